Source: an optimization exercise on an open RTL-to-GDS flow (aim: a short achievable clock period and few clock cycles). Production flows keep margins and buffers that such runs may drop. Where RTL was checked, it was by simulation tests only, not by an equivalence proof against the original. Order is by start time. A run may have started before the one above it ended, and the first run may already hold edits. The series may have gaps, and a smaller design here may also do less where the tests do not look. Function not checked in runs 1, 2, 4, 5, 7 to 9 and 11: the RTL went through the layout flow alone. Power is estimated from default activity; no workload was simulated.

===== design/flow/run.sh =====
#!/bin/bash
# synth_recipe.tcl (not shown) runs the flow's synth.tcl, then flattens the netlist and writes it again
# the make line also repeats each setting of config.mk as NAME=value (left out here)
make -C /OpenROAD-flow-scripts/flow DESIGN_CONFIG=/design/flow/config.mk WORK_HOME=/design/flow/orfs CLKGATE_MAP_FILE= SYNTH_SCRIPT=/design/flow/synth_recipe.tcl finish

===== design/flow/constraint.sdc =====
create_clock -name core_clock -period 24.0 [get_ports {clk}]
set_input_delay 4.8000 -clock core_clock [delete_from_list [all_inputs] [get_ports {clk}]]
set_output_delay 4.8000 -clock core_clock [all_outputs]
set_load 0.01 [all_outputs]

===== design/flow/config.mk =====
export PLATFORM = sky130hd
export DESIGN_NAME = wisc_core
export DESIGN_NICKNAME = wisc_core
export VERILOG_FILES = /design/flow/design.v
export SDC_FILE = /design/flow/constraint.sdc
export NUM_CORES = 4
export LEC_CHECK = 0
export ABC_CLOCK_PERIOD_IN_PS = 4000
export CAP_MARGIN = 20
export CORE_MARGIN = 2
export CORE_UTILIZATION = 40
export SLEW_MARGIN = 20

===== design/flow/design.v =====
module wisc_core (
	err, halt, imem_addr, dmem_addr, dmem_wdata, dmem_en, dmem_wr,
	clk, rst, imem_rdata, dmem_rdata
	);
	input clk;
	input rst;
	output err;
	output halt;
	output [15:0] imem_addr;
	input  [15:0] imem_rdata;
	output [15:0] dmem_addr;
	output [15:0] dmem_wdata;
	output dmem_en;
	output dmem_wr;
	input  [15:0] dmem_rdata;
	reg [15:0] pc_f;             
	reg [15:0] ir_x;             
	reg [15:0] pc2_x;            
	reg        v_x;              
	reg        pt_x;             
	reg [15:0] m_addr, m_wdata;  
	reg        m_en, m_wr, m_ld;
	reg [2:0]  m_rd;             
	reg        halted;
	reg        err_r;
	reg [15:0] r0, r1, r2, r3, r4, r5, r6, r7;
	wire [4:0] op = ir_x[15:11];
	wire [2:0] rs = ir_x[10:8];
	wire [2:0] rt = ir_x[7:5];
	wire [2:0] rd = ir_x[4:2];
	wire i_halt  = (op == 5'b00000);
	wire i_ill   = (op[4:1] == 4'b0001);
	wire i_j     = (op == 5'b00100);
	wire i_jr    = (op == 5'b00101);
	wire i_jal   = (op == 5'b00110);
	wire i_jalr  = (op == 5'b00111);
	wire i_subi  = (op == 5'b01000);
	wire i_immal = (op[4:2] == 3'b010);    
	wire i_br    = (op[4:2] == 3'b011);
	wire i_st    = (op == 5'b10000);
	wire i_ld    = (op == 5'b10001);
	wire i_slbi  = (op == 5'b10010);
	wire i_stu   = (op == 5'b10011);
	wire i_shi   = (op[4:2] == 3'b101);
	wire i_lbi   = (op == 5'b11000);
	wire i_btr   = (op == 5'b11001);
	wire i_shr   = (op == 5'b11010);
	wire i_arith = (op == 5'b11011);
	wire i_set   = (op[4:2] == 3'b111);
	wire rs_used = ~(op[4:2] == 3'b000 || i_j || i_jal || i_lbi);
	wire rt_used = i_st | i_stu | i_shr | i_arith | i_set;
	function [15:0] rsel(input [2:0] s, input [15:0] a0, input [15:0] a1,
		input [15:0] a2, input [15:0] a3, input [15:0] a4, input [15:0] a5,
		input [15:0] a6, input [15:0] a7);
		case (s)
			3'd0: rsel = a0; 3'd1: rsel = a1; 3'd2: rsel = a2; 3'd3: rsel = a3;
			3'd4: rsel = a4; 3'd5: rsel = a5; 3'd6: rsel = a6; default: rsel = a7;
		endcase
	endfunction
	wire [15:0] A = rsel(rs, r0, r1, r2, r3, r4, r5, r6, r7);
	wire [15:0] B = rsel(rt, r0, r1, r2, r3, r4, r5, r6, r7);
	wire stall = v_x & m_ld & ((rs_used & (rs == m_rd)) | (rt_used & (rt == m_rd)));
	wire ex = v_x & ~stall & ~halted;    
	wire [15:0] imm5s  = {{11{ir_x[4]}}, ir_x[4:0]};
	wire [15:0] imm5z  = {11'd0, ir_x[4:0]};
	wire [15:0] imm8s  = {{8{ir_x[7]}}, ir_x[7:0]};
	wire [15:0] imm11s = {{5{ir_x[10]}}, ir_x[10:0]};
	wire sub_op = i_subi | (i_arith & (ir_x[1:0] == 2'b01));
	wire [15:0] add_a = sub_op ? ~A : A;
	wire [15:0] add_b = i_arith ? B : imm5s;
	wire [15:0] sum = add_a + add_b + {15'd0, sub_op};
	wire [16:0] diff = {1'b0, A} + {1'b0, ~B} + 17'd1;
	wire lt  = (A[15] ^ B[15]) ? A[15] : diff[15];
	wire eq  = (A == B);
	wire [16:0] csum = {1'b0, A} + {1'b0, B};
	reg set_v;
	always @(*) begin
		case (op[1:0])
			2'b00: set_v = eq;
			2'b01: set_v = lt;
			2'b10: set_v = lt | eq;
			default: set_v = csum[16];
		endcase
	end
	wire [3:0] cnt = i_shr ? B[3:0] : ir_x[3:0];
	wire [1:0] sop = i_shr ? ir_x[1:0] : op[1:0];
	wire [31:0] rotl_w = {A, A} << cnt;
	wire [31:0] rotr_w = {A, A} >> cnt;
	reg [15:0] shv;
	always @(*) begin
		case (sop)
			2'b00: shv = rotl_w[31:16];           
			2'b01: shv = A << cnt;                
			2'b10: shv = rotr_w[15:0];            
			default: shv = A >> cnt;              
		endcase
	end
	wire [15:0] rev;
	genvar gi;
	generate for (gi = 0; gi < 16; gi = gi + 1) begin : g_rev
		assign rev[gi] = A[15-gi];
	end endgenerate
	wire [15:0] lop_b = i_arith ? B : imm5z;
	wire [15:0] xorv  = A ^ lop_b;
	wire [15:0] andnv = A & ~lop_b;
	wire is_xor = i_arith ? (ir_x[1:0] == 2'b10) : (op[1:0] == 2'b11);
	wire is_andn = i_arith ? (ir_x[1:0] == 2'b11) : (op[1:0] == 2'b10);
	reg [15:0] res;
	always @(*) begin
		if (i_jal | i_jalr)            res = pc2_x;
		else if (i_set)                res = {15'd0, set_v};
		else if (i_shi | i_shr)        res = shv;
		else if (i_btr)                res = rev;
		else if (i_lbi)                res = imm8s;
		else if (i_slbi)               res = {A[7:0], ir_x[7:0]};
		else if (is_xor & (i_immal | i_arith))  res = xorv;
		else if (is_andn & (i_immal | i_arith)) res = andnv;
		else                           res = sum;
	end
	wire wr_en = i_immal | i_shi | i_ld | i_stu | i_lbi | i_slbi | i_btr |
		i_shr | i_arith | i_set | i_jal | i_jalr;
	wire wr_x = ex & wr_en & ~i_ld;    
	reg [2:0] wsel;
	always @(*) begin
		if (i_jal | i_jalr)                    wsel = 3'd7;
		else if (i_stu | i_lbi | i_slbi)       wsel = rs;
		else if (i_immal | i_shi | i_ld)       wsel = rt;
		else                                   wsel = rd;
	end
	reg cond;
	always @(*) begin
		case (op[1:0])
			2'b00: cond = (A != 16'd0);
			2'b01: cond = (A == 16'd0);
			2'b10: cond = A[15];
			default: cond = ~A[15];
		endcase
	end
	wire [15:0] tgt_pc  = pc2_x + ((i_j | i_jal) ? imm11s : imm8s);
	wire [15:0] tgt_reg = A + imm8s;
	wire taken = i_j | i_jal | i_jr | i_jalr | (i_br & cond);
	wire redirect = ex & ((i_jr | i_jalr) | ((i_br | i_j | i_jal) & (taken != pt_x)));
	wire [15:0] npc = (i_jr | i_jalr) ? tgt_reg : taken ? tgt_pc : pc2_x;
	wire [15:0] fi = imem_rdata;
	wire [15:0] pc2_f = pc_f + 16'd2;
	wire f_j  = (fi[15:13] == 3'b001) & ~fi[11];      
	wire f_br = (fi[15:13] == 3'b011);
	wire res_nz = (res != 16'd0);
	wire [7:0] w_r = {8{wr_x}} & (8'd1 << wsel);
	wire [15:0] rv [0:7];
	assign rv[0] = r0; assign rv[1] = r1; assign rv[2] = r2; assign rv[3] = r3;
	assign rv[4] = r4; assign rv[5] = r5; assign rv[6] = r6; assign rv[7] = r7;
	wire [7:0] nz_n, ng_n, pend;
	generate for (gi = 0; gi < 8; gi = gi + 1) begin : g_flags
		assign nz_n[gi] = w_r[gi] ? res_nz : (rv[gi] != 16'd0);
		assign ng_n[gi] = w_r[gi] ? res[15] : rv[gi][15];
		assign pend[gi] = ~w_r[gi] & ((m_ld & (m_rd == gi)) | (ex & i_ld & (rt == gi)));
	end endgenerate
	wire f_nz = nz_n[fi[10:8]];
	wire f_ng = ng_n[fi[10:8]];
	reg f_cond;
	always @(*) begin
		case (fi[12:11])
			2'b00: f_cond = f_nz;
			2'b01: f_cond = ~f_nz;
			2'b10: f_cond = f_ng;
			default: f_cond = ~f_ng;
		endcase
	end
	wire f_taken = f_j | (f_br & f_cond & ~pend[fi[10:8]]);
	wire [15:0] t8  = pc2_f + {{8{fi[7]}}, fi[7:0]};
	wire [15:0] t11 = pc2_f + {{5{fi[10]}}, fi[10:0]};
	wire [15:0] f_tgt = f_j ? t11 : t8;
	wire m_ld_wr = m_ld;    
	always @(posedge clk) begin
		if (rst) begin
			pc_f   <= 16'd0;
			v_x    <= 1'b0;
			m_en   <= 1'b0;
			m_wr   <= 1'b0;
			m_ld   <= 1'b0;
			halted <= 1'b0;
			err_r  <= 1'b0;
		end else begin
			if (redirect) begin
				pc_f <= npc;
				v_x  <= 1'b0;
			end else if (!stall) begin
				pc_f  <= f_taken ? f_tgt : pc2_f;
				ir_x  <= imem_rdata;
				pc2_x <= pc2_f;
				pt_x  <= f_taken;
				v_x   <= 1'b1;
			end
			m_en <= ex & (i_st | i_ld | i_stu);
			m_wr <= ex & (i_st | i_stu);
			m_ld <= ex & i_ld;
			if (ex & i_halt) halted <= 1'b1;
			err_r <= ex & i_ill;
		end
		m_addr  <= sum;
		m_wdata <= B;
		m_rd    <= rt;
	end
	always @(posedge clk) begin
		if (m_ld_wr & (m_rd == 3'd0)) r0 <= dmem_rdata;
		if (m_ld_wr & (m_rd == 3'd1)) r1 <= dmem_rdata;
		if (m_ld_wr & (m_rd == 3'd2)) r2 <= dmem_rdata;
		if (m_ld_wr & (m_rd == 3'd3)) r3 <= dmem_rdata;
		if (m_ld_wr & (m_rd == 3'd4)) r4 <= dmem_rdata;
		if (m_ld_wr & (m_rd == 3'd5)) r5 <= dmem_rdata;
		if (m_ld_wr & (m_rd == 3'd6)) r6 <= dmem_rdata;
		if (m_ld_wr & (m_rd == 3'd7)) r7 <= dmem_rdata;
		if (wr_x & (wsel == 3'd0)) r0 <= res;
		if (wr_x & (wsel == 3'd1)) r1 <= res;
		if (wr_x & (wsel == 3'd2)) r2 <= res;
		if (wr_x & (wsel == 3'd3)) r3 <= res;
		if (wr_x & (wsel == 3'd4)) r4 <= res;
		if (wr_x & (wsel == 3'd5)) r5 <= res;
		if (wr_x & (wsel == 3'd6)) r6 <= res;
		if (wr_x & (wsel == 3'd7)) r7 <= res;
	end
	assign imem_addr  = pc_f;
	assign dmem_addr  = m_addr;
	assign dmem_wdata = m_wdata;
	assign dmem_en    = m_en;
	assign dmem_wr    = m_wr;
	assign halt       = halted;
	assign err        = err_r;
endmodule

==> impl_metrics.csv, run 1 <==
group,metric,value,unit
status,run_status,"no timing/DRC/antenna violations",
yosys,synth-compound-area-share,0.243,
timing,fin_setup_tns,0,ps
yosys,yosysWarnings,1,
yosys,synth_seq_area_share,0.290,
clock_tree,postCtsSetupBuffers,0,
global_routing,grt_first_pass_wirelength,131000,um
layout,layout.cells.non_filler,3067,
die,die_area,53400,um^2
routing,drt.antenna.violating_nets,0,
timing,min_cycle_time_layout,8690,ps
clock_tree,ctsResizeCount,0,
pwr,peak_supply_drop,0.0000529,V
routing,route.detailed.vias_per_inst,6.79,
yosys,yosys_register_bits,218,
pwr,power_leakage,0.00846,uW
yosys,ys.flop_type,"edfxtp_1",
yosys,number_of_synthesized_flops_with_an_enable_pin,161,
worst_setup_path,timing.critical_path.from_type,"input port",
clock_tree,cts_buffers,26,
worst_setup_path,worst_r2r_path_depth,22,
global_routing,maximum_number_of_pins_on_one_net_before_global_route_repair,61,
min_path,holdPathStages,0,
clock_tree,cts.sinks,218,
clock_tree,htree_levels,1,
routing,routed_wl,89600,um
worst_setup_path,critPathKind,"in2reg",
clock_tree,clock_tree.root_cell,"clkbuf_16",
clock_tree,clk_transition_reported_paths,60,ps
die,start_util,0.403,
min_path,worstHoldEndpoint,"pc2_x[0]$_DFFE_PP_",
routing,dr_total_vias,20800,
timing,relSlewSlack,0.194,
die,core_region_area,51100,um^2
timing,slew_viol_final,0,
timing,clock_skew,22.2,ps
worst_setup_path,critical_path.endpoint_type,"flip-flop",
die,row_count,83,
yosys,post_synth_and_or_nand_nor_area_fraction,0.189,
yosys,ys_async_sr_fraction,0,
yosys,muxShareOfSynthArea,0.112,
worst_setup_path,cp.arrival,9160,ps
routing,drc_errors,0,
yosys,synth_cell_types,127,
routing,detail_route.iter0.violations,3131,
routing,drt-wirelength-per-cell,29.2,um
min_path,min-delay-path-class,"reg2reg",
die,pin_count,86,
layout,post_route_cells_drive_above_1_share,0.121,
layout,ff_latch_area,5980,um^2
yosys,most_frequent_cell_after_synthesis,"nand2_1",
yosys,netlist.area_leader.share,0.235,
min_path,hold_path.startpoint,"pc_f[0]$_SDFFE_PP0P_",
worst_setup_path,regToRegStartpoint,"ir_x[6]$_DFFE_PP_",
place,io_buffer_count,85,
yosys,netlist_top_cells_count,"nand2_1, nor2_1, edfxtp_1",
yosys,synth_area_leader_cell,"edfxtp_1",
die,die_w,231,um
place,place_congestion,1.02,
yosys,post_synth_main_area_contributors,"edfxtp_1, ha_1, dfxtp_1, nand2_1, mux2_2",
timing,timing_worst_slew_pin_value,1210,ps
clock_tree,clkLatencyLatePin,600,ps
pwr,p_per_area,72.3,nW/um^2
worst_setup_path,r2r-end,"pc_f[1]$_SDFFE_PP0P_",
global_routing,grt_overflow_total,0,
clock_tree,cts_hold_repair_buffers,0,
timing,timing.final.setup_violations,0,
layout,area_growth_syn_to_layout,10.3,%
layout,combined_area_of_the_multi_input_logic_cells,13500,um^2
global_routing,antenna_violations_before_repair,0,
yosys,combinational_family_with_the_most_area_after_synthesis,"compound AO/OA/AOI/OAI gates",
global_routing,first_global_vias,19400,
yosys,synth_cells,2360,
place,dpl.cell_count,3018,
timing,layout_worst_path_cycle_share,0.362,
yosys,yosys.area_share.xor_xnor,0.0395,
global_routing,grt.total_usage,0.326,
run,drv.max_cap_violation_count,0,
worst_setup_path,crit_required,24470,ps
place,place_ws,14820,ps
yosys,cell_area_synth,20600,um^2
timing,grt_setup_unrepaired,"no",
layout,fillerInstances,5050,
yosys,syn_area_per_cell,8.74,um^2
clock_tree,cts.path.max_buffers,3,
die,die_height,231,um
layout,antenna_cells,0,
place,place_hpwl,63800,um
worst_setup_path,path_max_fanout,28,
worst_setup_path,worst-r2r-setup-slack,16070,ps
timing,report.final.hold_viol_count,0,
yosys,yosys.area_share.adder,0.0698,
timing,fmaxAchievable,115,MHz
routing,drtPass1Iterations,8,
layout,finish.net_count,2513,
timing,setup_slack,15310,ps
clock_tree,tritoncts,"built",
-- cells by family after synthesis --
kind of cell | Yosys count
compound gates | 692
simple gates | 805
flops | 218
fa+ha+maj | 112
xor+xnor | 93
mux | 200
buf+inv | 240
-- power by group --
part	leakage [uW]	switching, uW	total (uW)	internal, uW
Combinational	0.00609	487	759	272
Clock	0.000411	177	396	219
Sequential	0.00196	35.7	490	454
Total	0.00846	700	1640	945
-- critical path, cell delays in order --
cell	delay, ps
clkdlybuf4s50_1	1090
inv_1	400
o21ai_0	410
ha_1	360
and3_1	190
a211oi_1	250
or3_1	200
o21bai_1	80
a21oi_1	240
o21bai_1	90
a21oi_1	180
xnor2_1	130
o31a_1	160
mux2_1	320
o31a_1	270
-- routing by layer --
layer  wire [um]  part of all wire  track usage  vias up
li1            -                 -            -     8999
met1       36300              0.41        0.440    10000
met2       37900              0.42        0.488     1531
met3        9890              0.11       0.0684      307
met4        5460             0.061        0.170        0
met5           0                 0            0        -
-- layout by cell type (no fill, tap or decap), drive strengths merged, types with 13 or more instances in the layout --
| cell type | count |
|---|---|
| a211oi | 23 |
| a21o | 19 |
| a21oi | 142 |
| a221oi | 24 |
| a22oi | 21 |
| a31oi | 36 |
| and3 | 14 |
| buf | 53 |
| clkbuf | 34 |
| clkdlybuf4s50 | 85 |
| dfxtp | 57 |
| edfxtp | 161 |
| ha | 107 |
| inv | 82 |
| mux2 | 95 |
| mux2i | 92 |
| mux4 | 13 |
| nand2 | 267 |
| nand2b | 18 |
| nand3 | 66 |
| nand4 | 24 |
| nor2 | 202 |
| nor2b | 21 |
| nor3 | 67 |
| nor4 | 38 |
| o2111ai | 16 |
| o211ai | 25 |
| o21a | 14 |
| o21ai | 141 |
| o21bai | 16 |
| o221ai | 17 |
| o22a | 13 |
| o22ai | 31 |
| o31ai | 14 |
| or2 | 14 |
| or3 | 18 |
| xnor2 | 64 |
| xor2 | 29 |
-- worst max-delay path by stage --
| stage | startpoint | to | cells after the start |
|---|---|---|---|
| 3_3_place_gp | imem_rdata[8] | pc_f[15]$_SDFFE_PP0P_ | 15 |
| 4_1_cts | imem_rdata[8] | pc_f[15]$_SDFFE_PP0P_ | 15 |
| 3_5_place_dp | imem_rdata[8] | pc_f[15]$_SDFFE_PP0P_ | 15 |
| 6_report | imem_rdata[8] | pc_f[15]$_SDFFE_PP0P_ | 15 |
| 2_1_floorplan | imem_rdata[15] | pc_f[15]$_SDFFE_PP0P_ | 16 |
| 5_1_grt | imem_rdata[8] | pc_f[15]$_SDFFE_PP0P_ | 15 |
-- per-stage QoR --
| step | cell area [um^2] | total power (uW) | hold slack (ps) | util |
|---|---|---|---|---|
| floorplan | 20600 | 956 | 425 | - |
| global placement | 21900 | 1220 | 567 | 0.428 |
| detailed placement | 21900 | 1230 | 563 | 0.428 |
| CTS | 22700 | 1620 | 576 | 0.445 |
| global route | 22700 | 1700 | 592 | 0.445 |
| finish | 22700 | 1640 | 576 | 0.445 |
-- area by class of cell --
cell class,instances,share of cell area
multi-input cells,1902,0.594
inverters,81,0.0136
clock buffers,34,0.0323
clock inverters,14,0.00473
well taps,680,0.0374
flip-flops and latches,218,0.263
repair buffers,138,0.0551
==> run 2, diff against run 1 <==
==> design/flow/flow/run.sh (new file) <==
#!/bin/bash
# Layout flow: the standard flow (standard.sh, unchanged synthesis), with
# strong port buffers and timing repair that aims for much more setup slack
# than the 24 ns clock needs. Each tool's output goes to a log file here.
set -e
export SETUP_SLACK_MARGIN=18.3
export BUFFER_PORTS_ARGS="-buffer_cell sky130_fd_sc_hd__buf_4"
bash standard.sh > standard.log 2>&1
==> design/flow/standard.sh (new file) <==
#!/bin/bash
# synth_recipe.tcl (not shown) runs the flow's synth.tcl, then flattens the netlist and writes it again
# the make line also repeats each setting of config.mk as NAME=value (left out here)
make -C /OpenROAD-flow-scripts/flow DESIGN_CONFIG=/design/flow/config.mk WORK_HOME=/design/flow/orfs CLKGATE_MAP_FILE= SYNTH_SCRIPT=/design/flow/synth_recipe.tcl "${@:-finish}"
removed: design/flow/run.sh
==> impl_metrics.csv, run 2 <==
group,metric,value,unit
yosys,synth_area_leader_cell,"edfxtp_1",
yosys,ys.flop_type,"edfxtp_1",
routing,routed_wl,89800,um
clock_tree,cts_buffers,27,
place,place_hpwl,62900,um
timing,layout_worst_path_cycle_share,0.315,
yosys,post_synth_main_area_contributors,"edfxtp_1, ha_1, dfxtp_1, nand2_1, mux2_2",
layout,fillerInstances,4925,
worst_setup_path,crit_required,24390,ps
worst_setup_path,cp.arrival,7960,ps
yosys,synth_cell_types,127,
timing,grt_setup_unrepaired,"yes",
layout,post_route_utilization,0.466,
clock_tree,tritoncts,"built",
routing,drc_errors,0,
timing,fmaxAchievable,132,MHz
die,core_region_area,51100,um^2
routing,drt-wirelength-per-cell,28.9,um
timing,timing_worst_slew_pin_value,1160,ps
yosys,yosysWarnings,1,
timing,clock_skew,49.2,ps
die,pin_count,86,
worst_setup_path,critical_path.endpoint_type,"flip-flop",
yosys,synth_seq_area_share,0.290,
layout,final_cell_mix,"nand2_1, nor2_1, edfxtp_1",
timing,min_cycle_time_layout,7570,ps
worst_setup_path,path_max_fanout,3,
routing,route.detailed.vias_per_inst,6.77,
place,place_congestion,0.997,
clock_tree,cts.sinks,218,
layout,post_route_cells_drive_above_1_share,0.215,
worst_setup_path,critPathKind,"in2reg",
layout,leading_cell_type_in_the_layout_fill_and_taps_excluded,"nand2_1",
clock_tree,clk_transition_reported_paths,60,ps
die,die_height,231,um
yosys,ys_async_sr_fraction,0,
routing,drt.antenna.violating_nets,0,
pwr,power_leakage,0.00902,uW
global_routing,grt_overflow_total,0,
routing,detail_route.iter0.violations,2976,
global_routing,grt.total_usage,0.325,
place,io_buffer_count,85,
worst_setup_path,timing.critical_path.from_type,"input port",
timing,report.final.hold_viol_count,0,
global_routing,first_global_vias,19600,
layout,finish.net_count,2557,
timing,relSlewSlack,0.224,
clock_tree,htree_levels,1,
die,start_util,0.403,
die,die_area,53400,um^2
timing,slew_viol_final,0,
timing,timing.final.setup_violations,0,
pwr,peak_supply_drop,0.0000533,V
global_routing,antenna_violations_before_repair,2,
layout,area_growth_syn_to_layout,15.4,%
clock_tree,clock_tree.root_cell,"clkbuf_16",
routing,dr_total_vias,21100,
routing,drtPass1Iterations,8,
global_routing,grt_first_pass_wirelength,131000,um
clock_tree,cts.path.max_buffers,3,
yosys,netlist_top_cells_count,"nand2_1, nor2_1, edfxtp_1",
yosys,number_of_synthesized_flops_with_an_enable_pin,161,
yosys,synth_cells,2360,
yosys,netlist.area_leader.share,0.235,
pwr,p_per_area,72.3,nW/um^2
global_routing,maximum_number_of_pins_on_one_net_before_global_route_repair,61,
timing,fin_setup_tns,0,ps
run,drv.max_cap_violation_count,0,
yosys,syn_area_per_cell,8.74,um^2
yosys,cell_area_synth,20600,um^2
status,run_status,"no timing/DRC/antenna violations",
die,die_w,231,um
clock_tree,clkLatencyLatePin,610,ps
yosys,yosys_register_bits,218,
yosys,most_frequent_cell_after_synthesis,"nand2_1",
die,row_count,83,
layout,antenna_cells,0,
min_path,min-delay-path-class,"reg2reg",
[run 2: cell counts after synthesis]
Identical to the previous run, type by type.
[run 2: final cells by class]
type                    count  area, um^2  area share
multi-input cells        1902       13900       0.583
flip-flops and latches    218        6080       0.255
repair buffers            180        1740      0.0730
well taps                 680         851      0.0358
clock buffers              39         827      0.0348
inverters                  81         330      0.0139
clock inverters            11        87.6     0.00368
repair inverters            1        7.51    0.000315
[run 2: path summary, 6_finish.rpt]
path                            slack [ps]               endpoint                  from  cells past startpoint
worst max-delay path                 16440  pc_f[12]$_SDFFE_PP0P_         imem_rdata[0]                     16
worst min-delay path                   610     pc2_x[0]$_DFFE_PP_  pc_f[0]$_SDFFE_PP0P_                      1
worst max register to register       17390  pc_f[13]$_SDFFE_PP0P_     ir_x[6]$_DFFE_PP_                     21
worst min register to register         610     pc2_x[0]$_DFFE_PP_  pc_f[0]$_SDFFE_PP0P_                      1
[run 2: critical path, stage by stage]
cell       delay, ps
buf_6            100
ha_4             150
fa_2             360
a21o_1           190
a21o_1           170
a21o_1           150
a21o_1           170
a21o_1           170
a21oi_2          150
o21bai_1         120
a2111o_1         400
nand2_1          110
xor2_2           200
nor4_1            80
a2111oi_0        400
a41oi_1          230
[run 2: power by group]
part           switching, uW  internal (uW)  total (uW)
registers               36.7            459         496
clock network            185            243         427
logic                    499            298         797
total                    720            999        1720
[run 2: cell families (layout without fill, tap and decap cells)]
group / after synthesis / in the layout / share of synthesized area
AOI/OAI and AO/OA: 692 / 692 / 0.243
xor gates and xnor gates: 93 / 93 / 0.0395
adders and majority gates: 112 / 112 / 0.0698
buffers and inverters: 240 / 312 / 0.0575
DFF: 218 / 218 / 0.290
muxes: 200 / 200 / 0.112
and+or+nand+nor: 805 / 805 / 0.189
[run 2: metrics by stage]
stage / area, um^2 / total power [uW] / setup WS, ps / std cells / hold slack, ps
floorplan: 20800 / 960 / 16240 / 2360 / 425
global placement: 21800 / 1200 / 15930 / 3016 / 569
detailed placement: 21800 / 1210 / 15830 / 3018 / 574
CTS: 23600 / 1680 / 16530 / 3104 / 606
global route: 23800 / 1780 / 16230 / 3112 / 612
finish: 23800 / 1720 / 16440 / 3112 / 608
[run 2: routing by layer]
layer / wire length, um / GRT usage
met1: 36300 / 0.444
met2: 38300 / 0.492
met3: 9990 / 0.0632
met5: 19 / 0
met4: 5100 / 0.156
[run 2: timing repair]
action	4_1_cts	5_1_grt
setup buffers	33	8
setup endpoints to repair	173	127
cloned	3	0
endpoints found under the hold margin	0	0
hold buffers	0	0
resized for setup	161	46
pin swaps	31	14
==> run 3, diff against run 2 <==
--- a/design/flow/design.v
+++ b/design/flow/design.v
@@ -18,5 +18,4 @@
 	reg [15:0] pc2_x;            
 	reg        v_x;              
-	reg        pt_x;             
 	reg [15:0] m_addr, m_wdata;  
 	reg        m_en, m_wr, m_ld;
@@ -140,36 +139,6 @@
 	wire [15:0] tgt_reg = A + imm8s;
 	wire taken = i_j | i_jal | i_jr | i_jalr | (i_br & cond);
-	wire redirect = ex & ((i_jr | i_jalr) | ((i_br | i_j | i_jal) & (taken != pt_x)));
-	wire [15:0] npc = (i_jr | i_jalr) ? tgt_reg : taken ? tgt_pc : pc2_x;
-	wire [15:0] fi = imem_rdata;
-	wire [15:0] pc2_f = pc_f + 16'd2;
-	wire f_j  = (fi[15:13] == 3'b001) & ~fi[11];      
-	wire f_br = (fi[15:13] == 3'b011);
-	wire res_nz = (res != 16'd0);
-	wire [7:0] w_r = {8{wr_x}} & (8'd1 << wsel);
-	wire [15:0] rv [0:7];
-	assign rv[0] = r0; assign rv[1] = r1; assign rv[2] = r2; assign rv[3] = r3;
-	assign rv[4] = r4; assign rv[5] = r5; assign rv[6] = r6; assign rv[7] = r7;
-	wire [7:0] nz_n, ng_n, pend;
-	generate for (gi = 0; gi < 8; gi = gi + 1) begin : g_flags
-		assign nz_n[gi] = w_r[gi] ? res_nz : (rv[gi] != 16'd0);
-		assign ng_n[gi] = w_r[gi] ? res[15] : rv[gi][15];
-		assign pend[gi] = ~w_r[gi] & ((m_ld & (m_rd == gi)) | (ex & i_ld & (rt == gi)));
-	end endgenerate
-	wire f_nz = nz_n[fi[10:8]];
-	wire f_ng = ng_n[fi[10:8]];
-	reg f_cond;
-	always @(*) begin
-		case (fi[12:11])
-			2'b00: f_cond = f_nz;
-			2'b01: f_cond = ~f_nz;
-			2'b10: f_cond = f_ng;
-			default: f_cond = ~f_ng;
-		endcase
-	end
-	wire f_taken = f_j | (f_br & f_cond & ~pend[fi[10:8]]);
-	wire [15:0] t8  = pc2_f + {{8{fi[7]}}, fi[7:0]};
-	wire [15:0] t11 = pc2_f + {{5{fi[10]}}, fi[10:0]};
-	wire [15:0] f_tgt = f_j ? t11 : t8;
+	wire redirect = ex & taken;
+	wire [15:0] npc = (i_jr | i_jalr) ? tgt_reg : tgt_pc;
 	wire m_ld_wr = m_ld;    
 	always @(posedge clk) begin
@@ -187,8 +156,7 @@
 				v_x  <= 1'b0;
 			end else if (!stall) begin
-				pc_f  <= f_taken ? f_tgt : pc2_f;
+				pc_f  <= pc_f + 16'd2;
 				ir_x  <= imem_rdata;
-				pc2_x <= pc2_f;
-				pt_x  <= f_taken;
+				pc2_x <= pc_f + 16'd2;
 				v_x   <= 1'b1;
 			end
==> design/flow/run.sh (new file) <==
#!/bin/bash
# synth_recipe.tcl (not shown) runs the flow's synth.tcl, then flattens the netlist and writes it again
# the make line also repeats each setting of config.mk as NAME=value (left out here)
make -C /OpenROAD-flow-scripts/flow DESIGN_CONFIG=/design/flow/config.mk WORK_HOME=/design/flow/orfs CLKGATE_MAP_FILE= SYNTH_SCRIPT=/design/flow/synth_recipe.tcl finish
--- a/design/flow/config.mk
+++ b/design/flow/config.mk
@@ -6,5 +6,4 @@
 export NUM_CORES = 4
 export LEC_CHECK = 0
-export ABC_CLOCK_PERIOD_IN_PS = 4000
 export CAP_MARGIN = 20
 export CORE_MARGIN = 2
removed: design/flow/flow/run.sh
removed: design/flow/standard.sh
==> impl_metrics.csv, run 3 <==
group,metric,value,unit
clock_tree,cts_buffers,26,
place,place_congestion,1.01,
routing,top_signal_layer_used,"met5",
worst_setup_path,regToRegStartpoint,"ir_x[8]$_DFFE_PP_",
layout,area_growth_syn_to_layout,12.4,%
worst_setup_path,critical_path.top_delay_family,"buffers and inverters",
yosys,yosys_register_bits,217,
layout,final_cell_mix,"nand2_1, nor2_1, edfxtp_1",
yosys,synth_area_leader_cell,"edfxtp_1",
global_routing,grt_first_pass_wirelength,116000,um
pwr,p_per_area,64.8,nW/um^2
worst_setup_path,crit_chain,"clkdlybuf4s50_1 > inv_1 > nand2_1 > nor2_4",
die,core_region_area,45600,um^2
yosys,yosysWarnings,1,
yosys,number_of_synthesized_flops_with_an_enable_pin,160,
yosys,synth_seq_area_share,0.320,
timing,min_cycle_time_layout,6610,ps
place,dpl.cell_count,2678,
routing,route.detailed.vias_per_inst,6.67,
yosys,netlist.area_leader.share,0.259,
worst_setup_path,timing.critical_path.buf_inv,2,
clock_tree,htree_levels,1,
min_path,hold_path.startpoint,"pc_f[0]$_SDFFE_PP0P_",
timing,grt_setup_unrepaired,"no",
worst_setup_path,cp_slowest_cell,"clkdlybuf4s50_1",
routing,routed_wl,79200,um
timing,layout_worst_path_cycle_share,0.275,
layout,fillerInstances,4397,
worst_setup_path,cpPeakStageDelay,780,ps
timing,fmaxAchievable,151,MHz
layout,finish.net_count,2236,
routing,detail_route.iter0.violations,2184,
yosys,ys_async_sr_fraction,0,
layout,layout.cells.non_filler,2727,
timing,relSlewSlack,0.314,
yosys,syn_area_per_cell,8.96,um^2
layout,combined_area_of_the_multi_input_logic_cells,11700,um^2
die,die_height,219,um
run,drv.max_cap_violation_count,0,
pwr,power_leakage,0.00778,uW
clock_tree,ctsResizeCount,0,
timing,clock_skew,18.1,ps
timing,timing_worst_slew_pin_value,1030,ps
worst_setup_path,cp.arrival,6780,ps
layout,leading_cell_type_in_the_layout_fill_and_taps_excluded,"nand2_1",
routing,drt-wirelength-per-cell,29.0,um
layout,ff_latch_area,5950,um^2
worst_setup_path,crit_required,24170,ps
clock_tree,clkLatencyLatePin,560,ps
worst_setup_path,path_max_fanout,33,
clock_tree,cts.sinks,217,
clock_tree,tritoncts,"built",
timing,report.final.hold_viol_count,0,
routing,wl_met1,31600,um
clock_tree,postCtsSetupBuffers,0,
routing,dr_wl_met3,8970,um
clock_tree,cts_hold_repair_buffers,0,
routing,wl_met2,34900,um
die,pin_count,86,
worst_setup_path,timing.critical_path.from_type,"input port",
place,io_buffer_count,85,
worst_setup_path,crit_path_start,"rst",
clock_tree,cts.path.max_buffers,3,
timing,timing.final.setup_violations,0,
global_routing,grt_overflow_total,0,
die,die_w,219,um
worst_setup_path,critical_path.endpoint_type,"flip-flop",
min_path,min-delay-path-class,"reg2reg",
yosys,most_frequent_cell_after_synthesis,"nand2_1",
global_routing,grt.total_usage,0.325,
yosys,synth_cell_types,113,
clock_tree,clock_tree.root_cell,"clkbuf_16",
die,start_util,0.407,
worst_setup_path,critPathKind,"in2reg",
routing,drt.antenna.violating_nets,0,
status,run_status,"no timing/DRC/antenna violations",
routing,drtPass1Iterations,9,
yosys,cell_area_synth,18600,um^2
timing,slew_viol_final,0,
die,row_count,78,
global_routing,first_global_vias,17500,
yosys,netlist_top_cells_count,"nand2_1, nor2_1, edfxtp_1",
routing,dr_total_vias,18200,
global_routing,antenna_violations_before_repair,4,
timing,fin_setup_tns,0,ps
die,die_area,48100,um^2
pwr,peak_supply_drop,0.0000705,V
layout,post_route_cells_drive_above_1_share,0.136,
routing,drc_errors,0,
yosys,synth_cells,2072,
global_routing,maximum_number_of_pins_on_one_net_before_global_route_repair,47,
clock_tree,clk_transition_reported_paths,60,ps
place,place_hpwl,56100,um
yosys,post_synth_main_area_contributors,"edfxtp_1, mux2_2, ha_1, dfxtp_1, nand2_1",
yosys,ys.flop_type,"edfxtp_1",
[run 3: cell count changes in the layout (fill, tap and decap cells not counted), sizes merged, moves of 15 or more]
cell           before  now
mux2i              92   68
buf               179   68
ha                107   92
nand2             267  191
xnor2              64   37
nor4               38   14
nor3               67   41
a211oi             23   41
clkdlybuf4s50       0   85
nor2              202  180
inv                82   57
nand4              24    7
a21oi             142  127
[run 3: routing by layer]
layer,vias to the layer above,GRT usage
met1,8810,0.426
met5,-,0
met3,249,0.0808
met4,2,0.136
met2,1156,0.511
li1,7985,-
[run 3: power breakdown]
| part | switching [uW] | total (uW) | internal, uW |
|---|---|---|---|
| sequential | 16.8 | 449 | 433 |
| clock | 168 | 402 | 234 |
| combinational | 318 | 501 | 183 |
| total | 503 | 1350 | 850 |
[run 3: cell type report]
class / count / share of cell area
antenna: 1 / 0.000120
clock buffer: 32 / 0.0343
clock inverter: 16 / 0.00696
inverter: 57 / 0.0104
multi-input combinational: 1651 / 0.562
sequential: 217 / 0.285
tap: 600 / 0.0360
timing repair buffer: 153 / 0.0652
[run 3: kinds of logic after synthesis]
family,after synthesis,share of synthesized area
DFF,217,0.320
and+or+nand+nor,644,0.167
AOI/OAI and AO/OA,658,0.246
buffers and inverters,204,0.0526
xor gates and xnor gates,66,0.0311
adders and majority gates,96,0.0663
muxes,187,0.117
[run 3: stage by stage]
step            util  setup slack [ps]  hold WS, ps  instance area, um^2  total power, uW
2_1_floorplan      -             16980          397                18600              759
3_3_place_gp   0.439             16870          500                20000              936
3_5_place_dp   0.439             16830          505                20000              941
4_1_cts        0.458             17410          529                20900             1340
5_1_grt        0.458             17190          544                20900             1400
6_report       0.458             17390          532                20900             1350
[run 3: path summary, 6_finish.rpt]
kind / endpoint / slack (ps) / cells after the start
max: pc2_x[2]$_DFFE_PP_ / 17390 / 4
min: pc2_x[0]$_DFFE_PP_ / 530 / 0
max reg2reg: r0[0]$_DFFE_PP_ / 17460 / 22
min reg2reg: pc2_x[0]$_DFFE_PP_ / 530 / 0
[run 3: worst reg2reg max path: cells and delay by family, from the launching register on]
kind,cells,cell delay [ps]
and+or+nand+nor,6,1410
adders and majority gates,2,790
DFF,1,570
buffers and inverters,2,1070
AOI/OAI and AO/OA,11,2290
muxes,1,290
Testbench counts for the RTL of run 3, summed over its fixed seeds: cycles 101,860.
==> run 4, diff against run 3 <==
--- a/design/flow/design.v
+++ b/design/flow/design.v
@@ -18,4 +18,5 @@
 	reg [15:0] pc2_x;            
 	reg        v_x;              
+	reg        pt_x;             
 	reg [15:0] m_addr, m_wdata;  
 	reg        m_en, m_wr, m_ld;
@@ -68,9 +69,15 @@
 	wire [15:0] add_a = sub_op ? ~A : A;
 	wire [15:0] add_b = i_arith ? B : imm5s;
-	wire [15:0] sum = add_a + add_b + {15'd0, sub_op};
-	wire [16:0] diff = {1'b0, A} + {1'b0, ~B} + 17'd1;
+	wire [15:0] sum;
+	wire sum_co;
+	ks_add #(16) u_sum (.a(add_a), .b(add_b), .cin(sub_op), .s(sum), .cout(sum_co));
+	wire [15:0] diff;
+	wire diff_co;
+	ks_add #(16) u_diff (.a(A), .b(~B), .cin(1'b1), .s(diff), .cout(diff_co));
 	wire lt  = (A[15] ^ B[15]) ? A[15] : diff[15];
 	wire eq  = (A == B);
-	wire [16:0] csum = {1'b0, A} + {1'b0, B};
+	wire [15:0] csum_s;
+	wire csum_co;
+	ks_add #(16) u_csum (.a(A), .b(B), .cin(1'b0), .s(csum_s), .cout(csum_co));
 	reg set_v;
 	always @(*) begin
@@ -79,5 +86,5 @@
 			2'b01: set_v = lt;
 			2'b10: set_v = lt | eq;
-			default: set_v = csum[16];
+			default: set_v = csum_co;
 		endcase
 	end
@@ -136,9 +143,55 @@
 		endcase
 	end
-	wire [15:0] tgt_pc  = pc2_x + ((i_j | i_jal) ? imm11s : imm8s);
-	wire [15:0] tgt_reg = A + imm8s;
+	wire [15:0] tgt_pc, tgt_reg;
+	wire tgt_pc_co, tgt_reg_co;
+	ks_add #(16) u_tpc (.a(pc2_x), .b((i_j | i_jal) ? imm11s : imm8s), .cin(1'b0), .s(tgt_pc), .cout(tgt_pc_co));
+	ks_add #(16) u_treg (.a(A), .b(imm8s), .cin(1'b0), .s(tgt_reg), .cout(tgt_reg_co));
 	wire taken = i_j | i_jal | i_jr | i_jalr | (i_br & cond);
-	wire redirect = ex & taken;
-	wire [15:0] npc = (i_jr | i_jalr) ? tgt_reg : tgt_pc;
+	wire redirect = ex & ((i_jr | i_jalr) | ((i_br | i_j | i_jal) & (taken != pt_x)));
+	wire [15:0] npc = (i_jr | i_jalr) ? tgt_reg : taken ? tgt_pc : pc2_x;
+	wire [15:0] fi = imem_rdata;
+	wire [15:0] pc2_f = pc_f + 16'd2;
+	wire f_j  = (fi[15:13] == 3'b001) & ~fi[11];      
+	wire f_br = (fi[15:13] == 3'b011);
+	wire res_nz = (res != 16'd0);
+	wire [7:0] w_r = {8{wr_x}} & (8'd1 << wsel);
+	wire [15:0] rv [0:7];
+	assign rv[0] = r0; assign rv[1] = r1; assign rv[2] = r2; assign rv[3] = r3;
+	assign rv[4] = r4; assign rv[5] = r5; assign rv[6] = r6; assign rv[7] = r7;
+	wire [7:0] nz_n, ng_n, pend;
+	generate for (gi = 0; gi < 8; gi = gi + 1) begin : g_flags
+		assign nz_n[gi] = w_r[gi] ? res_nz : (rv[gi] != 16'd0);
+		assign ng_n[gi] = w_r[gi] ? res[15] : rv[gi][15];
+		assign pend[gi] = ~w_r[gi] & ((m_ld & (m_rd == gi)) | (ex & i_ld & (rt == gi)));
+	end endgenerate
+	wire f_nz = nz_n[fi[10:8]];
+	wire f_ng = ng_n[fi[10:8]];
+	reg f_cond;
+	always @(*) begin
+		case (fi[12:11])
+			2'b00: f_cond = f_nz;
+			2'b01: f_cond = ~f_nz;
+			2'b10: f_cond = f_ng;
+			default: f_cond = ~f_ng;
+		endcase
+	end
+	wire f_taken = f_j | (f_br & f_cond & ~pend[fi[10:8]]);
+	wire [7:0] lo8;
+	wire c8;
+	ks_add #(8) u_t8 (.a(pc2_f[7:0]), .b(fi[7:0]), .cin(1'b0), .s(lo8), .cout(c8));
+	wire [7:0] h8 = pc2_f[15:8];
+	wire [7:0] h8p = h8 + 8'd1;
+	wire [7:0] h8m = h8 - 8'd1;
+	wire [15:0] t8 = {fi[7] ? (c8 ? h8 : h8m) : (c8 ? h8p : h8), lo8};
+	wire [10:0] lo11;
+	wire c11;
+	ks_add #(11) u_t11 (.a(pc2_f[10:0]), .b(fi[10:0]), .cin(1'b0), .s(lo11), .cout(c11));
+	wire [4:0] h5 = pc2_f[15:11];
+	wire [4:0] h5p = h5 + 5'd1;
+	wire [4:0] h5m = h5 - 5'd1;
+	wire [15:0] t11 = {fi[10] ? (c11 ? h5 : h5m) : (c11 ? h5p : h5), lo11};
+	wire [15:0] f_tgt = f_j ? t11 : t8;
+	wire take_f = f_taken & ~redirect & ~stall;
+	wire [15:0] pc_early = redirect ? npc : stall ? pc_f : pc2_f;
 	wire m_ld_wr = m_ld;    
 	always @(posedge clk) begin
@@ -152,11 +205,11 @@
 			err_r  <= 1'b0;
 		end else begin
+			pc_f <= take_f ? f_tgt : pc_early;
 			if (redirect) begin
-				pc_f <= npc;
 				v_x  <= 1'b0;
 			end else if (!stall) begin
-				pc_f  <= pc_f + 16'd2;
 				ir_x  <= imem_rdata;
-				pc2_x <= pc_f + 16'd2;
+				pc2_x <= pc2_f;
+				pt_x  <= f_taken;
 				v_x   <= 1'b1;
 			end
@@ -197,2 +250,35 @@
 	assign err        = err_r;
 endmodule
+module ks_add #(parameter N = 16) (a, b, cin, s, cout);
+	input  [N-1:0] a, b;
+	input          cin;
+	output [N-1:0] s;
+	output         cout;
+	localparam L = $clog2(N + 1);
+	localparam W = N + 1;
+	wire [(L+1)*W-1:0] g, p;
+	assign g[0] = cin;
+	assign p[0] = 1'b0;
+	genvar i, k;
+	generate
+		for (i = 0; i < N; i = i + 1) begin : g_in
+			assign g[i+1] = a[i] & b[i];
+			assign p[i+1] = a[i] ^ b[i];
+		end
+		for (k = 0; k < L; k = k + 1) begin : g_lvl
+			for (i = 0; i < W; i = i + 1) begin : g_bit
+				if (i >= (1 << k)) begin : g_op
+					assign g[(k+1)*W+i] = g[k*W+i] | (p[k*W+i] & g[k*W+i-(1<<k)]);
+					assign p[(k+1)*W+i] = p[k*W+i] & p[k*W+i-(1<<k)];
+				end else begin : g_pass
+					assign g[(k+1)*W+i] = g[k*W+i];
+					assign p[(k+1)*W+i] = p[k*W+i];
+				end
+			end
+		end
+		for (i = 0; i < N; i = i + 1) begin : g_sum
+			assign s[i] = p[i+1] ^ g[L*W+i];
+		end
+	endgenerate
+	assign cout = g[L*W+N];
+endmodule
==> design/flow/flow/run.sh (new file) <==
#!/bin/bash
# Layout flow: the standard flow (standard.sh, unchanged synthesis), with
# strong port buffers and timing repair that aims for much more setup slack
# than the 24 ns clock needs. Each tool's output goes to a log file here.
set -e
export SETUP_SLACK_MARGIN=18.3
export BUFFER_PORTS_ARGS="-buffer_cell sky130_fd_sc_hd__buf_4"
bash standard.sh > standard.log 2>&1
==> design/flow/standard.sh (new file) <==
#!/bin/bash
# synth_recipe.tcl (not shown) runs the flow's synth.tcl, then flattens the netlist and writes it again
# the make line also repeats each setting of config.mk as NAME=value (left out here)
make -C /OpenROAD-flow-scripts/flow DESIGN_CONFIG=/design/flow/config.mk WORK_HOME=/design/flow/orfs CLKGATE_MAP_FILE= SYNTH_SCRIPT=/design/flow/synth_recipe.tcl "${@:-finish}"
--- a/design/flow/config.mk
+++ b/design/flow/config.mk
@@ -6,4 +6,5 @@
 export NUM_CORES = 4
 export LEC_CHECK = 0
+export ABC_CLOCK_PERIOD_IN_PS = 4000
 export CAP_MARGIN = 20
 export CORE_MARGIN = 2
removed: design/flow/run.sh
==> impl_metrics.csv, run 4 <==
group,metric,value,unit
status,run_status,"no timing/DRC/antenna violations",
clock_tree,clock_tree.root_cell,"clkbuf_16",
routing,dr_total_vias,21600,
layout,finish.net_count,2635,
layout,area_growth_syn_to_layout,15.6,%
layout,fillerInstances,4975,
die,die_w,233,um
timing,clock_skew,21.9,ps
yosys,syn_area_per_cell,8.68,um^2
routing,drtPass1Iterations,6,
clock_tree,clkLatencyLatePin,580,ps
routing,drt-wirelength-per-cell,29.3,um
yosys,post_synth_main_area_contributors,"edfxtp_1, ha_1, dfxtp_1, a21oi_1, mux2_2",
timing,fmaxAchievable,135,MHz
global_routing,grt_first_pass_wirelength,135000,um
timing,min_cycle_time_layout,7430,ps
timing,fin_setup_tns,0,ps
clock_tree,clk_transition_reported_paths,60,ps
global_routing,grt_overflow_total,0,
min_path,hold_path.startpoint,"pc_f[14]$_SDFFE_PP0P_",
yosys,netlist.area_leader.share,0.231,
worst_setup_path,path_max_fanout,3,
layout,post_route_cells_drive_above_1_share,0.228,
routing,detail_route.iter0.violations,3368,
pwr,p_per_area,64.4,nW/um^2
layout,ff_latch_area,6070,um^2
layout,post_route_utilization,0.469,
layout,leading_cell_type_in_the_layout_fill_and_taps_excluded,"nor2_1",
global_routing,maximum_number_of_pins_on_one_net_before_global_route_repair,63,
yosys,cell_area_synth,20900,um^2
worst_setup_path,timing.critical_path.from_type,"input port",
place,io_buffer_count,85,
timing,relSlewSlack,0.270,
yosys,ys_async_sr_fraction,0,
run,drv.max_cap_violation_count,0,
yosys,synth_area_leader_cell,"edfxtp_1",
global_routing,antenna_violations_before_repair,1,
yosys,yosysWarnings,1,
clock_tree,tritoncts,"built",
die,pin_count,86,
routing,drt.antenna.violating_nets,0,
timing,grt_setup_unrepaired,"yes",
timing,report.final.hold_viol_count,0,
place,dpl.cell_count,3063,
die,core_region_area,51500,um^2
clock_tree,cts.sinks,218,
routing,route.detailed.vias_per_inst,6.76,
timing,slew_viol_final,0,
worst_setup_path,r2r-end,"pc_f[12]$_SDFFE_PP0P_",
routing,routed_wl,93400,um
place,place_congestion,1.02,
worst_setup_path,critical_path.endpoint_type,"flip-flop",
timing,timing_worst_slew_pin_value,1090,ps
yosys,yosys_register_bits,218,
worst_setup_path,crit_required,24450,ps
die,row_count,83,
clock_tree,cts_buffers,27,
die,die_area,54100,um^2
global_routing,first_global_vias,19900,
min_path,min-delay-path-class,"reg2reg",
min_path,holdPathStages,2,
layout,layout.cells.non_filler,3191,
pwr,power_leakage,0.00904,uW
worst_setup_path,worst-r2r-setup-slack,16990,ps
pwr,peak_supply_drop,0.0000653,V
yosys,synth_seq_area_share,0.286,
die,die_height,233,um
timing,layout_worst_path_cycle_share,0.310,
yosys,ys.flop_type,"edfxtp_1",
timing,timing.final.setup_violations,0,
routing,drc_errors,0,
clock_tree,cts.path.max_buffers,3,
worst_setup_path,worst_r2r_path_depth,25,
worst_setup_path,regToRegStartpoint,"ir_x[5]$_DFFE_PP_",
layout,final_cell_mix,"nor2_1, a21oi_1, nand2_1",
worst_setup_path,cp.arrival,7880,ps
global_routing,grt.total_usage,0.334,
min_path,worstHoldEndpoint,"pc_f[14]$_SDFFE_PP0P_",
yosys,netlist_top_cells_count,"a21oi_1, nor2_1, nand2_1",
layout,combined_area_of_the_multi_input_logic_cells,14000,um^2
yosys,number_of_synthesized_flops_with_an_enable_pin,161,
yosys,synth_cells,2409,
yosys,synth_cell_types,129,
clock_tree,htree_levels,1,
worst_setup_path,critPathKind,"in2reg",
place,place_hpwl,66600,um
die,start_util,0.406,
## run 4: cell types whose count changed after synthesis, sizes merged, moves of 21 or more
cell,change
a21oi,+95
clkbuf,+27
inv,+32
xnor2,+29
nor2,+43
nand2,+24
mux2,-21
nor4,+41
nor3,+39
o21ai,+30
nand4,+22
## run 4: critical path: stages
cell	delay, ps
buf_8	100
ha_4	150
fa_2	340
a21oi_2	120
nor2_1	60
nor2_2	120
o21bai_1	90
a21oi_2	230
o21bai_2	120
a21oi_4	180
nand4_1	120
or2_4	260
o22a_4	260
nor4b_2	210
and4b_1	230
a311oi_2	60
mux2i_1	140
a211oi_1	180
o32ai_1	100
## run 4: metrics by stage
step | hold slack, ps | cell area, um^2 | setup slack (ps) | power [uW]
finish | 530 | 24200 | 16570 | 1560
CTS | 525 | 23800 | 16590 | 1520
global route | 569 | 24200 | 16450 | 1610
global placement | 487 | 22000 | 15660 | 1060
floorplan | 422 | 21100 | 16180 | 850
detailed placement | 497 | 22000 | 15520 | 1070
## run 4: power by group
group,internal (uW),switching [uW]
combinational,251,421
clock,231,178
sequential,445,29.7
## run 4: kinds of logic after synthesis
| family | Yosys count | share of synthesized area |
|---|---|---|
| xor gates and xnor gates | 91 | 0.0381 |
| and+or+nand+nor | 793 | 0.189 |
| muxes | 154 | 0.0849 |
| AOI/OAI and AO/OA | 787 | 0.267 |
| buffers and inverters | 252 | 0.0655 |
| DFF | 218 | 0.286 |
| adders and majority gates | 114 | 0.0694 |
## run 4: worst max path at each step
| stage | start | to | cells past startpoint |
|---|---|---|---|
| 4_1_cts | imem_rdata[0] | pc_f[15]$_SDFFE_PP0P_ | 19 |
| 6_report | imem_rdata[0] | pc_f[15]$_SDFFE_PP0P_ | 19 |
| 3_5_place_dp | imem_rdata[0] | pc_f[15]$_SDFFE_PP0P_ | 19 |
| 2_1_floorplan | imem_rdata[0] | pc_f[15]$_SDFFE_PP0P_ | 18 |
| 3_3_place_gp | imem_rdata[0] | pc_f[15]$_SDFFE_PP0P_ | 19 |
| 5_1_grt | imem_rdata[0] | pc_f[15]$_SDFFE_PP0P_ | 19 |
## run 4: timing repair
item / CTS / global route
buffers inserted: 49 / 24
gates cloned: 2 / 2
hold buffers: 0 / 0
pin swaps: 26 / 14
endpoints found under the setup margin: 173 / 174
gates resized for setup: 162 / 43
## run 4: area by class of cell
cell class / count / share of cell area
clock buffer: 35 / 0.0309
multi-input combinational: 1940 / 0.578
sequential: 218 / 0.251
clock inverter: 15 / 0.00497
tap: 680 / 0.0352
inverter: 88 / 0.0152
timing repair buffer: 214 / 0.0847
antenna: 1 / 0.000104
## run 4: layer usage
metal / track usage / up-vias / routed length [um]
li1: - / 9325 / -
met1: 0.447 / 10400 / 37300
met2: 0.503 / 1482 / 40100
met3: 0.0678 / 326 / 9860
met4: 0.180 / 0 / 6170
met5: 0 / - / 0
==> run 5, diff against run 4 <==
--- a/design/flow/config.mk
+++ b/design/flow/config.mk
@@ -6,5 +6,5 @@
 export NUM_CORES = 4
 export LEC_CHECK = 0
-export ABC_CLOCK_PERIOD_IN_PS = 4000
+export ABC_CLOCK_PERIOD_IN_PS = 1000
 export CAP_MARGIN = 20
 export CORE_MARGIN = 2
==> impl_metrics.csv, run 5 <==
group,metric,value,unit
global_routing,grt_first_pass_wirelength,135000,um
global_routing,most_congested_layer_reported_by_global_routing,"met2",
yosys,synth_cell_types,129,
global_routing,groute.layer.met1.usage,0.447,
timing,min_cycle_time_layout,7430,ps
place,place_hpwl,66600,um
timing,slew_viol_final,0,
routing,drt.antenna.violating_nets,0,
worst_setup_path,path_max_fanout,3,
yosys,netlist_top_cells_count,"a21oi_1, nor2_1, nand2_1",
die,pin_count,86,
clock_tree,clkLatencyLatePin,580,ps
pwr,power.share.clock,0.263,
timing,clock_skew,21.9,ps
timing,timing.final.setup_violations,0,
pwr,seq_power_share,0.305,
worst_setup_path,timing.critical_path.to,"pc_f[15]$_SDFFE_PP0P_",
pwr,peak_supply_drop,0.0000653,V
yosys,synth_area_leader_cell,"edfxtp_1",
layout,area_growth_syn_to_layout,15.6,%
global_routing,grt_overflow_total,0,
clock_tree,tritoncts,"built",
yosys,yosys_register_bits,218,
pwr,power.switching,629,uW
routing,route.detailed.vias_per_inst,6.76,
min_path,min-delay-path-class,"reg2reg",
run,drv.max_cap_violation_count,0,
worst_setup_path,r2r-end,"pc_f[12]$_SDFFE_PP0P_",
clock_tree,cts_buffers,27,
yosys,yosysWarnings,1,
worst_setup_path,worst_r2r_path_depth,25,
global_routing,groute.layer.met2.usage,0.503,
timing,grt_setup_unrepaired,"yes",
global_routing,grt_use_met3,0.0678,
die,die_w,233,um
layout,post_route_cells_drive_above_1_share,0.228,
layout,layout.cells.non_filler,3191,
clock_tree,clk_transition_reported_paths,60,ps
layout,leading_cell_type_in_the_layout_fill_and_taps_excluded,"nor2_1",
layout,final_cell_mix,"nor2_1, a21oi_1, nand2_1",
yosys,syn_area_per_cell,8.68,um^2
global_routing,first_global_vias,19900,
timing,fin_setup_tns,0,ps
routing,drtPass1Iterations,6,
worst_setup_path,regToRegStartpoint,"ir_x[5]$_DFFE_PP_",
timing,relSlewSlack,0.270,
status,run_status,"no timing/DRC/antenna violations",
die,core_region_area,51500,um^2
layout,finish.net_count,2635,
place,io_buffer_count,85,
die,die_height,233,um
routing,detail_route.iter0.violations,3368,
die,row_count,83,
place,place_congestion,1.02,
global_routing,antenna_violations_before_repair,1,
worst_setup_path,critical_path.endpoint_type,"flip-flop",
worst_setup_path,crit_path_start,"imem_rdata[0]",
yosys,netlist.area_leader.share,0.231,
pwr,switching_share,0.404,
pwr,p_per_area,64.4,nW/um^2
timing,layout_worst_path_cycle_share,0.310,
yosys,cell_area_synth,20900,um^2
yosys,post_synth_main_area_contributors,"edfxtp_1, ha_1, dfxtp_1, a21oi_1, mux2_2",
worst_setup_path,worst-r2r-setup-slack,16990,ps
worst_setup_path,critPathKind,"in2reg",
timing,timing_worst_slew_pin_value,1090,ps
worst_setup_path,crit_required,24450,ps
place,dpl.cell_count,3063,
routing,dr_total_vias,21600,
die,start_util,0.406,
timing,fmaxAchievable,135,MHz
global_routing,grt.total_usage,0.334,
die,die_area,54100,um^2
yosys,ys.flop_type,"edfxtp_1",
pwr,power.internal,927,uW
yosys,synth_seq_area_share,0.286,
yosys,number_of_synthesized_flops_with_an_enable_pin,161,
clock_tree,clock_tree.root_cell,"clkbuf_16",
clock_tree,cts.sinks,218,
yosys,synth_cells,2409,
routing,drc_errors,0,
routing,routed_wl,93400,um
timing,report.final.hold_viol_count,0,
global_routing,maximum_number_of_pins_on_one_net_before_global_route_repair,63,
routing,drt-wirelength-per-cell,29.3,um
clock_tree,htree_levels,1,
pwr,comb_power_share,0.432,
worst_setup_path,timing.critical_path.from_type,"input port",
yosys,ys_async_sr_fraction,0,
pwr,power_leakage,0.00904,uW
clock_tree,cts.path.max_buffers,3,
worst_setup_path,cp.arrival,7880,ps
## run 5: cell families (layout without fill, tap and decap cells)
group	Yosys count	count (layout)	synth area share
DFF	218	218	0.286
AOI/OAI and AO/OA	787	788	0.267
muxes	154	154	0.0849
adders and majority gates	114	114	0.0694
buffers and inverters	252	352	0.0655
and+or+nand+nor	793	793	0.189
other	0	1	0
xor gates and xnor gates	91	91	0.0381
## run 5: final cells by class
class / count / area (um^2)
multi-input combinational: 1940 / 14000
clock buffer: 35 / 746
sequential: 218 / 6070
timing repair buffer: 214 / 2050
antenna: 1 / 2.50
tap: 680 / 851
clock inverter: 15 / 120
inverter: 88 / 367
fill: 4975 / 27300
## run 5: routing by layer
layer,part of all wire,wire length [um],vias to the layer above
li1,-,-,9325
met1,0.40,37300,10400
met2,0.43,40100,1482
met3,0.11,9860,326
met4,0.066,6170,0
met5,0,0,-
## run 5: worst max-delay path, cell delays in order
cell	delay [ps]
buf_8	100
ha_4	150
fa_2	340
a21oi_2	120
nor2_1	60
nor2_2	120
o21bai_1	90
a21oi_2	230
o21bai_2	120
a21oi_4	180
nand4_1	120
or2_4	260
o22a_4	260
nor4b_2	210
and4b_1	230
a311oi_2	60
mux2i_1	140
a211oi_1	180
o32ai_1	100
## run 5: what timing repair did
item	4_1_cts	5_1_grt
buffers inserted	49	24
hold buffers	0	0
gates resized for setup	162	43
setup endpoints to repair	173	174
pin swaps	26	14
endpoints found under the hold margin	0	0
gates cloned	2	2
## run 5: power groups by stage
stage	clock network, uW	logic [uW]	registers [uW]
3_3_place_gp	0	588	476
6_report	409	673	474
4_1_cts	412	635	474
2_1_floorplan	0	378	472
3_5_place_dp	0	591	477
5_1_grt	426	708	476
## run 5: how the worst min path moves through the flow
stage | startpoint | endpoint | slack (ps) | cells after the start
floorplan | ir_x[5]$_DFFE_PP_ | m_rd[0]$_DFF_P_ | 420 | 0
global placement | halted$_SDFFE_PP0P_ | halted$_SDFFE_PP0P_ | 490 | 2
detailed placement | halted$_SDFFE_PP0P_ | halted$_SDFFE_PP0P_ | 500 | 2
CTS | pc_f[14]$_SDFFE_PP0P_ | pc_f[14]$_SDFFE_PP0P_ | 530 | 2
global route | pc_f[14]$_SDFFE_PP0P_ | pc_f[14]$_SDFFE_PP0P_ | 570 | 2
finish | pc_f[14]$_SDFFE_PP0P_ | pc_f[14]$_SDFFE_PP0P_ | 530 | 2
## run 5: metrics by stage
stage | util | instance area (um^2) | setup slack (ps) | hold WS [ps] | total power, uW
final | 0.469 | 24200 | 16570 | 530 | 1560
after floorplan | - | 21100 | 16180 | 422 | 850
after CTS | 0.462 | 23800 | 16590 | 525 | 1520
after global placement | 0.426 | 22000 | 15660 | 487 | 1060
after detailed placement | 0.427 | 22000 | 15520 | 497 | 1070
after global routing | 0.469 | 24200 | 16450 | 569 | 1610
==> run 6, diff against run 5 <==
==> design/flow/design.v: back to that of run 3 <==
--- a/design/flow/config.mk
+++ b/design/flow/config.mk
@@ -6,5 +6,5 @@
 export NUM_CORES = 4
 export LEC_CHECK = 0
-export ABC_CLOCK_PERIOD_IN_PS = 1000
+export ABC_CLOCK_PERIOD_IN_PS = 4000
 export CAP_MARGIN = 20
 export CORE_MARGIN = 2
==> impl_metrics.csv, run 6 <==
group,metric,value,unit
yosys,most_frequent_cell_after_synthesis,"nand2_1",
yosys,yosys_register_bits,217,
min_path,min-delay-path-class,"reg2reg",
worst_setup_path,worst-r2r-setup-slack,18420,ps
global_routing,first_global_vias,17100,
yosys,ys_async_sr_fraction,0,
worst_setup_path,worst_r2r_path_depth,10,
yosys,yosysWarnings,1,
global_routing,antenna_violations_before_repair,0,
timing,timing_worst_slew_pin_value,1240,ps
routing,drt-wirelength-per-cell,28.2,um
worst_setup_path,cpPeakStageDelay,370,ps
timing,fin_setup_tns,0,ps
place,io_buffer_count,85,
global_routing,grt_first_pass_wirelength,113000,um
global_routing,groute.layer.met2.usage,0.471,
place,place_congestion,1.03,
yosys,syn_area_per_cell,8.96,um^2
yosys,netlist.area_leader.share,0.259,
timing,clock_skew,38.2,ps
min_path,worstHoldEndpoint,"pc_f[15]$_SDFFE_PP0P_",
die,die_height,219,um
die,die_w,219,um
yosys,netlist_top_cells_count,"nand2_1, nor2_1, edfxtp_1",
worst_setup_path,crit_required,19200,ps
global_routing,maximum_number_of_pins_on_one_net_before_global_route_repair,51,
worst_setup_path,critical_path.top_delay_family,"flip-flops",
yosys,synth_area_leader_cell,"edfxtp_1",
yosys,synth_cell_types,113,
layout,finish.net_count,2248,
worst_setup_path,crit_chain,"buf_6",
timing,final.hold.worst_slack,520,ps
routing,drt.antenna.violating_nets,0,
die,core_region_area,45600,um^2
worst_setup_path,critical_path.endpoint_type,"output pin",
yosys,synth_seq_area_share,0.320,
yosys,number_of_synthesized_flops_with_an_enable_pin,160,
routing,drtPass1Iterations,8,
clock_tree,clock_tree.root_cell,"clkbuf_16",
timing,grt_setup_unrepaired,"yes",
timing,fmaxAchievable,171,MHz
min_path,hold_path.startpoint,"pc_f[15]$_SDFFE_PP0P_",
pwr,peak_supply_drop,0.0000573,V
timing,slew_viol_final,0,
die,row_count,78,
yosys,post_synth_main_area_contributors,"edfxtp_1, mux2_2, ha_1, dfxtp_1, nand2_1",
worst_setup_path,critPathKind,"reg2out",
timing,setup_slack,18140,ps
global_routing,grt_use_met3,0.0633,
status,run_status,"no timing/DRC/antenna violations",
die,start_util,0.407,
timing,timing.final.setup_violations,0,
worst_setup_path,r2r-end,"r3[7]$_DFFE_PP_",
layout,area_growth_syn_to_layout,14.5,%
clock_tree,cts_buffers,27,
worst_setup_path,cp.arrival,1060,ps
routing,route.detailed.vias_per_inst,6.73,
timing,report.final.hold_viol_count,0,
clock_tree,cts.path.max_buffers,3,
pwr,power_leakage,0.00806,uW
global_routing,most_congested_layer_reported_by_global_routing,"met2",
timing,layout_worst_path_cycle_share,0.244,
layout,leading_cell_type_in_the_layout_fill_and_taps_excluded,"nand2_1",
global_routing,groute.layer.met1.usage,0.437,
clock_tree,tritoncts,"built",
run,drv.max_cap_violation_count,0,
timing,min_cycle_time_layout,5860,ps
die,pin_count,86,
clock_tree,cts_hold_repair_buffers,0,
die,die_area,48100,um^2
global_routing,grt.total_usage,0.314,
routing,detail_route.iter0.violations,3037,
yosys,synth_cells,2072,
layout,final_cell_mix,"nand2_1, nor2_1, edfxtp_1",
worst_setup_path,timing.critical_path.buf_inv,1,
clock_tree,clk_transition_reported_paths,70,ps
timing,relSlewSlack,0.166,
clock_tree,clkLatencyLatePin,570,ps
clock_tree,htree_levels,1,
pwr,p_per_area,64.8,nW/um^2
worst_setup_path,path_max_fanout,1,
routing,routed_wl,77300,um
routing,dr_total_vias,18400,
worst_setup_path,timing.critical_path.from_type,"flip-flop",
min_path,holdPathStages,2,
layout,post_route_cells_drive_above_1_share,0.214,
place,place_hpwl,54200,um
place,place_ws,17700,ps
worst_setup_path,cp_slowest_cell,"dfxtp_2",
yosys,cell_area_synth,18600,um^2
worst_setup_path,regToRegStartpoint,"ir_x[12]$_DFFE_PP_",
global_routing,grt_overflow_total,0,
clock_tree,cts.sinks,217,
routing,drc_errors,0,
yosys,ys.flop_type,"edfxtp_1",
run 6: changes by cell type after synthesis, moves of 16 or more:
cell and change:
nand2_1 -19, inv_1 -28, buf_2 +21, mux2_2 +28
nor4_1 -42, nor2_1 -42, nor3_1 -33, nand3_1 +16
xnor2_1 -29, a21oi_1 -92, nand4_1 -22, ha_1 -16
o21ai_0 -22
run 6: worst max-delay path by stage:
stage                           start            endpoint  slack, ps  cells after the start
finish                m_en$_SDFF_PP0_             dmem_en      18140                      1
global route         err_r$_SDFF_PP0_                 err      18140                      1
CTS                   m_en$_SDFF_PP0_             dmem_en      18130                      1
detailed placement  ir_x[7]$_DFFE_PP_    r1[10]$_DFFE_PP_      17700                     18
global placement                  rst  pc2_x[4]$_DFFE_PP_      17760                      4
floorplan                         rst   ir_x[0]$_DFFE_PP_      18010                      4
run 6: final cells by class:
class	count	area [um^2]
multi-input cells	1652	11800
inverters	57	228
repair buffers	163	1510
diodes	1	2.50
clock inverters	10	101
fillers	4331	24300
flip-flops and latches	217	6040
clock buffers	38	777
well taps	600	751
run 6: repair_timing:
action | CTS | global route
setup endpoints to repair | 131 | 134
resized for setup | 125 | 36
cloned | 0 | 1
setup buffers | 15 | 4
pin swaps | 0 | 2
run 6: per-layer routing:
metal	up-vias	part of all wire
li1	7986	-
met1	8772	0.40
met2	1455	0.43
met3	225	0.12
met4	0	0.047
met5	-	0
run 6: kinds of logic (layout without fill, tap and decap cells):
logic type / count (synthesis) / after routing / synth area share
AOI/OAI and AO/OA: 658 / 658 / 0.246
xor gates and xnor gates: 66 / 66 / 0.0311
adders and majority gates: 96 / 96 / 0.0663
buffers and inverters: 204 / 268 / 0.0526
DFF: 217 / 217 / 0.320
muxes: 187 / 187 / 0.117
other: 0 / 1 / 0
and+or+nand+nor: 644 / 645 / 0.167
run 6: per-stage QoR:
step	instances	util	area (um^2)	power, uW
after global placement	2668	0.433	19700	925
after CTS	2731	0.462	21100	1350
after floorplan	2072	-	18600	760
after detailed placement	2668	0.433	19700	928
after global routing	2737	0.466	21200	1420
final	2738	0.466	21200	1380
run 6: where the power goes:
| group | internal, uW | total (uW) | switching, uW |
|---|---|---|---|
| clock | 237 | 409 | 171 |
| sequential | 435 | 456 | 21.1 |
| combinational | 191 | 511 | 320 |
Testbench counts for the RTL of run 6, summed over its fixed seeds: cycles 101,860.
==> run 7, diff against run 6 <==
--- a/design/flow/design.v
+++ b/design/flow/design.v
@@ -18,4 +18,9 @@
 	reg [15:0] pc2_x;            
 	reg        v_x;              
+	reg        pt_x;             
+	reg [15:0] pc_x;             
+	reg [7:0]  jb_v;
+	reg [127:0] jb_pc;           
+	reg [127:0] jb_tgt;
 	reg [15:0] m_addr, m_wdata;  
 	reg        m_en, m_wr, m_ld;
@@ -68,9 +73,15 @@
 	wire [15:0] add_a = sub_op ? ~A : A;
 	wire [15:0] add_b = i_arith ? B : imm5s;
-	wire [15:0] sum = add_a + add_b + {15'd0, sub_op};
-	wire [16:0] diff = {1'b0, A} + {1'b0, ~B} + 17'd1;
+	wire [15:0] sum;
+	wire sum_co;
+	ks_add #(16) u_sum (.a(add_a), .b(add_b), .cin(sub_op), .s(sum), .cout(sum_co));
+	wire [15:0] diff;
+	wire diff_co;
+	ks_add #(16) u_diff (.a(A), .b(~B), .cin(1'b1), .s(diff), .cout(diff_co));
 	wire lt  = (A[15] ^ B[15]) ? A[15] : diff[15];
 	wire eq  = (A == B);
-	wire [16:0] csum = {1'b0, A} + {1'b0, B};
+	wire [15:0] csum_s;
+	wire csum_co;
+	ks_add #(16) u_csum (.a(A), .b(B), .cin(1'b0), .s(csum_s), .cout(csum_co));
 	reg set_v;
 	always @(*) begin
@@ -79,5 +90,5 @@
 			2'b01: set_v = lt;
 			2'b10: set_v = lt | eq;
-			default: set_v = csum[16];
+			default: set_v = csum_co;
 		endcase
 	end
@@ -136,13 +147,44 @@
 		endcase
 	end
-	wire [15:0] tgt_pc  = pc2_x + ((i_j | i_jal) ? imm11s : imm8s);
-	wire [15:0] tgt_reg = A + imm8s;
+	wire [15:0] tgt_pc, tgt_reg;
+	wire tgt_pc_co, tgt_reg_co;
+	ks_add #(16) u_tpc (.a(pc2_x), .b((i_j | i_jal) ? imm11s : imm8s), .cin(1'b0), .s(tgt_pc), .cout(tgt_pc_co));
+	ks_add #(16) u_treg (.a(A), .b(imm8s), .cin(1'b0), .s(tgt_reg), .cout(tgt_reg_co));
 	wire taken = i_j | i_jal | i_jr | i_jalr | (i_br & cond);
-	wire redirect = ex & taken;
-	wire [15:0] npc = (i_jr | i_jalr) ? tgt_reg : tgt_pc;
+	wire redirect = ex & ((i_jr | i_jalr) ? (~pt_x | (tgt_reg != pc_f)) :
+		((i_br | i_j | i_jal) & (taken != pt_x)));
+	wire [15:0] npc = (i_jr | i_jalr) ? tgt_reg : taken ? tgt_pc : pc2_x;
+	wire [15:0] fi = imem_rdata;
+	wire [15:0] pc2_f = pc_f + 16'd2;
+	wire res_nz = (res != 16'd0);
+	wire [7:0] w_r = {8{wr_x}} & (8'd1 << wsel);
+	wire [15:0] rv [0:7];
+	assign rv[0] = r0; assign rv[1] = r1; assign rv[2] = r2; assign rv[3] = r3;
+	assign rv[4] = r4; assign rv[5] = r5; assign rv[6] = r6; assign rv[7] = r7;
+	wire [7:0] nz_n, ng_n, pend;
+	generate for (gi = 0; gi < 8; gi = gi + 1) begin : g_flags
+		assign nz_n[gi] = w_r[gi] ? res_nz : (rv[gi] != 16'd0);
+		assign ng_n[gi] = w_r[gi] ? res[15] : rv[gi][15];
+		assign pend[gi] = ~w_r[gi] & ((m_ld & (m_rd == gi)) | (ex & i_ld & (rt == gi)));
+	end endgenerate
+	wire [31:0] fcz;
+	generate for (gi = 0; gi < 8; gi = gi + 1) begin : g_fcz
+		assign fcz[4*gi+0] = ~pend[gi] & nz_n[gi];     
+		assign fcz[4*gi+1] = ~pend[gi] & ~nz_n[gi];    
+		assign fcz[4*gi+2] = ~pend[gi] & ng_n[gi];     
+		assign fcz[4*gi+3] = ~pend[gi] & ~ng_n[gi];    
+	end endgenerate
+	wire [2:0] jb_i = pc_f[3:1];
+	wire jb_hit = jb_v[jb_i] & (jb_pc[16*jb_i +: 16] == pc_f);
+	wire [15:0] pc_early = redirect ? npc : stall ? pc_f : pc2_f;
+	wire [15:0] pc_next;
+	wire f_taken;
+	fetch_next u_fn (.fi(fi), .pc2(pc2_f), .h8p(pc2_f[15:8] + 8'd1), .h8m(pc2_f[15:8] - 8'd1),
+		.h5p(pc2_f[15:11] + 5'd1), .h5m(pc2_f[15:11] - 5'd1), .fcz(fcz),
+		.jb_hit(jb_hit), .jb_tgt(jb_tgt[16*jb_i +: 16]), .pc_early(pc_early),
+		.hold(redirect | stall), .rst(rst), .pc_next(pc_next), .taken(f_taken));
 	wire m_ld_wr = m_ld;    
 	always @(posedge clk) begin
 		if (rst) begin
-			pc_f   <= 16'd0;
 			v_x    <= 1'b0;
 			m_en   <= 1'b0;
@@ -153,10 +195,10 @@
 		end else begin
 			if (redirect) begin
-				pc_f <= npc;
 				v_x  <= 1'b0;
 			end else if (!stall) begin
-				pc_f  <= pc_f + 16'd2;
 				ir_x  <= imem_rdata;
-				pc2_x <= pc_f + 16'd2;
+				pc2_x <= pc2_f;
+				pc_x  <= pc_f;
+				pt_x  <= f_taken;
 				v_x   <= 1'b1;
 			end
@@ -167,7 +209,17 @@
 			err_r <= ex & i_ill;
 		end
+		pc_f    <= pc_next;    
 		m_addr  <= sum;
 		m_wdata <= B;
 		m_rd    <= rt;
+	end
+	always @(posedge clk) begin
+		if (rst)
+			jb_v <= 8'd0;
+		else if (ex & (i_jr | i_jalr)) begin
+			jb_v[pc_x[3:1]]   <= 1'b1;
+			jb_pc[16*pc_x[3:1] +: 16]  <= pc_x;
+			jb_tgt[16*pc_x[3:1] +: 16] <= tgt_reg;
+		end
 	end
 	always @(posedge clk) begin
@@ -197,2 +249,68 @@
 	assign err        = err_r;
 endmodule
+module ks_add #(parameter N = 16) (a, b, cin, s, cout);
+	input  [N-1:0] a, b;
+	input          cin;
+	output [N-1:0] s;
+	output         cout;
+	localparam L = $clog2(N + 1);
+	localparam W = N + 1;
+	wire [(L+1)*W-1:0] g, p;
+	assign g[0] = cin;
+	assign p[0] = 1'b0;
+	genvar i, k;
+	generate
+		for (i = 0; i < N; i = i + 1) begin : g_in
+			assign g[i+1] = a[i] & b[i];
+			assign p[i+1] = a[i] ^ b[i];
+		end
+		for (k = 0; k < L; k = k + 1) begin : g_lvl
+			for (i = 0; i < W; i = i + 1) begin : g_bit
+				if (i >= (1 << k)) begin : g_op
+					assign g[(k+1)*W+i] = g[k*W+i] | (p[k*W+i] & g[k*W+i-(1<<k)]);
+					assign p[(k+1)*W+i] = p[k*W+i] & p[k*W+i-(1<<k)];
+				end else begin : g_pass
+					assign g[(k+1)*W+i] = g[k*W+i];
+					assign p[(k+1)*W+i] = p[k*W+i];
+				end
+			end
+		end
+		for (i = 0; i < N; i = i + 1) begin : g_sum
+			assign s[i] = p[i+1] ^ g[L*W+i];
+		end
+	endgenerate
+	assign cout = g[L*W+N];
+endmodule
+module fetch_next (fi, pc2, h8p, h8m, h5p, h5m, fcz, jb_hit, jb_tgt, pc_early,
+	hold, rst, pc_next, taken);
+	input  [15:0] fi;
+	input  [15:0] pc2;         
+	input  [7:0]  h8p, h8m;    
+	input  [4:0]  h5p, h5m;    
+	input  [31:0] fcz;
+	input         jb_hit;
+	input  [15:0] jb_tgt;
+	input  [15:0] pc_early;    
+	input         hold;        
+	input         rst;
+	output [15:0] pc_next;
+	output        taken;
+	wire f_j  = (fi[15:13] == 3'b001) & ~fi[11];      
+	wire f_jr = (fi[15:13] == 3'b001) & fi[11];       
+	wire f_br = (fi[15:13] == 3'b011);
+	wire f_cond = fcz[{fi[10:8], fi[12:11]}];
+	assign taken = f_j | (f_br & f_cond) | (f_jr & jb_hit);
+	wire [7:0] lo8;
+	wire c8;
+	ks_add #(8) u_t8 (.a(pc2[7:0]), .b(fi[7:0]), .cin(1'b0), .s(lo8), .cout(c8));
+	wire [7:0] h8 = pc2[15:8];
+	wire [15:0] t8 = {fi[7] ? (c8 ? h8 : h8m) : (c8 ? h8p : h8), lo8};
+	wire [10:0] lo11;
+	wire c11;
+	ks_add #(11) u_t11 (.a(pc2[10:0]), .b(fi[10:0]), .cin(1'b0), .s(lo11), .cout(c11));
+	wire [4:0] h5 = pc2[15:11];
+	wire [15:0] t11 = {fi[10] ? (c11 ? h5 : h5m) : (c11 ? h5p : h5), lo11};
+	wire [15:0] tgt = f_jr ? jb_tgt : f_j ? t11 : t8;
+	wire take = taken & ~hold;
+	assign pc_next = rst ? 16'd0 : take ? tgt : pc_early;
+endmodule
==> design/flow/flow/run.sh (replaced) <==
#!/bin/bash
# Layout flow: the standard flow (standard.sh, unchanged synthesis), with
# strong port buffers and timing repair that aims for much more setup slack
# than the 24 ns clock needs. Adders are left to ABC (no full-adder cells). Each tool's output goes to a log file here.
set -e
export SETUP_SLACK_MARGIN=18.3
export ADDER_MAP_FILE=
export BUFFER_PORTS_ARGS="-buffer_cell sky130_fd_sc_hd__buf_4"
bash standard.sh > standard.log 2>&1
--- a/design/flow/config.mk
+++ b/design/flow/config.mk
@@ -6,7 +6,9 @@
 export NUM_CORES = 4
 export LEC_CHECK = 0
-export ABC_CLOCK_PERIOD_IN_PS = 4000
+export ABC_CLOCK_PERIOD_IN_PS = 1000
 export CAP_MARGIN = 20
 export CORE_MARGIN = 2
 export CORE_UTILIZATION = 40
 export SLEW_MARGIN = 20
+export SYNTH_HIERARCHICAL = 1
+export SYNTH_MINIMUM_KEEP_SIZE = 0
==> impl_metrics.csv, run 7 <==
group,metric,value,unit
timing,fmaxAchievable,134,MHz
worst_setup_path,worst-r2r-setup-slack,16510,ps
clock_tree,clkLatencyLatePin,690,ps
worst_setup_path,timing.critical_path.from_type,"flip-flop",
yosys,cell_area_synth,35700,um^2
place,place_hpwl,94200,um
global_routing,grt.total_usage,0.304,
global_routing,first_global_vias,29200,
clock_tree,cts_hold_repair_buffers,0,
worst_setup_path,r2r-end,"pc_f[1]$_DFF_P_",
min_path,worstHoldEndpoint,"jb_v[5]$_SDFFE_PP0P_",
timing,min_cycle_time_layout,7490,ps
worst_setup_path,crit_required,24540,ps
clock_tree,cts.path.max_buffers,3,
die,pin_count,86,
routing,routed_wl,143000,um
routing,drtPass1Iterations,6,
timing,grt_setup_unrepaired,"yes",
global_routing,antenna_violations_before_repair,2,
routing,route.detailed.vias_per_inst,6.50,
min_path,hold_path.startpoint,"jb_v[5]$_SDFFE_PP0P_",
global_routing,maximum_number_of_pins_on_one_net_before_global_route_repair,53,
status,run_status,"no timing/DRC/antenna violations",
global_routing,grt_overflow_total,0,
clock_tree,tritoncts,"built",
layout,fillerInstances,7976,
pwr,power_leakage,0.0151,uW
clock_tree,clk_transition_reported_paths,60,ps
layout,area_growth_syn_to_layout,20.7,%
worst_setup_path,regToRegStartpoint,"ir_x[11]$_DFFE_PP_",
worst_setup_path,cp.arrival,8020,ps
min_path,min-delay-path-class,"reg2reg",
global_routing,grt_first_pass_wirelength,205000,um
routing,drc_errors,0,
worst_setup_path,cp_slowest_cell,"nand2_2",
die,die_height,303,um
pwr,p_per_area,71.8,nW/um^2
worst_setup_path,timing.critical_path.buf_inv,4,
routing,dr_total_vias,31000,
place,io_buffer_count,85,
yosys,synth_cells,3407,
die,start_util,0.404,
clock_tree,cts_buffers,58,
timing,clock_skew,90.8,ps
layout,leading_cell_type_in_the_layout_fill_and_taps_excluded,"edfxtp_1",
min_path,holdPathStages,1,
routing,detail_route.iter0.violations,4002,
worst_setup_path,critical_path.top_delay_family,"simple AND/OR/NAND/NOR gates",
worst_setup_path,cpPeakStageDelay,620,ps
worst_setup_path,critPathKind,"reg2reg",
worst_setup_path,path_max_fanout,37,
clock_tree,htree_levels,2,
timing,fin_setup_tns,0,ps
yosys,yosysWarnings,7,
yosys,syn_area_per_cell,10.5,um^2
timing,report.final.hold_viol_count,0,
worst_setup_path,crit_chain,"buf_4 > nor2b_1 > nand2_1 > nand2_1 > nand2_2 > a211oi_1 > a21oi_1 > a32o_1 > o41ai_2 > o221ai_2 > or4_4 > or2_4 > buf_4 > o41ai_2 > mux2_4 > or3_1 > a41oi_1 > o41a_1 > buf_12 > buf_12 > mux2i_1",
timing,setup_slack,16510,ps
layout,finish.net_count,3590,
place,place_congestion,1.02,
layout,final_cell_mix,"edfxtp_1, mux2_2, nand2_1",
timing,timing_worst_slew_pin_value,1250,ps
run,drv.max_cap_violation_count,0,
die,die_w,303,um
layout,post_route_cells_drive_above_1_share,0.329,
clock_tree,cts.sinks,497,
place,place_ws,15120,ps
worst_setup_path,critical_path.endpoint_type,"flip-flop",
worst_setup_path,worst_r2r_path_depth,21,
die,core_region_area,88400,um^2
timing,relSlewSlack,0.162,
die,row_count,109,
timing,timing.final.setup_violations,0,
die,die_area,91700,um^2
clock_tree,clock_tree.root_cell,"clkbuf_16",
routing,drt.antenna.violating_nets,0,
timing,layout_worst_path_cycle_share,0.312,
routing,drt-wirelength-per-cell,30.0,um
pwr,peak_supply_drop,0.0000673,V
timing,slew_viol_final,0,
-- run 7: how the worst max path moves through the flow --
stage / startpoint / depth (start not counted) / endpoint
after floorplan: rst / 3 / jb_pc[0]$_DFFE_PP_
after global placement: ir_x[9]$_DFFE_PP_ / 28 / pc_f[10]$_DFF_P_
after detailed placement: ir_x[9]$_DFFE_PP_ / 28 / pc_f[10]$_DFF_P_
after CTS: ir_x[8]$_DFFE_PP_ / 29 / pc_f[2]$_DFF_P_
after global routing: ir_x[8]$_DFFE_PP_ / 33 / pc_f[5]$_DFF_P_
final: ir_x[11]$_DFFE_PP_ / 21 / pc_f[1]$_DFF_P_
-- run 7: area by class of cell --
cell class / count / area, um^2 / area share
Antenna cell: 2 / 5.00 / 0.000116
Clock buffer: 76 / 1540 / 0.0357
Inverter: 73 / 338 / 0.00783
Timing Repair Buffer: 348 / 3650 / 0.0846
Sequential cell: 497 / 14400 / 0.333
Clock inverter: 34 / 493 / 0.0114
Multi-Input combinational cell: 2578 / 21300 / 0.493
Tap cell: 1165 / 1460 / 0.0338
-- run 7: per-stage QoR --
stage	hold slack, ps	instances	instance area (um^2)	util	total power [uW]
6_report	466	4773	43100	0.488	3100
5_1_grt	495	4771	43100	0.488	3200
4_1_cts	468	4734	42200	0.478	3040
3_5_place_dp	454	4502	37700	0.427	1990
3_3_place_gp	445	4502	37700	0.427	1990
2_1_floorplan	431	3416	36100	-	1670
-- run 7: power by group --
| part | switching, uW | internal, uW |
|---|---|---|
| registers | 47.6 | 992 |
| clock network | 392 | 554 |
| logic | 651 | 458 |
-- run 7: repair_timing --
item,in CTS,in global routing
setup endpoints to repair,498,229
gates cloned,15,7
setup buffers,107,30
resized for setup,292,93
pin swaps,60,52
-- run 7: metal layers --
layer  GRT usage  vias to the layer above  wire length, um
met5           0                        -                0
met4       0.152                        0             8860
met2       0.473                     1898            63900
met3      0.0659                      469            13900
li1            -                    13300                -
met1       0.399                    15300            56500
==> run 8, diff against run 7 <==
==> design/flow/flow/run.sh (replaced) <==
#!/bin/bash
# Layout flow: the standard flow (standard.sh, unchanged synthesis), with
# strong port buffers and timing repair that aims for much more setup slack
# than the 24 ns clock needs. Each tool's output goes to a log file here.
set -e
export SETUP_SLACK_MARGIN=18.3
export BUFFER_PORTS_ARGS="-buffer_cell sky130_fd_sc_hd__buf_4"
bash standard.sh > standard.log 2>&1
==> impl_metrics.csv, run 8 <==
group,metric,value,unit
status,run_status,"no timing/DRC/antenna violations",
worst_setup_path,timing.critical_path.from_type,"flip-flop",
routing,drt-wirelength-per-cell,30.2,um
worst_setup_path,regToRegStartpoint,"ir_x[9]$_DFFE_PP_",
layout,area_growth_syn_to_layout,19.9,%
routing,drtPass1Iterations,6,
layout,design_area,42900,um^2
die,die_height,303,um
pwr,comb_power_share,0.379,
worst_setup_path,path_max_fanout,15,
pwr,p_per_area,73.2,nW/um^2
layout,layout.cells.non_filler,4857,
worst_setup_path,cpPeakStageDelay,510,ps
global_routing,first_global_vias,30400,
clock_tree,cts.sinks,497,
routing,drt.antenna.violating_nets,0,
clock_tree,clkLatencyLatePin,710,ps
timing,report.final.hold_viol_count,0,
clock_tree,cts.path.max_buffers,3,
die,pin_count,86,
place,place_hpwl,95200,um
clock_tree,clock_tree.root_cell,"clkbuf_16",
pwr,peak_supply_drop,0.0000646,V
clock_tree,htree_levels,2,
die,die_area,91900,um^2
timing,grt_setup_unrepaired,"yes",
global_routing,antenna_violations_before_repair,4,
routing,routed_wl,147000,um
routing,dr_total_vias,32000,
worst_setup_path,critical_path.endpoint_type,"flip-flop",
pwr,power_leakage,0.0164,uW
min_path,min-delay-path-class,"reg2reg",
routing,route.detailed.vias_per_inst,6.60,
timing,relSlewSlack,0.271,
timing,layout_worst_path_cycle_share,0.297,
routing,detail_route.iter0.violations,3767,
timing,fmaxAchievable,140,MHz
worst_setup_path,cp_slowest_cell,"or4b_4",
worst_setup_path,worst-r2r-setup-slack,16870,ps
timing,min_cycle_time_layout,7130,ps
timing,timing_worst_slew_pin_value,1090,ps
yosys,yosysWarnings,7,
layout,final_cell_mix,"edfxtp_1, nand2_1, a22o_1",
worst_setup_path,critPathKind,"reg2reg",
pwr,power.share.clock,0.292,
place,io_buffer_count,85,
timing,fin_setup_tns,0,ps
run,drv.max_cap_violation_count,0,
worst_setup_path,timing.critical_path.to,"pc_f[10]$_DFF_P_",
die,start_util,0.404,
timing,timing.final.setup_violations,0,
layout,leading_cell_type_in_the_layout_fill_and_taps_excluded,"edfxtp_1",
global_routing,grt_overflow_total,0,
place,place_congestion,1.04,
layout,finish.net_count,3808,
timing,clock_skew,76.9,ps
layout,post_route_cells_drive_above_1_share,0.264,
die,die_w,303,um
pwr,power.switching,1150,uW
worst_setup_path,crit_path_start,"ir_x[9]$_DFFE_PP_",
clock_tree,cts_hold_repair_buffers,0,
clock_tree,cts_buffers,58,
worst_setup_path,worst_r2r_path_depth,30,
die,row_count,109,
yosys,cell_area_synth,35800,um^2
timing,slew_viol_final,0,
routing,drc_errors,0,
clock_tree,tritoncts,"built",
pwr,switching_share,0.367,
yosys,syn_area_per_cell,10.3,um^2
worst_setup_path,r2r-end,"pc_f[10]$_DFF_P_",
pwr,power.internal,1990,uW
layout,antenna_cells,0,
yosys,synth_cells,3490,
clock_tree,clk_transition_reported_paths,60,ps
place,dpl.cell_count,4570,
global_routing,maximum_number_of_pins_on_one_net_before_global_route_repair,59,
global_routing,grt.total_usage,0.309,
place,dpl_cell_area,37900,um^2
worst_setup_path,cp.arrival,7680,ps
pwr,seq_power_share,0.329,
worst_setup_path,crit_required,24550,ps
die,core_region_area,88500,um^2
global_routing,grt_first_pass_wirelength,210000,um
[run 8: timing repair]
item,4_1_cts,5_1_grt
gates resized for setup,228,135
cloned,14,6
pin swaps,32,45
setup endpoints to repair,449,350
buffers inserted,80,77
[run 8: critical path: cells and delay by family, from the launching register on]
family                   cells  cell delay (ps)
AO/OA/AOI/OAI               14             2630
AND/OR/NAND/NOR              5             1330
multiplexers                 3             1080
buffers and inverters        5              890
XOR/XNOR                     2              400
flip-flops                   1              380
adder cells (fa/ha/maj)      1              260
[run 8: power groups by stage]
stage	registers [uW]	logic, uW	clock network [uW]
3_5_place_dp	1070	1000	0
4_1_cts	1040	1100	932
3_3_place_gp	1070	997	0
2_1_floorplan	1030	685	0
5_1_grt	1040	1250	964
6_report	1030	1190	918
[run 8: metrics by stage]
stage	util	worst slack [ps]	power [uW]	hold WS, ps
after floorplan	-	14810	1720	427
after global placement	0.428	14470	2070	450
after detailed placement	0.428	14300	2070	446
after CTS	0.470	16940	3070	473
after global routing	0.485	16730	3250	499
final	0.485	16870	3140	474
[run 8: cell type report]
cell class,count,area [um^2]
fillers,8056,45600
multi-input cells,2645,21300
flip-flops and latches,497,14400
repair buffers,362,3510
clock buffers,74,1530
well taps,1165,1460
clock inverters,35,422
inverters,78,323
repair inverters,1,7.51
[run 8: how the worst min path moves through the flow]
| stage | depth (start not counted) | from | slack [ps] | endpoint |
|---|---|---|---|---|
| 5_1_grt | 1 | jb_v[4]$_SDFFE_PP0P_ | 500 | jb_v[4]$_SDFFE_PP0P_ |
| 6_report | 1 | jb_v[0]$_SDFFE_PP0P_ | 470 | jb_v[0]$_SDFFE_PP0P_ |
| 3_5_place_dp | 1 | jb_v[4]$_SDFFE_PP0P_ | 450 | jb_v[4]$_SDFFE_PP0P_ |
| 3_3_place_gp | 1 | jb_v[4]$_SDFFE_PP0P_ | 450 | jb_v[4]$_SDFFE_PP0P_ |
| 2_1_floorplan | 1 | jb_v[4]$_SDFFE_PP0P_ | 430 | jb_v[4]$_SDFFE_PP0P_ |
| 4_1_cts | 1 | jb_v[4]$_SDFFE_PP0P_ | 470 | jb_v[4]$_SDFFE_PP0P_ |
[run 8: metal layers]
| metal | GRT usage | vias to the layer above | part of all wire |
|---|---|---|---|
| li1 | - | 13800 | - |
| met1 | 0.416 | 15800 | 0.40 |
| met2 | 0.485 | 2022 | 0.44 |
| met3 | 0.0543 | 442 | 0.097 |
| met4 | 0.146 | 4 | 0.055 |
| met5 | 0 | - | 0.00022 |
==> run 9, diff against run 8 <==
--- a/design/flow/design.v
+++ b/design/flow/design.v
@@ -157,21 +157,16 @@
 	wire [15:0] fi = imem_rdata;
 	wire [15:0] pc2_f = pc_f + 16'd2;
-	wire res_nz = (res != 16'd0);
 	wire [7:0] w_r = {8{wr_x}} & (8'd1 << wsel);
 	wire [15:0] rv [0:7];
 	assign rv[0] = r0; assign rv[1] = r1; assign rv[2] = r2; assign rv[3] = r3;
 	assign rv[4] = r4; assign rv[5] = r5; assign rv[6] = r6; assign rv[7] = r7;
-	wire [7:0] nz_n, ng_n, pend;
-	generate for (gi = 0; gi < 8; gi = gi + 1) begin : g_flags
-		assign nz_n[gi] = w_r[gi] ? res_nz : (rv[gi] != 16'd0);
-		assign ng_n[gi] = w_r[gi] ? res[15] : rv[gi][15];
-		assign pend[gi] = ~w_r[gi] & ((m_ld & (m_rd == gi)) | (ex & i_ld & (rt == gi)));
-	end endgenerate
 	wire [31:0] fcz;
 	generate for (gi = 0; gi < 8; gi = gi + 1) begin : g_fcz
-		assign fcz[4*gi+0] = ~pend[gi] & nz_n[gi];     
-		assign fcz[4*gi+1] = ~pend[gi] & ~nz_n[gi];    
-		assign fcz[4*gi+2] = ~pend[gi] & ng_n[gi];     
-		assign fcz[4*gi+3] = ~pend[gi] & ~ng_n[gi];    
+		wire nz = (rv[gi] != 16'd0);
+		wire pend = (m_ld & (m_rd == gi)) | (ex & i_ld & (rt == gi));
+		assign fcz[4*gi+0] = w_r[gi] | (~pend & nz);             
+		assign fcz[4*gi+1] = ~w_r[gi] & ~pend & ~nz;             
+		assign fcz[4*gi+2] = ~w_r[gi] & ~pend & rv[gi][15];      
+		assign fcz[4*gi+3] = w_r[gi] | (~pend & ~rv[gi][15]);    
 	end endgenerate
 	wire [2:0] jb_i = pc_f[3:1];
==> impl_metrics.csv, run 9 <==
group,metric,value,unit
run,drv.max_cap_violation_count,0,
routing,drt-wirelength-per-cell,29.4,um
worst_setup_path,crit_chain,"buf_4 > ha_1 > and3_1 > nand3b_1 > o21ai_4 > mux2_4 > o211ai_1 > a311o_1 > mux2i_1",
place,io_buffer_count,85,
worst_setup_path,cpPeakStageDelay,500,ps
status,run_status,"no timing/DRC/antenna violations",
timing,slew_viol_final,0,
global_routing,grt_first_pass_wirelength,202000,um
die,start_util,0.403,
timing,relSlewSlack,0.235,
die,die_height,305,um
routing,route.detailed.vias_per_inst,6.64,
yosys,syn_area_per_cell,10.6,um^2
worst_setup_path,timing.critical_path.from_type,"input port",
timing,setup_slack,17430,ps
clock_tree,cts_buffers,58,
routing,dr_total_vias,31500,
pwr,power_leakage,0.0158,uW
global_routing,grt.total_usage,0.288,
clock_tree,clk_transition_reported_paths,60,ps
min_path,worstHoldEndpoint,"jb_v[4]$_SDFFE_PP0P_",
global_routing,maximum_number_of_pins_on_one_net_before_global_route_repair,62,
timing,fmaxAchievable,152,MHz
clock_tree,htree_levels,2,
routing,drt.antenna.violating_nets,0,
yosys,synth_cells,3422,
die,core_region_area,89900,um^2
pwr,p_per_area,73.9,nW/um^2
layout,final_cell_mix,"edfxtp_1, nand2_1, a22o_1",
die,pin_count,86,
worst_setup_path,crit_required,24540,ps
clock_tree,cts.sinks,497,
die,row_count,110,
min_path,hold_path.startpoint,"jb_v[4]$_SDFFE_PP0P_",
worst_setup_path,worst-r2r-setup-slack,18220,ps
layout,post_route_cells_drive_above_1_share,0.262,
routing,routed_wl,140000,um
die,die_area,93000,um^2
layout,antenna_cells,0,
clock_tree,clock_tree.root_cell,"clkbuf_16",
worst_setup_path,critical_path.endpoint_type,"flip-flop",
timing,fin_setup_tns,0,ps
worst_setup_path,r2r-end,"pc_f[9]$_DFF_P_",
layout,leading_cell_type_in_the_layout_fill_and_taps_excluded,"edfxtp_1",
global_routing,antenna_violations_before_repair,1,
routing,detail_route.iter0.violations,3810,
timing,min_cycle_time_layout,6570,ps
timing,timing_worst_slew_pin_value,1140,ps
global_routing,grt_overflow_total,0,
timing,final.hold.worst_slack,476,ps
worst_setup_path,worst_r2r_path_depth,24,
yosys,cell_area_synth,36200,um^2
worst_setup_path,cp.arrival,7110,ps
global_routing,first_global_vias,29400,
place,place_hpwl,92000,um
die,die_w,305,um
clock_tree,cts.path.max_buffers,3,
timing,grt_setup_unrepaired,"yes",
routing,drtPass1Iterations,7,
worst_setup_path,regToRegStartpoint,"ir_x[9]$_DFFE_PP_",
timing,timing.final.setup_violations,0,
timing,clock_skew,62.1,ps
worst_setup_path,path_max_fanout,10,
worst_setup_path,cp_slowest_cell,"ha_1",
routing,drc_errors,0,
clock_tree,clkLatencyLatePin,690,ps
worst_setup_path,critPathKind,"in2reg",
layout,finish.net_count,3686,
yosys,yosysWarnings,7,
clock_tree,tritoncts,"built",
place,place_ws,15860,ps
timing,report.final.hold_viol_count,0,
timing,layout_worst_path_cycle_share,0.274,
layout,area_growth_syn_to_layout,18.2,%
min_path,min-delay-path-class,"reg2reg",
place,place_congestion,1.01,
min_path,holdPathStages,1,
pwr,peak_supply_drop,0.0000645,V
## run 9: power breakdown
part	total, uW	switching, uW	internal [uW]
clock network	994	407	587
logic	1140	679	465
registers	1030	35.8	990
## run 9: worst max-delay path, delay by kind of cell
| family | cells | cell delay (ps) |
|---|---|---|
| fa+ha+maj | 1 | 500 |
| buf+inv | 1 | 160 |
| simple gates | 2 | 520 |
| mux | 2 | 410 |
| compound gates | 3 | 720 |
## run 9: layout make-up
class	instances	area [um^2]
Inverter	77	320
Fill cell	8243	47100
Multi-Input combinational cell	2574	21200
Clock buffer	70	1560
Tap cell	1176	1470
Clock inverter	38	573
Sequential cell	497	14400
Timing Repair Buffer	312	3290
Timing Repair inverter	1	5.00
## run 9: layer usage
layer  wire [um]  track usage  share of wire
met1       57600        0.402           0.41
met2       61000        0.440           0.44
met3       14100       0.0484           0.10
met4        6850        0.122          0.049
met5          34            0        0.00024
## run 9: worst max path at each step
stage                  start                   end  slack [ps]  depth (start not counted)
2_1_floorplan            rst  jb_v[2]$_SDFFE_PP0P_       14810                          4
3_3_place_gp             rst   jb_pc[45]$_DFFE_PP_       15880                          6
3_5_place_dp             rst   jb_pc[45]$_DFFE_PP_       15860                          6
4_1_cts        imem_rdata[0]      pc_f[11]$_DFF_P_       17490                         11
5_1_grt        imem_rdata[0]      pc_f[14]$_DFF_P_       17340                         12
6_report       imem_rdata[8]      pc_f[11]$_DFF_P_       17430                          9
## run 9: stage by stage
step           area (um^2)   util  power, uW  instances
6_report             42800  0.476       3160       4745
5_1_grt              42800  0.476       3270       4745
4_1_cts              41900  0.466       3110       4698
3_5_place_dp         38000  0.423       2030       4509
3_3_place_gp         38000  0.423       2020       4509
2_1_floorplan        36400      -       1690       3431
## run 9: what timing repair did
item	CTS	global route
pin swaps	43	44
buffers inserted	68	38
hold buffers	0	0
gates cloned	13	7
resized for setup	235	90
endpoints found under the setup margin	438	329
==> run 10, diff against run 9 <==
==> design/flow/design.v: back to that of run 3 <==
==> design/flow/config.mk (replaced) <==
export PLATFORM = sky130hd
export DESIGN_NAME = wisc_core
export DESIGN_NICKNAME = wisc_core
export VERILOG_FILES = /design/flow/design.v
export SDC_FILE = /design/flow/constraint.sdc
export NUM_CORES = 4
export LEC_CHECK = 0
export ABC_CLOCK_PERIOD_IN_PS = 4000
export CAP_MARGIN = 20
export CORE_MARGIN = 2
export CORE_UTILIZATION = 40
export CTS_CLUSTER_DIAMETER = 150
export CTS_CLUSTER_SIZE = 30
export SLEW_MARGIN = 20
==> impl_metrics.csv, run 10 <==
group,metric,value,unit
timing,relSlewSlack,0.188,
timing,final.hold.worst_slack,530,ps
pwr,power_leakage,0.00779,uW
clock_tree,cts.path.max_buffers,3,
routing,drtPass1Iterations,7,
clock_tree,cts_hold_repair_buffers,0,
die,start_util,0.407,
routing,routed_wl,76900,um
routing,drt.antenna.violating_nets,0,
layout,finish.net_count,2231,
worst_setup_path,regToRegStartpoint,"ir_x[12]$_DFFE_PP_",
place,io_buffer_count,85,
global_routing,antenna_violations_before_repair,0,
worst_setup_path,cp_slowest_cell,"dfxtp_4",
timing,clock_skew,21.7,ps
timing,timing_worst_slew_pin_value,1210,ps
yosys,synth_cell_types,113,
yosys,most_frequent_cell_after_synthesis,"nand2_1",
yosys,yosys.area_share.adder,0.0663,
die,die_height,219,um
yosys,yosys_register_bits,217,
routing,detail_route.iter0.violations,2860,
timing,layout_worst_path_cycle_share,0.243,
yosys,synth_cells,2072,
place,dpl.cell_count,2668,
clock_tree,clk_transition_reported_paths,120,ps
yosys,post_synth_main_area_contributors,"edfxtp_1, mux2_2, ha_1, dfxtp_1, nand2_1",
status,run_status,"no timing/DRC/antenna violations",
worst_setup_path,critPathKind,"reg2out",
place,place_congestion,1.03,
clock_tree,clkLatencyLatePin,500,ps
yosys,muxShareOfSynthArea,0.117,
yosys,netlist.area_leader.share,0.259,
timing,min_cycle_time_layout,5830,ps
die,core_region_area,45600,um^2
clock_tree,clock_tree.root_cell,"clkbuf_16",
yosys,syn_area_per_cell,8.96,um^2
layout,area_growth_syn_to_layout,11.4,%
worst_setup_path,worst_r2r_path_depth,10,
yosys,synth-compound-area-share,0.246,
worst_setup_path,cp.arrival,1030,ps
min_path,min-delay-path-class,"reg2reg",
yosys,yosys.area_share.xor_xnor,0.0311,
worst_setup_path,path_max_fanout,1,
worst_setup_path,crit_required,19200,ps
worst_setup_path,critical_path_depth,1,
routing,route.detailed.vias_per_inst,6.78,
clock_tree,tritoncts,"built",
yosys,ys.flop_type,"edfxtp_1",
yosys,synth_area_leader_cell,"edfxtp_1",
worst_setup_path,crit_chain,"buf_6",
timing,report.final.hold_viol_count,0,
die,die_w,219,um
yosys,netlist_top_cells_count,"nand2_1, nor2_1, edfxtp_1",
global_routing,grt_overflow_total,0,
yosys,yosysWarnings,1,
layout,final_cell_mix,"nand2_1, nor2_1, edfxtp_1",
routing,drt-wirelength-per-cell,28.4,um
worst_setup_path,timing.critical_path.buf_inv,1,
timing,fin_setup_tns,0,ps
yosys,post_synth_and_or_nand_nor_area_fraction,0.167,
yosys,synth_seq_area_share,0.320,
global_routing,maximum_number_of_pins_on_one_net_before_global_route_repair,51,
pwr,peak_supply_drop,0.0000417,V
worst_setup_path,r2r-end,"r6[7]$_DFFE_PP_",
worst_setup_path,timing.critical_path.from_type,"flip-flop",
yosys,combinational_family_with_the_most_area_after_synthesis,"compound AO/OA/AOI/OAI gates",
min_path,hold_path.startpoint,"pc_f[15]$_SDFFE_PP0P_",
yosys,ys_async_sr_fraction,0,
worst_setup_path,timing.critical_path.to,"err",
layout,fillerInstances,4386,
pwr,p_per_area,57.4,nW/um^2
clock_tree,cts_buffers,11,
timing,grt_setup_unrepaired,"yes",
run,drv.max_cap_violation_count,0,
worst_setup_path,crit_path_start,"err_r$_SDFF_PP0_",
die,die_area,48100,um^2
worst_setup_path,critical_path.endpoint_type,"output pin",
routing,dr_total_vias,18300,
layout,antenna_cells,0,
global_routing,first_global_vias,17100,
worst_setup_path,worst-r2r-setup-slack,18430,ps
routing,drc_errors,0,
timing,timing.final.setup_violations,0,
worst_setup_path,critical_path.top_delay_family,"flip-flops",
pwr,totalPowerFinal,1190,uW
clock_tree,cts.sinks,217,
timing,slew_viol_final,0,
place,place_hpwl,54200,um
layout,post_route_cells_drive_above_1_share,0.202,
global_routing,grt.total_usage,0.312,
timing,fmaxAchievable,172,MHz
global_routing,grt_first_pass_wirelength,112000,um
die,row_count,78,
layout,leading_cell_type_in_the_layout_fill_and_taps_excluded,"nand2_1",
die,pin_count,86,
layout,layout.cells.non_filler,2705,
yosys,number_of_synthesized_flops_with_an_enable_pin,160,
yosys,cell_area_synth,18600,um^2
clock_tree,htree_levels,1,
worst_setup_path,cpPeakStageDelay,420,ps
-- run 10: report_power, final --
| part | total [uW] | switching, uW | internal (uW) |
|---|---|---|---|
| clock network | 222 | 133 | 89.4 |
| logic | 509 | 319 | 191 |
| registers | 455 | 20.9 | 435 |
| total | 1190 | 472 | 715 |
-- run 10: worst min-delay path by stage --
stage,depth (start not counted),end
floorplan,0,m_rd[0]$_DFF_P_
global placement,0,pc2_x[0]$_DFFE_PP_
detailed placement,0,pc2_x[0]$_DFFE_PP_
CTS,2,pc_f[15]$_SDFFE_PP0P_
global route,2,pc_f[15]$_SDFFE_PP0P_
finish,2,pc_f[15]$_SDFFE_PP0P_
-- run 10: repair_timing --
action,CTS,global route
setup endpoints to repair,165,120
resized for setup,125,36
pin swaps,1,1
gates cloned,1,0
setup buffers,15,3
-- run 10: layer usage --
| metal | up-vias | part of all wire | track usage |
|---|---|---|---|
| li1 | 7940 | - | - |
| met5 | - | 0 | 0 |
| met4 | 0 | 0.045 | 0.131 |
| met1 | 8857 | 0.40 | 0.437 |
| met2 | 1344 | 0.43 | 0.467 |
| met3 | 189 | 0.12 | 0.0589 |
-- run 10: metrics by stage --
stage | util | setup slack, ps | instance area, um^2
floorplan | - | 18010 | 18600
global placement | 0.433 | 17760 | 19700
detailed placement | 0.433 | 17700 | 19700
CTS | 0.450 | 18180 | 20500
global route | 0.454 | 18150 | 20700
finish | 0.454 | 18170 | 20700
-- run 10: area by class of cell --
class | count | area [um^2] | area share
sequential | 217 | 6040 | 0.292
multi-input combinational | 1652 | 11800 | 0.572
timing repair buffer | 162 | 1510 | 0.0728
clock inverter | 2 | 27.5 | 0.00133
inverter | 57 | 228 | 0.0110
clock buffer | 15 | 290 | 0.0140
tap | 600 | 751 | 0.0363
-- run 10: cells by family after synthesis --
group	count (synthesis)
AOI/OAI and AO/OA	658
muxes	187
adders and majority gates	96
DFF	217
buffers and inverters	204
and+or+nand+nor	644
xor gates and xnor gates	66
Testbench counts for the RTL of run 10, summed over its fixed seeds: cycles 101,860.
==> run 11, diff against run 10 <==
--- a/design/flow/design.v
+++ b/design/flow/design.v
@@ -18,4 +18,9 @@
 	reg [15:0] pc2_x;            
 	reg        v_x;              
+	reg        pt_x;             
+	reg [15:0] pc_x;             
+	reg [15:0]  bt_v;
+	reg [255:0] bt_pc;
+	reg [255:0] bt_tgt;
 	reg [15:0] m_addr, m_wdata;  
 	reg        m_en, m_wr, m_ld;
@@ -139,6 +144,10 @@
 	wire [15:0] tgt_reg = A + imm8s;
 	wire taken = i_j | i_jal | i_jr | i_jalr | (i_br & cond);
-	wire redirect = ex & taken;
-	wire [15:0] npc = (i_jr | i_jalr) ? tgt_reg : tgt_pc;
+	wire ctl = i_j | i_jal | i_jr | i_jalr | i_br;
+	wire redirect = ex & ((taken != pt_x) | ((i_jr | i_jalr) & (tgt_reg != pc_f)));
+	wire [15:0] npc = ~taken ? pc2_x : (i_jr | i_jalr) ? tgt_reg : tgt_pc;
+	wire [3:0] bt_i = pc_f[4:1];
+	wire bt_hit = bt_v[bt_i] & (bt_pc[16*bt_i +: 16] == pc_f);
+	wire [15:0] pc2_f = pc_f + 16'd2;
 	wire m_ld_wr = m_ld;    
 	always @(posedge clk) begin
@@ -156,7 +165,9 @@
 				v_x  <= 1'b0;
 			end else if (!stall) begin
-				pc_f  <= pc_f + 16'd2;
+				pc_f  <= bt_hit ? bt_tgt[16*bt_i +: 16] : pc2_f;
 				ir_x  <= imem_rdata;
-				pc2_x <= pc_f + 16'd2;
+				pc2_x <= pc2_f;
+				pc_x  <= pc_f;
+				pt_x  <= bt_hit;
 				v_x   <= 1'b1;
 			end
@@ -170,4 +181,13 @@
 		m_wdata <= B;
 		m_rd    <= rt;
+	end
+	always @(posedge clk) begin
+		if (rst)
+			bt_v <= 16'd0;
+		else if (ex & ctl) begin
+			bt_v[pc_x[4:1]] <= taken;
+			bt_pc[16*pc_x[4:1] +: 16]  <= pc_x;
+			bt_tgt[16*pc_x[4:1] +: 16] <= npc;
+		end
 	end
 	always @(posedge clk) begin
--- a/design/flow/config.mk
+++ b/design/flow/config.mk
@@ -10,5 +10,3 @@
 export CORE_MARGIN = 2
 export CORE_UTILIZATION = 40
-export CTS_CLUSTER_DIAMETER = 150
-export CTS_CLUSTER_SIZE = 30
 export SLEW_MARGIN = 20
==> impl_metrics.csv, run 11 <==
group,metric,value,unit
die,row_count,122,
yosys,ys_async_sr_fraction,0,
min_path,holdPathStages,2,
clock_tree,cts.sinks,761,
timing,min_cycle_time_layout,6080,ps
clock_tree,clock_tree.root_cell,"clkbuf_16",
yosys,post_synth_main_area_contributors,"edfxtp_1, mux4_2, mux2_2, nand2_1, o21ai_0",
worst_setup_path,worst-r2r-setup-slack,18420,ps
run,drv.max_cap_violation_count,0,
clock_tree,cts_hold_repair_buffers,0,
routing,drc_errors,0,
routing,route.detailed.vias_per_inst,6.10,
min_path,worstHoldEndpoint,"bt_v[12]$_SDFFE_PP0P_",
yosys,netlist_top_cells_count,"edfxtp_1, nand2_1, o21ai_0",
worst_setup_path,critPathKind,"reg2out",
die,pin_count,86,
yosys,synth_seq_area_share,0.499,
place,place_congestion,1.00,
yosys,yosys_register_bits,761,
worst_setup_path,crit_required,19200,ps
clock_tree,cts.path.max_buffers,3,
pwr,p_per_area,76.4,nW/um^2
yosys,cell_area_synth,44400,um^2
place,io_buffer_count,85,
worst_setup_path,timing.critical_path.from_type,"flip-flop",
layout,fillerInstances,10200,
timing,timing_worst_slew_pin_value,1180,ps
yosys,ys.flop_type,"edfxtp_1",
timing,timing.final.setup_violations,0,
routing,drt-wirelength-per-cell,26.5,um
pwr,power_leakage,0.0183,uW
global_routing,grt_first_pass_wirelength,216000,um
yosys,synth_cells,3952,
clock_tree,cts_buffers,86,
routing,drt.antenna.violating_nets,0,
routing,detail_route.iter0.violations,3901,
routing,dr_total_vias,33800,
yosys,number_of_synthesized_flops_with_an_enable_pin,688,
yosys,syn_area_per_cell,11.2,um^2
clock_tree,tritoncts,"built",
place,place_hpwl,91100,um
timing,slew_viol_final,0,
worst_setup_path,r2r-end,"ir_x[1]$_DFFE_PP_",
global_routing,grt_overflow_total,0,
clock_tree,clk_transition_reported_paths,60,ps
layout,leading_cell_type_in_the_layout_fill_and_taps_excluded,"edfxtp_1",
pwr,peak_supply_drop,0.0000557,V
worst_setup_path,critical_path.endpoint_type,"output pin",
clock_tree,htree_levels,3,
yosys,synth_cell_types,105,
worst_setup_path,path_max_fanout,2,
layout,post_route_cells_drive_above_1_share,0.232,
layout,finish.net_count,4127,
timing,layout_worst_path_cycle_share,0.253,
worst_setup_path,worst_r2r_path_depth,19,
layout,combined_area_of_the_multi_input_logic_cells,21000,um^2
timing,relSlewSlack,0.209,
timing,fmaxAchievable,165,MHz
yosys,yosysWarnings,1,
clock_tree,clkLatencyLatePin,680,ps
die,die_area,114000,um^2
timing,report.final.hold_viol_count,0,
die,die_height,337,um
die,start_util,0.402,
min_path,hold_path.startpoint,"bt_v[12]$_SDFFE_PP0P_",
timing,grt_setup_unrepaired,"yes",
status,run_status,"no timing/DRC/antenna violations",
die,core_region_area,110000,um^2
yosys,netlist.area_leader.share,0.466,
worst_setup_path,cp.arrival,1280,ps
layout,ff_latch_area,22200,um^2
yosys,synth_area_leader_cell,"edfxtp_1",
routing,routed_wl,147000,um
min_path,min-delay-path-class,"reg2reg",
global_routing,grt.total_usage,0.254,
timing,clock_skew,51.7,ps
global_routing,maximum_number_of_pins_on_one_net_before_global_route_repair,93,
routing,drtPass1Iterations,6,
worst_setup_path,regToRegStartpoint,"ir_x[9]$_DFFE_PP_",
layout,layout.cells.non_filler,5551,
yosys,most_frequent_cell_after_synthesis,"edfxtp_1",
layout,area_growth_syn_to_layout,14.7,%
timing,fin_setup_tns,0,ps
pwr,totalPowerFinal,3890,uW
die,die_w,337,um
global_routing,first_global_vias,32400,
global_routing,antenna_violations_before_repair,5,
place,dpl.cell_count,5321,
layout,final_cell_mix,"edfxtp_1, nand2_1, o21ai_0",
## run 11: area by class of cell
class / count / area share
Sequential cell: 761 / 0.436
Clock inverter: 42 / 0.00823
Inverter: 69 / 0.00590
Timing Repair Buffer: 254 / 0.0525
Antenna cell: 4 / 0.000197
Tap cell: 1488 / 0.0366
Multi-Input combinational cell: 2820 / 0.413
Clock buffer: 113 / 0.0467
## run 11: worst max path at each step
stage	start	to	slack, ps	cells past startpoint
after floorplan	rst	bt_pc[0]$_DFFE_PP_	10950	3
after global placement	rst	bt_pc[193]$_DFFE_PP_	15890	5
after detailed placement	rst	bt_pc[17]$_DFFE_PP_	15870	5
after CTS	pc_f[7]$_SDFFE_PP0P_	imem_addr[7]	17890	2
after global routing	pc_f[7]$_SDFFE_PP0P_	imem_addr[7]	17900	2
final	pc_f[7]$_SDFFE_PP0P_	imem_addr[7]	17920	2
## run 11: power breakdown
part | switching (uW) | internal (uW) | total (uW)
Combinational | 622 | 392 | 1010
Sequential | 41.6 | 1520 | 1560
Clock | 572 | 747 | 1320
Total | 1240 | 2660 | 3890
## run 11: routing by layer
metal	vias up	wire [um]	share of wire	GRT usage
li1	15000	-	-	-
met1	16800	62200	0.42	0.357
met2	1650	66600	0.45	0.396
met3	328	12400	0.084	0.0403
met4	0	5670	0.039	0.0948
met5	-	0	0	0
## run 11: repair_timing
| action | 4_1_cts | 5_1_grt |
|---|---|---|
| setup endpoints to repair | 679 | 284 |
| gates cloned | 10 | 4 |
| buffers inserted | 30 | 25 |
| gates resized for setup | 178 | 59 |
| pin swaps | 3 | 11 |
## run 11: worst max-delay path, cell delays in order (launching register included)
cell and delay [ps]:
dfxtp_4 340, buf_8 130, buf_6 120
## run 11: logic make-up after synthesis
family                     synth area share
AOI/OAI and AO/OA                     0.138
xor gates and xnor gates             0.0199
adders and majority gates            0.0294
buffers and inverters                0.0361
DFF                                   0.499
muxes                                 0.165
and+or+nand+nor                       0.113
## run 11: through the flow
step	util	cell area, um^2	worst slack, ps	hold slack, ps
finish	0.461	50900	17920	486
global route	0.461	50900	17900	536
CTS	0.456	50400	17890	493
detailed placement	0.421	46500	15870	485
global placement	0.421	46400	15890	469
floorplan	-	44400	10950	397
==> run 12, diff against run 11 <==
--- a/design/flow/design.v
+++ b/design/flow/design.v
@@ -15,12 +15,14 @@
 	input  [15:0] dmem_rdata;
 	reg [15:0] pc_f;             
+	reg [15:0] p2_f;             
 	reg [15:0] ir_x;             
 	reg [15:0] pc2_x;            
 	reg        v_x;              
 	reg        pt_x;             
-	reg [15:0] pc_x;             
-	reg [15:0]  bt_v;
-	reg [255:0] bt_pc;
-	reg [255:0] bt_tgt;
+	reg [15:0] pt_tgt_x;         
+	reg [7:0]   bt_v;
+	reg [103:0] bt_pc;
+	reg [127:0] bt_tgt;
+	reg [127:0] bt_tgt2;
 	reg [15:0] m_addr, m_wdata;  
 	reg        m_en, m_wr, m_ld;
@@ -145,13 +147,15 @@
 	wire taken = i_j | i_jal | i_jr | i_jalr | (i_br & cond);
 	wire ctl = i_j | i_jal | i_jr | i_jalr | i_br;
-	wire redirect = ex & ((taken != pt_x) | ((i_jr | i_jalr) & (tgt_reg != pc_f)));
+	wire redirect = ex & ((taken != pt_x) | ((i_jr | i_jalr) & (tgt_reg != pt_tgt_x)));
 	wire [15:0] npc = ~taken ? pc2_x : (i_jr | i_jalr) ? tgt_reg : tgt_pc;
-	wire [3:0] bt_i = pc_f[4:1];
-	wire bt_hit = bt_v[bt_i] & (bt_pc[16*bt_i +: 16] == pc_f);
-	wire [15:0] pc2_f = pc_f + 16'd2;
+	wire [15:0] npc2 = npc + 16'd2;
+	wire [2:0] bt_i = p2_f[3:1];
+	wire bt_hit = bt_v[bt_i] & (bt_pc[13*bt_i +: 13] == {p2_f[15:4], p2_f[0]});
+	wire [15:0] p4_f = p2_f + 16'd2;
 	wire m_ld_wr = m_ld;    
 	always @(posedge clk) begin
 		if (rst) begin
 			pc_f   <= 16'd0;
+			p2_f   <= 16'd2;
 			v_x    <= 1'b0;
 			m_en   <= 1'b0;
@@ -163,10 +167,12 @@
 			if (redirect) begin
 				pc_f <= npc;
+				p2_f <= npc2;
 				v_x  <= 1'b0;
 			end else if (!stall) begin
-				pc_f  <= bt_hit ? bt_tgt[16*bt_i +: 16] : pc2_f;
+				pc_f  <= bt_hit ? bt_tgt[16*bt_i +: 16] : p2_f;
+				p2_f  <= bt_hit ? bt_tgt2[16*bt_i +: 16] : p4_f;
 				ir_x  <= imem_rdata;
-				pc2_x <= pc2_f;
-				pc_x  <= pc_f;
+				pc2_x <= p2_f;
+				pt_tgt_x <= bt_tgt[16*bt_i +: 16];
 				pt_x  <= bt_hit;
 				v_x   <= 1'b1;
@@ -184,9 +190,10 @@
 	always @(posedge clk) begin
 		if (rst)
-			bt_v <= 16'd0;
+			bt_v <= 8'd0;
 		else if (ex & ctl) begin
-			bt_v[pc_x[4:1]] <= taken;
-			bt_pc[16*pc_x[4:1] +: 16]  <= pc_x;
-			bt_tgt[16*pc_x[4:1] +: 16] <= npc;
+			bt_v[pc2_x[3:1]] <= taken;
+			bt_pc[13*pc2_x[3:1] +: 13]   <= {pc2_x[15:4], pc2_x[0]};
+			bt_tgt[16*pc2_x[3:1] +: 16]  <= npc;
+			bt_tgt2[16*pc2_x[3:1] +: 16] <= npc2;
 		end
 	end
==> impl_metrics.csv, run 12 <==
group,metric,value,unit
status,run_status,"no timing/DRC/antenna violations",
clock_tree,cts.sinks,618,
worst_setup_path,crit_required,19200,ps
yosys,synth_cells,3583,
routing,drt-wirelength-per-cell,27.9,um
routing,detail_route.iter0.violations,4029,
routing,drtPass1Iterations,7,
global_routing,grt.total_usage,0.271,
pwr,totalPowerFinal,3490,uW
worst_setup_path,critPathKind,"reg2out",
timing,timing.final.setup_violations,0,
routing,route.detailed.vias_per_inst,6.35,
layout,final_cell_mix,"edfxtp_1, nand2_1, o21ai_0",
worst_setup_path,crit_path_start,"pc_f[15]$_SDFFE_PP0P_",
routing,routed_wl,138000,um
layout,finish.net_count,3750,
die,die_w,315,um
yosys,syn_area_per_cell,10.8,um^2
routing,dr_total_vias,31300,
worst_setup_path,r2r-end,"bt_tgt2[31]$_DFFE_PP_",
run,drv.max_cap_violation_count,0,
min_path,min-delay-path-class,"reg2reg",
yosys,netlist.area_leader.share,0.418,
yosys,yosys_register_bits,618,
yosys,ys_async_sr_fraction,0,
timing,clock_skew,30.8,ps
die,row_count,113,
global_routing,groute.layer.met2.usage,0.427,
yosys,ys.flop_type,"edfxtp_1",
clock_tree,htree_levels,3,
die,die_area,99000,um^2
yosys,synth_cell_types,108,
worst_setup_path,path_max_fanout,2,
timing,min_cycle_time_layout,5950,ps
global_routing,maximum_number_of_pins_on_one_net_before_global_route_repair,80,
yosys,synth_area_leader_cell,"edfxtp_1",
timing,final.hold.worst_slack,481,ps
worst_setup_path,critical_path.endpoint_type,"output pin",
pwr,p_per_area,78.7,nW/um^2
routing,drt.antenna.violating_nets,0,
place,io_buffer_count,85,
yosys,cell_area_synth,38600,um^2
timing,grt_setup_unrepaired,"yes",
worst_setup_path,critical_path.top_delay_family,"flip-flops",
global_routing,grt_overflow_total,0,
clock_tree,cts_hold_repair_buffers,0,
global_routing,antenna_violations_before_repair,4,
pwr,power_leakage,0.0162,uW
die,core_region_area,95300,um^2
worst_setup_path,critical_path_depth,1,
pwr,peak_supply_drop,0.0000499,V
worst_setup_path,worst-r2r-setup-slack,18460,ps
layout,leading_cell_type_in_the_layout_fill_and_taps_excluded,"edfxtp_1",
yosys,synth_seq_area_share,0.460,
worst_setup_path,timing.critical_path.to,"imem_addr[15]",
timing,relSlewSlack,0.244,
worst_setup_path,crit_chain,"buf_6",
yosys,yosysWarnings,1,
clock_tree,clock_tree.root_cell,"clkbuf_16",
layout,area_growth_syn_to_layout,14.8,%
yosys,post_synth_main_area_contributors,"edfxtp_1, mux4_2, mux2_2, nand2_1, dfxtp_1",
yosys,netlist_top_cells_count,"edfxtp_1, nand2_1, o21ai_0",
global_routing,most_congested_layer_reported_by_global_routing,"met2",
routing,drc_errors,0,
clock_tree,clk_transition_reported_paths,70,ps
timing,slew_viol_final,0,
timing,fmaxAchievable,168,MHz
place,place_hpwl,90100,um
clock_tree,clkLatencyLatePin,660,ps
yosys,most_frequent_cell_after_synthesis,"edfxtp_1",
timing,timing_worst_slew_pin_value,1130,ps
worst_setup_path,timing.critical_path.from_type,"flip-flop",
die,start_util,0.405,
timing,fin_setup_tns,0,ps
worst_setup_path,cp_slowest_cell,"dfxtp_4",
clock_tree,cts_buffers,73,
worst_setup_path,worst_r2r_path_depth,20,
timing,layout_worst_path_cycle_share,0.248,
global_routing,groute.layer.met1.usage,0.363,
place,place_congestion,0.968,
yosys,number_of_synthesized_flops_with_an_enable_pin,537,
layout,post_route_cells_drive_above_1_share,0.218,
global_routing,grt_use_met3,0.0495,
worst_setup_path,regToRegStartpoint,"ir_x[9]$_DFFE_PP_",
global_routing,first_global_vias,29800,
worst_setup_path,timing.critical_path.buf_inv,1,
clock_tree,tritoncts,"built",
worst_setup_path,cpPeakStageDelay,390,ps
clock_tree,cts.path.max_buffers,3,
die,die_height,315,um
worst_setup_path,cp.arrival,1150,ps
die,pin_count,86,
global_routing,grt_first_pass_wirelength,200000,um
timing,report.final.hold_viol_count,0,
==> run 12: changes by cell type after synthesis, moves of 28 or more <==
cell,before,now
mux2_2,210,182
nand2_1,619,477
a22o_1,9,145
edfxtp_1,688,537
mux4_2,158,105
a211oi_1,23,56
o21ai_0,460,322
==> run 12: what timing repair did <==
item | in CTS | in global routing
buffers inserted | 10 | 14
endpoints found under the hold margin | 0 | 0
cloned | 8 | 4
pin swaps | 9 | 6
resized for setup | 179 | 60
setup endpoints to repair | 644 | 371
==> run 12: per-stage QoR <==
| step | setup WS [ps] | util | cell area [um^2] | cells |
|---|---|---|---|---|
| floorplan | 13180 | - | 38700 | 3583 |
| global placement | 15640 | 0.426 | 40600 | 4765 |
| detailed placement | 15620 | 0.426 | 40600 | 4766 |
| CTS | 18030 | 0.460 | 43900 | 4919 |
| global route | 18040 | 0.465 | 44300 | 4938 |
| finish | 18050 | 0.465 | 44300 | 4939 |
==> run 12: final cells by class <==
cell class / instances / area (um^2)
antenna: 2 / 5.00
clock inverter: 33 / 365
inverter: 68 / 270
tap: 1265 / 1580
clock buffer: 102 / 2010
multi-input combinational: 2631 / 20000
fill: 8855 / 51000
sequential: 618 / 17900
timing repair buffer: 220 / 2270
==> run 12: metal layers <==
metal | up-vias | share of wire
li1 | 13700 | -
met1 | 15500 | 0.40
met4 | 6 | 0.051
met2 | 1723 | 0.46
met5 | - | 0.00028
met3 | 406 | 0.094
==> run 12: kinds of logic after synthesis <==
family,share of synthesized area
AND/OR/NAND/NOR,0.116
AO/OA/AOI/OAI,0.174
flip-flops,0.460
multiplexers,0.151
buffers and inverters,0.0357
XOR/XNOR,0.0288
adder cells (fa/ha/maj),0.0345
==> run 12: power breakdown <==
part / switching, uW / leakage, uW / internal (uW)
logic: 660 / 0.00950 / 403
registers: 59.1 / 0.00559 / 1250
clock network: 484 / 0.00114 / 635
==> run 12: worst min path at each step <==
stage	startpoint	slack, ps	end	cells past startpoint
floorplan	ir_x[5]$_DFFE_PP_	400	m_rd[0]$_DFF_P_	0
global placement	bt_v[0]$_SDFFE_PP0P_	460	bt_v[0]$_SDFFE_PP0P_	2
detailed placement	bt_v[1]$_SDFFE_PP0P_	470	bt_v[1]$_SDFFE_PP0P_	2
CTS	bt_v[1]$_SDFFE_PP0P_	480	bt_v[1]$_SDFFE_PP0P_	2
global route	bt_v[2]$_SDFFE_PP0P_	510	bt_v[2]$_SDFFE_PP0P_	2
finish	bt_v[1]$_SDFFE_PP0P_	480	bt_v[1]$_SDFFE_PP0P_	2
Testbench counts for the RTL of run 12, summed over its fixed seeds: cycles 98,628.
==> run 13, diff against run 12 <==
--- a/design/flow/design.v
+++ b/design/flow/design.v
@@ -152,4 +152,24 @@
 	wire [2:0] bt_i = p2_f[3:1];
 	wire bt_hit = bt_v[bt_i] & (bt_pc[13*bt_i +: 13] == {p2_f[15:4], p2_f[0]});
+	wire res_sum = ~(i_jal | i_jalr | i_set | i_shi | i_shr | i_btr | i_lbi | i_slbi |
+		((is_xor | is_andn) & (i_immal | i_arith)));
+	wire [15:0] zc = {add_a[14:0] | add_b[14:0], sub_op};
+	wire sum_z = ((add_a ^ add_b) == zc);
+	wire [7:0] w_r = {8{wr_x}} & (8'd1 << wsel);
+	wire [15:0] rv [0:7];
+	assign rv[0] = r0; assign rv[1] = r1; assign rv[2] = r2; assign rv[3] = r3;
+	assign rv[4] = r4; assign rv[5] = r5; assign rv[6] = r6; assign rv[7] = r7;
+	wire [31:0] kf;
+	generate for (gi = 0; gi < 8; gi = gi + 1) begin : g_kf
+		wire z = (rv[gi] == 16'd0);
+		wire pend = (m_ld & (m_rd == gi)) | (ex & i_ld & (rt == gi));
+		wire known = ~w_r[gi] & ~pend;
+		assign kf[4*gi+0] = w_r[gi] ? (res_sum & sum_z)  : (known & z);            
+		assign kf[4*gi+1] = w_r[gi] ? (res_sum & ~sum_z) : (known & ~z);           
+		assign kf[4*gi+2] = known & ~rv[gi][15];                                   
+		assign kf[4*gi+3] = known & rv[gi][15];                                    
+	end endgenerate
+	wire fi_br = (imem_rdata[15:13] == 3'b011);
+	wire f_follow = bt_hit & ~(fi_br & kf[{imem_rdata[10:8], imem_rdata[12:11]}]);
 	wire [15:0] p4_f = p2_f + 16'd2;
 	wire m_ld_wr = m_ld;    
@@ -170,10 +190,10 @@
 				v_x  <= 1'b0;
 			end else if (!stall) begin
-				pc_f  <= bt_hit ? bt_tgt[16*bt_i +: 16] : p2_f;
-				p2_f  <= bt_hit ? bt_tgt2[16*bt_i +: 16] : p4_f;
+				pc_f  <= f_follow ? bt_tgt[16*bt_i +: 16] : p2_f;
+				p2_f  <= f_follow ? bt_tgt2[16*bt_i +: 16] : p4_f;
 				ir_x  <= imem_rdata;
 				pc2_x <= p2_f;
 				pt_tgt_x <= bt_tgt[16*bt_i +: 16];
-				pt_x  <= bt_hit;
+				pt_x  <= f_follow;
 				v_x   <= 1'b1;
 			end
==> impl_metrics.csv, run 13 <==
group,metric,value,unit
worst_setup_path,critical_path.endpoint_type,"flip-flop",
die,die_height,320,um
die,die_w,320,um
yosys,post_synth_main_area_contributors,"edfxtp_1, mux4_2, nand2_1, mux2_2, dfxtp_1",
clock_tree,clk_transition_reported_paths,60,ps
worst_setup_path,timing.critical_path.from_type,"input port",
layout,leading_cell_type_in_the_layout_fill_and_taps_excluded,"edfxtp_1",
yosys,netlist_top_cells_count,"edfxtp_1, nand2_1, o21ai_0",
yosys,number_of_synthesized_flops_with_an_enable_pin,537,
timing,fmaxAchievable,151,MHz
pwr,power_leakage,0.0173,uW
place,place_ws,15300,ps
clock_tree,clkLatencyLatePin,680,ps
worst_setup_path,critPathKind,"in2reg",
yosys,syn_area_per_cell,10.4,um^2
timing,slew_viol_final,0,
global_routing,maximum_number_of_pins_on_one_net_before_global_route_repair,89,
layout,layout.cells.non_filler,5270,
worst_setup_path,path_max_fanout,7,
place,io_buffer_count,85,
routing,route.detailed.vias_per_inst,6.49,
timing,timing_worst_slew_pin_value,1110,ps
timing,relSlewSlack,0.255,
clock_tree,clock_tree.root_cell,"clkbuf_16",
min_path,min-delay-path-class,"reg2reg",
yosys,synth_area_leader_cell,"edfxtp_1",
yosys,most_frequent_cell_after_synthesis,"edfxtp_1",
worst_setup_path,crit_required,24590,ps
status,run_status,"no timing/DRC/antenna violations",
yosys,synth_cell_types,105,
routing,drtPass1Iterations,6,
run,drv.max_cap_violation_count,0,
die,start_util,0.402,
die,die_area,103000,um^2
pwr,p_per_area,77.7,nW/um^2
clock_tree,cts.path.max_buffers,3,
worst_setup_path,crit_chain,"buf_16 > clkinv_8 > mux2i_2 > xor2_1 > o311a_1 > o31ai_2 > a21oi_2 > nor3b_4 > a2111o_2 > nand2_8 > mux2_4 > o32ai_2",
die,row_count,116,
routing,detail_route.iter0.violations,4431,
clock_tree,cts_buffers,74,
routing,routed_wl,152000,um
worst_setup_path,cp.arrival,7210,ps
place,dpl.cell_count,5045,
yosys,synth_seq_area_share,0.443,
global_routing,first_global_vias,31900,
timing,grt_setup_unrepaired,"yes",
routing,drt-wirelength-per-cell,28.8,um
global_routing,grt_first_pass_wirelength,220000,um
pwr,peak_supply_drop,0.0000522,V
die,pin_count,86,
clock_tree,cts_hold_repair_buffers,0,
layout,area_growth_syn_to_layout,17.6,%
global_routing,antenna_violations_before_repair,3,
layout,post_route_cells_drive_above_1_share,0.228,
clock_tree,tritoncts,"built",
timing,report.final.hold_viol_count,0,
clock_tree,htree_levels,3,
yosys,netlist.area_leader.share,0.402,
timing,min_cycle_time_layout,6620,ps
routing,dr_total_vias,34200,
die,core_region_area,99700,um^2
yosys,cell_area_synth,40100,um^2
yosys,yosysWarnings,1,
yosys,synth_cells,3843,
timing,fin_setup_tns,0,ps
clock_tree,cts.sinks,618,
worst_setup_path,cpPeakStageDelay,560,ps
global_routing,grt.total_usage,0.286,
timing,layout_worst_path_cycle_share,0.276,
layout,final_cell_mix,"edfxtp_1, nand2_1, o21ai_0",
timing,setup_slack,17380,ps
worst_setup_path,cp_slowest_cell,"a2111o_2",
place,place_hpwl,99900,um
routing,drt.antenna.violating_nets,0,
place,place_congestion,0.990,
yosys,yosys_register_bits,618,
global_routing,grt_overflow_total,0,
routing,drc_errors,0,
yosys,ys.flop_type,"edfxtp_1",
timing,timing.final.setup_violations,0,
yosys,ys_async_sr_fraction,0,
timing,clock_skew,37.1,ps
layout,finish.net_count,4061,
-- run 13: worst max-delay path, delay by kind of cell --
family	cells	cell delay, ps
AND/OR/NAND/NOR	2	310
multiplexers	2	460
XOR/XNOR	1	190
buffers and inverters	2	160
AO/OA/AOI/OAI	5	1280
-- run 13: final timing paths --
check        slack, ps                   end            startpoint  cells after the start
max              17380  p2_f[5]$_SDFFE_PP0P_        imem_rdata[12]                     12
min                480  bt_v[6]$_SDFFE_PP0P_  bt_v[6]$_SDFFE_PP0P_                      2
max reg2reg      17590  p2_f[5]$_SDFFE_PP0P_     ir_x[6]$_DFFE_PP_                     21
min reg2reg        480  bt_v[6]$_SDFFE_PP0P_  bt_v[6]$_SDFFE_PP0P_                      2
-- run 13: routing by layer --
metal / vias to the layer above / GRT usage / wire length [um]
li1: 14800 / - / -
met1: 17000 / 0.401 / 62700
met2: 1973 / 0.429 / 66200
met3: 416 / 0.0581 / 15500
met4: 4 / 0.125 / 7330
met5: - / 0 / 25
-- run 13: layout make-up --
class	count	area (um^2)
inverters	106	423
clock inverters	46	598
flip-flops and latches	618	17800
clock buffers	89	1960
repair buffers	275	2920
fillers	9178	52600
diodes	4	10.0
multi-input cells	2834	21700
well taps	1298	1620
-- run 13: kinds of logic after synthesis --
| kind of cell | Yosys count | share of synthesized area |
|---|---|---|
| buf+inv | 392 | 0.0389 |
| mux | 424 | 0.143 |
| flops | 618 | 0.443 |
| xor+xnor | 134 | 0.0305 |
| simple gates | 1129 | 0.130 |
| fa+ha+maj | 118 | 0.0376 |
| compound gates | 1028 | 0.177 |
-- run 13: stage by stage --
stage / total power, uW / cell area (um^2) / utilization / hold WS [ps]
after detailed placement: 2370 / 42300 / 0.424 / 466
after CTS: 3610 / 46400 / 0.465 / 475
final: 3660 / 47100 / 0.472 / 480
after global routing: 3780 / 47100 / 0.472 / 495
after global placement: 2370 / 42300 / 0.424 / 461
after floorplan: 1990 / 40300 / - / 397
-- run 13: timing repair --
action | in CTS | in global routing
resized for setup | 205 | 100
buffers inserted | 42 | 26
endpoints found under the setup margin | 722 | 416
cloned | 14 | 4
pin swaps | 31 | 27
-- run 13: where the power goes --
group,internal [uW],leakage (uW),switching (uW)
clock network,699,0.00124,497
logic,429,0.0105,715
registers,1250,0.00559,69.6
Testbench counts for the RTL of run 13, summed over its fixed seeds: cycles 97,497.
==> run 14, diff against run 13 <==
--- a/design/flow/design.v
+++ b/design/flow/design.v
@@ -152,25 +152,11 @@
 	wire [2:0] bt_i = p2_f[3:1];
 	wire bt_hit = bt_v[bt_i] & (bt_pc[13*bt_i +: 13] == {p2_f[15:4], p2_f[0]});
+	wire [15:0] p4_f = p2_f + 16'd2;
 	wire res_sum = ~(i_jal | i_jalr | i_set | i_shi | i_shr | i_btr | i_lbi | i_slbi |
 		((is_xor | is_andn) & (i_immal | i_arith)));
 	wire [15:0] zc = {add_a[14:0] | add_b[14:0], sub_op};
-	wire sum_z = ((add_a ^ add_b) == zc);
-	wire [7:0] w_r = {8{wr_x}} & (8'd1 << wsel);
-	wire [15:0] rv [0:7];
-	assign rv[0] = r0; assign rv[1] = r1; assign rv[2] = r2; assign rv[3] = r3;
-	assign rv[4] = r4; assign rv[5] = r5; assign rv[6] = r6; assign rv[7] = r7;
-	wire [31:0] kf;
-	generate for (gi = 0; gi < 8; gi = gi + 1) begin : g_kf
-		wire z = (rv[gi] == 16'd0);
-		wire pend = (m_ld & (m_rd == gi)) | (ex & i_ld & (rt == gi));
-		wire known = ~w_r[gi] & ~pend;
-		assign kf[4*gi+0] = w_r[gi] ? (res_sum & sum_z)  : (known & z);            
-		assign kf[4*gi+1] = w_r[gi] ? (res_sum & ~sum_z) : (known & ~z);           
-		assign kf[4*gi+2] = known & ~rv[gi][15];                                   
-		assign kf[4*gi+3] = known & rv[gi][15];                                    
-	end endgenerate
-	wire fi_br = (imem_rdata[15:13] == 3'b011);
-	wire f_follow = bt_hit & ~(fi_br & kf[{imem_rdata[10:8], imem_rdata[12:11]}]);
-	wire [15:0] p4_f = p2_f + 16'd2;
+	wire x_zero = wr_x & res_sum & ((add_a ^ add_b) == zc);
+	wire f_can = bt_hit & ~redirect & ~stall & x_zero;     
+	wire f_exit = f_can & (imem_rdata[15:11] == 5'b01100) & (imem_rdata[10:8] == wsel);
 	wire m_ld_wr = m_ld;    
 	always @(posedge clk) begin
@@ -185,15 +171,22 @@
 			err_r  <= 1'b0;
 		end else begin
-			if (redirect) begin
+			if (f_exit) begin
+				pc_f  <= p2_f;
+				p2_f  <= p4_f;
+				ir_x  <= imem_rdata;
+				pc2_x <= p2_f;
+				pt_x  <= 1'b0;
+				v_x   <= 1'b1;
+			end else if (redirect) begin
 				pc_f <= npc;
 				p2_f <= npc2;
 				v_x  <= 1'b0;
 			end else if (!stall) begin
-				pc_f  <= f_follow ? bt_tgt[16*bt_i +: 16] : p2_f;
-				p2_f  <= f_follow ? bt_tgt2[16*bt_i +: 16] : p4_f;
+				pc_f  <= bt_hit ? bt_tgt[16*bt_i +: 16] : p2_f;
+				p2_f  <= bt_hit ? bt_tgt2[16*bt_i +: 16] : p4_f;
 				ir_x  <= imem_rdata;
 				pc2_x <= p2_f;
 				pt_tgt_x <= bt_tgt[16*bt_i +: 16];
-				pt_x  <= f_follow;
+				pt_x  <= bt_hit;
 				v_x   <= 1'b1;
 			end
==> impl_metrics.csv, run 14 <==
group,metric,value,unit
status,run_status,"no timing/DRC/antenna violations",
die,core_region_area,98000,um^2
clock_tree,htree_levels,3,
worst_setup_path,r2r-end,"pc_f[0]$_SDFFE_PP0P_",
yosys,synth_cell_types,102,
yosys,netlist.area_leader.share,0.410,
layout,layout.cells.non_filler,5247,
global_routing,first_global_vias,31300,
yosys,post_synth_and_or_nand_nor_area_fraction,0.136,
yosys,synth_seq_area_share,0.451,
timing,grt_setup_unrepaired,"yes",
worst_setup_path,path_max_fanout,6,
layout,area_growth_syn_to_layout,16.8,%
timing,fin_setup_tns,0,ps
yosys,synth-compound-area-share,0.179,
routing,route.detailed.vias_per_inst,6.34,
yosys,synth_cells,3838,
layout,final_cell_mix,"nand2_1, edfxtp_1, o21ai_0",
place,place_hpwl,92700,um
layout,leading_cell_type_in_the_layout_fill_and_taps_excluded,"nand2_1",
clock_tree,tritoncts,"built",
routing,drtPass1Iterations,6,
clock_tree,cts.sinks,618,
layout,finish.net_count,4051,
die,die_area,101000,um^2
min_path,min-delay-path-class,"reg2reg",
worst_setup_path,critical_path.endpoint_type,"flip-flop",
die,die_w,318,um
timing,slew_viol_final,0,
timing,relSlewSlack,0.245,
die,pin_count,86,
timing,fmaxAchievable,152,MHz
routing,routed_wl,145000,um
routing,dr_total_vias,33300,
worst_setup_path,worst_r2r_path_depth,23,
die,die_height,318,um
pwr,p_per_area,75.3,nW/um^2
layout,post_route_cells_drive_above_1_share,0.209,
place,dpl.cell_count,5039,
clock_tree,clkLatencyLatePin,680,ps
pwr,peak_supply_drop,0.0000622,V
pwr,power_leakage,0.0171,uW
yosys,most_frequent_cell_after_synthesis,"nand2_1",
yosys,ys.flop_type,"edfxtp_1",
yosys,syn_area_per_cell,10.3,um^2
place,place_congestion,1.01,
clock_tree,cts_hold_repair_buffers,0,
yosys,post_synth_main_area_contributors,"edfxtp_1, mux4_2, nand2_1, dfxtp_1, o21ai_0",
timing,timing_worst_slew_pin_value,1130,ps
worst_setup_path,timing.critical_path.from_type,"input port",
timing,layout_worst_path_cycle_share,0.274,
global_routing,grt.total_usage,0.278,
place,io_buffer_count,85,
worst_setup_path,worst-r2r-setup-slack,18170,ps
clock_tree,clock_tree.root_cell,"clkbuf_16",
yosys,cell_area_synth,39400,um^2
worst_setup_path,regToRegStartpoint,"ir_x[7]$_DFFE_PP_",
worst_setup_path,critPathKind,"in2reg",
global_routing,maximum_number_of_pins_on_one_net_before_global_route_repair,64,
routing,drt-wirelength-per-cell,27.6,um
timing,min_cycle_time_layout,6580,ps
clock_tree,cts.path.max_buffers,3,
routing,drt.antenna.violating_nets,0,
global_routing,grt_overflow_total,0,
min_path,holdPathStages,2,
die,start_util,0.402,
timing,final.hold.worst_slack,453,ps
routing,drc_errors,0,
timing,clock_skew,42.4,ps
global_routing,antenna_violations_before_repair,9,
die,row_count,115,
yosys,number_of_synthesized_flops_with_an_enable_pin,537,
worst_setup_path,cp.arrival,7180,ps
yosys,yosys.area_share.xor_xnor,0.0293,
yosys,combinational_family_with_the_most_area_after_synthesis,"compound AO/OA/AOI/OAI gates",
yosys,yosys.area_share.adder,0.0383,
yosys,ys_async_sr_fraction,0,
clock_tree,cts_buffers,73,
clock_tree,clk_transition_reported_paths,60,ps
yosys,netlist_top_cells_count,"nand2_1, edfxtp_1, o21ai_0",
worst_setup_path,crit_required,24590,ps
run,drv.max_cap_violation_count,0,
timing,report.final.hold_viol_count,0,
routing,detail_route.iter0.violations,4178,
yosys,yosys_register_bits,618,
yosys,synth_area_leader_cell,"edfxtp_1",
yosys,muxShareOfSynthArea,0.128,
yosys,yosysWarnings,1,
global_routing,grt_first_pass_wirelength,212000,um
min_path,hold_path.startpoint,"bt_v[3]$_SDFFE_PP0P_",
timing,timing.final.setup_violations,0,
min_path,worstHoldEndpoint,"bt_v[3]$_SDFFE_PP0P_",
==> run 14: worst max-delay path, stage by stage <==
cell	delay, ps
buf_12	130
nor4_4	270
buf_6	180
nand4_1	110
nor3_1	160
nand4_1	140
nor4_1	210
and3_2	270
nor3b_4	280
buf_6	180
buf_12	110
buf_16	130
a22oi_2	50
a21oi_1	140
==> run 14: kinds of logic (layout without fill, tap and decap cells) <==
logic type,count (synthesis),in the layout
simple gates,1190,1194
compound gates,1053,1053
flops,618,618
buf+inv,378,492
mux,359,359
xor+xnor,122,122
fa+ha+maj,118,118
other cells,0,4
==> run 14: through the flow <==
step	setup WS (ps)	utilization	total power (uW)	cell area, um^2
2_1_floorplan	9930	-	1910	39600
3_3_place_gp	13860	0.425	2270	41700
3_5_place_dp	13930	0.425	2270	41700
4_1_cts	17560	0.464	3420	45500
5_1_grt	17380	0.469	3570	46000
6_report	17420	0.469	3460	46000
==> run 14: timing repair <==
action | 4_1_cts | 5_1_grt
setup buffers | 40 | 11
gates resized for setup | 186 | 82
setup endpoints to repair | 752 | 273
gates cloned | 18 | 2
pin swaps | 15 | 13
==> run 14: area by class of cell <==
| type | instances | area (um^2) |
|---|---|---|
| tap | 1287 | 1610 |
| fill | 9022 | 52000 |
| clock buffer | 94 | 1940 |
| clock inverter | 38 | 409 |
| multi-input combinational | 2846 | 20900 |
| timing repair buffer | 275 | 2960 |
| sequential | 618 | 17800 |
| antenna | 4 | 10.0 |
| inverter | 85 | 330 |
==> run 14: worst max path at each step <==
stage                        start               endpoint  slack (ps)
finish              imem_rdata[11]   pc_f[0]$_SDFFE_PP0P_       17420
global route        imem_rdata[11]  p2_f[13]$_SDFFE_PP0P_       17380
CTS                 imem_rdata[11]   pc_f[6]$_SDFFE_PP0P_       17560
detailed placement             rst  bt_tgt2[10]$_DFFE_PP_       13930
global placement               rst  bt_tgt2[25]$_DFFE_PP_       13860
floorplan                      rst     bt_pc[0]$_DFFE_PP_        9930
==> run 14: routing by layer <==
metal	track usage	part of all wire
met3	0.0586	0.11
met5	0	0.00016
met1	0.377	0.40
met4	0.140	0.055
met2	0.420	0.44
==> run 14: power breakdown <==
part	internal (uW)	switching [uW]
Sequential	1240	54.9
Clock	632	487
Combinational	389	660
Total	2260	1200
Testbench counts for the RTL of run 14, summed over its fixed seeds: cycles 97,587.
==> run 15, diff against run 14 <==
--- a/design/flow/design.v
+++ b/design/flow/design.v
@@ -25,4 +25,8 @@
 	reg [127:0] bt_tgt;
 	reg [127:0] bt_tgt2;
+	reg [7:0]   bt_cb;
+	reg [15:0]  bt_kd;
+	reg [23:0]  bt_rs;
+	reg [7:0]   bt_lt;
 	reg [15:0] m_addr, m_wdata;  
 	reg        m_en, m_wr, m_ld;
@@ -152,11 +156,36 @@
 	wire [2:0] bt_i = p2_f[3:1];
 	wire bt_hit = bt_v[bt_i] & (bt_pc[13*bt_i +: 13] == {p2_f[15:4], p2_f[0]});
-	wire [15:0] p4_f = p2_f + 16'd2;
 	wire res_sum = ~(i_jal | i_jalr | i_set | i_shi | i_shr | i_btr | i_lbi | i_slbi |
 		((is_xor | is_andn) & (i_immal | i_arith)));
 	wire [15:0] zc = {add_a[14:0] | add_b[14:0], sub_op};
-	wire x_zero = wr_x & res_sum & ((add_a ^ add_b) == zc);
-	wire f_can = bt_hit & ~redirect & ~stall & x_zero;     
-	wire f_exit = f_can & (imem_rdata[15:11] == 5'b01100) & (imem_rdata[10:8] == wsel);
+	wire sum_z = ((add_a ^ add_b) == zc);
+	wire [7:0] w_r = {8{wr_x}} & (8'd1 << wsel);
+	wire [15:0] rv [0:7];
+	assign rv[0] = r0; assign rv[1] = r1; assign rv[2] = r2; assign rv[3] = r3;
+	assign rv[4] = r4; assign rv[5] = r5; assign rv[6] = r6; assign rv[7] = r7;
+	wire [7:0] k_z, k_nz, k_ng, k_ps;
+	generate for (gi = 0; gi < 8; gi = gi + 1) begin : g_known
+		wire z = (rv[gi] == 16'd0);
+		wire pend = (m_ld & (m_rd == gi)) | (ex & i_ld & (rt == gi));
+		wire known = ~w_r[gi] & ~pend;
+		assign k_z[gi]  = w_r[gi] ? (res_sum & sum_z)  : (known & z);
+		assign k_nz[gi] = w_r[gi] ? (res_sum & ~sum_z) : (known & ~z);
+		assign k_ng[gi] = known & rv[gi][15];
+		assign k_ps[gi] = known & ~rv[gi][15];
+	end endgenerate
+	wire [2:0] e_rs = bt_rs[3*bt_i +: 3];
+	wire [1:0] e_kd = bt_kd[2*bt_i +: 2];
+	reg e_true, e_false;
+	always @(*) begin
+		case (e_kd)
+			2'b00: begin e_true = k_nz[e_rs]; e_false = k_z[e_rs];  end    
+			2'b01: begin e_true = k_z[e_rs];  e_false = k_nz[e_rs]; end    
+			2'b10: begin e_true = k_ng[e_rs]; e_false = k_ps[e_rs]; end    
+			default: begin e_true = k_ps[e_rs]; e_false = k_ng[e_rs]; end  
+		endcase
+	end
+	wire f_follow = bt_hit & (~bt_cb[bt_i] | e_true | (~e_false & bt_lt[bt_i]));
+	wire [15:0] ctl_tgt = (i_jr | i_jalr) ? tgt_reg : tgt_pc;
+	wire [15:0] p4_f = p2_f + 16'd2;
 	wire m_ld_wr = m_ld;    
 	always @(posedge clk) begin
@@ -171,22 +200,15 @@
 			err_r  <= 1'b0;
 		end else begin
-			if (f_exit) begin
-				pc_f  <= p2_f;
-				p2_f  <= p4_f;
-				ir_x  <= imem_rdata;
-				pc2_x <= p2_f;
-				pt_x  <= 1'b0;
-				v_x   <= 1'b1;
-			end else if (redirect) begin
+			if (redirect) begin
 				pc_f <= npc;
 				p2_f <= npc2;
 				v_x  <= 1'b0;
 			end else if (!stall) begin
-				pc_f  <= bt_hit ? bt_tgt[16*bt_i +: 16] : p2_f;
-				p2_f  <= bt_hit ? bt_tgt2[16*bt_i +: 16] : p4_f;
+				pc_f  <= f_follow ? bt_tgt[16*bt_i +: 16] : p2_f;
+				p2_f  <= f_follow ? bt_tgt2[16*bt_i +: 16] : p4_f;
 				ir_x  <= imem_rdata;
 				pc2_x <= p2_f;
 				pt_tgt_x <= bt_tgt[16*bt_i +: 16];
-				pt_x  <= bt_hit;
+				pt_x  <= f_follow;
 				v_x   <= 1'b1;
 			end
@@ -205,8 +227,12 @@
 			bt_v <= 8'd0;
 		else if (ex & ctl) begin
-			bt_v[pc2_x[3:1]] <= taken;
+			bt_v[pc2_x[3:1]] <= 1'b1;
 			bt_pc[13*pc2_x[3:1] +: 13]   <= {pc2_x[15:4], pc2_x[0]};
-			bt_tgt[16*pc2_x[3:1] +: 16]  <= npc;
-			bt_tgt2[16*pc2_x[3:1] +: 16] <= npc2;
+			bt_tgt[16*pc2_x[3:1] +: 16]  <= ctl_tgt;
+			bt_tgt2[16*pc2_x[3:1] +: 16] <= ctl_tgt + 16'd2;
+			bt_cb[pc2_x[3:1]] <= i_br;
+			bt_kd[2*pc2_x[3:1] +: 2] <= op[1:0];
+			bt_rs[3*pc2_x[3:1] +: 3] <= rs;
+			bt_lt[pc2_x[3:1]] <= taken;
 		end
 	end
==> impl_metrics.csv, run 15 <==
group,metric,value,unit
routing,routed_wl,164000,um
pwr,power_leakage,0.0190,uW
clock_tree,tritoncts,"built",
worst_setup_path,crit_required,19200,ps
global_routing,maximum_number_of_pins_on_one_net_before_global_route_repair,92,
timing,min_cycle_time_layout,6010,ps
yosys,synth_cell_types,103,
place,dpl.cell_count,5283,
routing,wl_met1,65700,um
place,place_ws,13870,ps
layout,layout.cells.non_filler,5617,
worst_setup_path,path_max_fanout,2,
global_routing,first_global_vias,33600,
routing,drt.antenna.violating_nets,0,
min_path,min-delay-path-class,"reg2reg",
timing,setup_slack,17990,ps
worst_setup_path,critical_path.top_delay_family,"flip-flops",
yosys,number_of_synthesized_flops_with_an_enable_pin,593,
worst_setup_path,timing.critical_path.buf_inv,1,
yosys,yosysWarnings,1,
worst_setup_path,cp_slowest_cell,"dfxtp_4",
routing,route.detailed.vias_per_inst,6.47,
worst_setup_path,crit_chain,"buf_6",
global_routing,grt_first_pass_wirelength,233000,um
yosys,synth_seq_area_share,0.461,
status,run_status,"no timing/DRC/antenna violations",
layout,area_growth_syn_to_layout,20.4,%
place,io_buffer_count,85,
die,die_height,329,um
timing,fin_setup_tns,0,ps
worst_setup_path,critPathKind,"reg2out",
layout,ff_latch_area,19500,um^2
pwr,peak_supply_drop,0.0000750,V
clock_tree,clkLatencyLatePin,690,ps
clock_tree,cts.path.max_buffers,3,
global_routing,grt.total_usage,0.291,
timing,timing_worst_slew_pin_value,1210,ps
clock_tree,cts_buffers,78,
die,die_area,108000,um^2
yosys,cell_area_synth,42200,um^2
yosys,netlist_top_cells_count,"nand2_1, edfxtp_1, o21ai_0",
yosys,ys_async_sr_fraction,0,
routing,dr_wl_met3,19000,um
timing,timing.final.setup_violations,0,
timing,report.final.hold_viol_count,0,
layout,post_route_utilization,0.483,
timing,clock_skew,40.4,ps
yosys,syn_area_per_cell,10.5,um^2
worst_setup_path,crit_path_start,"pc_f[15]$_SDFFE_PP0P_",
die,core_region_area,105000,um^2
yosys,synth_cells,4010,
clock_tree,htree_levels,3,
layout,combined_area_of_the_multi_input_logic_cells,22200,um^2
yosys,yosys_register_bits,674,
global_routing,grt_overflow_total,0,
yosys,post_synth_main_area_contributors,"edfxtp_1, mux4_2, nand2_1, a22o_1, dfxtp_1",
place,place_congestion,0.997,
timing,relSlewSlack,0.193,
layout,finish.net_count,4316,
worst_setup_path,cpPeakStageDelay,410,ps
worst_setup_path,critical_path.endpoint_type,"output pin",
yosys,ys.flop_type,"edfxtp_1",
die,die_w,329,um
yosys,synth_area_leader_cell,"edfxtp_1",
min_path,hold_path.startpoint,"bt_v[2]$_SDFFE_PP0P_",
worst_setup_path,timing.critical_path.from_type,"flip-flop",
timing,slew_viol_final,0,
yosys,most_frequent_cell_after_synthesis,"nand2_1",
timing,layout_worst_path_cycle_share,0.251,
clock_tree,clock_tree.root_cell,"clkbuf_16",
worst_setup_path,cp.arrival,1210,ps
timing,grt_setup_unrepaired,"yes",
routing,top_signal_layer_used,"met5",
die,pin_count,86,
layout,final_cell_mix,"nand2_1, edfxtp_1, o21ai_0",
layout,fillerInstances,9520,
clock_tree,clk_transition_reported_paths,60,ps
routing,dr_total_vias,36300,
die,row_count,119,
clock_tree,cts.sinks,674,
worst_setup_path,regToRegStartpoint,"ir_x[9]$_DFFE_PP_",
routing,drt-wirelength-per-cell,29.2,um
timing,fmaxAchievable,166,MHz
layout,post_route_cells_drive_above_1_share,0.235,
global_routing,antenna_violations_before_repair,9,
routing,wl_met2,70900,um
routing,drc_errors,0,
yosys,netlist.area_leader.share,0.422,
layout,design_area,50700,um^2
die,start_util,0.402,
place,dpl_cell_area,44200,um^2
place,place_hpwl,104000,um
layout,leading_cell_type_in_the_layout_fill_and_taps_excluded,"nand2_1",
routing,detail_route.iter0.violations,5026,
routing,drtPass1Iterations,7,
pwr,p_per_area,75.9,nW/um^2
run,drv.max_cap_violation_count,0,
clock_tree,cts_hold_repair_buffers,0,
-- run 15: changes by cell type in the layout (fill, tap and decap cells not counted), sizes merged, moves of 45 or more --
| cell | change |
|---|---|
| nor2 | -45 |
| a21oi | -46 |
| a22o | +67 |
| edfxtp | +56 |
| buf | +88 |
| nand2 | +65 |
-- run 15: worst paths after layout --
check | endpoint | slack, ps | cells past startpoint
setup reg to reg | p2_f[2]$_SDFFE_PP0P_ | 18270 | 29
setup / recovery | imem_addr[15] | 17990 | 1
hold / removal | bt_v[2]$_SDFFE_PP0P_ | 480 | 2
hold reg to reg | bt_v[2]$_SDFFE_PP0P_ | 480 | 2
-- run 15: cell type report --
| class | instances | area share |
|---|---|---|
| timing repair inverter | 3 | 0.000444 |
| clock buffer | 107 | 0.0426 |
| timing repair buffer | 371 | 0.0826 |
| inverter | 116 | 0.00937 |
| clock inverter | 35 | 0.00769 |
| multi-input combinational | 2919 | 0.438 |
| antenna | 1 | 0.0000493 |
| tap | 1391 | 0.0343 |
| sequential | 674 | 0.385 |
-- run 15: where the power goes --
part | switching, uW | leakage, uW | internal, uW
Clock | 528 | 0.00125 | 683
Combinational | 762 | 0.0116 | 465
Sequential | 60.3 | 0.00610 | 1350
-- run 15: logic make-up (layout without fill, tap and decap cells) --
logic type / after synthesis / after routing / synth area share
buffers and inverters: 418 / 632 / 0.0396
adders and majority gates: 119 / 119 / 0.0360
AOI/OAI and AO/OA: 1054 / 1054 / 0.174
xor gates and xnor gates: 140 / 140 / 0.0294
and+or+nand+nor: 1228 / 1229 / 0.132
DFF: 674 / 674 / 0.461
muxes: 377 / 377 / 0.128
other: 0 / 1 / 0
-- run 15: repair_timing --
| item | 4_1_cts | 5_1_grt |
|---|---|---|
| pin swaps | 22 | 66 |
| gates resized for setup | 273 | 177 |
| buffers inserted | 60 | 94 |
| setup endpoints to repair | 763 | 442 |
| cloned | 25 | 9 |
-- run 15: per-layer routing --
layer / up-vias / global-route usage
li1: 15500 / -
met1: 17900 / 0.402
met2: 2378 / 0.436
met3: 492 / 0.0680
met4: 4 / 0.129
met5: - / 0
-- run 15: through the flow --
stage | hold slack, ps | power (uW)
final | 480 | 3850
after global placement | 460 | 2480
after CTS | 478 | 3760
after global routing | 497 | 3970
after floorplan | 397 | 2090
after detailed placement | 463 | 2490
Testbench counts for the RTL of run 15, summed over its fixed seeds: cycles 97,414.
==> run 16, diff against run 15 <==
--- a/design/flow/design.v
+++ b/design/flow/design.v
@@ -156,8 +156,7 @@
 	wire [2:0] bt_i = p2_f[3:1];
 	wire bt_hit = bt_v[bt_i] & (bt_pc[13*bt_i +: 13] == {p2_f[15:4], p2_f[0]});
-	wire res_sum = ~(i_jal | i_jalr | i_set | i_shi | i_shr | i_btr | i_lbi | i_slbi |
-		((is_xor | is_andn) & (i_immal | i_arith)));
-	wire [15:0] zc = {add_a[14:0] | add_b[14:0], sub_op};
-	wire sum_z = ((add_a ^ add_b) == zc);
+	wire [15:0] nimm5 = 16'd0 - imm5s;
+	wire [7:0] eq_n;
+	wire i_addi = (op == 5'b01001);
 	wire [7:0] w_r = {8{wr_x}} & (8'd1 << wsel);
 	wire [15:0] rv [0:7];
@@ -165,10 +164,14 @@
 	assign rv[4] = r4; assign rv[5] = r5; assign rv[6] = r6; assign rv[7] = r7;
 	wire [7:0] k_z, k_nz, k_ng, k_ps;
+	generate for (gi = 0; gi < 8; gi = gi + 1) begin : g_eq
+		assign eq_n[gi] = (rv[gi] == nimm5);
+	end endgenerate
+	wire x_z = eq_n[rs];
 	generate for (gi = 0; gi < 8; gi = gi + 1) begin : g_known
 		wire z = (rv[gi] == 16'd0);
 		wire pend = (m_ld & (m_rd == gi)) | (ex & i_ld & (rt == gi));
 		wire known = ~w_r[gi] & ~pend;
-		assign k_z[gi]  = w_r[gi] ? (res_sum & sum_z)  : (known & z);
-		assign k_nz[gi] = w_r[gi] ? (res_sum & ~sum_z) : (known & ~z);
+		assign k_z[gi]  = w_r[gi] ? (i_addi & x_z)  : (known & z);
+		assign k_nz[gi] = w_r[gi] ? (i_addi & ~x_z) : (known & ~z);
 		assign k_ng[gi] = known & rv[gi][15];
 		assign k_ps[gi] = known & ~rv[gi][15];
==> impl_metrics.csv, run 16 <==
group,metric,value,unit
clock_tree,tritoncts,"built",
global_routing,first_global_vias,33000,
yosys,combinational_family_with_the_most_area_after_synthesis,"compound AO/OA/AOI/OAI gates",
worst_setup_path,critPathKind,"reg2out",
pwr,power.share.clock,0.304,
clock_tree,cts_buffers,78,
yosys,yosys_register_bits,674,
worst_setup_path,crit_chain,"buf_6",
place,place_hpwl,102000,um
yosys,synth_seq_area_share,0.460,
global_routing,antenna_violations_before_repair,4,
clock_tree,clock_tree.root_cell,"clkbuf_16",
die,die_height,329,um
yosys,netlist_top_cells_count,"edfxtp_1, nand2_1, a22o_1",
yosys,netlist.area_leader.share,0.422,
worst_setup_path,worst-r2r-setup-slack,18520,ps
worst_setup_path,crit_required,19200,ps
routing,detail_route.iter0.violations,4386,
yosys,post_synth_main_area_contributors,"edfxtp_1, mux4_2, a22o_1, nand2_1, dfxtp_1",
yosys,number_of_synthesized_flops_with_an_enable_pin,593,
clock_tree,cts.sinks,674,
yosys,ys_async_sr_fraction,0,
clock_tree,clk_transition_reported_paths,60,ps
timing,min_cycle_time_layout,6000,ps
die,pin_count,86,
run,drv.max_cap_violation_count,0,
layout,antenna_cells,0,
die,row_count,119,
timing,slew_viol_final,0,
global_routing,maximum_number_of_pins_on_one_net_before_global_route_repair,62,
clock_tree,cts.path.max_buffers,3,
pwr,seq_power_share,0.378,
yosys,yosysWarnings,1,
yosys,ys.flop_type,"edfxtp_1",
worst_setup_path,worst_r2r_path_depth,20,
pwr,comb_power_share,0.318,
routing,dr_total_vias,35300,
die,start_util,0.402,
worst_setup_path,regToRegStartpoint,"ir_x[5]$_DFFE_PP_",
yosys,synth_cells,3945,
place,dpl.cell_count,5248,
pwr,peak_supply_drop,0.0000673,V
worst_setup_path,timing.critical_path.from_type,"flip-flop",
layout,layout.cells.non_filler,5450,
worst_setup_path,cp_slowest_cell,"dfxtp_4",
clock_tree,htree_levels,3,
timing,timing.final.setup_violations,0,
die,die_w,329,um
global_routing,grt.total_usage,0.279,
worst_setup_path,critical_path.top_delay_family,"flip-flops",
clock_tree,cts_hold_repair_buffers,0,
pwr,p_per_area,77.8,nW/um^2
yosys,yosys.area_share.adder,0.0327,
timing,relSlewSlack,0.224,
worst_setup_path,r2r-end,"r7[15]$_DFFE_PP_",
pwr,power.switching,1340,uW
worst_setup_path,crit_path_start,"pc_f[10]$_SDFFE_PP0P_",
worst_setup_path,timing.critical_path.to,"imem_addr[10]",
timing,fmaxAchievable,167,MHz
yosys,post_synth_and_or_nand_nor_area_fraction,0.135,
pwr,power.internal,2440,uW
timing,final.hold.worst_slack,466,ps
routing,drtPass1Iterations,6,
yosys,most_frequent_cell_after_synthesis,"edfxtp_1",
yosys,yosys.area_share.xor_xnor,0.0339,
timing,layout_worst_path_cycle_share,0.250,
yosys,synth-compound-area-share,0.180,
place,dpl_cell_area,44500,um^2
layout,finish.net_count,4141,
pwr,power_leakage,0.0176,uW
die,core_region_area,105000,um^2
global_routing,grt_first_pass_wirelength,226000,um
layout,leading_cell_type_in_the_layout_fill_and_taps_excluded,"edfxtp_1",
status,run_status,"no timing/DRC/antenna violations",
routing,route.detailed.vias_per_inst,6.47,
layout,area_growth_syn_to_layout,15.3,%
worst_setup_path,critical_path_depth,1,
routing,drt-wirelength-per-cell,28.6,um
yosys,syn_area_per_cell,10.7,um^2
place,io_buffer_count,85,
routing,drt.antenna.violating_nets,0,
worst_setup_path,cpPeakStageDelay,410,ps
die,die_area,108000,um^2
timing,report.final.hold_viol_count,0,
timing,fin_setup_tns,0,ps
layout,post_route_cells_drive_above_1_share,0.201,
yosys,muxShareOfSynthArea,0.124,
timing,clock_skew,43.1,ps
layout,final_cell_mix,"edfxtp_1, nand2_1, a22o_1",
place,place_congestion,0.964,
timing,grt_setup_unrepaired,"yes",
routing,routed_wl,156000,um
routing,drc_errors,0,
layout,design_area,48700,um^2
global_routing,grt_overflow_total,0,
worst_setup_path,path_max_fanout,2,
min_path,min-delay-path-class,"reg2reg",
yosys,cell_area_synth,42200,um^2
worst_setup_path,timing.critical_path.buf_inv,1,
clock_tree,clkLatencyLatePin,680,ps
yosys,synth_cell_types,111,
min_path,holdPathStages,1,
worst_setup_path,critical_path.endpoint_type,"output pin",
pwr,switching_share,0.355,
layout,post_route_utilization,0.464,
worst_setup_path,cp.arrival,1200,ps
timing,timing_worst_slew_pin_value,1160,ps
yosys,synth_area_leader_cell,"edfxtp_1",
## run 16: cell types whose count changed after synthesis, moves of 17 or more
cell / change
clkbuf_1: -23
xor2_1: -22
a22o_1: +90
a211oi_1: +24
nand2_1: -121
xnor2_1: +43
a22oi_1: -17
nor3_1: +29
inv_1: -37
mux2i_1: -31
nor2_1: +71
o21ai_0: -77
## run 16: cell families (layout without fill, tap and decap cells)
logic type	count (synthesis)	count (layout)
buf+inv	370	484
fa+ha+maj	108	108
flops	674	674
xor+xnor	162	162
mux	355	355
compound gates	1046	1046
simple gates	1230	1230
## run 16: what timing repair did
item	4_1_cts	5_1_grt
pin swaps	2	11
resized for setup	181	72
gates cloned	15	4
setup buffers	22	19
endpoints found under the setup margin	747	387
## run 16: layer usage
layer | up-vias | wire length [um] | GRT usage
met3 | 385 | 15700 | 0.0525
met1 | 17600 | 63700 | 0.390
met2 | 2007 | 69600 | 0.424
li1 | 15300 | - | -
met4 | 4 | 6840 | 0.122
met5 | - | 34 | 0
## run 16: per-stage QoR
stage          worst slack, ps  power, uW
6_report                 18000       3790
5_1_grt                  17970       3920
4_1_cts                  17980       3740
3_5_place_dp             14580       2560
3_3_place_gp             14580       2550
2_1_floorplan            12310       2140
## run 16: power by group through the flow
| stage | combinational [uW] | sequential (uW) | clock [uW] |
|---|---|---|---|
| 6_report | 1200 | 1430 | 1150 |
| 5_1_grt | 1270 | 1440 | 1210 |
| 4_1_cts | 1150 | 1430 | 1160 |
| 3_5_place_dp | 1110 | 1450 | 0 |
| 3_3_place_gp | 1100 | 1450 | 0 |
| 2_1_floorplan | 726 | 1420 | 0 |
## run 16: worst min-delay path by stage
stage,start,to,slack (ps)
after floorplan,p2_f[12]$_SDFFE_PP0P_,pc2_x[12]$_DFFE_PP_,410
after global placement,bt_v[1]$_SDFFE_PP0P_,bt_v[1]$_SDFFE_PP0P_,440
after detailed placement,bt_v[7]$_SDFFE_PP0P_,bt_v[7]$_SDFFE_PP0P_,440
after CTS,bt_v[1]$_SDFFE_PP0P_,bt_v[1]$_SDFFE_PP0P_,470
after global routing,bt_v[7]$_SDFFE_PP0P_,bt_v[7]$_SDFFE_PP0P_,490
final,bt_v[0]$_SDFFE_PP0P_,bt_v[0]$_SDFFE_PP0P_,470
## run 16: worst register-to-register path, stage by stage (launching register included)
cell and delay [ps]:
edfxtp_1 370, buf_12 280, clkinv_2 320, nor2_1 300
a22o_1 170, a221o_2 290, inv_1 120, o21ai_1 240
ha_1 320, and2_1 180, o21ai_0 250, a31o_2 250
o21ai_0 150, nor3_1 220, o21bai_1 140, and4_1 240
a2111oi_4 360, xnor2_2 210, o2111ai_1 170, a221o_2 530
a31oi_1 210
## run 16: final cells by class
cell class	count	area, um^2
Tap cell	1391	1740
Timing Repair inverter	1	5.00
Multi-Input combinational cell	2901	21800
Clock inverter	46	353
Clock buffer	94	2050
Inverter	83	335
Fill cell	9555	56300
Timing Repair Buffer	260	2870
Sequential cell	674	19500
Testbench counts for the RTL of run 16, summed over its fixed seeds: cycles 97,414.
==> run 17, diff against run 16 <==
--- a/design/flow/design.v
+++ b/design/flow/design.v
@@ -24,5 +24,4 @@
 	reg [103:0] bt_pc;
 	reg [127:0] bt_tgt;
-	reg [127:0] bt_tgt2;
 	reg [7:0]   bt_cb;
 	reg [15:0]  bt_kd;
@@ -191,4 +190,5 @@
 	wire [15:0] ctl_tgt = (i_jr | i_jalr) ? tgt_reg : tgt_pc;
 	wire [15:0] p4_f = p2_f + 16'd2;
+	wire [15:0] bt_t2 = bt_tgt[16*bt_i +: 16] + 16'd2;
 	wire m_ld_wr = m_ld;    
 	always @(posedge clk) begin
@@ -209,5 +209,5 @@
 			end else if (!stall) begin
 				pc_f  <= f_follow ? bt_tgt[16*bt_i +: 16] : p2_f;
-				p2_f  <= f_follow ? bt_tgt2[16*bt_i +: 16] : p4_f;
+				p2_f  <= f_follow ? bt_t2 : p4_f;
 				ir_x  <= imem_rdata;
 				pc2_x <= p2_f;
@@ -233,5 +233,4 @@
 			bt_pc[13*pc2_x[3:1] +: 13]   <= {pc2_x[15:4], pc2_x[0]};
 			bt_tgt[16*pc2_x[3:1] +: 16]  <= ctl_tgt;
-			bt_tgt2[16*pc2_x[3:1] +: 16] <= ctl_tgt + 16'd2;
 			bt_cb[pc2_x[3:1]] <= i_br;
 			bt_kd[2*pc2_x[3:1] +: 2] <= op[1:0];
==> impl_metrics.csv, run 17 <==
group,metric,value,unit
status,run_status,"no timing/DRC/antenna violations",
yosys,syn_area_per_cell,9.90,um^2
run,drv.max_cap_violation_count,0,
timing,slew_viol_final,0,
die,row_count,110,
yosys,synth_cells,3645,
clock_tree,clock_tree.root_cell,"clkbuf_16",
place,place_hpwl,92800,um
routing,drt-wirelength-per-cell,28.2,um
pwr,peak_supply_drop,0.0000673,V
pwr,p_per_area,86.9,nW/um^2
routing,routed_wl,141000,um
routing,dr_wl_met3,14200,um
routing,drtPass1Iterations,6,
clock_tree,clkLatencyLatePin,720,ps
timing,clock_skew,75.8,ps
pwr,comb_power_share,0.410,
layout,post_route_cells_drive_above_1_share,0.227,
clock_tree,cts_buffers,60,
die,core_region_area,89700,um^2
routing,wl_met1,56800,um
place,place_congestion,0.965,
yosys,cell_area_synth,36100,um^2
routing,drc_errors,0,
worst_setup_path,cp.arrival,1210,ps
yosys,ys.flop_type,"edfxtp_1",
clock_tree,cts.path.max_buffers,3,
global_routing,grt_first_pass_wirelength,204000,um
layout,max_reg_flops,128,
layout,fillerInstances,8273,
timing,relSlewSlack,0.181,
yosys,ys_async_sr_fraction,0,
timing,layout_worst_path_cycle_share,0.250,
die,die_height,304,um
routing,dr_total_vias,32200,
global_routing,antenna_violations_before_repair,3,
global_routing,grt.total_usage,0.293,
pwr,power.share.clock,0.258,
timing,report.final.hold_viol_count,0,
die,pin_count,86,
layout,layout.cells.non_filler,4999,
pwr,power.internal,2260,uW
routing,top_signal_layer_used,"met5",
routing,route.detailed.vias_per_inst,6.45,
worst_setup_path,cp_slowest_cell,"dfxtp_4",
timing,timing.final.setup_violations,0,
pwr,power_leakage,0.0160,uW
clock_tree,tritoncts,"built",
worst_setup_path,cpPeakStageDelay,370,ps
worst_setup_path,critPathKind,"reg2out",
yosys,yosysWarnings,1,
yosys,number_of_synthesized_flops_with_an_enable_pin,465,
global_routing,grt_overflow_total,0,
worst_setup_path,critical_path.top_delay_family,"flip-flops",
clock_tree,cts.sinks,546,
worst_setup_path,timing.critical_path.from_type,"flip-flop",
pwr,power.switching,1460,uW
pwr,seq_power_share,0.332,
layout,finish.net_count,3912,
global_routing,maximum_number_of_pins_on_one_net_before_global_route_repair,72,
timing,fmaxAchievable,167,MHz
worst_setup_path,path_max_fanout,2,
yosys,synth_cell_types,108,
clock_tree,htree_levels,2,
global_routing,first_global_vias,30000,
layout,ff_latch_area,15700,um^2
routing,drt.antenna.violating_nets,0,
timing,fin_setup_tns,0,ps
yosys,synth_seq_area_share,0.432,
layout,antenna_cells,0,
yosys,netlist_top_cells_count,"nand2_1, edfxtp_1, o21ai_0",
yosys,post_synth_main_area_contributors,"edfxtp_1, nand2_1, mux4_2, dfxtp_1, o21ai_0",
routing,detail_route.iter0.violations,4300,
timing,grt_setup_unrepaired,"yes",
place,io_buffer_count,85,
layout,final_cell_mix,"nand2_1, edfxtp_1, o21ai_0",
timing,timing_worst_slew_pin_value,1190,ps
layout,combined_area_of_the_multi_input_logic_cells,20100,um^2
die,die_area,92700,um^2
yosys,synth_area_leader_cell,"edfxtp_1",
min_path,min-delay-path-class,"reg2reg",
layout,area_growth_syn_to_layout,18.7,%
die,start_util,0.402,
clock_tree,cts_hold_repair_buffers,0,
die,die_w,304,um
routing,wl_met2,62500,um
worst_setup_path,crit_required,19200,ps
yosys,most_frequent_cell_after_synthesis,"nand2_1",
layout,leading_cell_type_in_the_layout_fill_and_taps_excluded,"nand2_1",
place,dpl.cell_count,4742,
yosys,yosys_register_bits,546,
worst_setup_path,crit_chain,"buf_6",
worst_setup_path,timing.critical_path.buf_inv,1,
worst_setup_path,worst-r2r-setup-slack,18180,ps
worst_setup_path,critical_path.endpoint_type,"output pin",
pwr,switching_share,0.392,
clock_tree,clk_transition_reported_paths,60,ps
timing,min_cycle_time_layout,6010,ps
yosys,netlist.area_leader.share,0.387,
## run 17: cell count changes after synthesis, moves of 13 or more
cell,change
a22o_1,-223
o21a_1,+13
clkbuf_1,-43
nor3_1,-18
edfxtp_1,-128
xnor2_1,-43
mux2i_1,-30
o21ai_0,+59
mux2_2,-17
nor2_1,-35
mux4_2,-27
nand2_1,+139
buf_2,+16
## run 17: stage by stage
step	utilization	hold slack [ps]	total power, uW	setup WS, ps	cell area [um^2]
floorplan	-	403	2090	14240	36200
global placement	0.423	444	2560	16460	37900
detailed placement	0.423	447	2570	16320	38000
CTS	0.468	463	3620	17970	42000
global route	0.477	479	3850	17960	42800
finish	0.477	462	3720	17990	42800
## run 17: power groups by stage
stage / Clock (uW) / Sequential [uW] / Combinational, uW
final: 958 / 1240 / 1530
after CTS: 965 / 1230 / 1430
after global routing: 998 / 1240 / 1610
after global placement: 0 / 1240 / 1320
after detailed placement: 0 / 1240 / 1330
after floorplan: 0 / 1190 / 896
## run 17: metal layers
metal,track usage,vias to the layer above
met5,0,-
met4,0.136,4
met3,0.0560,412
met2,0.453,1923
met1,0.396,15900
li1,-,14000
## run 17: repair_timing
action / CTS / global route
setup endpoints to repair: 470 / 244
pin swaps: 38 / 39
gates resized for setup: 259 / 91
gates cloned: 16 / 3
setup buffers: 80 / 45
## run 17: layout make-up
cell class,count,share of cell area
inverters,74,0.00716
repair buffers,312,0.0776
well taps,1176,0.0343
clock inverters,42,0.00932
multi-input cells,2778,0.468
flip-flops and latches,546,0.366
clock buffers,71,0.0375
## run 17: kinds of logic after synthesis
family / after synthesis / synth area share
muxes: 281 / 0.114
DFF: 546 / 0.432
xor gates and xnor gates: 132 / 0.0384
buffers and inverters: 323 / 0.0366
adders and majority gates: 106 / 0.0376
AOI/OAI and AO/OA: 926 / 0.171
and+or+nand+nor: 1331 / 0.170
## run 17: final timing paths
kind | start | endpoint | cells after the start
setup / recovery | halted$_SDFFE_PP0P_ | halt | 1
hold / removal | bt_v[6]$_SDFFE_PP0P_ | bt_v[6]$_SDFFE_PP0P_ | 1
setup reg to reg | ir_x[0]$_DFFE_PP_ | p2_f[15]$_SDFFE_PP0P_ | 23
hold reg to reg | bt_v[6]$_SDFFE_PP0P_ | bt_v[6]$_SDFFE_PP0P_ | 1
Testbench counts for the RTL of run 17, summed over its fixed seeds: cycles 97,414.

[port drivers added, routing unchanged]
No port has a modelled driver above. Below, the same layouts with a new extraction and two added sets of constraints. Step 1 assumes that a clkbuf_16 drives the clock port and a buf_2 every other input. Step 2 times the ports against the registers' clock, not the clock port: input delays grow and output delays shrink by t, the midpoint of the rising clock arrivals with the driver on. a / b / c = ideal ports / drivers / drivers and shift; a / b = the first two.
run | t, ns | slack for setup (ns) | hold WS [ns] | slew at the worst register clock pin (ns) | pins driven straight from the clock port
run 1 | 0.640 | 15.310 / 15.343 / 14.703 | 0.576 / 0.576 / 0.576 | 0.07 / 0.07 | 1
run 2 | 0.636 | 16.435 / 16.454 / 15.818 | 0.608 / 0.608 / 0.608 | 0.07 / 0.07 | 1
run 3 | 0.604 | 17.390 / 17.425 / 16.821 | 0.532 / 0.532 / 0.532 | 0.07 / 0.07 | 1
run 4 | 0.627 | 16.571 / 16.586 / 15.959 | 0.530 / 0.530 / 0.530 | 0.08 / 0.08 | 1
run 5 | 0.627 | 16.571 / 16.586 / 15.959 | 0.530 / 0.530 / 0.530 | 0.08 / 0.08 | 1
run 6 | 0.611 | 18.140 / 18.079 / 18.008 | 0.520 / 0.520 / 0.520 | 0.07 / 0.07 | 1
run 7 | 0.715 | 16.515 / 16.515 / 16.265 | 0.466 / 0.466 / 0.466 | 0.07 / 0.07 | 1
run 8 | 0.734 | 16.867 / 16.867 / 16.268 | 0.474 / 0.474 / 0.474 | 0.07 / 0.07 | 1
run 9 | 0.729 | 17.430 / 17.460 / 16.731 | 0.476 / 0.476 / 0.476 | 0.07 / 0.07 | 1
run 10 | 0.550 | 18.170 / 18.112 / 18.040 | 0.530 / 0.530 / 0.530 | 0.12 / 0.12 | 1
run 11 | 0.723 | 17.924 / 17.855 / 17.630 | 0.486 / 0.486 / 0.486 | 0.07 / 0.07 | 1
run 12 | 0.712 | 18.051 / 17.981 / 17.612 | 0.481 / 0.481 / 0.481 | 0.07 / 0.07 | 1
run 13 | 0.727 | 17.383 / 17.308 / 16.581 | 0.480 / 0.480 / 0.480 | 0.07 / 0.07 | 1
run 14 | 0.721 | 17.418 / 17.434 / 16.713 | 0.453 / 0.453 / 0.453 | 0.07 / 0.07 | 1
run 15 | 0.740 | 17.987 / 17.915 / 17.534 | 0.480 / 0.480 / 0.480 | 0.07 / 0.07 | 1
run 16 | 0.736 | 18.000 / 17.921 / 17.568 | 0.466 / 0.466 / 0.466 | 0.07 / 0.07 | 1
run 17 | 0.750 | 17.995 / 17.927 / 17.599 | 0.462 / 0.462 / 0.462 | 0.07 / 0.07 | 1
After both steps setup and hold are still met in every run listed. The setup slack of run 13, which loses most, moves by -0.075 ns with the drivers and by -0.802 ns with both steps.
